Context: an optimization exercise on an open-source flow, tuned for small area. The choices shown serve that exercise and are no tape-out recipe. Where RTL was checked, it was by simulation tests only, not by an equivalence proof against the original. Runs are listed by start time; runs that overlapped did not see each other's results, and the first one shown may already differ from the original design. Some runs may be left out. An edit can pass the tests and still lose a function that they never use. No functional check of the RTL was part of runs 2 and 4.

==> flow/design.v <==
module b8Xb8_s16( 
  input clk,
  input rst_n, 
  input [7:0] in1_0  ,
  input [7:0] in1_1  ,
  input [7:0] in1_2  ,
  input [7:0] in1_3  ,
  input [7:0] in1_4  ,
  input [7:0] in1_5  ,
  input [7:0] in1_6  ,
  input [7:0] in1_7  ,
  input [7:0] in1_8  ,
  input [7:0] in1_9  ,
  input [7:0] in1_10 ,
  input [7:0] in1_11 ,
  input [7:0] in1_12 ,
  input [7:0] in1_13 ,
  input [7:0] in1_14 ,
  input [7:0] in1_15 ,
  input [7:0] in2_0  ,
  input [7:0] in2_1  ,
  input [7:0] in2_2  ,
  input [7:0] in2_3  ,
  input [7:0] in2_4  ,
  input [7:0] in2_5  ,
  input [7:0] in2_6  ,
  input [7:0] in2_7  ,
  input [7:0] in2_8  ,
  input [7:0] in2_9  ,
  input [7:0] in2_10 ,
  input [7:0] in2_11 ,
  input [7:0] in2_12 ,
  input [7:0] in2_13 ,
  input [7:0] in2_14 ,
  input [7:0] in2_15 ,
  output [11:0] out
  );
  reg [19:0] psum;
  reg [15:0] prod_0  ;
  reg [15:0] prod_1  ;
  reg [15:0] prod_2  ;
  reg [15:0] prod_3  ;
  reg [15:0] prod_4  ;
  reg [15:0] prod_5  ;
  reg [15:0] prod_6  ;
  reg [15:0] prod_7  ;
  reg [15:0] prod_8  ;
  reg [15:0] prod_9  ;
  reg [15:0] prod_10 ;
  reg [15:0] prod_11 ;
  reg [15:0] prod_12 ;
  reg [15:0] prod_13 ;
  reg [15:0] prod_14 ;
  reg [15:0] prod_15 ;
  always @(negedge rst_n or posedge clk) begin
    if (rst_n == 1'b0) begin
      prod_0  <= 16'b0;
      prod_1  <= 16'b0;
      prod_2  <= 16'b0;
      prod_3  <= 16'b0;
      prod_4  <= 16'b0;
      prod_5  <= 16'b0;
      prod_6  <= 16'b0;
      prod_7  <= 16'b0;
      prod_8  <= 16'b0;
      prod_9  <= 16'b0;
      prod_10 <= 16'b0;
      prod_11 <= 16'b0;
      prod_12 <= 16'b0;
      prod_13 <= 16'b0;
      prod_14 <= 16'b0;
      prod_15 <= 16'b0;
      psum <= 20'b0;
    end else begin
      prod_0  <= in1_0  * in2_0  ;
      prod_1  <= in1_1  * in2_1  ;
      prod_2  <= in1_2  * in2_2  ;
      prod_3  <= in1_3  * in2_3  ;
      prod_4  <= in1_4  * in2_4  ;
      prod_5  <= in1_5  * in2_5  ;
      prod_6  <= in1_6  * in2_6  ;
      prod_7  <= in1_7  * in2_7  ;
      prod_8  <= in1_8  * in2_8  ;
      prod_9  <= in1_9  * in2_9  ;
      prod_10 <= in1_10 * in2_10 ;
      prod_11 <= in1_11 * in2_11 ;
      prod_12 <= in1_12 * in2_12 ;
      prod_13 <= in1_13 * in2_13 ;
      prod_14 <= in1_14 * in2_14 ;
      prod_15 <= in1_15 * in2_15 ;
      psum <= prod_0  + prod_1  + prod_2  + prod_3
           + prod_4  + prod_5  + prod_6  + prod_7
           + prod_8  + prod_9  + prod_10 + prod_11
           + prod_12 + prod_13 + prod_14 + prod_15;
    end
  end
  assign out = psum[19:9];
endmodule
==> flow/run.sh <==
#!/bin/bash
# synth_recipe.tcl (not shown) runs the flow's synth.tcl, then flattens the netlist and writes it again
# the make line also repeats each setting of config.mk as NAME=value (left out here)
make -C /OpenROAD-flow-scripts/flow DESIGN_CONFIG=/design/flow/config.mk WORK_HOME=/design/flow/orfs CLKGATE_MAP_FILE= SYNTH_SCRIPT=/design/flow/synth_recipe.tcl finish
==> flow/config.mk <==
export PLATFORM = sky130hd
export DESIGN_NAME = b8Xb8_s16
export DESIGN_NICKNAME = b8Xb8_s16
export VERILOG_FILES = /design/flow/design.v
export SDC_FILE = /design/flow/constraint.sdc
export NUM_CORES = 4
export LEC_CHECK = 0
export CAP_MARGIN = 20
export CORE_MARGIN = 2
export CORE_UTILIZATION = 40
export SLEW_MARGIN = 20
==> flow/constraint.sdc <==
create_clock -name core_clock -period 7.5 [get_ports {clk}]
set_input_delay 1.5000 -clock core_clock [delete_from_list [all_inputs] [get_ports {clk}]]
set_output_delay 1.5000 -clock core_clock [all_outputs]
set_load 0.01 [all_outputs]
==> impl_metrics.yaml, run 1 <==
status:
  status: "timing/DRC/antenna clean"
route:
  num_vias: 31324
  vias_per_cell: 4.81
  avgRoutedWirePerCell_um: 17.1
  drc: 0
  drtPass1Iterations: 5
  drt_iter0_drc: 1303
  drt_wl_total_um: 111000
  ant_nets: 0
setup_path:
  endpoint_kind: "flip-flop"
  crit_path_start_kind: "primary input"
  cp.arrival_ns: 6.06
  critical_path_class: "in -> reg"
  cp_max_fo: 8
  required_ns: 7.90
logic_synthesis:
  synth_cells: 4684
  synth-main-ff-cell: "dfrtp_1"
  synthesis.nets: 6339
  synth_cell_type_count: 64
  yosysWarningCount: 1
  synth_seq_area_share_pct: 14.8
  postSynthAreaPerCell_um2: 9.64
  synth_async_sr_flop_share_pct: 100
  ys_ff_latch: 267
  netlist_area_um2: 45200
  synth_edf_count: 0
timing:
  finalCritPeriodShare_pct: 75.4
  clock-skew-final_ns: 0.0140
  drv_slew: 0
  setup_tns_ns: 0
  clock.fmax_mhz: 177
  tightest_slew_ns: 0.814
  final-setup-viol-count: 0
  slew_headroom_pct: 45.8
  rsz0062_at_grt: "false"
  final.min_clock_period_ns: 5.65
  final_hold_viol_count: 0
cts:
  numCtsBuffers: 31
  postCtsHoldBufs: 0
  cts_root_buffer: "clkbuf_16"
  htree_num_levels: 1
  clk_latency_ns: 0.57
  clk_path_buf_depth: 3
  numClockSinks: 267
  clkTransAtPathRegs_ns: 0.06
  cts_tree: "done"
  cts-resized-gates: 0
  cts_setup_buffers: 0
grt:
  grt_usage_pct: 20.0
  grt_max_degree: 124
  antenna_found_initial: 8
  overflow: 0
  grt_pass1_vias: 33842
  grt_pass1_wl_um: 184000
die:
  rows: 123
  initial_core_util_pct: 40.3
  num_io_pins: 270
  coreArea_um2: 112000
  die_height_um: 340
  die-area_um2: 116000
  die_w_um: 340
run:
  cap_viol_max_count: 0
placed_design:
  portBuffers: 268
  place_hpwl_um: 96600
  gp_congestion: 0.855
cells_and_area:
  fin_nets: 6639
  final_common_cell: "inv_1"
  synthToLayoutAreaGrowth_pct: 12.4
  drive_above_1_share_pct: 1.56
  fill_cells: 10784
  final_cell_mix: "1113 x inv_1, 795 x fa_1, 602 x ha_1"
min_path:
  hp-class: "in -> async"
metrics by stage:
step	hold WS (ns)	std cells	cell area (um2)	util [%]	setup WS [ns]
floorplan	0.903	4684	45200	-	2.14
global route	1.01	6514	50800	45.2	1.56
global placement	1.17	6451	49700	44.3	1.26
finish	0.952	6514	50800	45.2	1.85
CTS	0.970	6506	50700	45.2	1.88
detailed placement	1.17	6451	49700	44.3	1.27
final cells by class:
class	count	area, um2	share of cell area (%)
Sequential cell	267	6680	13.2
Multi-Input combinational cell	3301	34300	67.5
Clock buffer	42	857	1.69
Inverter	1113	4180	8.23
Tap cell	1500	1880	3.70
Clock inverter	13	153	0.301
Timing Repair Buffer	270	2720	5.35
Antenna cell	8	20.0	0.0394
worst paths after layout:
kind                                 start          to  slack (ns)  cells after the start
min in group core_clock         prod_15[0]     psum[9]        1.18                      5
worst min-delay path                 rst_n  prod_7[12]        0.95                      1
worst max register to register   prod_6[6]    psum[19]        1.96                     15
max in group asynchronous            rst_n    psum[14]        5.35                      2
worst min register to register  prod_15[0]     psum[9]        1.18                      5
worst max-delay path              in1_6[5]  prod_6[15]        1.85                     16
flip-flops by register name, summed over array words and instances (netlist names):
register and cells:
prod_14 16, prod_1 16, prod_15 16, prod_8 16, prod_10 16, prod_0 16
prod_2 16, prod_9 16, prod_6 16, prod_13 16, prod_5 16, prod_4 16
prod_3 16, prod_7 16, prod_11 16, prod_12 16, psum 11
logic make-up after synthesis:
kind of cell	after synthesis	synth area share, %
AOI/OAI and AO/OA	373	5.44
xor gates and xnor gates	170	3.30
adders and majority gates	1397	51.9
buffers and inverters	1116	9.28
DFF	267	14.8
other	1	0.00830
and+or+nand+nor	1360	15.3
critical path, stage by stage:
cell and delay (ns):
clkdlybuf4s50_1 0.68, nand2_1 0.13, fa_1 0.52, fa_1 0.54, inv_1 0.05, fa_1 0.48
inv_1 0.05, fa_1 0.47, inv_1 0.04, ha_1 0.28, o21ai_0 0.14, a21oi_1 0.27
o211ai_1 0.15, a21o_1 0.19, and3_1 0.14, a311oi_1 0.43
routing by layer:
| layer | wire length, um | up-vias | share of wire (%) | global-route usage [%] |
|---|---|---|---|---|
| li1 | - | 14870 | - | - |
| met1 | 48700 | 15762 | 44 | 26.6 |
| met2 | 55900 | 557 | 50 | 35.0 |
| met3 | 3590 | 135 | 3.2 | 1.87 |
| met4 | 3020 | 0 | 2.7 | 5.31 |
| met5 | 0 | - | 0 | 0 |
cells in the mapped netlist, types with 14 or more instances:
cell	number	area, um2
inv_1	1113	4180
nor2_1	107	402
nor2b_1	16	100
nand3_1	22	110
o211ai_1	14	105
o21ai_0	59	295
or3_1	28	175
and2_1	559	3500
a211oi_1	36	270
nand2b_1	26	163
fa_1	795	15900
o31ai_1	20	150
a21oi_1	116	581
a21boi_0	17	128
a21o_1	23	173
and3_1	21	131
xnor2_1	153	1340
nor3_1	32	160
dfrtp_1	267	6680
xor2_1	17	149
o21a_1	36	270
nand2_1	522	1960
ha_1	602	7530
Power of run 1 is not shown: default switching activity piles up to over one toggle a cycle in this logic, so the estimate is an artifact.
--- run 2: outline of the changes from run 1 ---
flow/design.v: 98 -> 6176 lines; modules unchanged: 0
  b8Xb8_s16: edited, 98 -> 6176 lines, shown in part
==> module b8Xb8_s16, changes in run 2, first 79 of 6270 lines <==
@@ -1,98 +1,6176 @@
-module b8Xb8_s16( 
+module b8Xb8_s16(
   input clk,
-  input rst_n, 
-  input [7:0] in1_0  ,
-  input [7:0] in1_1  ,
-  input [7:0] in1_2  ,
-  input [7:0] in1_3  ,
-  input [7:0] in1_4  ,
-  input [7:0] in1_5  ,
-  input [7:0] in1_6  ,
-  input [7:0] in1_7  ,
-  input [7:0] in1_8  ,
-  input [7:0] in1_9  ,
-  input [7:0] in1_10 ,
-  input [7:0] in1_11 ,
-  input [7:0] in1_12 ,
-  input [7:0] in1_13 ,
-  input [7:0] in1_14 ,
-  input [7:0] in1_15 ,
-  input [7:0] in2_0  ,
-  input [7:0] in2_1  ,
-  input [7:0] in2_2  ,
-  input [7:0] in2_3  ,
-  input [7:0] in2_4  ,
-  input [7:0] in2_5  ,
-  input [7:0] in2_6  ,
-  input [7:0] in2_7  ,
-  input [7:0] in2_8  ,
-  input [7:0] in2_9  ,
-  input [7:0] in2_10 ,
-  input [7:0] in2_11 ,
-  input [7:0] in2_12 ,
-  input [7:0] in2_13 ,
-  input [7:0] in2_14 ,
-  input [7:0] in2_15 ,
+  input rst_n,
+  input [7:0] in1_0,
+  input [7:0] in1_1,
+  input [7:0] in1_2,
+  input [7:0] in1_3,
+  input [7:0] in1_4,
+  input [7:0] in1_5,
+  input [7:0] in1_6,
+  input [7:0] in1_7,
+  input [7:0] in1_8,
+  input [7:0] in1_9,
+  input [7:0] in1_10,
+  input [7:0] in1_11,
+  input [7:0] in1_12,
+  input [7:0] in1_13,
+  input [7:0] in1_14,
+  input [7:0] in1_15,
+  input [7:0] in2_0,
+  input [7:0] in2_1,
+  input [7:0] in2_2,
+  input [7:0] in2_3,
+  input [7:0] in2_4,
+  input [7:0] in2_5,
+  input [7:0] in2_6,
+  input [7:0] in2_7,
+  input [7:0] in2_8,
+  input [7:0] in2_9,
+  input [7:0] in2_10,
+  input [7:0] in2_11,
+  input [7:0] in2_12,
+  input [7:0] in2_13,
+  input [7:0] in2_14,
+  input [7:0] in2_15,
   output [11:0] out
   );
-  reg [19:0] psum;
-  reg [15:0] prod_0  ;
-  reg [15:0] prod_1  ;
-  reg [15:0] prod_2  ;
-  reg [15:0] prod_3  ;
-  reg [15:0] prod_4  ;
-  reg [15:0] prod_5  ;
==> run 2 against run 1 <==
Against the previous run:
- the layout now fails its checks (negative setup slack)
- fmax decreased by 31%
- register-to-register slack improved by 1.9 ns
- area after synthesis decreased by 34%
- flip-flop and latch count decreased by 239
- synthesized cell count decreased by 38%
==> impl_metrics.yaml, run 2 <==
status:
  status: "finished with violations"
  so.violations: "negative setup slack"
route:
  num_vias: 21799
  drc: 0
  drt_wl_total_um: 118000
  drt_iter0_drc: 1862
  ant_nets: 0
  avgRoutedWirePerCell_um: 26.4
  vias_per_cell: 4.89
  drtPass1Iterations: 5
logic_synthesis:
  yosys.area.top_type: "fa_1"
  synth.most_common_cell: "fa_1"
  ys_ff_latch: 28
  synth.top_cells.by_area: "fa_1 68%, and2_1 16%, inv_1 10%"
  synth_common_cells: "1003 x fa_1, 826 x inv_1, 756 x and2_1, 268 x nand2_1, 17 x dfxtp_1"
  synth_simple_gate_area_share_pct: 19.4
  synth_top_family_by_area: "adder cells"
  synth-adder-area-share_pct: 67.9
  synth-main-ff-cell: "dfxtp_1"
  synthesis.nets: 4157
  yosysWarningCount: 1
  synth_edf_count: 0
  synth_cells: 2892
  synth_top_area_share_pct: 67.8
  netlist_area_um2: 29600
  synth_cell_type_count: 14
  synth_compound_area_share_pct: 0.0676
  synthMuxAreaShare_pct: 0
  synth_async_sr_flop_share_pct: 39.3
  postSynthAreaPerCell_um2: 10.2
  synth_xor_xnor_area_share_pct: 0
  synth_seq_area_share_pct: 2.08
die:
  initial_core_util_pct: 40.5
  num_io_pins: 270
  rows: 99
  coreArea_um2: 73200
  die_w_um: 276
  die-area_um2: 76300
  die_height_um: 276
grt:
  grt_pass1_wl_um: 172000
  grt_pass1_vias: 25269
  antenna_found_initial: 3
  grt_usage_pct: 32.1
  overflow: 0
  grt_max_degree: 16
timing:
  tightest_slew_ns: 0.513
  rsz0062_at_grt: "true"
  hold_ws_ns: 0.475
  setup_tns_ns: -2.02
  final.min_clock_period_ns: 8.19
  clock.fmax_mhz: 122
  final-setup-viol-count: 4
  slew_headroom_pct: 65.7
  final_hold_viol_count: 0
  drv_slew: 0
  layout_setup_ws_ns: -0.686
  finalCritPeriodShare_pct: 109
  clock-skew-final_ns: 0.0133
cells_and_area:
  final_common_cell: "fa_1"
  fin_nets: 4765
  largest_register_ffs: 11
  drive_above_1_share_pct: 28.9
  final_cell_mix: "766 x fa_1, 701 x inv_1, 664 x and2_1"
  largest-register: "res"
  synthToLayoutAreaGrowth_pct: 23.3
  post-route-util_pct: 49.9
setup_path:
  path_buf_inv: 6
  max_stage_delay_ns: 0.53
  critical_path_class: "in -> reg"
  slowest_stage: "fa_2"
  crit_chain: "dlygate4sd2_1 > and2_4 > fa_2 > inv_2 > fa_2 > fa_2 > fa_1 > inv_1 > fa_1 > inv_2 > fa_1 > inv_1 > fa_1 > fa_1 > fa_1 > fa_2 > fa_2 > fa_2 > fa_2 > inv_2 > fa_1"
  cp_max_fo: 2
  required_ns: 7.66
  cp_top_family: "adder cells"
  crit_path_start_kind: "primary input"
  endpoint_kind: "flip-flop"
  cp.arrival_ns: 8.35
cts:
  numCtsBuffers: 3
  cts_tree: "done"
  postCtsHoldBufs: 0
  clk_path_buf_depth: 2
  clkTransAtPathRegs_ns: 0.09
  cts_root_buffer: "clkbuf_16"
  numClockSinks: 28
  htree_num_levels: 1
  clk_latency_ns: 0.28
run:
  cap_viol_max_count: 0
placed_design:
  dp_slack_ns: -1.54
  place_hpwl_um: 109000
  portBuffers: 268
  gp_congestion: 1.03
min_path:
  hp-class: "reg -> reg"
## run 2: through the flow
step	cell area [um2]	instances
global placement	35800	4412
detailed placement	35800	4412
finish	36500	4460
global route	36500	4460
CTS	36600	4454
floorplan	29700	2892
## run 2: cells by family after synthesis
kind of cell / count (synthesis)
other cells: 1
simple gates: 1027
compound gates: 2
flops: 28
buf+inv: 827
fa+ha+maj: 1007
## run 2: what timing repair did
item,4_1_cts,5_1_grt
setup buffers,38,5
endpoints found under the hold margin,0,0
resized for setup,1132,278
pin swaps,200,115
setup endpoints to repair,11,8
## run 2: layer usage
| layer | part of all wire, % | vias to the layer above | GRT usage [%] |
|---|---|---|---|
| met5 | 0.0085 | - | 0 |
| met4 | 6.0 | 2 | 14.9 |
| met3 | 8.1 | 200 | 6.10 |
| met2 | 47 | 923 | 52.3 |
| met1 | 38 | 11570 | 41.7 |
| li1 | - | 9104 | - |
## run 2: path summary, 6_finish.rpt
check	cells after the start	startpoint	endpoint	slack (ns)
max in group asynchronous	1	rst_n	res[8]	5.59
min in group asynchronous	1	rst_n	res[3]	1.55
setup / recovery	21	in2_9[6]	q1_12_0	-0.69
setup reg to reg	11	q1_9_0	res[9]	3.90
hold / removal	2	q1_cy	res[0]	0.47
hold reg to reg	2	q1_cy	res[0]	0.47
## run 2: worst min-delay path, delay by kind of cell, from the launching register on
| family | cells | cell delay [ns] |
|---|---|---|
| adder cells (fa/ha/maj) | 1 | 0.11 |
| flip-flops | 1 | 0.30 |
| buffers and inverters | 1 | 0.05 |
## run 2: layout make-up
type	instances	area, um2
diodes	2	5.00
multi-input cells	2037	26800
inverters	826	3110
repair buffers	604	4730
clock buffers	4	88.8
flip-flops and latches	28	616
fillers	6965	36700
well taps	959	1200
Power of run 2 is left out for the same reason.
==> run 3: too many edits to list; what changed since run 2 <==
flow/design.v: 6176 -> 5204 lines; modules unchanged: 0
  b8Xb8_s16: edited, 6176 -> 5200 lines, shown in part
  b8Xb8_s16_fa: new, 4 lines
==> module b8Xb8_s16, changes in run 3, first 118 of 3252 lines <==
@@ -3033,73 +3033,87 @@
   wire c1972;
   wire s1973;
   wire c1974;
-  wire s1975;
-  wire c1976;
-  wire s1977;
-  wire c1978;
+  wire g1975;
+  wire g1976;
+  wire g1977;
+  wire g1978;
   wire s1979;
   wire c1980;
-  wire s1981;
-  wire c1982;
-  wire s1983;
-  wire c1984;
+  wire g1981;
+  wire g1982;
+  wire x1983;
+  wire g1984;
   wire s1985;
   wire c1986;
-  wire s1987;
-  wire c1988;
+  wire x1987;
+  wire g1988;
   wire s1989;
   wire c1990;
-  wire s1991;
-  wire c1992;
+  wire x1991;
+  wire g1992;
   wire s1993;
   wire c1994;
-  wire k1995;
-  wire k1996;
-  wire k1997;
-  wire k1998;
-  wire k1999;
-  wire k2000;
-  wire k2001;
-  wire k2002;
-  wire k2003;
-  wire t2004;
-  wire u2005;
-  wire t2006;
-  wire u2007;
-  wire t2008;
-  wire u2009;
-  wire t2010;
-  wire u2011;
-  wire t2012;
-  wire u2013;
-  wire t2014;
-  wire u2015;
-  wire t2016;
-  wire u2017;
-  wire t2018;
-  wire u2019;
-  wire t2020;
-  wire u2021;
-  wire t2022;
-  wire u2023;
-  wire t2024;
-  reg q1_9_0;
-  reg q1_10_0;
-  reg q1_11_0;
-  reg q1_12_0;
-  reg q1_13_0;
-  reg q1_13_1;
-  reg q1_14_0;
-  reg q1_14_1;
-  reg q1_15_0;
-  reg q1_15_1;
-  reg q1_16_0;
-  reg q1_16_1;
-  reg q1_17_0;
-  reg q1_17_1;
-  reg q1_18_0;
-  reg q1_18_1;
-  reg q1_cy;
+  wire x1995;
+  wire g1996;
+  wire s1997;
+  wire c1998;
+  wire s1999;
+  wire c2000;
+  wire x2001;
+  wire g2002;
+  wire s2003;
+  wire c2004;
+  wire s2005;
+  wire c2006;
+  wire x2007;
+  wire g2008;
+  wire s2009;
+  wire c2010;
+  wire s2011;
+  wire c2012;
+  wire s2013;
+  wire c2014;
+  wire s2015;
+  wire c2016;
+  wire s2017;
+  wire c2018;
+  wire s2019;
+  wire c2020;
+  wire s2021;
+  wire c2022;
+  wire s2023;
+  wire c2024;
+  wire s2025;
+  wire c2026;
+  reg q_7_0;
+  reg q_7_1;
+  reg q_8_0;
==> module b8Xb8_s16_fa as of run 3 <==
module b8Xb8_s16_fa(input a, input b, input c, output s, output co);
  assign s = a ^ b ^ c;
  assign co = (a & b) | (a & c) | (b & c);
endmodule
--- a/flow/config.mk
+++ b/flow/config.mk
@@ -9,3 +9,4 @@
 export CORE_MARGIN = 2
 export CORE_UTILIZATION = 40
 export SLEW_MARGIN = 20
+export SYNTH_HIERARCHICAL = 1
==> run 3 against run 2 <==
Against the previous run:
- now clean on timing, DRC and antenna
- via count fell by 12%
- global-route usage rose by 3.9 points
- critical endpoint is now q_10_1
- die area fell by 11%
- register-to-register slack got worse by 1.8 ns
- clock-buffer cell count rose by 2
- clock skew fell by 0.0053 ns
- final area fell by 15%
- setup slack improved by 0.80 ns
- wire length fell by 0.58%
- fmax rose by 11%
==> impl_metrics.yaml, run 3 <==
status:
  status: "timing/DRC/antenna clean"
logic_synthesis:
  synth-main-ff-cell: "dfxtp_1"
  synth_cell_type_count: 13
  ys_ff_latch: 40
  synthesis.nets: 3613
  synth_top_area_share_pct: 76.7
  synth_cells: 2347
  yosysWarningCount: 7
  synth_seq_area_share_pct: 3.27
  synth.top_cells.by_area: "fa_1 77%, nand2_1 15%, clkbuf_2 2.5%"
  synth_async_sr_flop_share_pct: 27.5
  synth_edf_count: 0
  synth.most_common_cell: "nand2_1"
  netlist_area_um2: 26200
  postSynthAreaPerCell_um2: 11.2
  yosys.area.top_type: "fa_1"
  synth_common_cells: "1025 x nand2_1, 1004 x fa_1, 131 x clkbuf_2, 125 x buf_2, 29 x dfxtp_1"
die:
  coreArea_um2: 64600
  rows: 93
  num_io_pins: 270
  initial_core_util_pct: 40.6
  die-area_um2: 67600
  die_w_um: 260
  die_height_um: 260
cts:
  clk_latency_ns: 0.30
  numClockSinks: 40
  clkTransAtPathRegs_ns: 0.07
  cts-resized-gates: 0
  htree_num_levels: 2
  cts_setup_buffers: 0
  cts_root_buffer: "clkbuf_16"
  clk_path_buf_depth: 2
  numCtsBuffers: 5
  cts_tree: "done"
  postCtsHoldBufs: 0
grt:
  antenna_found_initial: 2
  grt_pass1_vias: 21806
  overflow: 0
  grt_max_degree: 13
  grt_usage_pct: 36.0
  grt_pass1_wl_um: 164000
cells_and_area:
  fill_cells: 5971
  stdcell_area_um2: 31100
  synthToLayoutAreaGrowth_pct: 18.6
  drive_above_1_share_pct: 10.1
  diodes: 0
  final_common_cell: "nand2_1"
  multi_input_area_um2: 24000
  largest_register_ffs: 11
  post-route-util_pct: 48.1
  fin_nets: 3888
  seq_area_um2: 856
  layout.cells.non_filler: 3478
  largest-register: "res"
  final_cell_mix: "1025 x nand2_1, 1004 x fa_1, 268 x clkdlybuf4s50_1"
placed_design:
  numPlacedInstances: 3470
  gp_congestion: 1.08
  dp_slack_ns: -0.165
  place_hpwl_um: 109000
  place_area_um2: 30900
  portBuffers: 268
route:
  avgRoutedWirePerCell_um: 33.6
  drt_iter0_drc: 2103
  drtPass1Iterations: 6
  ant_nets: 0
  drt_wl_total_um: 117000
  num_vias: 19190
  vias_per_cell: 5.52
  drc: 0
min_path:
  hp-class: "reg -> reg"
setup_path:
  reg2reg_from: "q_8_0"
  r2r_end: "res[9]"
  required_ns: 7.67
  cp.arrival_ns: 7.56
  critical_path_class: "in -> reg"
  cp_max_fo: 8
  endpoint_kind: "flip-flop"
  crit_path_start_kind: "primary input"
  reg2reg_slack_ns: 2.11
  critPathCapture: "q_10_1"
  crit_path_start: "in1_11[1]"
  worst_r2r_path_depth: 15
timing:
  layout_setup_ws_ns: 0.110
  rsz0062_at_grt: "false"
  final_hold_viol_count: 0
  clock.fmax_mhz: 135
  final.min_clock_period_ns: 7.39
  drv_slew: 0
  slew_headroom_pct: 38.4
  finalCritPeriodShare_pct: 98.5
  clock-skew-final_ns: 0.00803
  tightest_slew_ns: 0.921
  final-setup-viol-count: 0
run:
  cap_viol_max_count: 0
## run 3: how the worst min path moves through the flow
stage,start,endpoint,depth (start not counted)
after CTS,q_16_0,res[7],2
final,q_16_0,res[7],2
after detailed placement,q_16_0,res[7],2
after floorplan,q_17_1,res[8],2
after global routing,q_16_0,res[7],2
after global placement,q_16_0,res[7],2
## run 3: cell families (layout without fill, tap and decap cells)
| logic type | after synthesis | count (layout) | synth area share, % |
|---|---|---|---|
| fa+ha+maj | 1008 | 1008 | 76.9 |
| buf+inv | 269 | 545 | 5.09 |
| other cells | 1 | 1 | 0.0143 |
| simple gates | 1029 | 1029 | 14.8 |
| flops | 40 | 40 | 3.27 |
## run 3: layout make-up
cell class / instances / share of cell area [%]
Clock buffer: 6 / 0.415
Clock inverter: 2 / 0.113
Tap cell: 855 / 3.44
Multi-Input combinational cell: 2038 / 77.3
Inverter: 12 / 0.145
Timing Repair Buffer: 525 / 15.8
Sequential cell: 40 / 2.75
## run 3: layer usage
layer	up-vias	routed length, um	track usage [%]
met5	-	7	0
met4	2	7180	16.7
met3	194	9570	5.56
met2	1132	54900	56.8
met1	10523	45300	49.2
li1	7339	-	-
## run 3: metrics by stage
step                hold slack (ns)  TNS, ns
floorplan                     0.536        0
global placement              0.576   -0.187
detailed placement            0.574   -0.322
CTS                           0.574        0
global route                  0.602        0
finish                        0.571        0
## run 3: critical path: stages
cell	delay [ns]
clkdlybuf4s50_1	0.77
nand2_1	0.15
fa_1	0.58
fa_1	0.47
fa_1	0.59
fa_1	0.50
fa_1	0.50
fa_1	0.52
fa_1	0.59
fa_1	0.44
fa_1	0.53
fa_1	0.42
## run 3: Yosys stat by module, one instance, submodules excluded
module	flops+latches	times used	cells inside
b8Xb8_s16	40	1	1343
b8Xb8_s16_fa	0	1004	1
Power of run 3 is not shown: the default activity estimate is doubtful for this run.
==> run 4: changes to the inputs <==
--- a/flow/design.v
+++ b/flow/design.v
@@ -3033,42 +3033,42 @@
   wire c1972;
   wire s1973;
   wire c1974;
-  wire g1975;
-  wire g1976;
-  wire g1977;
-  wire g1978;
+  wire s1975;
+  wire c1976;
+  wire s1977;
+  wire c1978;
   wire s1979;
   wire c1980;
-  wire g1981;
-  wire g1982;
-  wire x1983;
+  wire s1981;
+  wire c1982;
+  wire g1983;
   wire g1984;
-  wire s1985;
-  wire c1986;
-  wire x1987;
-  wire g1988;
-  wire s1989;
-  wire c1990;
-  wire x1991;
-  wire g1992;
-  wire s1993;
-  wire c1994;
-  wire x1995;
-  wire g1996;
-  wire s1997;
-  wire c1998;
+  wire g1985;
+  wire g1986;
+  wire s1987;
+  wire c1988;
+  wire g1989;
+  wire g1990;
+  wire g1991;
+  wire s1992;
+  wire c1993;
+  wire g1994;
+  wire s1995;
+  wire c1996;
+  wire x1997;
+  wire g1998;
   wire s1999;
   wire c2000;
   wire x2001;
   wire g2002;
   wire s2003;
   wire c2004;
-  wire s2005;
-  wire c2006;
-  wire x2007;
-  wire g2008;
-  wire s2009;
-  wire c2010;
+  wire x2005;
+  wire g2006;
+  wire s2007;
+  wire c2008;
+  wire x2009;
+  wire g2010;
   wire s2011;
   wire c2012;
   wire s2013;
@@ -3083,33 +3083,24 @@
   wire c2022;
   wire s2023;
   wire c2024;
-  wire s2025;
-  wire c2026;
-  reg q_7_0;
-  reg q_7_1;
-  reg q_8_0;
-  reg q_8_1;
-  reg q_8_2;
   reg q_9_0;
   reg q_9_1;
+  reg q_9_2;
+  reg q_9_3;
   reg q_10_0;
   reg q_10_1;
   reg q_11_0;
   reg q_11_1;
-  reg q_11_2;
-  reg q_11_3;
   reg q_12_0;
   reg q_12_1;
-  reg q_12_2;
   reg q_13_0;
   reg q_13_1;
+  reg q_13_2;
   reg q_14_0;
-  reg q_14_1;
-  reg q_14_2;
   reg q_15_0;
   reg q_15_1;
-  reg q_15_2;
   reg q_16_0;
+  reg q_16_1;
   reg q_17_0;
   reg q_17_1;
   reg q_18_0;
@@ -4971,230 +4962,221 @@
   b8Xb8_s16_fa u1660 (.a(s1651), .b(c1504), .c(s1653), .s(s1659), .co(c1660));
   b8Xb8_s16_fa u1662 (.a(s1655), .b(c1506), .c(c1508), .s(s1661), .co(c1662));
   b8Xb8_s16_fa u1664 (.a(s1657), .b(s1659), .c(c1510), .s(s1663), .co(c1664));
-  b8Xb8_s16_fa u1666 (.a(p_0_5_7), .b(p_0_6_6), .c(p_0_7_5), .s(s1665), .co(c1666));
-  b8Xb8_s16_fa u1668 (.a(p_1_5_7), .b(p_1_6_6), .c(p_1_7_5), .s(s1667), .co(c1668));
-  b8Xb8_s16_fa u1670 (.a(p_2_5_7), .b(p_2_6_6), .c(p_2_7_5), .s(s1669), .co(c1670));
-  b8Xb8_s16_fa u1672 (.a(p_3_5_7), .b(p_3_6_6), .c(p_3_7_5), .s(s1671), .co(c1672));
-  b8Xb8_s16_fa u1674 (.a(p_4_5_7), .b(p_4_6_6), .c(p_4_7_5), .s(s1673), .co(c1674));
-  b8Xb8_s16_fa u1676 (.a(p_5_5_7), .b(p_5_6_6), .c(p_5_7_5), .s(s1675), .co(c1676));
-  b8Xb8_s16_fa u1678 (.a(p_6_5_7), .b(p_6_6_6), .c(p_6_7_5), .s(s1677), .co(c1678));
-  b8Xb8_s16_fa u1680 (.a(p_7_5_7), .b(p_7_6_6), .c(p_7_7_5), .s(s1679), .co(c1680));
-  b8Xb8_s16_fa u1682 (.a(p_8_5_7), .b(p_8_6_6), .c(p_8_7_5), .s(s1681), .co(c1682));
-  b8Xb8_s16_fa u1684 (.a(p_9_5_7), .b(p_9_6_6), .c(p_9_7_5), .s(s1683), .co(c1684));
-  b8Xb8_s16_fa u1686 (.a(p_10_5_7), .b(p_10_6_6), .c(p_10_7_5), .s(s1685), .co(c1686));
-  b8Xb8_s16_fa u1688 (.a(p_11_5_7), .b(p_11_6_6), .c(p_11_7_5), .s(s1687), .co(c1688));
-  b8Xb8_s16_fa u1690 (.a(p_12_5_7), .b(p_12_6_6), .c(p_12_7_5), .s(s1689), .co(c1690));
-  b8Xb8_s16_fa u1692 (.a(p_13_5_7), .b(p_13_6_6), .c(p_13_7_5), .s(s1691), .co(c1692));
-  b8Xb8_s16_fa u1694 (.a(p_14_5_7), .b(p_14_6_6), .c(p_14_7_5), .s(s1693), .co(c1694));
-  b8Xb8_s16_fa u1696 (.a(p_15_5_7), .b(p_15_6_6), .c(p_15_7_5), .s(s1695), .co(c1696));
-  b8Xb8_s16_fa u1698 (.a(c1516), .b(c1518), .c(c1520), .s(s1697), .co(c1698));
-  b8Xb8_s16_fa u1700 (.a(c1522), .b(c1524), .c(c1526), .s(s1699), .co(c1700));
-  b8Xb8_s16_fa u1702 (.a(c1528), .b(c1530), .c(c1532), .s(s1701), .co(c1702));
-  b8Xb8_s16_fa u1704 (.a(c1534), .b(c1536), .c(c1538), .s(s1703), .co(c1704));
-  b8Xb8_s16_fa u1706 (.a(c1540), .b(c1542), .c(c1544), .s(s1705), .co(c1706));
-  b8Xb8_s16_fa u1708 (.a(c1546), .b(c1548), .c(c1550), .s(s1707), .co(c1708));
-  b8Xb8_s16_fa u1710 (.a(c1552), .b(c1554), .c(c1556), .s(s1709), .co(c1710));
-  b8Xb8_s16_fa u1712 (.a(s1665), .b(s1667), .c(s1669), .s(s1711), .co(c1712));
-  b8Xb8_s16_fa u1714 (.a(s1671), .b(s1673), .c(s1675), .s(s1713), .co(c1714));
-  b8Xb8_s16_fa u1716 (.a(s1677), .b(s1679), .c(s1681), .s(s1715), .co(c1716));
-  b8Xb8_s16_fa u1718 (.a(s1683), .b(s1685), .c(s1687), .s(s1717), .co(c1718));
-  b8Xb8_s16_fa u1720 (.a(s1689), .b(s1691), .c(s1693), .s(s1719), .co(c1720));
-  b8Xb8_s16_fa u1722 (.a(s1695), .b(c1558), .c(c1560), .s(s1721), .co(c1722));
-  b8Xb8_s16_fa u1724 (.a(c1562), .b(c1564), .c(c1566), .s(s1723), .co(c1724));
-  b8Xb8_s16_fa u1726 (.a(c1568), .b(c1570), .c(c1572), .s(s1725), .co(c1726));
-  b8Xb8_s16_fa u1728 (.a(c1574), .b(c1576), .c(c1578), .s(s1727), .co(c1728));
-  b8Xb8_s16_fa u1730 (.a(c1580), .b(c1582), .c(c1584), .s(s1729), .co(c1730));
-  b8Xb8_s16_fa u1732 (.a(c1586), .b(c1588), .c(s1697), .s(s1731), .co(c1732));
-  b8Xb8_s16_fa u1734 (.a(s1699), .b(s1701), .c(s1703), .s(s1733), .co(c1734));
-  b8Xb8_s16_fa u1736 (.a(s1705), .b(s1707), .c(s1709), .s(s1735), .co(c1736));
-  b8Xb8_s16_fa u1738 (.a(s1711), .b(s1713), .c(s1715), .s(s1737), .co(c1738));
-  b8Xb8_s16_fa u1740 (.a(s1717), .b(s1719), .c(c1590), .s(s1739), .co(c1740));
-  b8Xb8_s16_fa u1742 (.a(c1592), .b(c1594), .c(c1596), .s(s1741), .co(c1742));
-  b8Xb8_s16_fa u1744 (.a(c1598), .b(c1600), .c(c1602), .s(s1743), .co(c1744));
-  b8Xb8_s16_fa u1746 (.a(c1604), .b(c1606), .c(s1721), .s(s1745), .co(c1746));
-  b8Xb8_s16_fa u1748 (.a(s1723), .b(s1725), .c(c1608), .s(s1747), .co(c1748));
-  b8Xb8_s16_fa u1750 (.a(c1610), .b(c1612), .c(s1727), .s(s1749), .co(c1750));
-  b8Xb8_s16_fa u1752 (.a(s1729), .b(s1731), .c(s1733), .s(s1751), .co(c1752));
-  b8Xb8_s16_fa u1754 (.a(s1735), .b(s1737), .c(c1614), .s(s1753), .co(c1754));
-  b8Xb8_s16_fa u1756 (.a(c1616), .b(c1618), .c(s1739), .s(s1755), .co(c1756));
-  b8Xb8_s16_fa u1758 (.a(c1620), .b(s1741), .c(s1743), .s(s1757), .co(c1758));
-  b8Xb8_s16_fa u1760 (.a(c1622), .b(c1624), .c(c1626), .s(s1759), .co(c1760));
-  b8Xb8_s16_fa u1762 (.a(s1745), .b(c1628), .c(s1747), .s(s1761), .co(c1762));
-  b8Xb8_s16_fa u1764 (.a(s1749), .b(s1751), .c(c1630), .s(s1763), .co(c1764));
-  b8Xb8_s16_fa u1766 (.a(c1632), .b(s1753), .c(c1634), .s(s1765), .co(c1766));
-  b8Xb8_s16_fa u1768 (.a(s1755), .b(c1636), .c(c1638), .s(s1767), .co(c1768));
-  b8Xb8_s16_fa u1770 (.a(s1757), .b(c1640), .c(s1759), .s(s1769), .co(c1770));
-  b8Xb8_s16_fa u1772 (.a(s1761), .b(c1642), .c(s1763), .s(s1771), .co(c1772));
-  b8Xb8_s16_fa u1774 (.a(c1644), .b(c1646), .c(s1765), .s(s1773), .co(c1774));
-  b8Xb8_s16_fa u1776 (.a(c1648), .b(s1767), .c(c1650), .s(s1775), .co(c1776));
-  b8Xb8_s16_fa u1778 (.a(s1769), .b(c1652), .c(s1771), .s(s1777), .co(c1778));
-  b8Xb8_s16_fa u1780 (.a(c1654), .b(s1773), .c(c1656), .s(s1779), .co(c1780));
-  b8Xb8_s16_fa u1782 (.a(s1775), .b(c1658), .c(s1777), .s(s1781), .co(c1782));
-  b8Xb8_s16_fa u1784 (.a(c1660), .b(s1779), .c(c1662), .s(s1783), .co(c1784));
-  b8Xb8_s16_fa u1786 (.a(p_0_6_7), .b(p_0_7_6), .c(p_1_6_7), .s(s1785), .co(c1786));
-  b8Xb8_s16_fa u1788 (.a(p_1_7_6), .b(p_2_6_7), .c(p_2_7_6), .s(s1787), .co(c1788));
-  b8Xb8_s16_fa u1790 (.a(p_3_6_7), .b(p_3_7_6), .c(p_4_6_7), .s(s1789), .co(c1790));
-  b8Xb8_s16_fa u1792 (.a(p_4_7_6), .b(p_5_6_7), .c(p_5_7_6), .s(s1791), .co(c1792));
-  b8Xb8_s16_fa u1794 (.a(p_6_6_7), .b(p_6_7_6), .c(p_7_6_7), .s(s1793), .co(c1794));
-  b8Xb8_s16_fa u1796 (.a(p_7_7_6), .b(p_8_6_7), .c(p_8_7_6), .s(s1795), .co(c1796));
-  b8Xb8_s16_fa u1798 (.a(p_9_6_7), .b(p_9_7_6), .c(p_10_6_7), .s(s1797), .co(c1798));
-  b8Xb8_s16_fa u1800 (.a(p_10_7_6), .b(p_11_6_7), .c(p_11_7_6), .s(s1799), .co(c1800));
-  b8Xb8_s16_fa u1802 (.a(p_12_6_7), .b(p_12_7_6), .c(p_13_6_7), .s(s1801), .co(c1802));
-  b8Xb8_s16_fa u1804 (.a(p_13_7_6), .b(p_14_6_7), .c(p_14_7_6), .s(s1803), .co(c1804));
-  b8Xb8_s16_fa u1806 (.a(p_15_6_7), .b(p_15_7_6), .c(c1666), .s(s1805), .co(c1806));
-  b8Xb8_s16_fa u1808 (.a(c1668), .b(c1670), .c(c1672), .s(s1807), .co(c1808));
-  b8Xb8_s16_fa u1810 (.a(c1674), .b(c1676), .c(c1678), .s(s1809), .co(c1810));
-  b8Xb8_s16_fa u1812 (.a(c1680), .b(c1682), .c(c1684), .s(s1811), .co(c1812));
-  b8Xb8_s16_fa u1814 (.a(c1686), .b(c1688), .c(c1690), .s(s1813), .co(c1814));
-  b8Xb8_s16_fa u1816 (.a(c1692), .b(c1694), .c(c1696), .s(s1815), .co(c1816));
-  b8Xb8_s16_fa u1818 (.a(s1785), .b(s1787), .c(s1789), .s(s1817), .co(c1818));
-  b8Xb8_s16_fa u1820 (.a(s1791), .b(s1793), .c(s1795), .s(s1819), .co(c1820));
-  b8Xb8_s16_fa u1822 (.a(s1797), .b(s1799), .c(s1801), .s(s1821), .co(c1822));
-  b8Xb8_s16_fa u1824 (.a(s1803), .b(c1698), .c(c1700), .s(s1823), .co(c1824));
-  b8Xb8_s16_fa u1826 (.a(c1702), .b(c1704), .c(c1706), .s(s1825), .co(c1826));
-  b8Xb8_s16_fa u1828 (.a(c1708), .b(c1710), .c(c1712), .s(s1827), .co(c1828));
-  b8Xb8_s16_fa u1830 (.a(c1714), .b(c1716), .c(c1718), .s(s1829), .co(c1830));
-  b8Xb8_s16_fa u1832 (.a(c1720), .b(s1805), .c(s1807), .s(s1831), .co(c1832));
-  b8Xb8_s16_fa u1834 (.a(s1809), .b(s1811), .c(s1813), .s(s1833), .co(c1834));
-  b8Xb8_s16_fa u1836 (.a(s1815), .b(s1817), .c(s1819), .s(s1835), .co(c1836));
-  b8Xb8_s16_fa u1838 (.a(s1821), .b(c1722), .c(c1724), .s(s1837), .co(c1838));
-  b8Xb8_s16_fa u1840 (.a(c1726), .b(c1728), .c(c1730), .s(s1839), .co(c1840));
-  b8Xb8_s16_fa u1842 (.a(c1732), .b(c1734), .c(c1736), .s(s1841), .co(c1842));
-  b8Xb8_s16_fa u1844 (.a(s1823), .b(s1825), .c(c1738), .s(s1843), .co(c1844));
-  b8Xb8_s16_fa u1846 (.a(s1827), .b(s1829), .c(s1831), .s(s1845), .co(c1846));
-  b8Xb8_s16_fa u1848 (.a(s1833), .b(s1835), .c(c1740), .s(s1847), .co(c1848));
-  b8Xb8_s16_fa u1850 (.a(c1742), .b(c1744), .c(s1837), .s(s1849), .co(c1850));
-  b8Xb8_s16_fa u1852 (.a(c1746), .b(s1839), .c(s1841), .s(s1851), .co(c1852));
-  b8Xb8_s16_fa u1854 (.a(c1748), .b(c1750), .c(c1752), .s(s1853), .co(c1854));
-  b8Xb8_s16_fa u1856 (.a(s1843), .b(s1845), .c(c1754), .s(s1855), .co(c1856));
-  b8Xb8_s16_fa u1858 (.a(c1756), .b(s1847), .c(c1758), .s(s1857), .co(c1858));
-  b8Xb8_s16_fa u1860 (.a(s1849), .b(c1760), .c(s1851), .s(s1859), .co(c1860));
-  b8Xb8_s16_fa u1862 (.a(c1762), .b(s1853), .c(c1764), .s(s1861), .co(c1862));
-  b8Xb8_s16_fa u1864 (.a(s1855), .b(c1766), .c(c1768), .s(s1863), .co(c1864));
-  b8Xb8_s16_fa u1866 (.a(s1857), .b(c1770), .c(s1859), .s(s1865), .co(c1866));
-  b8Xb8_s16_fa u1868 (.a(c1772), .b(s1861), .c(c1774), .s(s1867), .co(c1868));
-  b8Xb8_s16_fa u1870 (.a(s1863), .b(c1776), .c(s1865), .s(s1869), .co(c1870));
-  b8Xb8_s16_fa u1872 (.a(c1778), .b(c1780), .c(s1867), .s(s1871), .co(c1872));
-  b8Xb8_s16_fa u1874 (.a(s1869), .b(c1782), .c(s1871), .s(s1873), .co(c1874));
-  b8Xb8_s16_fa u1876 (.a(p_0_7_7), .b(p_1_7_7), .c(p_2_7_7), .s(s1875), .co(c1876));
-  b8Xb8_s16_fa u1878 (.a(p_3_7_7), .b(p_4_7_7), .c(p_5_7_7), .s(s1877), .co(c1878));
-  b8Xb8_s16_fa u1880 (.a(p_6_7_7), .b(p_7_7_7), .c(p_8_7_7), .s(s1879), .co(c1880));
-  b8Xb8_s16_fa u1882 (.a(p_9_7_7), .b(p_10_7_7), .c(p_11_7_7), .s(s1881), .co(c1882));
-  b8Xb8_s16_fa u1884 (.a(p_12_7_7), .b(p_13_7_7), .c(p_14_7_7), .s(s1883), .co(c1884));
-  b8Xb8_s16_fa u1886 (.a(p_15_7_7), .b(c1786), .c(c1788), .s(s1885), .co(c1886));
-  b8Xb8_s16_fa u1888 (.a(c1790), .b(c1792), .c(c1794), .s(s1887), .co(c1888));
-  b8Xb8_s16_fa u1890 (.a(c1796), .b(c1798), .c(c1800), .s(s1889), .co(c1890));
-  b8Xb8_s16_fa u1892 (.a(c1802), .b(c1804), .c(s1875), .s(s1891), .co(c1892));
-  b8Xb8_s16_fa u1894 (.a(s1877), .b(s1879), .c(s1881), .s(s1893), .co(c1894));
-  b8Xb8_s16_fa u1896 (.a(s1883), .b(c1806), .c(c1808), .s(s1895), .co(c1896));
-  b8Xb8_s16_fa u1898 (.a(c1810), .b(c1812), .c(c1814), .s(s1897), .co(c1898));
-  b8Xb8_s16_fa u1900 (.a(c1816), .b(c1818), .c(c1820), .s(s1899), .co(c1900));
-  b8Xb8_s16_fa u1902 (.a(c1822), .b(s1885), .c(s1887), .s(s1901), .co(c1902));
-  b8Xb8_s16_fa u1904 (.a(s1889), .b(s1891), .c(s1893), .s(s1903), .co(c1904));
-  b8Xb8_s16_fa u1906 (.a(c1824), .b(c1826), .c(c1828), .s(s1905), .co(c1906));
-  b8Xb8_s16_fa u1908 (.a(c1830), .b(c1832), .c(c1834), .s(s1907), .co(c1908));
-  b8Xb8_s16_fa u1910 (.a(s1895), .b(s1897), .c(c1836), .s(s1909), .co(c1910));
-  b8Xb8_s16_fa u1912 (.a(s1899), .b(s1901), .c(s1903), .s(s1911), .co(c1912));
-  b8Xb8_s16_fa u1914 (.a(c1838), .b(c1840), .c(c1842), .s(s1913), .co(c1914));
-  b8Xb8_s16_fa u1916 (.a(s1905), .b(s1907), .c(c1844), .s(s1915), .co(c1916));
-  b8Xb8_s16_fa u1918 (.a(c1846), .b(s1909), .c(s1911), .s(s1917), .co(c1918));
-  b8Xb8_s16_fa u1920 (.a(c1848), .b(c1850), .c(c1852), .s(s1919), .co(c1920));
-  b8Xb8_s16_fa u1922 (.a(s1913), .b(c1854), .c(s1915), .s(s1921), .co(c1922));
-  b8Xb8_s16_fa u1924 (.a(s1917), .b(c1856), .c(c1858), .s(s1923), .co(c1924));
-  b8Xb8_s16_fa u1926 (.a(c1860), .b(s1919), .c(s1921), .s(s1925), .co(c1926));
-  b8Xb8_s16_fa u1928 (.a(c1862), .b(c1864), .c(s1923), .s(s1927), .co(c1928));
-  b8Xb8_s16_fa u1930 (.a(c1866), .b(s1925), .c(c1868), .s(s1929), .co(c1930));
-  b8Xb8_s16_fa u1932 (.a(s1927), .b(c1870), .c(c1872), .s(s1931), .co(c1932));
-  b8Xb8_s16_fa u1934 (.a(c1876), .b(c1878), .c(c1880), .s(s1933), .co(c1934));
-  b8Xb8_s16_fa u1936 (.a(c1882), .b(c1884), .c(c1886), .s(s1935), .co(c1936));
-  b8Xb8_s16_fa u1938 (.a(c1888), .b(c1890), .c(c1892), .s(s1937), .co(c1938));
-  b8Xb8_s16_fa u1940 (.a(c1894), .b(s1933), .c(c1896), .s(s1939), .co(c1940));
-  b8Xb8_s16_fa u1942 (.a(c1898), .b(c1900), .c(c1902), .s(s1941), .co(c1942));
-  b8Xb8_s16_fa u1944 (.a(s1935), .b(c1904), .c(s1937), .s(s1943), .co(c1944));
-  b8Xb8_s16_fa u1946 (.a(c1906), .b(c1908), .c(s1939), .s(s1945), .co(c1946));
-  b8Xb8_s16_fa u1948 (.a(s1941), .b(c1910), .c(c1912), .s(s1947), .co(c1948));
-  b8Xb8_s16_fa u1950 (.a(s1943), .b(c1914), .c(s1945), .s(s1949), .co(c1950));
-  b8Xb8_s16_fa u1952 (.a(c1916), .b(s1947), .c(c1918), .s(s1951), .co(c1952));
-  b8Xb8_s16_fa u1954 (.a(c1920), .b(s1949), .c(c1922), .s(s1953), .co(c1954));
-  b8Xb8_s16_fa u1956 (.a(s1951), .b(c1924), .c(c1926), .s(s1955), .co(c1956));
-  b8Xb8_s16_fa u1958 (.a(s1953), .b(c1928), .c(s1955), .s(s1957), .co(c1958));
-  b8Xb8_s16_fa u1960 (.a(c1934), .b(c1936), .c(c1938), .s(s1959), .co(c1960));
-  b8Xb8_s16_fa u1962 (.a(c1940), .b(c1942), .c(s1959), .s(s1961), .co(c1962));
-  b8Xb8_s16_fa u1964 (.a(c1944), .b(c1946), .c(s1961), .s(s1963), .co(c1964));
-  b8Xb8_s16_fa u1966 (.a(c1948), .b(c1950), .c(s1963), .s(s1965), .co(c1966));
-  b8Xb8_s16_fa u1968 (.a(c1952), .b(c1954), .c(s1965), .s(s1967), .co(c1968));
-  b8Xb8_s16_fa u1970 (.a(c1956), .b(s1967), .c(c1958), .s(s1969), .co(c1970));
-  b8Xb8_s16_fa u1972 (.a(c1960), .b(c1962), .c(c1964), .s(s1971), .co(c1972));
-  b8Xb8_s16_fa u1974 (.a(c1966), .b(s1971), .c(c1968), .s(s1973), .co(c1974));
-  assign g1975 = s11 | s13;
-  assign g1976 = g1975 | s51;
-  assign g1977 = g1976 | s117;
-  assign g1978 = g1977 | s213;
-  b8Xb8_s16_fa u1980 (.a(c214), .b(s339), .c(g1978), .s(s1979), .co(c1980));
-  assign g1981 = s497 | c1980;
-  assign g1982 = g1981 | s687;
+  b8Xb8_s16_fa u1666 (.a(c1512), .b(s1661), .c(s1663), .s(s1665), .co(c1666));
+  b8Xb8_s16_fa u1668 (.a(p_0_5_7), .b(p_0_6_6), .c(p_0_7_5), .s(s1667), .co(c1668));
+  b8Xb8_s16_fa u1670 (.a(p_1_5_7), .b(p_1_6_6), .c(p_1_7_5), .s(s1669), .co(c1670));
+  b8Xb8_s16_fa u1672 (.a(p_2_5_7), .b(p_2_6_6), .c(p_2_7_5), .s(s1671), .co(c1672));
+  b8Xb8_s16_fa u1674 (.a(p_3_5_7), .b(p_3_6_6), .c(p_3_7_5), .s(s1673), .co(c1674));
+  b8Xb8_s16_fa u1676 (.a(p_4_5_7), .b(p_4_6_6), .c(p_4_7_5), .s(s1675), .co(c1676));
+  b8Xb8_s16_fa u1678 (.a(p_5_5_7), .b(p_5_6_6), .c(p_5_7_5), .s(s1677), .co(c1678));
+  b8Xb8_s16_fa u1680 (.a(p_6_5_7), .b(p_6_6_6), .c(p_6_7_5), .s(s1679), .co(c1680));
+  b8Xb8_s16_fa u1682 (.a(p_7_5_7), .b(p_7_6_6), .c(p_7_7_5), .s(s1681), .co(c1682));
+  b8Xb8_s16_fa u1684 (.a(p_8_5_7), .b(p_8_6_6), .c(p_8_7_5), .s(s1683), .co(c1684));
+  b8Xb8_s16_fa u1686 (.a(p_9_5_7), .b(p_9_6_6), .c(p_9_7_5), .s(s1685), .co(c1686));
+  b8Xb8_s16_fa u1688 (.a(p_10_5_7), .b(p_10_6_6), .c(p_10_7_5), .s(s1687), .co(c1688));
+  b8Xb8_s16_fa u1690 (.a(p_11_5_7), .b(p_11_6_6), .c(p_11_7_5), .s(s1689), .co(c1690));
+  b8Xb8_s16_fa u1692 (.a(p_12_5_7), .b(p_12_6_6), .c(p_12_7_5), .s(s1691), .co(c1692));
+  b8Xb8_s16_fa u1694 (.a(p_13_5_7), .b(p_13_6_6), .c(p_13_7_5), .s(s1693), .co(c1694));
+  b8Xb8_s16_fa u1696 (.a(p_14_5_7), .b(p_14_6_6), .c(p_14_7_5), .s(s1695), .co(c1696));
+  b8Xb8_s16_fa u1698 (.a(p_15_5_7), .b(p_15_6_6), .c(p_15_7_5), .s(s1697), .co(c1698));
+  b8Xb8_s16_fa u1700 (.a(c1516), .b(c1518), .c(c1520), .s(s1699), .co(c1700));
+  b8Xb8_s16_fa u1702 (.a(c1522), .b(c1524), .c(c1526), .s(s1701), .co(c1702));
+  b8Xb8_s16_fa u1704 (.a(c1528), .b(c1530), .c(c1532), .s(s1703), .co(c1704));
+  b8Xb8_s16_fa u1706 (.a(c1534), .b(c1536), .c(c1538), .s(s1705), .co(c1706));
+  b8Xb8_s16_fa u1708 (.a(c1540), .b(c1542), .c(c1544), .s(s1707), .co(c1708));
+  b8Xb8_s16_fa u1710 (.a(c1546), .b(c1548), .c(c1550), .s(s1709), .co(c1710));
+  b8Xb8_s16_fa u1712 (.a(c1552), .b(c1554), .c(c1556), .s(s1711), .co(c1712));
+  b8Xb8_s16_fa u1714 (.a(s1667), .b(s1669), .c(s1671), .s(s1713), .co(c1714));
+  b8Xb8_s16_fa u1716 (.a(s1673), .b(s1675), .c(s1677), .s(s1715), .co(c1716));
+  b8Xb8_s16_fa u1718 (.a(s1679), .b(s1681), .c(s1683), .s(s1717), .co(c1718));
+  b8Xb8_s16_fa u1720 (.a(s1685), .b(s1687), .c(s1689), .s(s1719), .co(c1720));
+  b8Xb8_s16_fa u1722 (.a(s1691), .b(s1693), .c(s1695), .s(s1721), .co(c1722));
+  b8Xb8_s16_fa u1724 (.a(s1697), .b(c1558), .c(c1560), .s(s1723), .co(c1724));
+  b8Xb8_s16_fa u1726 (.a(c1562), .b(c1564), .c(c1566), .s(s1725), .co(c1726));
+  b8Xb8_s16_fa u1728 (.a(c1568), .b(c1570), .c(c1572), .s(s1727), .co(c1728));
+  b8Xb8_s16_fa u1730 (.a(c1574), .b(c1576), .c(c1578), .s(s1729), .co(c1730));
+  b8Xb8_s16_fa u1732 (.a(c1580), .b(c1582), .c(c1584), .s(s1731), .co(c1732));
+  b8Xb8_s16_fa u1734 (.a(c1586), .b(c1588), .c(s1699), .s(s1733), .co(c1734));
+  b8Xb8_s16_fa u1736 (.a(s1701), .b(s1703), .c(s1705), .s(s1735), .co(c1736));
+  b8Xb8_s16_fa u1738 (.a(s1707), .b(s1709), .c(s1711), .s(s1737), .co(c1738));
+  b8Xb8_s16_fa u1740 (.a(s1713), .b(s1715), .c(s1717), .s(s1739), .co(c1740));
+  b8Xb8_s16_fa u1742 (.a(s1719), .b(s1721), .c(c1590), .s(s1741), .co(c1742));
+  b8Xb8_s16_fa u1744 (.a(c1592), .b(c1594), .c(c1596), .s(s1743), .co(c1744));
+  b8Xb8_s16_fa u1746 (.a(c1598), .b(c1600), .c(c1602), .s(s1745), .co(c1746));
+  b8Xb8_s16_fa u1748 (.a(c1604), .b(c1606), .c(s1723), .s(s1747), .co(c1748));
+  b8Xb8_s16_fa u1750 (.a(s1725), .b(s1727), .c(c1608), .s(s1749), .co(c1750));
+  b8Xb8_s16_fa u1752 (.a(c1610), .b(c1612), .c(s1729), .s(s1751), .co(c1752));
+  b8Xb8_s16_fa u1754 (.a(s1731), .b(s1733), .c(s1735), .s(s1753), .co(c1754));
+  b8Xb8_s16_fa u1756 (.a(s1737), .b(s1739), .c(c1614), .s(s1755), .co(c1756));
+  b8Xb8_s16_fa u1758 (.a(c1616), .b(c1618), .c(s1741), .s(s1757), .co(c1758));
+  b8Xb8_s16_fa u1760 (.a(c1620), .b(s1743), .c(s1745), .s(s1759), .co(c1760));
+  b8Xb8_s16_fa u1762 (.a(c1622), .b(c1624), .c(c1626), .s(s1761), .co(c1762));
+  b8Xb8_s16_fa u1764 (.a(s1747), .b(c1628), .c(s1749), .s(s1763), .co(c1764));
+  b8Xb8_s16_fa u1766 (.a(s1751), .b(s1753), .c(c1630), .s(s1765), .co(c1766));
+  b8Xb8_s16_fa u1768 (.a(c1632), .b(s1755), .c(c1634), .s(s1767), .co(c1768));
+  b8Xb8_s16_fa u1770 (.a(s1757), .b(c1636), .c(c1638), .s(s1769), .co(c1770));
+  b8Xb8_s16_fa u1772 (.a(s1759), .b(c1640), .c(s1761), .s(s1771), .co(c1772));
+  b8Xb8_s16_fa u1774 (.a(s1763), .b(c1642), .c(s1765), .s(s1773), .co(c1774));
+  b8Xb8_s16_fa u1776 (.a(c1644), .b(c1646), .c(s1767), .s(s1775), .co(c1776));
+  b8Xb8_s16_fa u1778 (.a(c1648), .b(s1769), .c(c1650), .s(s1777), .co(c1778));
+  b8Xb8_s16_fa u1780 (.a(s1771), .b(c1652), .c(s1773), .s(s1779), .co(c1780));
+  b8Xb8_s16_fa u1782 (.a(c1654), .b(s1775), .c(c1656), .s(s1781), .co(c1782));
+  b8Xb8_s16_fa u1784 (.a(s1777), .b(c1658), .c(s1779), .s(s1783), .co(c1784));
+  b8Xb8_s16_fa u1786 (.a(c1660), .b(s1781), .c(c1662), .s(s1785), .co(c1786));
+  b8Xb8_s16_fa u1788 (.a(s1783), .b(c1664), .c(s1785), .s(s1787), .co(c1788));
+  b8Xb8_s16_fa u1790 (.a(p_0_6_7), .b(p_0_7_6), .c(p_1_6_7), .s(s1789), .co(c1790));
+  b8Xb8_s16_fa u1792 (.a(p_1_7_6), .b(p_2_6_7), .c(p_2_7_6), .s(s1791), .co(c1792));
+  b8Xb8_s16_fa u1794 (.a(p_3_6_7), .b(p_3_7_6), .c(p_4_6_7), .s(s1793), .co(c1794));
+  b8Xb8_s16_fa u1796 (.a(p_4_7_6), .b(p_5_6_7), .c(p_5_7_6), .s(s1795), .co(c1796));
+  b8Xb8_s16_fa u1798 (.a(p_6_6_7), .b(p_6_7_6), .c(p_7_6_7), .s(s1797), .co(c1798));
+  b8Xb8_s16_fa u1800 (.a(p_7_7_6), .b(p_8_6_7), .c(p_8_7_6), .s(s1799), .co(c1800));
+  b8Xb8_s16_fa u1802 (.a(p_9_6_7), .b(p_9_7_6), .c(p_10_6_7), .s(s1801), .co(c1802));
+  b8Xb8_s16_fa u1804 (.a(p_10_7_6), .b(p_11_6_7), .c(p_11_7_6), .s(s1803), .co(c1804));
+  b8Xb8_s16_fa u1806 (.a(p_12_6_7), .b(p_12_7_6), .c(p_13_6_7), .s(s1805), .co(c1806));
+  b8Xb8_s16_fa u1808 (.a(p_13_7_6), .b(p_14_6_7), .c(p_14_7_6), .s(s1807), .co(c1808));
+  b8Xb8_s16_fa u1810 (.a(p_15_6_7), .b(p_15_7_6), .c(c1668), .s(s1809), .co(c1810));
+  b8Xb8_s16_fa u1812 (.a(c1670), .b(c1672), .c(c1674), .s(s1811), .co(c1812));
+  b8Xb8_s16_fa u1814 (.a(c1676), .b(c1678), .c(c1680), .s(s1813), .co(c1814));
+  b8Xb8_s16_fa u1816 (.a(c1682), .b(c1684), .c(c1686), .s(s1815), .co(c1816));
+  b8Xb8_s16_fa u1818 (.a(c1688), .b(c1690), .c(c1692), .s(s1817), .co(c1818));
+  b8Xb8_s16_fa u1820 (.a(c1694), .b(c1696), .c(c1698), .s(s1819), .co(c1820));
+  b8Xb8_s16_fa u1822 (.a(s1789), .b(s1791), .c(s1793), .s(s1821), .co(c1822));
+  b8Xb8_s16_fa u1824 (.a(s1795), .b(s1797), .c(s1799), .s(s1823), .co(c1824));
+  b8Xb8_s16_fa u1826 (.a(s1801), .b(s1803), .c(s1805), .s(s1825), .co(c1826));
+  b8Xb8_s16_fa u1828 (.a(s1807), .b(c1700), .c(c1702), .s(s1827), .co(c1828));
+  b8Xb8_s16_fa u1830 (.a(c1704), .b(c1706), .c(c1708), .s(s1829), .co(c1830));
+  b8Xb8_s16_fa u1832 (.a(c1710), .b(c1712), .c(c1714), .s(s1831), .co(c1832));
+  b8Xb8_s16_fa u1834 (.a(c1716), .b(c1718), .c(c1720), .s(s1833), .co(c1834));
+  b8Xb8_s16_fa u1836 (.a(c1722), .b(s1809), .c(s1811), .s(s1835), .co(c1836));
+  b8Xb8_s16_fa u1838 (.a(s1813), .b(s1815), .c(s1817), .s(s1837), .co(c1838));
+  b8Xb8_s16_fa u1840 (.a(s1819), .b(s1821), .c(s1823), .s(s1839), .co(c1840));
+  b8Xb8_s16_fa u1842 (.a(s1825), .b(c1724), .c(c1726), .s(s1841), .co(c1842));
+  b8Xb8_s16_fa u1844 (.a(c1728), .b(c1730), .c(c1732), .s(s1843), .co(c1844));
+  b8Xb8_s16_fa u1846 (.a(c1734), .b(c1736), .c(c1738), .s(s1845), .co(c1846));
+  b8Xb8_s16_fa u1848 (.a(s1827), .b(s1829), .c(c1740), .s(s1847), .co(c1848));
+  b8Xb8_s16_fa u1850 (.a(s1831), .b(s1833), .c(s1835), .s(s1849), .co(c1850));
+  b8Xb8_s16_fa u1852 (.a(s1837), .b(s1839), .c(c1742), .s(s1851), .co(c1852));
+  b8Xb8_s16_fa u1854 (.a(c1744), .b(c1746), .c(s1841), .s(s1853), .co(c1854));
+  b8Xb8_s16_fa u1856 (.a(c1748), .b(s1843), .c(s1845), .s(s1855), .co(c1856));
+  b8Xb8_s16_fa u1858 (.a(c1750), .b(c1752), .c(c1754), .s(s1857), .co(c1858));
+  b8Xb8_s16_fa u1860 (.a(s1847), .b(s1849), .c(c1756), .s(s1859), .co(c1860));
+  b8Xb8_s16_fa u1862 (.a(c1758), .b(s1851), .c(c1760), .s(s1861), .co(c1862));
+  b8Xb8_s16_fa u1864 (.a(s1853), .b(c1762), .c(s1855), .s(s1863), .co(c1864));
+  b8Xb8_s16_fa u1866 (.a(c1764), .b(s1857), .c(c1766), .s(s1865), .co(c1866));
+  b8Xb8_s16_fa u1868 (.a(s1859), .b(c1768), .c(c1770), .s(s1867), .co(c1868));
+  b8Xb8_s16_fa u1870 (.a(s1861), .b(c1772), .c(s1863), .s(s1869), .co(c1870));
+  b8Xb8_s16_fa u1872 (.a(c1774), .b(s1865), .c(c1776), .s(s1871), .co(c1872));
+  b8Xb8_s16_fa u1874 (.a(s1867), .b(c1778), .c(s1869), .s(s1873), .co(c1874));
+  b8Xb8_s16_fa u1876 (.a(c1780), .b(c1782), .c(s1871), .s(s1875), .co(c1876));
+  b8Xb8_s16_fa u1878 (.a(s1873), .b(c1784), .c(s1875), .s(s1877), .co(c1878));
+  b8Xb8_s16_fa u1880 (.a(p_0_7_7), .b(p_1_7_7), .c(p_2_7_7), .s(s1879), .co(c1880));
+  b8Xb8_s16_fa u1882 (.a(p_3_7_7), .b(p_4_7_7), .c(p_5_7_7), .s(s1881), .co(c1882));
+  b8Xb8_s16_fa u1884 (.a(p_6_7_7), .b(p_7_7_7), .c(p_8_7_7), .s(s1883), .co(c1884));
+  b8Xb8_s16_fa u1886 (.a(p_9_7_7), .b(p_10_7_7), .c(p_11_7_7), .s(s1885), .co(c1886));
+  b8Xb8_s16_fa u1888 (.a(p_12_7_7), .b(p_13_7_7), .c(p_14_7_7), .s(s1887), .co(c1888));
+  b8Xb8_s16_fa u1890 (.a(p_15_7_7), .b(c1790), .c(c1792), .s(s1889), .co(c1890));
+  b8Xb8_s16_fa u1892 (.a(c1794), .b(c1796), .c(c1798), .s(s1891), .co(c1892));
+  b8Xb8_s16_fa u1894 (.a(c1800), .b(c1802), .c(c1804), .s(s1893), .co(c1894));
+  b8Xb8_s16_fa u1896 (.a(c1806), .b(c1808), .c(s1879), .s(s1895), .co(c1896));
+  b8Xb8_s16_fa u1898 (.a(s1881), .b(s1883), .c(s1885), .s(s1897), .co(c1898));
+  b8Xb8_s16_fa u1900 (.a(s1887), .b(c1810), .c(c1812), .s(s1899), .co(c1900));
+  b8Xb8_s16_fa u1902 (.a(c1814), .b(c1816), .c(c1818), .s(s1901), .co(c1902));
+  b8Xb8_s16_fa u1904 (.a(c1820), .b(c1822), .c(c1824), .s(s1903), .co(c1904));
+  b8Xb8_s16_fa u1906 (.a(c1826), .b(s1889), .c(s1891), .s(s1905), .co(c1906));
+  b8Xb8_s16_fa u1908 (.a(s1893), .b(s1895), .c(s1897), .s(s1907), .co(c1908));
+  b8Xb8_s16_fa u1910 (.a(c1828), .b(c1830), .c(c1832), .s(s1909), .co(c1910));
+  b8Xb8_s16_fa u1912 (.a(c1834), .b(c1836), .c(c1838), .s(s1911), .co(c1912));
+  b8Xb8_s16_fa u1914 (.a(s1899), .b(s1901), .c(c1840), .s(s1913), .co(c1914));
+  b8Xb8_s16_fa u1916 (.a(s1903), .b(s1905), .c(s1907), .s(s1915), .co(c1916));
+  b8Xb8_s16_fa u1918 (.a(c1842), .b(c1844), .c(c1846), .s(s1917), .co(c1918));
+  b8Xb8_s16_fa u1920 (.a(s1909), .b(s1911), .c(c1848), .s(s1919), .co(c1920));
+  b8Xb8_s16_fa u1922 (.a(c1850), .b(s1913), .c(s1915), .s(s1921), .co(c1922));
+  b8Xb8_s16_fa u1924 (.a(c1852), .b(c1854), .c(c1856), .s(s1923), .co(c1924));
+  b8Xb8_s16_fa u1926 (.a(s1917), .b(c1858), .c(s1919), .s(s1925), .co(c1926));
+  b8Xb8_s16_fa u1928 (.a(s1921), .b(c1860), .c(c1862), .s(s1927), .co(c1928));
+  b8Xb8_s16_fa u1930 (.a(c1864), .b(s1923), .c(s1925), .s(s1929), .co(c1930));
+  b8Xb8_s16_fa u1932 (.a(c1866), .b(c1868), .c(s1927), .s(s1931), .co(c1932));
+  b8Xb8_s16_fa u1934 (.a(c1870), .b(s1929), .c(c1872), .s(s1933), .co(c1934));
+  b8Xb8_s16_fa u1936 (.a(s1931), .b(c1874), .c(c1876), .s(s1935), .co(c1936));
+  b8Xb8_s16_fa u1938 (.a(s1933), .b(c1878), .c(s1935), .s(s1937), .co(c1938));
+  b8Xb8_s16_fa u1940 (.a(c1880), .b(c1882), .c(c1884), .s(s1939), .co(c1940));
+  b8Xb8_s16_fa u1942 (.a(c1886), .b(c1888), .c(c1890), .s(s1941), .co(c1942));
+  b8Xb8_s16_fa u1944 (.a(c1892), .b(c1894), .c(c1896), .s(s1943), .co(c1944));
+  b8Xb8_s16_fa u1946 (.a(c1898), .b(s1939), .c(c1900), .s(s1945), .co(c1946));
+  b8Xb8_s16_fa u1948 (.a(c1902), .b(c1904), .c(c1906), .s(s1947), .co(c1948));
+  b8Xb8_s16_fa u1950 (.a(s1941), .b(c1908), .c(s1943), .s(s1949), .co(c1950));
+  b8Xb8_s16_fa u1952 (.a(c1910), .b(c1912), .c(s1945), .s(s1951), .co(c1952));
+  b8Xb8_s16_fa u1954 (.a(s1947), .b(c1914), .c(c1916), .s(s1953), .co(c1954));
+  b8Xb8_s16_fa u1956 (.a(s1949), .b(c1918), .c(s1951), .s(s1955), .co(c1956));
+  b8Xb8_s16_fa u1958 (.a(c1920), .b(s1953), .c(c1922), .s(s1957), .co(c1958));
+  b8Xb8_s16_fa u1960 (.a(c1924), .b(s1955), .c(c1926), .s(s1959), .co(c1960));
+  b8Xb8_s16_fa u1962 (.a(s1957), .b(c1928), .c(c1930), .s(s1961), .co(c1962));
+  b8Xb8_s16_fa u1964 (.a(s1959), .b(c1932), .c(s1961), .s(s1963), .co(c1964));
+  b8Xb8_s16_fa u1966 (.a(c1934), .b(s1963), .c(c1936), .s(s1965), .co(c1966));
+  b8Xb8_s16_fa u1968 (.a(c1940), .b(c1942), .c(c1944), .s(s1967), .co(c1968));
+  b8Xb8_s16_fa u1970 (.a(c1946), .b(c1948), .c(s1967), .s(s1969), .co(c1970));
+  b8Xb8_s16_fa u1972 (.a(c1950), .b(c1952), .c(s1969), .s(s1971), .co(c1972));
+  b8Xb8_s16_fa u1974 (.a(c1954), .b(c1956), .c(s1971), .s(s1973), .co(c1974));
+  b8Xb8_s16_fa u1976 (.a(c1958), .b(c1960), .c(s1973), .s(s1975), .co(c1976));
+  b8Xb8_s16_fa u1978 (.a(c1962), .b(s1975), .c(c1964), .s(s1977), .co(c1978));
+  b8Xb8_s16_fa u1980 (.a(c1968), .b(c1970), .c(c1972), .s(s1979), .co(c1980));
+  b8Xb8_s16_fa u1982 (.a(c1974), .b(s1979), .c(c1976), .s(s1981), .co(c1982));
+  assign g1983 = s11 | s13;
+  assign g1984 = g1983 | s51;
+  assign g1985 = g1984 | s117;
+  assign g1986 = g1985 | s213;
+  b8Xb8_s16_fa u1988 (.a(c214), .b(s339), .c(g1986), .s(s1987), .co(c1988));
+  assign g1989 = s497 | c1988;
+  assign g1990 = g1989 | s687;
+  assign g1991 = g1990 | s909;
+  b8Xb8_s16_fa u1993 (.a(c908), .b(s1129), .c(c910), .s(s1992), .co(c1993));
+  assign g1994 = g1991 | s1992;
   always @(posedge clk) begin
-    q_7_0 <= g1982;
-    q_7_1 <= s909;
-    q_8_0 <= c908;
-    q_8_1 <= s1129;
-    q_8_2 <= c910;
     q_9_0 <= c1130;
     q_9_1 <= s1333;
+    q_9_2 <= c1993;
+    q_9_3 <= g1994;
     q_10_0 <= c1334;
     q_10_1 <= s1513;
-    q_11_0 <= c1512;
-    q_11_1 <= s1661;
-    q_11_2 <= s1663;
-    q_11_3 <= c1514;
-    q_12_0 <= s1781;
-    q_12_1 <= c1664;
-    q_12_2 <= s1783;
-    q_13_0 <= c1784;
-    q_13_1 <= s1873;
-    q_14_0 <= s1929;
-    q_14_1 <= c1874;
-    q_14_2 <= s1931;
-    q_15_0 <= c1930;
-    q_15_1 <= s1957;
-    q_15_2 <= c1932;
-    q_16_0 <= s1969;
-    q_17_0 <= s1973;
-    q_17_1 <= c1970;
-    q_18_0 <= c1972;
-    q_18_1 <= c1974;
+    q_11_0 <= c1514;
+    q_11_1 <= s1665;
+    q_12_0 <= c1666;
+    q_12_1 <= s1787;
+    q_13_0 <= c1786;
+    q_13_1 <= s1877;
+    q_13_2 <= c1788;
+    q_14_0 <= s1937;
+    q_15_0 <= c1938;
+    q_15_1 <= s1965;
+    q_16_0 <= s1977;
+    q_16_1 <= c1966;
+    q_17_0 <= s1981;
+    q_17_1 <= c1978;
+    q_18_0 <= c1980;
+    q_18_1 <= c1982;
   end
-  assign x1983 = ~(q_7_0 ^ q_7_1);
-  assign g1984 = q_7_0 | q_7_1;
-  b8Xb8_s16_fa u1986 (.a(q_8_0), .b(q_8_1), .c(q_8_2), .s(s1985), .co(c1986));
-  assign x1987 = ~(g1984 ^ s1985);
-  assign g1988 = g1984 | s1985;
-  b8Xb8_s16_fa u1990 (.a(q_9_0), .b(q_9_1), .c(c1986), .s(s1989), .co(c1990));
-  assign x1991 = ~(g1988 ^ s1989);
-  assign g1992 = g1988 | s1989;
-  b8Xb8_s16_fa u1994 (.a(q_10_0), .b(q_10_1), .c(c1990), .s(s1993), .co(c1994));
-  assign x1995 = ~(g1992 ^ s1993);
-  assign g1996 = g1992 | s1993;
-  b8Xb8_s16_fa u1998 (.a(q_11_0), .b(q_11_1), .c(q_11_2), .s(s1997), .co(c1998));
-  b8Xb8_s16_fa u2000 (.a(q_11_3), .b(s1997), .c(c1994), .s(s1999), .co(c2000));
-  assign x2001 = ~(g1996 ^ s1999);
-  assign g2002 = g1996 | s1999;
-  b8Xb8_s16_fa u2004 (.a(q_12_0), .b(q_12_1), .c(q_12_2), .s(s2003), .co(c2004));
-  b8Xb8_s16_fa u2006 (.a(c1998), .b(s2003), .c(c2000), .s(s2005), .co(c2006));
-  assign x2007 = ~(g2002 ^ s2005);
-  assign g2008 = g2002 | s2005;
-  b8Xb8_s16_fa u2010 (.a(q_13_0), .b(q_13_1), .c(c2004), .s(s2009), .co(c2010));
-  b8Xb8_s16_fa u2012 (.a(s2009), .b(c2006), .c(g2008), .s(s2011), .co(c2012));
-  b8Xb8_s16_fa u2014 (.a(q_14_0), .b(q_14_1), .c(q_14_2), .s(s2013), .co(c2014));
-  b8Xb8_s16_fa u2016 (.a(s2013), .b(c2010), .c(c2012), .s(s2015), .co(c2016));
-  b8Xb8_s16_fa u2018 (.a(q_15_0), .b(q_15_1), .c(q_15_2), .s(s2017), .co(c2018));
-  b8Xb8_s16_fa u2020 (.a(c2014), .b(s2017), .c(c2016), .s(s2019), .co(c2020));
-  b8Xb8_s16_fa u2022 (.a(q_16_0), .b(c2018), .c(c2020), .s(s2021), .co(c2022));
-  b8Xb8_s16_fa u2024 (.a(q_17_0), .b(q_17_1), .c(c2022), .s(s2023), .co(c2024));
-  b8Xb8_s16_fa u2026 (.a(q_18_0), .b(q_18_1), .c(c2024), .s(s2025), .co(c2026));
+  b8Xb8_s16_fa u1996 (.a(q_9_0), .b(q_9_1), .c(q_9_2), .s(s1995), .co(c1996));
+  assign x1997 = ~(q_9_3 ^ s1995);
+  assign g1998 = q_9_3 | s1995;
+  b8Xb8_s16_fa u2000 (.a(q_10_0), .b(q_10_1), .c(c1996), .s(s1999), .co(c2000));
+  assign x2001 = ~(g1998 ^ s1999);
+  assign g2002 = g1998 | s1999;
+  b8Xb8_s16_fa u2004 (.a(q_11_0), .b(q_11_1), .c(c2000), .s(s2003), .co(c2004));
+  assign x2005 = ~(g2002 ^ s2003);
+  assign g2006 = g2002 | s2003;
+  b8Xb8_s16_fa u2008 (.a(q_12_0), .b(q_12_1), .c(c2004), .s(s2007), .co(c2008));
+  assign x2009 = ~(g2006 ^ s2007);
+  assign g2010 = g2006 | s2007;
+  b8Xb8_s16_fa u2012 (.a(q_13_0), .b(q_13_1), .c(q_13_2), .s(s2011), .co(c2012));
+  b8Xb8_s16_fa u2014 (.a(s2011), .b(c2008), .c(g2010), .s(s2013), .co(c2014));
+  b8Xb8_s16_fa u2016 (.a(q_14_0), .b(c2012), .c(c2014), .s(s2015), .co(c2016));
+  b8Xb8_s16_fa u2018 (.a(q_15_0), .b(q_15_1), .c(c2016), .s(s2017), .co(c2018));
+  b8Xb8_s16_fa u2020 (.a(q_16_0), .b(q_16_1), .c(c2018), .s(s2019), .co(c2020));
+  b8Xb8_s16_fa u2022 (.a(q_17_0), .b(q_17_1), .c(c2020), .s(s2021), .co(c2022));
+  b8Xb8_s16_fa u2024 (.a(q_18_0), .b(q_18_1), .c(c2022), .s(s2023), .co(c2024));
   always @(posedge clk or negedge rst_n) begin
     if (!rst_n) res <= 11'd0;
-    else res <= ~{c2026, s2025, s2023, s2021, s2019, s2015, s2011, x2007, x2001, x1995, x1991};
+    else res <= ~{c2024, s2023, s2021, s2019, s2017, s2015, s2013, x2009, x2005, x2001, x1997};
   end
   assign out = {1'b0, res};
 endmodule
==> run 4 against run 3 <==
Against the previous run:
- hold slack lost 0.063 ns
- setup slack lost 0.0091 ns
- clock skew grew 0.0027 ns
- sequential share of layout area shrank 0.56 points
- clock-buffer cell count shrank 1
- die area shrank 0.51%
- register-to-register slack gained 0.25 ns
- area after synthesis shrank 0.52%
- critical path depth grew 1
- synthesized cell count shrank 0.21%
- non-clock buffer count grew 144
==> impl_metrics.yaml, run 4 <==
status:
  status: "timing/DRC/antenna clean"
timing:
  final_hold_viol_count: 0
  final.min_clock_period_ns: 7.40
  drv_slew: 0
  tightest_slew_ns: 0.936
  rsz0062_at_grt: "true"
  clock-skew-final_ns: 0.0107
  final-setup-viol-count: 0
  clock.fmax_mhz: 135
  finalCritPeriodShare_pct: 98.7
  layout_setup_ws_ns: 0.101
  slew_headroom_pct: 37.4
grt:
  grt_max_degree: 13
  grt_pass1_wl_um: 164000
  antenna_found_initial: 1
  grt_pass1_vias: 22540
  grt_usage_pct: 35.5
  overflow: 0
die:
  num_io_pins: 270
  rows: 93
  die_height_um: 259
  die-area_um2: 67200
  initial_core_util_pct: 40.4
  coreArea_um2: 64500
  die_w_um: 259
cts:
  clk_path_buf_depth: 2
  htree_num_levels: 2
  cts_root_buffer: "clkbuf_16"
  clkTransAtPathRegs_ns: 0.07
  clk_latency_ns: 0.31
  cts_tree: "done"
  numCtsBuffers: 5
  cts_setup_buffers: 0
  postCtsHoldBufs: 0
  numClockSinks: 33
placed_design:
  gp_congestion: 1.08
  place_hpwl_um: 107000
  portBuffers: 268
  place_area_um2: 32200
  numPlacedInstances: 3609
  dp_slack_ns: -0.437
cells_and_area:
  largest_register_ffs: 11
  synthToLayoutAreaGrowth_pct: 25.3
  layout.cells.non_filler: 3618
  stdcell_area_um2: 32700
  final_cell_mix: "1025 x nand2_1, 934 x fa_1, 352 x buf_4"
  final_common_cell: "nand2_1"
  fin_nets: 4027
  largest-register: "res"
  drive_above_1_share_pct: 17.4
setup_path:
  reg2reg_from: "q_9_0"
  cp_max_fo: 5
  crit_chain: "clkdlybuf4s50_1 > nand2_1 > fa_1 > fa_1 > fa_1 > fa_1 > fa_1 > fa_1 > fa_1 > fa_1 > fa_1 > fa_1 > fa_2"
  cp_top_family: "adder cells"
  required_ns: 7.75
  worst_r2r_path_depth: 14
  max_stage_delay_ns: 0.63
  slowest_stage: "clkdlybuf4s50_1"
  crit_path_start_kind: "primary input"
  r2r_end: "res[9]"
  reg2reg_slack_ns: 2.36
  cpMostUsedCell: "fa_1"
  cp.arrival_ns: 7.65
  endpoint_kind: "flip-flop"
  critical_path_class: "in -> reg"
  path_buf_inv: 1
min_path:
  hp-start: "q_9_3"
  hp-class: "reg -> reg"
  hold_end: "res[0]"
  hold_path_depth: 2
logic_synthesis:
  synth_cells: 2342
  synth_seq_area_share_pct: 2.74
  synth_async_sr_flop_share_pct: 33.3
  synth_common_cells: "1026 x nand2_1, 1004 x fa_1, 256 x buf_2, 22 x dfxtp_1, 13 x inv_1"
  synth_edf_count: 0
  yosys.area.top_type: "fa_1"
  synthesis.nets: 3608
  yosysWarningCount: 7
  synth_top_area_share_pct: 77.1
  synth_cell_type_count: 11
  netlist_area_um2: 26100
  synth.most_common_cell: "nand2_1"
  postSynthAreaPerCell_um2: 11.1
  ys_ff_latch: 33
  synth-main-ff-cell: "dfxtp_1"
  synth.top_cells.by_area: "fa_1 77%, nand2_1 15%, buf_2 4.9%"
run:
  cap_viol_max_count: 0
route:
  drt_iter0_drc: 2144
  drtPass1Iterations: 8
  ant_nets: 0
  num_vias: 19756
  drc: 0
  drt_wl_total_um: 115000
  avgRoutedWirePerCell_um: 31.7
  vias_per_cell: 5.46
run 4: cell types whose count changed after synthesis:
| cell | change |
|---|---|
| buf_2 | +131 |
| clkbuf_2 | -131 |
| dfxtp_1 | -7 |
| inv_1 | +1 |
| nand2_1 | +1 |
| nor2_1 | +1 |
| or3_1 | -1 |
run 4: cells by family (layout without fill, tap and decap cells):
kind of cell / Yosys count / after routing / synth area share [%]
and+or+nand+nor: 1030 / 1030 / 14.8
adders and majority gates: 1008 / 1008 / 77.3
buffers and inverters: 270 / 690 / 5.13
DFF: 33 / 33 / 2.74
other: 1 / 2 / 0.0144
run 4: worst min-delay path, delay by kind of cell, from the launching register on:
kind	cells	cell delay, ns
adder cells (fa/ha/maj)	1	0.12
buffers and inverters	1	0.06
flip-flops	1	0.30
run 4: area by class of cell:
class / instances / area, um2
fillers: 5818 / 31800
multi-input cells: 2039 / 24200
repair buffers: 669 / 6450
well taps: 855 / 1070
flip-flops and latches: 33 / 716
clock buffers: 5 / 125
inverters: 13 / 48.8
clock inverters: 3 / 46.3
diodes: 1 / 2.50
run 4: stage by stage:
stage	utilization (%)	TNS (ns)	hold slack (ns)
5_1_grt	50.7	-0.0159	0.530
3_5_place_dp	49.9	-2.93	0.501
4_1_cts	50.2	0	0.520
6_report	50.7	0	0.509
2_1_floorplan	-	0	0.452
3_3_place_gp	49.9	-2.85	0.489
run 4: what timing repair did:
action,CTS,global route
gates resized for setup,7,129
endpoints found under the setup margin,3,9
cloned,0,0
pin swaps,0,6
run 4: routing by layer:
metal	vias up	share of wire [%]	GRT usage, %
met2	1294	47	56.1
met1	10652	38	48.5
li1	7608	-	-
met3	202	9.4	6.29
met5	-	0	0
met4	0	5.8	15.5
run 4: per-module statistics from Yosys, one instance, submodules excluded:
| module | cells | copies in the design | cell area [um2] |
|---|---|---|---|
| b8Xb8_s16 | 1338 | 1 | 5980 |
| b8Xb8_s16_fa | 1 | 1004 | 20.0 |
run 4: how the worst max path moves through the flow:
| stage | from | endpoint | slack, ns | depth (start not counted) |
|---|---|---|---|---|
| 2_1_floorplan | in1_5[1] | q_9_3 | 0.57 | 15 |
| 3_3_place_gp | in2_10[2] | q_9_3 | -0.45 | 16 |
| 3_5_place_dp | in1_10[2] | q_9_3 | -0.44 | 16 |
| 4_1_cts | in2_1[6] | q_15_0 | 0.001 | 13 |
| 5_1_grt | in2_2[2] | q_9_3 | -0.02 | 17 |
| 6_report | in1_3[7] | q_14_0 | 0.10 | 13 |
Power of run 4 is left out: the tool's default activity adds up to more than one toggle a clock period on the data nets, which glitch-free logic cannot reach.
==> run 5: changes to the inputs <==
==> flow/design.v: back to that of run 3 <==
--- a/flow/config.mk
+++ b/flow/config.mk
@@ -5,8 +5,8 @@
 export SDC_FILE = /design/flow/constraint.sdc
 export NUM_CORES = 4
 export LEC_CHECK = 0
-export CAP_MARGIN = 20
+export CAP_MARGIN = 0
 export CORE_MARGIN = 2
 export CORE_UTILIZATION = 40
-export SLEW_MARGIN = 20
+export SLEW_MARGIN = 0
 export SYNTH_HIERARCHICAL = 1
==> run 5 against run 4 <==
Against the previous run:
- clock skew fell by 0.0027 ns
- first-iteration DRC count fell by 1.9%
- highest routed layer is now met5
- largest cell class unchanged
- setup slack improved by 0.0091 ns
- non-clock buffer count fell by 144
- clock-buffer cell count rose by 1
==> impl_metrics.yaml, run 5 <==
timing:
  clock.fmax_mhz: 135
  final_hold_viol_count: 0
  clock-skew-final_ns: 0.00803
  final.min_clock_period_ns: 7.39
  rsz0062_at_grt: "false"
  setup_tns_ns: 0
  final-setup-viol-count: 0
  slew_headroom_pct: 38.4
  drv_slew: 0
  tightest_slew_ns: 0.921
  layout_setup_ws_ns: 0.110
  hold_ws_ns: 0.571
  finalCritPeriodShare_pct: 98.5
cells_and_area:
  fin_nets: 3888
  largest_register_ffs: 11
  final_common_cell: "nand2_1"
  largest-register: "res"
  diodes: 0
  synthToLayoutAreaGrowth_pct: 18.6
  drive_above_1_share_pct: 10.1
  fill_cells: 5971
  final_cell_mix: "1025 x nand2_1, 1004 x fa_1, 268 x clkdlybuf4s50_1"
  layout.cells.non_filler: 3478
cts:
  clkTransAtPathRegs_ns: 0.07
  clk_path_buf_depth: 2
  htree_num_levels: 2
  numCtsBuffers: 5
  postCtsHoldBufs: 0
  cts-resized-gates: 0
  numClockSinks: 40
  cts_root_buffer: "clkbuf_16"
  clk_latency_ns: 0.30
  cts_setup_buffers: 0
  cts_tree: "done"
logic_synthesis:
  synth-main-ff-cell: "dfxtp_1"
  postSynthAreaPerCell_um2: 11.2
  netlist_area_um2: 26200
  synth_top_area_share_pct: 76.7
  yosysWarningCount: 7
  synth_cell_type_count: 13
  synth_cells: 2347
  synth_edf_count: 0
  ys_ff_latch: 40
  synth.most_common_cell: "nand2_1"
  synth.top_cells.by_area: "fa_1 77%, nand2_1 15%, clkbuf_2 2.5%"
  synth_seq_area_share_pct: 3.27
  synthesis.nets: 3613
  synth_async_sr_flop_share_pct: 27.5
  synth_common_cells: "1025 x nand2_1, 1004 x fa_1, 131 x clkbuf_2, 125 x buf_2, 29 x dfxtp_1"
  yosys.area.top_type: "fa_1"
grt:
  antenna_found_initial: 2
  overflow: 0
  grt_pass1_wl_um: 164000
  grt_usage_pct: 36.0
  grt_pass1_vias: 21806
  grt_max_degree: 13
placed_design:
  gp_congestion: 1.08
  portBuffers: 268
  numPlacedInstances: 3470
  place_hpwl_um: 109000
  dp_slack_ns: -0.165
route:
  ant_nets: 0
  drtPass1Iterations: 6
  drt_wl_total_um: 117000
  num_vias: 19190
  avgRoutedWirePerCell_um: 33.6
  vias_per_cell: 5.52
  drc: 0
  drt_iter0_drc: 2103
die:
  die_height_um: 260
  die_w_um: 260
  die-area_um2: 67600
  num_io_pins: 270
  coreArea_um2: 64600
  initial_core_util_pct: 40.6
  rows: 93
setup_path:
  required_ns: 7.67
  crit_path_start_kind: "primary input"
  endpoint_kind: "flip-flop"
  cp.arrival_ns: 7.56
  critical_path_class: "in -> reg"
  cp_max_fo: 8
min_path:
  hp-class: "reg -> reg"
run:
  cap_viol_max_count: 0
status:
  status: "timing/DRC/antenna clean"
run 5: per-layer routing:
layer  up-vias  track usage, %  part of all wire (%)
li1       7339               -                     -
met1     10523            49.2                    39
met2      1132            56.8                    47
met3       194            5.56                   8.2
met4         2            16.7                   6.1
met5         -               0                0.0060
run 5: path summary, 6_finish.rpt:
check / slack, ns / from / endpoint / cells past startpoint
max reg2reg: 2.11 / q_8_0 / res[9] / 15
min: 0.57 / q_16_0 / res[7] / 2
max in group asynchronous: 5.22 / rst_n / res[1] / 1
min in group asynchronous: 1.71 / rst_n / res[8] / 1
min reg2reg: 0.57 / q_16_0 / res[7] / 2
max: 0.11 / in1_11[1] / q_10_1 / 12
run 5: through the flow:
step | area, um2 | utilization (%)
2_1_floorplan | 26200 | -
3_3_place_gp | 30900 | 47.9
3_5_place_dp | 30900 | 47.9
4_1_cts | 31100 | 48.1
5_1_grt | 31100 | 48.1
6_report | 31100 | 48.1
run 5: cell type report:
cell class | count | area (um2) | share of cell area, %
clock buffer | 6 | 129 | 0.415
clock inverter | 2 | 35.0 | 0.113
inverter | 12 | 45.0 | 0.145
multi-input combinational | 2038 | 24000 | 77.3
sequential | 40 | 856 | 2.75
tap | 855 | 1070 | 3.44
timing repair buffer | 525 | 4920 | 15.8
run 5: modules after synthesis (local to each module, per instance):
module | times used | flops+latches | cells inside | cell area (um2)
b8Xb8_s16 | 1 | 40 | 1343 | 6110
b8Xb8_s16_fa | 1004 | 0 | 1 | 20.0
run 5: kinds of logic after synthesis:
group,count (synthesis),share of synthesized area (%)
adders and majority gates,1008,76.9
buffers and inverters,269,5.09
DFF,40,3.27
other,1,0.0143
and+or+nand+nor,1029,14.8
run 5: worst max-delay path: stages:
cell	delay, ns
clkdlybuf4s50_1	0.77
nand2_1	0.15
fa_1	0.58
fa_1	0.47
fa_1	0.59
fa_1	0.50
fa_1	0.50
fa_1	0.52
fa_1	0.59
fa_1	0.44
fa_1	0.53
fa_1	0.42
Power of run 5 is not shown: the default activity estimate is doubtful for this run.
==> run 6: changes to the inputs <==
--- a/flow/config.mk
+++ b/flow/config.mk
@@ -8,5 +8,6 @@
 export CAP_MARGIN = 0
 export CORE_MARGIN = 2
 export CORE_UTILIZATION = 40
+export GPL_TIMING_DRIVEN = 0
 export SLEW_MARGIN = 0
 export SYNTH_HIERARCHICAL = 1
==> run 6 against run 5 <==
Against the previous run:
- critical endpoint unchanged
- final area fell by 11%
- global-route usage fell by 2.1 points
- sequential share of layout area up 0.35 points
- still clean
- critical path type unchanged
==> impl_metrics.yaml, run 6 <==
timing:
  setup_tns_ns: 0
  layout_setup_ws_ns: 0.685
  clock.fmax_mhz: 147
  final-setup-viol-count: 0
  finalCritPeriodShare_pct: 90.9
  rsz0062_at_grt: "false"
  slew_headroom_pct: 41.2
  final_hold_viol_count: 0
  final.min_clock_period_ns: 6.82
  clock-skew-final_ns: 0.0162
  tightest_slew_ns: 0.879
  drv_slew: 0
cells_and_area:
  diodes: 0
  largest_register_ffs: 11
  fin_nets: 3632
  final_cell_mix: "1025 x nand2_1, 1004 x fa_1, 131 x clkbuf_2"
  layout.cells.non_filler: 3222
  fill_cells: 6076
  final_common_cell: "nand2_1"
  largest-register: "res"
  multi_input_area_um2: 24000
  seq_area_um2: 856
  drive_above_1_share_pct: 11.2
  synthToLayoutAreaGrowth_pct: 5.19
logic_synthesis:
  synth-adder-area-share_pct: 76.9
  synth_xor_xnor_area_share_pct: 0
  synth_top_family_by_area: "adder cells"
  synth_cell_type_count: 13
  synth_compound_area_share_pct: 0
  synth_cells: 2347
  yosys.area.top_type: "fa_1"
  synth_edf_count: 0
  synthesis.nets: 3613
  yosysWarningCount: 7
  postSynthAreaPerCell_um2: 11.2
  synth_async_sr_flop_share_pct: 27.5
  synth_simple_gate_area_share_pct: 14.8
  synthMuxAreaShare_pct: 0
  synth.top_cells.by_area: "fa_1 77%, nand2_1 15%, clkbuf_2 2.5%"
  synth.most_common_cell: "nand2_1"
  synth_top_area_share_pct: 76.7
  synth_common_cells: "1025 x nand2_1, 1004 x fa_1, 131 x clkbuf_2, 125 x buf_2, 29 x dfxtp_1"
  synth_seq_area_share_pct: 3.27
  netlist_area_um2: 26200
  ys_ff_latch: 40
  synth-main-ff-cell: "dfxtp_1"
status:
  status: "timing/DRC/antenna clean"
die:
  rows: 93
  die-area_um2: 67600
  num_io_pins: 270
  initial_core_util_pct: 40.6
  die_height_um: 260
  die_w_um: 260
  coreArea_um2: 64600
grt:
  antenna_found_initial: 4
  overflow: 0
  grt_pass1_vias: 21369
  grt_usage_pct: 33.9
  grt_max_degree: 15
  grt_pass1_wl_um: 157000
cts:
  htree_num_levels: 2
  cts_root_buffer: "clkbuf_16"
  clk_latency_ns: 0.31
  numClockSinks: 40
  cts_setup_buffers: 0
  clk_path_buf_depth: 2
  cts_tree: "done"
  clkTransAtPathRegs_ns: 0.06
  postCtsHoldBufs: 0
  cts-resized-gates: 0
  numCtsBuffers: 5
setup_path:
  max_stage_delay_ns: 0.69
  endpoint_kind: "flip-flop"
  cp_max_fo: 8
  crit_path_start_kind: "primary input"
  cp_top_family: "adder cells"
  cp.arrival_ns: 6.98
  slowest_stage: "fa_1"
  crit_chain: "clkbuf_2 > nand2_1 > fa_1 > fa_1 > fa_1 > fa_1 > fa_1 > fa_1 > fa_1 > fa_1 > fa_1 > fa_1"
  path_buf_inv: 1
  critical_path_class: "in -> reg"
  cpMostUsedCell: "fa_1"
  required_ns: 7.66
min_path:
  hp-class: "reg -> reg"
placed_design:
  gp_congestion: 1.04
  dp_slack_ns: 0.419
  place_hpwl_um: 98700
  numPlacedInstances: 3214
  portBuffers: 12
route:
  num_vias: 18756
  drc: 0
  vias_per_cell: 5.82
  ant_nets: 0
  drt_iter0_drc: 2368
  drt_wl_total_um: 110000
  drtPass1Iterations: 6
  avgRoutedWirePerCell_um: 34.2
run:
  cap_viol_max_count: 0
==> run 6: cell counts after synthesis <==
No cell type changed its count.
==> run 6: layer usage <==
metal	global-route usage (%)	vias up	part of all wire, %	wire length [um]
li1	-	6818	-	-
met1	44.9	10268	36	39900
met2	52.9	1393	47	51500
met3	5.78	271	9.4	10400
met4	19.4	6	7.6	8410
met5	0	-	0.035	39
==> run 6: per-stage QoR <==
| step | hold slack, ns | instance area, um2 | util (%) |
|---|---|---|---|
| 2_1_floorplan | 0.536 | 26200 | - |
| 3_3_place_gp | 0.560 | 27400 | 42.4 |
| 3_5_place_dp | 0.555 | 27400 | 42.4 |
| 4_1_cts | 0.567 | 27600 | 42.7 |
| 5_1_grt | 0.611 | 27600 | 42.7 |
| 6_report | 0.565 | 27600 | 42.7 |
==> run 6: logic make-up (layout without fill, tap and decap cells) <==
logic type / count (synthesis) / after routing
simple gates: 1029 / 1029
fa+ha+maj: 1008 / 1008
buf+inv: 269 / 289
flops: 40 / 40
other cells: 1 / 1
==> run 6: area by class of cell <==
type                    count  area share (%)
plain buffers             257            4.67
clock buffers               5           0.454
clock inverters             3           0.168
inverters                  12           0.163
multi-input cells        2038            87.1
flip-flops and latches     40            3.10
well taps                 855            3.88
repair buffers             12           0.436
==> run 6: path summary, 6_finish.rpt <==
kind	startpoint	endpoint	slack (ns)	cells after the start
hold / removal	q_18_1	res[10]	0.56	2
hold reg to reg	q_18_1	res[10]	0.56	2
max in group asynchronous	rst_n	res[2]	5.26	1
setup / recovery	in2_0[3]	q_10_1	0.68	12
min in group asynchronous	rst_n	res[7]	1.68	1
setup reg to reg	q_8_0	res[9]	2.03	15
==> run 6: modules after synthesis, one instance, submodules excluded <==
module / area, um2 / times used
b8Xb8_s16: 6110 / 1
b8Xb8_s16_fa: 20.0 / 1004
==> run 6: worst min-delay path: stages, from the launching register on <==
cell and delay [ns]:
dfxtp_1 0.34, fa_1 0.16, inv_1 0.03
Power of run 6 is not shown: default switching activity piles up to over one toggle a cycle in this logic, so the estimate is an artifact.
--- run 7: outline of the changes from run 6 ---
flow/design.v: 5204 -> 5190 lines; modules unchanged: 1
  b8Xb8_s16: edited, 5200 -> 5186 lines, shown in part
==> module b8Xb8_s16, changes in run 7, first 119 of 1232 lines <==
@@ -3033,83 +3033,76 @@
   wire c1972;
   wire s1973;
   wire c1974;
-  wire g1975;
-  wire g1976;
-  wire g1977;
-  wire g1978;
+  wire s1975;
+  wire c1976;
+  wire s1977;
+  wire c1978;
   wire s1979;
   wire c1980;
-  wire g1981;
-  wire g1982;
-  wire x1983;
-  wire g1984;
-  wire s1985;
-  wire c1986;
-  wire x1987;
+  wire s1981;
+  wire c1982;
+  wire s1983;
+  wire c1984;
+  wire g1985;
+  wire g1986;
+  wire g1987;
   wire g1988;
   wire s1989;
   wire c1990;
-  wire x1991;
+  wire g1991;
   wire g1992;
-  wire s1993;
-  wire c1994;
-  wire x1995;
-  wire g1996;
-  wire s1997;
-  wire c1998;
-  wire s1999;
-  wire c2000;
-  wire x2001;
-  wire g2002;
-  wire s2003;
-  wire c2004;
-  wire s2005;
-  wire c2006;
-  wire x2007;
-  wire g2008;
-  wire s2009;
-  wire c2010;
-  wire s2011;
-  wire c2012;
-  wire s2013;
-  wire c2014;
-  wire s2015;
-  wire c2016;
-  wire s2017;
-  wire c2018;
-  wire s2019;
-  wire c2020;
-  wire s2021;
-  wire c2022;
-  wire s2023;
-  wire c2024;
-  wire s2025;
-  wire c2026;
-  reg q_7_0;
-  reg q_7_1;
+  wire g1993;
+  wire x1994;
+  wire g1995;
+  wire s1996;
+  wire c1997;
+  wire x1998;
+  wire g1999;
+  wire s2000;
+  wire c2001;
+  wire x2002;
+  wire g2003;
+  wire s2004;
+  wire c2005;
+  wire x2006;
+  wire g2007;
+  wire s2008;
+  wire c2009;
+  wire x2010;
+  wire g2011;
+  wire s2012;
+  wire c2013;
+  wire s2014;
+  wire c2015;
+  wire s2016;
+  wire c2017;
+  wire s2018;
+  wire c2019;
+  wire s2020;
+  wire c2021;
+  wire s2022;
+  wire c2023;
+  wire s2024;
+  wire c2025;
   reg q_8_0;
   reg q_8_1;
-  reg q_8_2;
   reg q_9_0;
   reg q_9_1;
+  reg q_9_2;
   reg q_10_0;
   reg q_10_1;
   reg q_11_0;
   reg q_11_1;
-  reg q_11_2;
-  reg q_11_3;
   reg q_12_0;
   reg q_12_1;
-  reg q_12_2;
   reg q_13_0;
--- a/flow/config.mk
+++ b/flow/config.mk
@@ -5,9 +5,9 @@
 export SDC_FILE = /design/flow/constraint.sdc
 export NUM_CORES = 4
 export LEC_CHECK = 0
-export CAP_MARGIN = 0
+export CAP_MARGIN = 20
 export CORE_MARGIN = 2
 export CORE_UTILIZATION = 40
 export GPL_TIMING_DRIVEN = 0
-export SLEW_MARGIN = 0
+export SLEW_MARGIN = 20
 export SYNTH_HIERARCHICAL = 1
==> run 7 against run 6 <==
Against the previous run:
- via count hardly changed
- hold slack lost 0.0058 ns
- global-route usage rose by 0.67 points
- clock skew decreased by 0.014 ns
- area after synthesis is 1.7% lower
- final cell count is essentially flat
- flip-flop and latch count shrank 6
- final area decreased by 1.1%
- critical endpoint is now q_14_0
- sequential share of layout area is 0.40 points lower
- non-clock buffer count is the same
- synthesized cell count fell by 0.26%
==> impl_metrics.yaml, run 7 <==
setup_path:
  critical_path_class: "in -> reg"
  slowest_stage: "fa_1"
  crit_path_start_kind: "primary input"
  cp_max_fo: 8
  crit_chain: "clkbuf_1 > nand2_1 > fa_1 > fa_1 > fa_1 > fa_1 > fa_1 > fa_1 > fa_1 > fa_1 > fa_1 > fa_1 > fa_1"
  required_ns: 7.66
  endpoint_kind: "flip-flop"
  cp.arrival_ns: 7.56
  cpMostUsedCell: "fa_1"
  max_stage_delay_ns: 0.62
min_path:
  hp-class: "reg -> reg"
placed_design:
  portBuffers: 12
  gp_congestion: 1.02
  dp_slack_ns: -0.286
  place_hpwl_um: 99700
timing:
  clock-skew-final_ns: 0.00252
  layout_setup_ws_ns: 0.0943
  final_hold_viol_count: 0
  finalCritPeriodShare_pct: 98.7
  tightest_slew_ns: 0.836
  hold_ws_ns: 0.559
  final.min_clock_period_ns: 7.41
  slew_headroom_pct: 44.1
  clock.fmax_mhz: 135
  drv_slew: 0
  final-setup-viol-count: 0
  rsz0062_at_grt: "false"
grt:
  overflow: 0
  grt_pass1_vias: 21760
  grt_max_degree: 12
  grt_usage_pct: 34.5
  grt_pass1_wl_um: 158000
  antenna_found_initial: 4
die:
  die_w_um: 258
  die-area_um2: 66500
  rows: 93
  die_height_um: 258
  num_io_pins: 270
  initial_core_util_pct: 40.2
  coreArea_um2: 64100
logic_synthesis:
  yosys.area.top_type: "fa_1"
  synth_seq_area_share_pct: 2.85
  synthesis.nets: 3607
  synth_cell_type_count: 13
  synth_compound_area_share_pct: 0
  synth_top_family_by_area: "adder cells"
  ys_ff_latch: 34
  synth.top_cells.by_area: "fa_1 78%, nand2_1 15%, clkbuf_1 3.7%"
  synth-main-ff-cell: "dfxtp_1"
  yosysWarningCount: 7
  synth-adder-area-share_pct: 78.2
  synth_async_sr_flop_share_pct: 32.4
  postSynthAreaPerCell_um2: 11.0
  synth_common_cells: "1025 x nand2_1, 1004 x fa_1, 253 x clkbuf_1, 23 x dfxtp_1, 12 x inv_1"
  synth_cells: 2341
  synth_top_area_share_pct: 78.0
  synth_xor_xnor_area_share_pct: 0
  synth.most_common_cell: "nand2_1"
  synthMuxAreaShare_pct: 0
  netlist_area_um2: 25800
  synth_simple_gate_area_share_pct: 15.0
  synth_edf_count: 0
cts:
  clk_path_buf_depth: 2
  numCtsBuffers: 5
  cts_root_buffer: "clkbuf_16"
  numClockSinks: 34
  htree_num_levels: 2
  clk_latency_ns: 0.30
  clkTransAtPathRegs_ns: 0.06
  cts_tree: "done"
cells_and_area:
  fin_nets: 3626
  largest-register: "res"
  final_cell_mix: "1025 x nand2_1, 1004 x fa_1, 182 x clkbuf_1"
  final_common_cell: "nand2_1"
  synthToLayoutAreaGrowth_pct: 5.76
  largest_register_ffs: 11
  drive_above_1_share_pct: 3.39
route:
  vias_per_cell: 5.83
  drc: 0
  drtPass1Iterations: 5
  drt_iter0_drc: 2164
  avgRoutedWirePerCell_um: 34.5
  ant_nets: 0
  drt_wl_total_um: 111000
  num_vias: 18768
run:
  cap_viol_max_count: 0
status:
  status: "timing/DRC/antenna clean"
-- run 7: cell count changes after synthesis, moves of 3 or more --
cell	delta
clkbuf_2	-131
buf_2	-125
clkbuf_1	+253
dfxtp_1	-6
buf_1	+3
-- run 7: per-layer routing --
metal	vias up	GRT usage (%)	share of wire [%]
met5	-	0	0.032
met4	4	20.4	8.2
met3	298	6.20	9.1
met2	1355	55.0	47
met1	10309	44.6	36
li1	6802	-	-
-- run 7: area by class of cell --
class | instances | area, um2
multi-input cells | 2038 | 24000
plain buffers | 257 | 1060
clock inverters | 2 | 60.1
inverters | 12 | 45.0
repair buffers | 12 | 120
diodes | 3 | 7.51
clock buffers | 6 | 139
flip-flops and latches | 34 | 736
fillers | 6060 | 36900
well taps | 855 | 1070
-- run 7: timing repair --
item,in CTS,in global routing
resized for setup,0,142
endpoints found under the setup margin,0,4
hold buffers,0,0
setup buffers,0,0
-- run 7: final timing paths --
path	from	end	slack (ns)	cells after the start
hold reg to reg	q_8_0	res[0]	0.56	2
min in group asynchronous	rst_n	res[4]	1.68	1
max in group asynchronous	rst_n	res[1]	5.29	1
setup / recovery	in2_5[7]	q_14_0	0.09	13
setup reg to reg	q_9_0	res[9]	2.41	14
hold / removal	q_8_0	res[0]	0.56	2
-- run 7: kinds of logic after synthesis --
logic type | Yosys count
other cells | 1
buf+inv | 269
simple gates | 1029
flops | 34
fa+ha+maj | 1008
-- run 7: critical path, delay by kind of cell --
family | cells | cell delay (ns)
simple gates | 1 | 0.18
fa+ha+maj | 11 | 5.45
buf+inv | 1 | 0.43
-- run 7: modules after synthesis, one instance, submodules excluded --
module,times used,flip-flops and latches,cells inside
b8Xb8_s16_fa,1004,0,1
b8Xb8_s16,1,34,1337
-- run 7: metrics by stage --
stage	instance area (um2)	utilization (%)	TNS [ns]	instances
detailed placement	27000	42.0	-1.26	3208
finish	27300	42.5	0	3219
global route	27300	42.5	0	3218
floorplan	25800	-	0	2341
CTS	27200	42.4	0	3216
global placement	27000	42.0	-1.00	3208
Power of run 7 is left out for the same reason.
==> run 8: changes to the inputs <==
--- a/flow/config.mk
+++ b/flow/config.mk
@@ -8,6 +8,7 @@
 export CAP_MARGIN = 20
 export CORE_MARGIN = 2
 export CORE_UTILIZATION = 40
+export CTS_BUF_LIST = sky130_fd_sc_hd__clkbuf_4
 export GPL_TIMING_DRIVEN = 0
 export SLEW_MARGIN = 20
 export SYNTH_HIERARCHICAL = 1
==> run 8 against run 7 <==
Against the previous run:
- global-route usage barely moved
- clock skew increased by 0.0069 ns
- hold slack gained 0.014 ns
- area after synthesis unchanged
- critical path depth is the same
- register-to-register slack worse by 0.05 ns
- setup slack gained 0.0059 ns
- final cell count hardly changed
- non-clock buffer count stayed put
- first-iteration DRC count decreased by 5.5%
- wire length barely moved
- sequential share of layout area barely moved
==> impl_metrics.yaml, run 8 <==
logic_synthesis:
  postSynthAreaPerCell_um2: 11.0
  synth-main-ff-cell: "dfxtp_1"
  synth.most_common_cell: "nand2_1"
  synth_cells: 2341
  synth.top_cells.by_area: "fa_1 78%, nand2_1 15%, clkbuf_1 3.7%"
  synthesis.nets: 3607
  netlist_area_um2: 25800
  yosysWarningCount: 7
  synth_top_area_share_pct: 78.0
  synth_async_sr_flop_share_pct: 32.4
  ys_ff_latch: 34
  yosys.area.top_type: "fa_1"
  synth_common_cells: "1025 x nand2_1, 1004 x fa_1, 253 x clkbuf_1, 23 x dfxtp_1, 12 x inv_1"
  synth_seq_area_share_pct: 2.85
  synth_cell_type_count: 13
  synth_edf_count: 0
timing:
  rsz0062_at_grt: "false"
  slew_headroom_pct: 45.2
  drv_slew: 0
  clock-skew-final_ns: 0.00938
  clock.fmax_mhz: 135
  final_hold_viol_count: 0
  hold_ws_ns: 0.572
  final-setup-viol-count: 0
  final.min_clock_period_ns: 7.40
  tightest_slew_ns: 0.820
  finalCritPeriodShare_pct: 98.7
grt:
  grt_max_degree: 12
  overflow: 0
  antenna_found_initial: 3
  grt_pass1_vias: 21748
  grt_usage_pct: 34.5
  grt_pass1_wl_um: 158000
setup_path:
  cp.arrival_ns: 7.67
  endpoint_kind: "flip-flop"
  cp_max_fo: 8
  critPathCapture: "q_14_0"
  worst_r2r_path_depth: 14
  required_ns: 7.77
  r2r_end: "res[9]"
  reg2reg_slack_ns: 2.36
  crit_path_start_kind: "primary input"
  crit_path_start: "in1_10[4]"
  reg2reg_from: "q_9_0"
  critical_path_class: "in -> reg"
min_path:
  hp-class: "reg -> reg"
cts:
  clk_latency_ns: 0.40
  clk_path_buf_depth: 2
  numCtsBuffers: 5
  cts-resized-gates: 0
  htree_num_levels: 2
  cts_setup_buffers: 0
  clkTransAtPathRegs_ns: 0.12
  cts_tree: "done"
  numClockSinks: 34
  postCtsHoldBufs: 0
  cts_root_buffer: "clkbuf_4"
route:
  top_layer_used: "met4"
  wl_met2_um: 52200
  vias_per_cell: 5.83
  drc: 0
  routed-wl-met3_um: 9680
  num_vias: 18761
  avgRoutedWirePerCell_um: 34.5
  drt_wl_total_um: 111000
  wl_met1_um: 40300
  ant_nets: 0
  drtPass1Iterations: 5
  drt_iter0_drc: 2046
die:
  coreArea_um2: 64100
  die_w_um: 258
  initial_core_util_pct: 40.2
  rows: 93
  die-area_um2: 66500
  die_height_um: 258
  num_io_pins: 270
cells_and_area:
  largest-register: "res"
  final_cell_mix: "1025 x nand2_1, 1004 x fa_1, 250 x clkbuf_1"
  drive_above_1_share_pct: 0.466
  fill_cells: 6070
  multi_input_area_um2: 24000
  layout.cells.non_filler: 3220
  fin_nets: 3626
  synthToLayoutAreaGrowth_pct: 5.06
  largest_register_ffs: 11
  seq_area_um2: 736
  final_common_cell: "nand2_1"
run:
  cap_viol_max_count: 0
placed_design:
  portBuffers: 12
  numPlacedInstances: 3208
  place_hpwl_um: 99700
  gp_congestion: 1.02
status:
  status: "timing/DRC/antenna clean"
[run 8: cell counts after synthesis]
No cell type changed its count.
[run 8: layer usage]
| metal | vias up | global-route usage [%] |
|---|---|---|
| li1 | 6802 | - |
| met1 | 10362 | 44.9 |
| met2 | 1327 | 54.7 |
| met3 | 270 | 5.74 |
| met4 | 0 | 21.0 |
| met5 | - | 0 |
[run 8: kinds of logic (layout without fill, tap and decap cells)]
| family | count (synthesis) | after routing | share of synthesized area (%) |
|---|---|---|---|
| buffers and inverters | 269 | 289 | 3.93 |
| and+or+nand+nor | 1029 | 1029 | 15.0 |
| DFF | 34 | 34 | 2.85 |
| other | 1 | 5 | 0.0146 |
| adders and majority gates | 1008 | 1008 | 78.2 |
[run 8: worst min-delay path by stage]
stage	start	to	slack (ns)	cells after the start
after floorplan	q_8_0	res[0]	0.50	2
after global placement	q_8_0	res[0]	0.54	2
after detailed placement	q_8_0	res[0]	0.56	2
after CTS	q_8_0	res[0]	0.58	2
after global routing	q_8_0	res[0]	0.61	2
final	q_8_0	res[0]	0.57	2
[run 8: final cells by class]
class,count,area share [%]
Clock inverter,3,0.236
Timing Repair Buffer,12,0.444
Sequential cell,34,2.72
Multi-Input combinational cell,2038,88.7
Buffer,257,3.59
Antenna cell,4,0.0370
Tap cell,855,3.95
Inverter,12,0.166
Clock buffer,5,0.139
[run 8: stage by stage]
stage / TNS, ns / instance area, um2 / setup WS (ns) / utilization (%)
after floorplan: 0 / 25800 / 0.487 / -
after global placement: -1.00 / 27000 / -0.256 / 42.0
after detailed placement: -1.26 / 27000 / -0.286 / 42.0
after CTS: 0 / 27100 / 0.145 / 42.2
after global routing: 0 / 27100 / 0.00471 / 42.2
final: 0 / 27100 / 0.100 / 42.2
[run 8: per-module statistics from Yosys, one instance, submodules excluded]
module / cells / flops+latches
b8Xb8_s16: 1337 / 34
b8Xb8_s16_fa: 1 / 0
[run 8: critical path, cell delays in order]
cell and delay [ns]:
clkbuf_1 0.45, nand2_1 0.17, fa_1 0.55, fa_1 0.47, fa_1 0.61, fa_1 0.57, fa_1 0.46, fa_1 0.45
fa_1 0.47, fa_1 0.52, fa_1 0.50, fa_1 0.42, fa_1 0.52
Power of run 8 is left out for the same reason.
==> run 9: changes to the inputs <==
--- a/flow/config.mk
+++ b/flow/config.mk
@@ -8,7 +8,8 @@
 export CAP_MARGIN = 20
 export CORE_MARGIN = 2
 export CORE_UTILIZATION = 40
-export CTS_BUF_LIST = sky130_fd_sc_hd__clkbuf_4
+export CTS_CLUSTER_DIAMETER = 500
+export CTS_CLUSTER_SIZE = 40
 export GPL_TIMING_DRIVEN = 0
 export SLEW_MARGIN = 20
 export SYNTH_HIERARCHICAL = 1
==> run 9 against run 8 <==
Against the previous run:
- non-clock buffer count is the same
- critical path type unchanged
- flip-flop and latch count is the same
- critical endpoint unchanged
- setup slack lost 0.0059 ns
- die area unchanged
- highest routed layer is now met5
- global-route usage barely moved
==> impl_metrics.yaml, run 9 <==
setup_path:
  endpoint_kind: "flip-flop"
  crit_path_start_kind: "primary input"
  slowest_stage: "fa_1"
  max_stage_delay_ns: 0.62
  path_buf_inv: 1
  crit_chain: "clkbuf_1 > nand2_1 > fa_1 > fa_1 > fa_1 > fa_1 > fa_1 > fa_1 > fa_1 > fa_1 > fa_1 > fa_1 > fa_1"
  critical_path_class: "in -> reg"
  cp_max_fo: 8
  crit_path_start: "in2_5[7]"
  cp_top_family: "adder cells"
  cpMostUsedCell: "fa_1"
  cp.depth: 13
  r2r_end: "res[9]"
  worst_r2r_path_depth: 14
  cp.arrival_ns: 7.56
  reg2reg_slack_ns: 2.41
  required_ns: 7.66
  critPathCapture: "q_14_0"
  reg2reg_from: "q_9_0"
cells_and_area:
  synthToLayoutAreaGrowth_pct: 5.76
  largest-register: "res"
  seq_area_um2: 736
  final_cell_mix: "1025 x nand2_1, 1004 x fa_1, 182 x clkbuf_1"
  multi_input_area_um2: 24000
  drive_above_1_share_pct: 3.39
  fin_nets: 3626
  largest_register_ffs: 11
  layout.cells.non_filler: 3219
  final_common_cell: "nand2_1"
  fill_cells: 6060
grt:
  grt_pass1_wl_um: 158000
  use_met3_pct: 6.20
  busiest_layer: "met2"
  met2_usage_pct: 55.0
  antenna_found_initial: 4
  grtUsageMet1_pct: 44.6
  grt_usage_pct: 34.5
  grt_max_degree: 12
  grt_pass1_vias: 21760
  overflow: 0
cts:
  cts_setup_buffers: 0
  cts_tree: "done"
  clk_path_buf_depth: 2
  cts_root_buffer: "clkbuf_16"
  numClockSinks: 34
  cts-resized-gates: 0
  postCtsHoldBufs: 0
  clk_latency_ns: 0.30
  clkTransAtPathRegs_ns: 0.06
  numCtsBuffers: 5
  htree_num_levels: 2
logic_synthesis:
  synth_cells: 2341
  synth_async_sr_flop_share_pct: 32.4
  yosysWarningCount: 7
  synth_top_area_share_pct: 78.0
  synth.most_common_cell: "nand2_1"
  synth.top_cells.by_area: "fa_1 78%, nand2_1 15%, clkbuf_1 3.7%"
  ys_ff_latch: 34
  synth_edf_count: 0
  synth_seq_area_share_pct: 2.85
  yosys.area.top_type: "fa_1"
  synth_common_cells: "1025 x nand2_1, 1004 x fa_1, 253 x clkbuf_1, 23 x dfxtp_1, 12 x inv_1"
  synth_cell_type_count: 13
  netlist_area_um2: 25800
  postSynthAreaPerCell_um2: 11.0
  synth-main-ff-cell: "dfxtp_1"
  synthesis.nets: 3607
die:
  die_w_um: 258
  coreArea_um2: 64100
  rows: 93
  die_height_um: 258
  die-area_um2: 66500
  initial_core_util_pct: 40.2
  num_io_pins: 270
placed_design:
  gp_congestion: 1.02
  place_hpwl_um: 99700
  numPlacedInstances: 3208
  portBuffers: 12
route:
  avgRoutedWirePerCell_um: 34.5
  drtPass1Iterations: 5
  vias_per_cell: 5.83
  ant_nets: 0
  drc: 0
  drt_iter0_drc: 2164
  drt_wl_total_um: 111000
  num_vias: 18768
timing:
  finalCritPeriodShare_pct: 98.7
  final-setup-viol-count: 0
  final.min_clock_period_ns: 7.41
  clock-skew-final_ns: 0.00252
  clock.fmax_mhz: 135
  slew_headroom_pct: 44.1
  final_hold_viol_count: 0
  drv_slew: 0
  tightest_slew_ns: 0.836
  rsz0062_at_grt: "false"
run:
  cap_viol_max_count: 0
status:
  status: "timing/DRC/antenna clean"
min_path:
  hp-class: "reg -> reg"
run 9: cell counts after synthesis:
Identical to the previous run, type by type.
run 9: worst min-delay path, cell delays in order (launching register included):
cell	delay (ns)
dfxtp_1	0.30
nor2_1	0.10
ha_1	0.13
run 9: worst min path at each step:
stage / startpoint / to / cells after the start
floorplan: q_8_0 / res[0] / 2
global placement: q_8_0 / res[0] / 2
detailed placement: q_8_0 / res[0] / 2
CTS: q_8_0 / res[0] / 2
global route: q_8_0 / res[0] / 2
finish: q_8_0 / res[0] / 2
run 9: layout make-up:
cell class / count / share of cell area [%]
antenna: 3 / 0.0275
clock inverter: 2 / 0.220
inverter: 12 / 0.165
tap: 855 / 3.93
clock buffer: 6 / 0.510
timing repair buffer: 12 / 0.441
multi-input combinational: 2038 / 88.1
sequential: 34 / 2.70
buffer: 257 / 3.88
run 9: logic make-up after synthesis:
group | after synthesis | share of synthesized area (%)
other cells | 1 | 0.0146
flops | 34 | 2.85
fa+ha+maj | 1008 | 78.2
simple gates | 1029 | 15.0
buf+inv | 269 | 3.93
run 9: routing by layer:
layer	vias to the layer above	share of wire, %
li1	6802	-
met4	4	8.2
met3	298	9.1
met1	10309	36
met2	1355	47
met5	-	0.032
run 9: metrics by stage:
| stage | hold WS [ns] | worst slack, ns | setup TNS, ns | util [%] | cell area [um2] |
|---|---|---|---|---|---|
| 3_5_place_dp | 0.558 | -0.286 | -1.26 | 42.0 | 27000 |
| 2_1_floorplan | 0.501 | 0.487 | 0 | - | 25800 |
| 4_1_cts | 0.570 | 0.0208 | 0 | 42.4 | 27200 |
| 5_1_grt | 0.594 | 0.00270 | 0 | 42.5 | 27300 |
| 3_3_place_gp | 0.541 | -0.256 | -1.00 | 42.0 | 27000 |
| 6_report | 0.559 | 0.0943 | 0 | 42.5 | 27300 |
run 9: modules after synthesis, one instance, submodules excluded:
module,flip-flops and latches,area [um2],cells,times used
b8Xb8_s16,34,5670,1337,1
b8Xb8_s16_fa,0,20.0,1,1004
Power of run 9 is left out for the same reason.
==> run 10: changes to the inputs <==
--- a/flow/config.mk
+++ b/flow/config.mk
@@ -8,8 +8,7 @@
 export CAP_MARGIN = 20
 export CORE_MARGIN = 2
 export CORE_UTILIZATION = 40
-export CTS_CLUSTER_DIAMETER = 500
-export CTS_CLUSTER_SIZE = 40
+export CTS_BUF_LIST = sky130_fd_sc_hd__clkbuf_8
 export GPL_TIMING_DRIVEN = 0
 export SLEW_MARGIN = 20
 export SYNTH_HIERARCHICAL = 1
==> run 10 against run 9 <==
Against the previous run:
- highest routed layer unchanged
- still clean on timing, DRC and antenna
- clock skew rose by 0.0024 ns
- utilization is 0.15 points lower
- non-clock buffer count stayed put
- critical endpoint unchanged
- flip-flop and latch count stayed put
- global-route usage about the same
- register-to-register slack got worse by 0.02 ns
- fmax increased by 0.28%
==> impl_metrics.yaml, run 10 <==
setup_path:
  reg2reg_slack_ns: 2.39
  required_ns: 7.69
  critical_path_class: "in -> reg"
  r2r_end: "res[9]"
  slowest_stage: "fa_1"
  reg2reg_from: "q_9_0"
  endpoint_kind: "flip-flop"
  crit_chain: "clkbuf_1 > nand2_1 > fa_1 > fa_1 > fa_1 > fa_1 > fa_1 > fa_1 > fa_1 > fa_1 > fa_1 > fa_1 > fa_1"
  cp_max_fo: 8
  cpMostUsedCell: "fa_1"
  worst_r2r_path_depth: 14
  crit_path_start: "in1_4[6]"
  max_stage_delay_ns: 0.58
  crit_path_start_kind: "primary input"
  path_buf_inv: 1
  cp_top_family: "adder cells"
  cp.arrival_ns: 7.58
cells_and_area:
  final_common_cell: "nand2_1"
  layout.cells.non_filler: 3219
  synthToLayoutAreaGrowth_pct: 5.39
  drive_above_1_share_pct: 2.08
  largest_register_ffs: 11
  largest-register: "res"
  final_cell_mix: "1025 x nand2_1, 1004 x fa_1, 213 x clkbuf_1"
  fin_nets: 3626
  post-route-util_pct: 42.4
die:
  die_w_um: 258
  die-area_um2: 66500
  coreArea_um2: 64100
  rows: 93
  num_io_pins: 270
  initial_core_util_pct: 40.2
  die_height_um: 258
status:
  status: "timing/DRC/antenna clean"
route:
  num_vias: 18823
  ant_nets: 0
  drt_iter0_drc: 2254
  drt_wl_total_um: 111000
  drtPass1Iterations: 6
  vias_per_cell: 5.85
  drc: 0
  avgRoutedWirePerCell_um: 34.5
placed_design:
  numPlacedInstances: 3208
  place_hpwl_um: 99700
  portBuffers: 12
  gp_congestion: 1.02
logic_synthesis:
  synth_cell_type_count: 13
  ys_ff_latch: 34
  yosys.area.top_type: "fa_1"
  synth.most_common_cell: "nand2_1"
  synth_edf_count: 0
  yosysWarningCount: 7
  synth_cells: 2341
  synth_seq_area_share_pct: 2.85
  synth_async_sr_flop_share_pct: 32.4
  synthesis.nets: 3607
  synth.top_cells.by_area: "fa_1 78%, nand2_1 15%, clkbuf_1 3.7%"
  synth-main-ff-cell: "dfxtp_1"
  netlist_area_um2: 25800
  postSynthAreaPerCell_um2: 11.0
  synth_top_area_share_pct: 78.0
  synth_common_cells: "1025 x nand2_1, 1004 x fa_1, 253 x clkbuf_1, 23 x dfxtp_1, 12 x inv_1"
cts:
  cts_root_buffer: "clkbuf_8"
  numCtsBuffers: 5
  clkTransAtPathRegs_ns: 0.08
  htree_num_levels: 2
  clk_path_buf_depth: 2
  cts_tree: "done"
  numClockSinks: 34
  clk_latency_ns: 0.32
  postCtsHoldBufs: 0
timing:
  final_hold_viol_count: 0
  drv_slew: 0
  slew_headroom_pct: 44.1
  final-setup-viol-count: 0
  final.min_clock_period_ns: 7.39
  rsz0062_at_grt: "false"
  clock-skew-final_ns: 0.00492
  clock.fmax_mhz: 135
  tightest_slew_ns: 0.835
  finalCritPeriodShare_pct: 98.5
  setup_tns_ns: 0
min_path:
  hp-class: "reg -> reg"
  hold_path_depth: 2
  hold_end: "res[0]"
  hp-start: "q_8_0"
grt:
  grt_pass1_vias: 21689
  grt_usage_pct: 34.6
  grt_pass1_wl_um: 158000
  antenna_found_initial: 3
  overflow: 0
  grt_max_degree: 12
run:
  cap_viol_max_count: 0
run 10: cell counts after synthesis:
Identical to the previous run, type by type.
run 10: final cells by class:
type / instances / area, um2
Clock buffer: 6 / 82.6
Fill cell: 6062 / 37000
Tap cell: 855 / 1070
Antenna cell: 3 / 7.51
Multi-Input combinational cell: 2038 / 24000
Buffer: 257 / 1020
Sequential cell: 34 / 736
Clock inverter: 2 / 60.1
Inverter: 12 / 45.0
Timing Repair Buffer: 12 / 120
run 10: how the worst max path moves through the flow:
| stage | endpoint | slack (ns) | depth (start not counted) |
|---|---|---|---|
| 2_1_floorplan | q_14_0 | 0.49 | 13 |
| 3_3_place_gp | q_14_0 | -0.26 | 13 |
| 3_5_place_dp | q_14_0 | -0.29 | 13 |
| 4_1_cts | q_14_0 | 0.06 | 13 |
| 5_1_grt | q_14_0 | 0.002 | 13 |
| 6_report | q_14_0 | 0.11 | 13 |
run 10: per-stage QoR:
step / worst slack, ns / instance area, um2 / hold slack [ns]
finish: 0.115 / 27200 / 0.563
global route: 0.00192 / 27200 / 0.598
CTS: 0.0580 / 27100 / 0.574
detailed placement: -0.286 / 27000 / 0.558
global placement: -0.256 / 27000 / 0.541
floorplan: 0.487 / 25800 / 0.501
run 10: timing repair:
item / in CTS / in global routing
endpoints found under the hold margin: 0 / 0
endpoints found under the setup margin: 0 / 3
gates resized for setup: 0 / 80
buffers inserted: 0 / 0
run 10: worst register-to-register path, delay by kind of cell, from the launching register on:
family / cells / cell delay [ns]
adders and majority gates: 11 / 4.49
DFF: 1 / 0.32
buffers and inverters: 3 / 0.20
run 10: routing by layer:
layer	share of wire (%)	GRT usage, %	up-vias
met5	0.032	0	-
met4	7.8	20.3	4
met3	8.9	5.44	288
met2	47	55.2	1380
met1	36	45.1	10349
li1	-	-	6802
run 10: Yosys stat by module (local to each module, per instance):
module | cells | cell area (um2)
b8Xb8_s16 | 1337 | 5670
b8Xb8_s16_fa | 1 | 20.0
run 10: cells by family after synthesis:
logic type,after synthesis,synth area share [%]
buffers and inverters,269,3.93
and+or+nand+nor,1029,15.0
adders and majority gates,1008,78.2
DFF,34,2.85
other,1,0.0146
Power of run 10 is left out for the same reason.
==> run 11: changes to the inputs <==
==> flow/flow/run.sh (new file) <==
#!/bin/bash
# The standard layout (standard.sh), with two CTS/port-buffer choices:
# every port still gets its own buffer, but a plain buf_1 rather than the
# clkdlybuf4s50_1 delay cell, and CTS uses clkbuf_8 with no dummy loads.
set -euo pipefail
export BUFFER_PORTS_ARGS="-buffer_cell sky130_fd_sc_hd__buf_1"
export CTS_ARGS="-sink_clustering_enable -repair_clock_nets -dont_use_dummy_load -buf_list sky130_fd_sc_hd__clkbuf_8"
bash standard.sh finish > standard.log 2>&1
==> flow/standard.sh (new file) <==
#!/bin/bash
# synth_recipe.tcl (not shown) runs the flow's synth.tcl, then flattens the netlist and writes it again
# the make line also repeats each setting of config.mk as NAME=value (left out here)
make -C /OpenROAD-flow-scripts/flow DESIGN_CONFIG=/design/flow/config.mk WORK_HOME=/design/flow/orfs CLKGATE_MAP_FILE= SYNTH_SCRIPT=/design/flow/synth_recipe.tcl "${@:-finish}"
--- a/flow/config.mk
+++ b/flow/config.mk
@@ -7,8 +7,7 @@
 export LEC_CHECK = 0
 export CAP_MARGIN = 20
 export CORE_MARGIN = 2
-export CORE_UTILIZATION = 40
-export CTS_BUF_LIST = sky130_fd_sc_hd__clkbuf_8
+export CORE_UTILIZATION = 60
 export GPL_TIMING_DRIVEN = 0
 export SLEW_MARGIN = 20
 export SYNTH_HIERARCHICAL = 1
removed: flow/run.sh
==> run 11 against run 10 <==
Against the previous run:
- still clean on timing, DRC and antenna
- setup slack got worse by 0.064 ns
- final area fell by 2.2%
- hold slack got worse by 0.028 ns
- sequential share of layout area rose by 0.060 points
- final cell count decreased by 10%
- area after synthesis unchanged
==> impl_metrics.yaml, run 11 <==
status:
  status: "timing/DRC/antenna clean"
cts:
  numCtsBuffers: 5
  cts_setup_buffers: 0
  cts_tree: "done"
  htree_num_levels: 2
  cts_root_buffer: "clkbuf_8"
  numClockSinks: 34
  clkTransAtPathRegs_ns: 0.10
  clk_path_buf_depth: 2
  clk_latency_ns: 0.34
route:
  vias_per_cell: 6.57
  drt_wl_total_um: 102000
  drtPass1Iterations: 9
  num_vias: 19036
  ant_nets: 0
  drt_iter0_drc: 2480
  drc: 0
  avgRoutedWirePerCell_um: 35.3
timing:
  clock-skew-final_ns: 0.0278
  setup_tns_ns: 0
  rsz0062_at_grt: "false"
  final_hold_viol_count: 0
  clock.fmax_mhz: 134
  drv_slew: 0
  tightest_slew_ns: 0.730
  final.min_clock_period_ns: 7.45
  hold_ws_ns: 0.535
  final-setup-viol-count: 0
  slew_headroom_pct: 51.3
  finalCritPeriodShare_pct: 99.3
cells_and_area:
  post-route-util_pct: 63.1
  stdcell_area_um2: 26600
  largest_register_ffs: 11
  largest-register: "res"
  final_common_cell: "nand2_1"
  synthToLayoutAreaGrowth_pct: 3.12
  fin_nets: 3626
  final_cell_mix: "1025 x nand2_1, 1004 x fa_1, 243 x clkbuf_1"
  drive_above_1_share_pct: 0.679
logic_synthesis:
  synth_common_cells: "1025 x nand2_1, 1004 x fa_1, 253 x clkbuf_1, 23 x dfxtp_1, 12 x inv_1"
  yosysWarningCount: 7
  synth.most_common_cell: "nand2_1"
  synth_cells: 2341
  synth_top_area_share_pct: 78.0
  yosys.area.top_type: "fa_1"
  synth_cell_type_count: 13
  postSynthAreaPerCell_um2: 11.0
  synth_async_sr_flop_share_pct: 32.4
  synth_seq_area_share_pct: 2.85
  synth.top_cells.by_area: "fa_1 78%, nand2_1 15%, clkbuf_1 3.7%"
  ys_ff_latch: 34
  synthesis.nets: 3607
  synth-main-ff-cell: "dfxtp_1"
  synth_edf_count: 0
  netlist_area_um2: 25800
die:
  num_io_pins: 270
  coreArea_um2: 42100
  rows: 75
  die-area_um2: 44600
  die_w_um: 211
  initial_core_util_pct: 61.2
  die_height_um: 211
placed_design:
  place_area_um2: 26500
  portBuffers: 12
  gp_congestion: 1.06
  place_hpwl_um: 92100
setup_path:
  required_ns: 7.72
  crit_path_start: "in1_4[6]"
  reg2reg_from: "q_9_0"
  r2r_end: "res[9]"
  critical_path_class: "in -> reg"
  cp.arrival_ns: 7.67
  reg2reg_slack_ns: 2.52
  crit_path_start_kind: "primary input"
  endpoint_kind: "flip-flop"
  crit_chain: "clkbuf_1 > nand2_1 > fa_1 > fa_1 > fa_1 > fa_1 > fa_1 > fa_1 > fa_1 > fa_1 > fa_1 > fa_1 > fa_1"
  cpMostUsedCell: "fa_1"
  cp_max_fo: 8
  critPathCapture: "q_14_0"
  slowest_stage: "fa_1"
  worst_r2r_path_depth: 14
  max_stage_delay_ns: 0.71
grt:
  grt_pass1_wl_um: 146000
  grt_max_degree: 13
  antenna_found_initial: 2
  grt_pass1_vias: 20851
  grt_usage_pct: 48.6
  overflow: 0
run:
  cap_viol_max_count: 0
min_path:
  hold_path_depth: 2
  hp-class: "reg -> reg"
run 11: cell counts after synthesis:
No cell type changed its count.
run 11: cells by family (layout without fill, tap and decap cells):
group	count (synthesis)	count (layout)	share of synthesized area, %
simple gates	1029	1029	15.0
fa+ha+maj	1008	1008	78.2
buf+inv	269	286	3.93
flops	34	34	2.85
other cells	1	2	0.0146
run 11: how the worst min path moves through the flow:
stage               startpoint       to
global route            q_18_0  res[10]
CTS                     q_18_0  res[10]
floorplan                q_8_0   res[0]
global placement        q_15_1   res[6]
detailed placement      q_16_1   res[7]
finish                  q_18_0  res[10]
run 11: modules after synthesis (local to each module, per instance):
module,flip-flops and latches,cell area (um2)
b8Xb8_s16,34,5670
b8Xb8_s16_fa,0,20.0
run 11: what timing repair did:
action / in CTS / in global routing
hold buffers: 0 / 0
setup endpoints to repair: 0 / 2
resized for setup: 0 / 20
hold endpoints to repair: 0 / 0
run 11: metrics by stage:
stage               instances  setup WS [ns]
floorplan                2341          0.487
global placement         2892         -0.202
detailed placement       2892         -0.243
CTS                      2897          0.130
global route             2898        0.00373
finish                   2898         0.0503
run 11: area by class of cell:
type / instances / area (um2)
multi-input combinational: 2038 / 24000
fill: 3526 / 15600
buffer: 257 / 981
sequential: 34 / 736
tap: 539 / 674
clock buffer: 5 / 68.8
timing repair buffer: 12 / 45.0
inverter: 12 / 45.0
antenna: 1 / 2.50
run 11: per-layer routing:
metal  track usage (%)  routed length, um  vias up  share of wire (%)
li1                  -                  -     6801                  -
met2              70.7              45200     1693                 44
met4              26.4               7930        2                7.8
met3              12.8              13800      330                 14
met5                 0                 15        -              0.015
met1              68.3              35200    10210                 34
run 11: critical path, delay by kind of cell:
kind,cells,cell delay (ns)
adders and majority gates,11,5.55
buffers and inverters,1,0.44
and+or+nand+nor,1,0.19
Power of run 11 is left out for the same reason.
==> run 12: changes to the inputs <==
--- a/flow/config.mk
+++ b/flow/config.mk
@@ -7,7 +7,8 @@
 export LEC_CHECK = 0
 export CAP_MARGIN = 20
 export CORE_MARGIN = 2
-export CORE_UTILIZATION = 60
+export CORE_UTILIZATION = 40
 export GPL_TIMING_DRIVEN = 0
+export SETUP_SLACK_MARGIN = 0.1
 export SLEW_MARGIN = 20
 export SYNTH_HIERARCHICAL = 1
==> run 12 against run 11 <==
Against the previous run:
- still clean on timing, DRC and antenna
- non-clock buffer count stayed put
- clock skew is 0.0072 ns lower
- first-iteration DRC count is 15% lower
- final cell count is 11% higher
- hold slack better by 0.030 ns
- area after synthesis stayed put
- largest cell class unchanged
==> impl_metrics.yaml, run 12 <==
grt:
  grt_pass1_vias: 21174
  grt_max_degree: 12
  overflow: 0
  antenna_found_initial: 0
  grt_pass1_wl_um: 156000
  grt_usage_pct: 34.3
cts:
  clk_latency_ns: 0.32
  htree_num_levels: 2
  cts_setup_buffers: 0
  clk_path_buf_depth: 2
  numCtsBuffers: 5
  cts_tree: "done"
  cts_root_buffer: "clkbuf_8"
  numClockSinks: 34
  postCtsHoldBufs: 0
  clkTransAtPathRegs_ns: 0.08
setup_path:
  critical_path_class: "in -> reg"
  crit_path_start_kind: "primary input"
  cp_max_fo: 8
  worst_r2r_path_depth: 14
  cp.arrival_ns: 7.50
  max_stage_delay_ns: 0.65
  crit_path_start: "in2_12[0]"
  crit_chain: "buf_1 > nand2_1 > fa_1 > fa_1 > fa_1 > fa_1 > fa_1 > fa_1 > fa_1 > fa_1 > fa_1 > fa_1 > fa_1"
  cpMostUsedCell: "fa_1"
  reg2reg_from: "q_9_0"
  slowest_stage: "fa_1"
  endpoint_kind: "flip-flop"
  required_ns: 7.66
logic_synthesis:
  synth_top_area_share_pct: 78.0
  synth_async_sr_flop_share_pct: 32.4
  synth-main-ff-cell: "dfxtp_1"
  synth.most_common_cell: "nand2_1"
  netlist_area_um2: 25800
  synth_edf_count: 0
  synth_cell_type_count: 13
  synthesis.nets: 3607
  postSynthAreaPerCell_um2: 11.0
  synth_common_cells: "1025 x nand2_1, 1004 x fa_1, 253 x clkbuf_1, 23 x dfxtp_1, 12 x inv_1"
  yosys.area.top_type: "fa_1"
  synth.top_cells.by_area: "fa_1 78%, nand2_1 15%, clkbuf_1 3.7%"
  yosysWarningCount: 7
  synth_cells: 2341
  ys_ff_latch: 34
  synth_seq_area_share_pct: 2.85
cells_and_area:
  layout.cells.non_filler: 3216
  final_common_cell: "nand2_1"
  synthToLayoutAreaGrowth_pct: 5.09
  stdcell_area_um2: 27100
  largest-register: "res"
  largest_register_ffs: 11
  drive_above_1_share_pct: 4.33
  final_cell_mix: "1025 x nand2_1, 1004 x fa_1, 154 x clkbuf_1"
  fin_nets: 3626
timing:
  final_hold_viol_count: 0
  drv_slew: 0
  rsz0062_at_grt: "false"
  slew_headroom_pct: 37.3
  clock-skew-final_ns: 0.0206
  final.min_clock_period_ns: 7.34
  clock.fmax_mhz: 136
  tightest_slew_ns: 0.941
  finalCritPeriodShare_pct: 97.9
  final-setup-viol-count: 0
min_path:
  hp-start: "q_8_0"
  hold_path_depth: 2
  hp-class: "reg -> reg"
die:
  num_io_pins: 270
  die_w_um: 258
  rows: 93
  initial_core_util_pct: 40.2
  coreArea_um2: 64100
  die-area_um2: 66500
  die_height_um: 258
placed_design:
  place_area_um2: 26900
  portBuffers: 12
  gp_congestion: 1.03
  place_hpwl_um: 99800
  numPlacedInstances: 3208
run:
  cap_viol_max_count: 0
route:
  drc: 0
  vias_per_cell: 5.82
  ant_nets: 0
  drt_wl_total_um: 111000
  avgRoutedWirePerCell_um: 34.5
  drtPass1Iterations: 8
  drt_iter0_drc: 2116
  num_vias: 18711
status:
  status: "timing/DRC/antenna clean"
[run 12: cell counts after synthesis]
Identical to the previous run, type by type.
[run 12: per-layer routing]
metal  vias to the layer above  wire length (um)  part of all wire [%]  track usage, %
li1                       6799                 -                     -               -
met1                     10226             39600                    36            44.7
met2                      1396             52700                    48            55.2
met3                       290             10600                   9.6            6.54
met4                         0              7980                   7.2            17.5
met5                         -                 0                     0               0
[run 12: what timing repair did]
| item | in CTS | in global routing |
|---|---|---|
| pin swaps | 0 | 0 |
| gates resized for setup | 7 | 181 |
| setup endpoints to repair | 1 | 6 |
| gates cloned | 0 | 0 |
[run 12: Yosys stat by module (local to each module, per instance)]
module	cells inside	copies in the design	flops+latches
b8Xb8_s16	1337	1	34
b8Xb8_s16_fa	1	1004	0
[run 12: logic make-up after synthesis]
kind of cell | after synthesis | synth area share (%)
buffers and inverters | 269 | 3.93
other | 1 | 0.0146
adder cells (fa/ha/maj) | 1008 | 78.2
AND/OR/NAND/NOR | 1029 | 15.0
flip-flops | 34 | 2.85
[run 12: worst paths after layout]
kind,endpoint,slack (ns)
max,q_13_2,0.16
min,res[0],0.56
max reg2reg,res[9],2.39
min reg2reg,res[0],0.56
max in group asynchronous,res[0],5.61
min in group asynchronous,res[10],1.30
[run 12: stage by stage]
stage | setup TNS, ns | hold WS [ns] | util [%] | worst slack [ns]
final | 0 | 0.565 | 42.2 | 0.158
after global routing | 0 | 0.606 | 42.2 | 0.101
after CTS | 0 | 0.570 | 42.1 | 0.108
after detailed placement | -1.34 | 0.532 | 41.9 | -0.283
after global placement | -1.04 | 0.542 | 41.9 | -0.267
after floorplan | 0 | 0.501 | - | 0.487
[run 12: cell type report]
cell class / count / area [um2]
fillers: 6153 / 37000
multi-input cells: 2038 / 24000
plain buffers: 257 / 1090
well taps: 855 / 1070
flip-flops and latches: 34 / 736
clock buffers: 5 / 68.8
repair buffers: 12 / 45.0
inverters: 12 / 45.0
diodes: 3 / 7.51
[run 12: worst max-delay path: cells and delay by family]
family / cells / cell delay [ns]
fa+ha+maj: 11 / 5.36
simple gates: 1 / 0.17
buf+inv: 1 / 0.44
Power of run 12 is left out for the same reason.
==> run 13: changes to the inputs <==
--- a/flow/config.mk
+++ b/flow/config.mk
@@ -7,7 +7,7 @@
 export LEC_CHECK = 0
 export CAP_MARGIN = 20
 export CORE_MARGIN = 2
-export CORE_UTILIZATION = 40
+export CORE_UTILIZATION = 60
 export GPL_TIMING_DRIVEN = 0
 export SETUP_SLACK_MARGIN = 0.1
 export SLEW_MARGIN = 20
==> run 13 against run 12 <==
Against the previous run:
- wire length down 7.8%
- hold slack got worse by 0.031 ns
- register-to-register slack improved by 0.13 ns
- die area decreased by 33%
- sequential share of layout area is essentially flat
- final area decreased by 1.5%
- fmax fell by 0.12%
- non-clock buffer count did not move
- clock skew rose by 0.0072 ns
- clock-buffer cell count is the same
- critical path depth did not move
- utilization rose by 21 points
==> impl_metrics.yaml, run 13 <==
logic_synthesis:
  synth_common_cells: "1025 x nand2_1, 1004 x fa_1, 253 x clkbuf_1, 23 x dfxtp_1, 12 x inv_1"
  synth-main-ff-cell: "dfxtp_1"
  synth_seq_area_share_pct: 2.85
  synth_xor_xnor_area_share_pct: 0
  postSynthAreaPerCell_um2: 11.0
  synth_edf_count: 0
  synth.top_cells.by_area: "fa_1 78%, nand2_1 15%, clkbuf_1 3.7%"
  synthesis.nets: 3607
  synth_cells: 2341
  synth_cell_type_count: 13
  netlist_area_um2: 25800
  yosys.area.top_type: "fa_1"
  synth-adder-area-share_pct: 78.2
  synth_compound_area_share_pct: 0
  synth_simple_gate_area_share_pct: 15.0
  synth.most_common_cell: "nand2_1"
  ys_ff_latch: 34
  synthMuxAreaShare_pct: 0
  synth_async_sr_flop_share_pct: 32.4
  synth_top_area_share_pct: 78.0
  yosysWarningCount: 7
  synth_top_family_by_area: "adder cells"
setup_path:
  cp.arrival_ns: 7.57
  crit_path_start_kind: "primary input"
  slowest_stage: "fa_1"
  required_ns: 7.72
  cp_top_family: "adder cells"
  crit_chain: "clkbuf_1 > nand2_1 > fa_1 > fa_1 > fa_1 > fa_1 > fa_1 > fa_1 > fa_1 > fa_1 > fa_1 > fa_1 > fa_1"
  cpMostUsedCell: "fa_1"
  max_stage_delay_ns: 0.73
  critical_path_class: "in -> reg"
  path_buf_inv: 1
  endpoint_kind: "flip-flop"
  cp_max_fo: 8
grt:
  grt_usage_pct: 48.6
  grt_pass1_vias: 20851
  grt_pass1_wl_um: 146000
  grtUsageMet1_pct: 68.3
  busiest_layer: "met2"
  met2_usage_pct: 70.7
  overflow: 0
  grt_max_degree: 13
  use_met3_pct: 12.8
  antenna_found_initial: 2
cts:
  clk_latency_ns: 0.34
  clkTransAtPathRegs_ns: 0.10
  cts_root_buffer: "clkbuf_8"
  numClockSinks: 34
  postCtsHoldBufs: 0
  numCtsBuffers: 5
  clk_path_buf_depth: 2
  htree_num_levels: 2
  cts_tree: "done"
timing:
  clock-skew-final_ns: 0.0278
  drv_slew: 0
  slew_headroom_pct: 51.4
  final-setup-viol-count: 0
  tightest_slew_ns: 0.729
  clock.fmax_mhz: 136
  final.min_clock_period_ns: 7.35
  hold_ws_ns: 0.534
  rsz0062_at_grt: "false"
  final_hold_viol_count: 0
  layout_setup_ws_ns: 0.149
  finalCritPeriodShare_pct: 98.0
cells_and_area:
  post-route-util_pct: 63.3
  largest-register: "res"
  fill_cells: 3509
  final_cell_mix: "1025 x nand2_1, 1004 x fa_1, 165 x clkbuf_1"
  final_common_cell: "nand2_1"
  drive_above_1_share_pct: 3.86
  multi_input_area_um2: 24000
  largest_register_ffs: 11
  synthToLayoutAreaGrowth_pct: 3.48
  seq_area_um2: 736
  fin_nets: 3626
route:
  drt_wl_total_um: 102000
  ant_nets: 0
  drt_iter0_drc: 2585
  avgRoutedWirePerCell_um: 35.3
  drtPass1Iterations: 6
  vias_per_cell: 6.57
  drc: 0
  num_vias: 19044
die:
  die_height_um: 211
  coreArea_um2: 42100
  rows: 75
  initial_core_util_pct: 61.2
  num_io_pins: 270
  die-area_um2: 44600
  die_w_um: 211
run:
  cap_viol_max_count: 0
placed_design:
  portBuffers: 12
  place_hpwl_um: 92100
  dp_slack_ns: -0.243
  gp_congestion: 1.06
min_path:
  hp-class: "reg -> reg"
status:
  status: "timing/DRC/antenna clean"
## run 13: worst reg2reg max path, delay by kind of cell (launching register included)
kind                       cells  cell delay (ns)
DFF                            1             0.32
buffers and inverters          3             0.18
adders and majority gates     11             4.38
## run 13: stage by stage
step | cell area, um2 | setup TNS, ns | instances
detailed placement | 26500 | -0.866 | 2892
CTS | 26600 | 0 | 2897
global route | 26700 | 0 | 2898
global placement | 26500 | -0.546 | 2892
floorplan | 25800 | 0 | 2341
finish | 26700 | 0 | 2898
## run 13: logic make-up (layout without fill, tap and decap cells)
logic type               after synthesis  count (layout)
adder cells (fa/ha/maj)             1008            1008
AND/OR/NAND/NOR                     1029            1029
other                                  1               2
flip-flops                            34              34
buffers and inverters                269             286
## run 13: what timing repair did
item,4_1_cts,5_1_grt
gates resized for setup,0,173
endpoints found under the setup margin,0,6
setup buffers,0,0
## run 13: per-module statistics from Yosys (local to each module, per instance)
module / cells / cell area [um2] / times used
b8Xb8_s16: 1337 / 5670 / 1
b8Xb8_s16_fa: 1 / 20.0 / 1004
## run 13: routing by layer
| metal | part of all wire (%) | wire [um] |
|---|---|---|
| met1 | 35 | 35600 |
| met2 | 45 | 45600 |
| met3 | 13 | 13500 |
| met4 | 7.4 | 7590 |
| met5 | 0.015 | 15 |
## run 13: path summary, 6_finish.rpt
| path | start | endpoint | slack, ns | depth (start not counted) |
|---|---|---|---|---|
| max | in1_9[6] | q_14_0 | 0.15 | 13 |
| min | q_18_0 | res[10] | 0.53 | 2 |
| max reg2reg | q_9_0 | res[9] | 2.52 | 14 |
| min reg2reg | q_18_0 | res[10] | 0.53 | 2 |
| max in group asynchronous | rst_n | res[0] | 5.82 | 1 |
| min in group asynchronous | rst_n | res[10] | 1.18 | 1 |
## run 13: cell type report
cell class | instances | share of cell area, %
timing repair buffer | 12 | 0.169
antenna | 1 | 0.00938
tap | 539 | 2.53
multi-input combinational | 2038 | 90.1
buffer | 257 | 4.03
inverter | 12 | 0.169
sequential | 34 | 2.76
clock buffer | 5 | 0.258
Power of run 13 is left out for the same reason.
==> run 14: changes to the inputs <==
--- a/flow/config.mk
+++ b/flow/config.mk
@@ -7,7 +7,7 @@
 export LEC_CHECK = 0
 export CAP_MARGIN = 20
 export CORE_MARGIN = 2
-export CORE_UTILIZATION = 60
+export CORE_UTILIZATION = 70
 export GPL_TIMING_DRIVEN = 0
 export SETUP_SLACK_MARGIN = 0.1
 export SLEW_MARGIN = 20
==> run 14 against run 13 <==
Against the previous run:
- setup slack gained 0.021 ns
- clock skew shrank 0.016 ns
- still clean
- first-iteration DRC count grew 4.1%
- synthesized cell count is the same
- global-route usage grew 5.8 points
- clock-buffer cell count is the same
- critical path depth is the same
- largest cell class unchanged
- flip-flop and latch count is the same
- utilization grew 9.4 points
- critical endpoint is now q_12_1
- non-clock buffer count is the same
- final cell count shrank 2.5%
- area after synthesis is the same
==> impl_metrics.yaml, run 14 <==
cells_and_area:
  multi_input_area_um2: 24000
  synthToLayoutAreaGrowth_pct: 2.74
  fin_nets: 3626
  largest-register: "res"
  seq_area_um2: 736
  drive_above_1_share_pct: 0.509
  fill_cells: 2708
  largest_register_ffs: 11
  diodes: 0
  final_common_cell: "nand2_1"
  final_cell_mix: "1025 x nand2_1, 1004 x fa_1, 247 x clkbuf_1"
cts:
  clk_latency_ns: 0.32
  clk_path_buf_depth: 2
  cts_root_buffer: "clkbuf_8"
  htree_num_levels: 2
  cts_tree: "done"
  clkTransAtPathRegs_ns: 0.08
  postCtsHoldBufs: 0
  numCtsBuffers: 5
  numClockSinks: 34
  cts_setup_buffers: 0
route:
  drt_iter0_drc: 2691
  ant_nets: 0
  num_vias: 19401
  drtPass1Iterations: 8
  avgRoutedWirePerCell_um: 34.7
  drc: 0
  vias_per_cell: 6.87
  drt_wl_total_um: 98100
timing:
  tightest_slew_ns: 0.836
  clock-skew-final_ns: 0.0115
  hold_ws_ns: 0.571
  rsz0062_at_grt: "true"
  final.min_clock_period_ns: 7.33
  drv_slew: 0
  setup_tns_ns: 0
  final-setup-viol-count: 0
  finalCritPeriodShare_pct: 97.7
  clock.fmax_mhz: 136
  slew_headroom_pct: 44.2
  final_hold_viol_count: 0
logic_synthesis:
  synthesis.nets: 3607
  synth_top_area_share_pct: 78.0
  synth.top_cells.by_area: "fa_1 78%, nand2_1 15%, clkbuf_1 3.7%"
  synth_seq_area_share_pct: 2.85
  synth_cell_type_count: 13
  synth_async_sr_flop_share_pct: 32.4
  synth-main-ff-cell: "dfxtp_1"
  synth_edf_count: 0
  netlist_area_um2: 25800
  synth_cells: 2341
  ys_ff_latch: 34
  postSynthAreaPerCell_um2: 11.0
  synth_common_cells: "1025 x nand2_1, 1004 x fa_1, 253 x clkbuf_1, 23 x dfxtp_1, 12 x inv_1"
  synth.most_common_cell: "nand2_1"
  yosys.area.top_type: "fa_1"
  yosysWarningCount: 7
die:
  initial_core_util_pct: 70.7
  coreArea_um2: 36400
  num_io_pins: 270
  die_w_um: 196
  die-area_um2: 38400
  die_height_um: 196
  rows: 70
setup_path:
  crit_path_start: "in1_5[1]"
  worst_r2r_path_depth: 14
  cp.arrival_ns: 7.52
  reg2reg_from: "q_9_0"
  critical_path_class: "in -> reg"
  endpoint_kind: "flip-flop"
  crit_path_start_kind: "primary input"
  r2r_end: "res[9]"
  critPathCapture: "q_12_1"
  reg2reg_slack_ns: 2.45
  cp_max_fo: 8
  required_ns: 7.69
grt:
  grt_pass1_wl_um: 141000
  overflow: 0
  grt_max_degree: 12
  grt_pass1_vias: 21073
  grt_usage_pct: 54.5
  antenna_found_initial: 2
placed_design:
  portBuffers: 12
  gp_congestion: 1.13
  place_hpwl_um: 87500
min_path:
  hp-class: "reg -> reg"
status:
  status: "timing/DRC/antenna clean"
run:
  cap_viol_max_count: 0
run 14: cell counts after synthesis:
No cell type changed its count.
run 14: repair_timing:
item,in CTS,in global routing
hold endpoints to repair,0,0
setup endpoints to repair,0,2
gates resized for setup,0,12
run 14: per-module statistics from Yosys (local to each module, per instance):
module / times used / area, um2
b8Xb8_s16_fa: 1004 / 20.0
b8Xb8_s16: 1 / 5670
run 14: cell type report:
cell class	count	share of cell area (%)
multi-input cells	2038	90.7
plain buffers	257	3.69
flip-flops and latches	34	2.78
well taps	468	2.21
clock buffers	5	0.260
repair buffers	12	0.170
inverters	12	0.170
run 14: worst max-delay path, stage by stage:
cell and delay (ns):
clkbuf_1 0.47, nand2_1 0.17, fa_1 0.57, fa_1 0.61
fa_1 0.47, fa_1 0.47, fa_1 0.48, fa_1 0.45
fa_1 0.46, fa_1 0.47, fa_1 0.43, fa_1 0.52
fa_1 0.46
run 14: worst min path at each step:
stage	depth (start not counted)	to	from
floorplan	2	res[0]	q_8_0
global placement	2	res[6]	q_15_1
detailed placement	2	res[9]	q_18_1
CTS	2	res[9]	q_18_1
global route	2	res[10]	q_18_1
finish	2	res[9]	q_18_1
run 14: routing by layer:
layer	wire, um	vias to the layer above	GRT usage (%)	part of all wire (%)
met5	29	-	0	0.030
met4	10400	4	38.6	11
met3	16600	488	21.0	17
met2	41100	2020	75.8	42
met1	30000	10089	71.6	31
li1	-	6800	-	-
run 14: kinds of logic (layout without fill, tap and decap cells):
logic type,Yosys count,count (layout),synth area share [%]
simple gates,1029,1029,15.0
fa+ha+maj,1008,1008,78.2
buf+inv,269,286,3.93
flops,34,34,2.85
other cells,1,1,0.0146
run 14: through the flow:
| step | utilization (%) | area, um2 | instances | worst slack, ns |
|---|---|---|---|---|
| after floorplan | - | 25800 | 2341 | 0.487 |
| after global placement | 72.5 | 26400 | 2821 | -0.0814 |
| after detailed placement | 72.5 | 26400 | 2821 | -0.137 |
| after CTS | 72.6 | 26500 | 2826 | 0.201 |
| after global routing | 72.7 | 26500 | 2826 | 0.0994 |
| final | 72.7 | 26500 | 2826 | 0.170 |
Power of run 14 is left out for the same reason.

## afterwards: timing with drivers on the ports
No port has a modelled driver above. Below, the same layouts with a new extraction and two added sets of constraints.
Step 1 assumes that a clkbuf_16 drives the clock port and a buf_2 every other input.
Step 2 times the ports against the registers' clock, not the clock port: input delays grow and output delays shrink by t, the midpoint of the rising clock arrivals with the driver on.
Slacks: no drivers / after step 1 / after step 2; pairs: no drivers / after step 1.
run	t, ns	slack for setup (ns)	clock arrival spread, ns
run 1	0.632	1.846 / 1.889 / 1.257	0.014 / 0.014
run 2	0.311	-0.686 / -0.689 / -1.000	0.014 / 0.014
run 3	0.350	0.110 / 0.141 / -0.209	0.008 / 0.008
run 4	0.351	0.101 / 0.115 / -0.237	0.011 / 0.011
run 5	0.350	0.110 / 0.141 / -0.209	0.008 / 0.008
run 6	0.354	0.685 / 0.704 / 0.350	0.016 / 0.017
run 7	0.345	0.094 / 0.113 / -0.232	0.003 / 0.002
run 8	0.441	0.100 / 0.102 / -0.338	0.009 / 0.009
run 9	0.345	0.094 / 0.113 / -0.232	0.003 / 0.002
run 10	0.366	0.115 / 0.122 / -0.244	0.005 / 0.006
run 11	0.365	0.050 / 0.066 / -0.299	0.028 / 0.028
run 12	0.354	0.158 / 0.161 / -0.193	0.021 / 0.020
run 13	0.364	0.149 / 0.132 / -0.233	0.028 / 0.027
run 14	0.355	0.170 / 0.179 / -0.176	0.012 / 0.012
Met with ideal ports but missed after step 2: setup timing in 11 of these runs. The setup slack of run 1, which loses most, moves by +0.043 ns with the drivers and by -0.589 ns with both steps.
